Background: an optimization exercise with open tools, aiming at small area. Do not read the settings as production practice. In this exercise RTL edits were held to simulation tests only and were not proved equivalent to the original. Order is by start time. A run may have started before the one above it ended, and the first run may already hold edits. Not every run is shown, and edits may drop behaviour that the tests do not exercise.

==> flow/run.sh <==
#!/bin/bash
# synth_recipe.tcl (not shown) runs the flow's synth.tcl, then flattens the netlist and writes it again
# the make line also repeats each setting of config.mk as NAME=value (left out here)
make -C /OpenROAD-flow-scripts/flow DESIGN_CONFIG=/design/flow/config.mk WORK_HOME=/design/flow/orfs CLKGATE_MAP_FILE= SYNTH_SCRIPT=/design/flow/synth_recipe.tcl finish
==> flow/config.mk <==
export PLATFORM = sky130hd
export DESIGN_NAME = runningdog
export DESIGN_NICKNAME = runningdog
export VERILOG_FILES = /design/flow/design.v
export SDC_FILE = /design/flow/constraint.sdc
export NUM_CORES = 4
export LEC_CHECK = 0
export CAP_MARGIN = 20
export CORE_MARGIN = 2
export CORE_UTILIZATION = 40
export SLEW_MARGIN = 20
==> flow/constraint.sdc <==
create_clock -name core_clock -period 10.0 [get_ports {CLOCK_50}]
set_input_delay 2.0000 -clock core_clock [delete_from_list [all_inputs] [get_ports {CLOCK_50}]]
set_output_delay 2.0000 -clock core_clock [all_outputs]
set_load 0.01 [all_outputs]
==> flow/design.v <==
module counter(count, hex0, hex1, hex2, hex3, hex4, hex5, clk, resetn, enable);
	input clk;
	input resetn, enable;
	output [6:0] hex0, hex1, hex2, hex3, hex4, hex5;
	output [23:0] count;
	wire signal;
	wire [23:0] display;
	RateDivider rate(.pulse(signal),
					.enable(enable),
					.reset(resetn),
					.clock(clk),
					.counting(28'd49_999));
	DisplayCounter dis(.num(display), .en_able(signal), .reset_n(resetn), .clk(clk));
	hex_decoder h0(.hex_digit(display[3:0]), .segments(hex0));
	hex_decoder h1(.hex_digit(display[7:4]), .segments(hex1));
	hex_decoder h2(.hex_digit(display[11:8]), .segments(hex2));
	hex_decoder h3(.hex_digit(display[15:12]), .segments(hex3));
	hex_decoder h4(.hex_digit(display[19:16]), .segments(hex4));
	hex_decoder h5(.hex_digit(display[23:20]), .segments(hex5));
	assign count = display;
endmodule
module RateDivider(pulse, enable, reset, clock, counting);
	input enable, clock, reset;
	input [27:0] counting;
	output pulse;
	reg [27:0] out;
	always @(posedge clock)
	begin
		if (reset == 1'b0)
			out[27:0] <= counting[27:0];
		else if (enable == 1'b1)
			begin
				if (out == 28'd0)
					out <= counting[27:0];
				else
					out <= out - 1'd1;
			end
	end
	assign pulse = (out == 28'd0) ? 1 : 0;
endmodule
module DisplayCounter(num, en_able, reset_n, clk);
	input en_able, reset_n, clk;
	output reg [23:0] num;
	always @(posedge clk)
	begin
		if (reset_n == 1'b0)
			num <= 23'b0;
		else if (en_able == 1'b1)
			begin
				if (num == 24'b1111_1111_1111_1111_1111_1111) num <= num;
				else
					begin
						num <= num + 1'b1;
					end
			end
	end
endmodule
module hex_decoder(hex_digit, segments);
    input [3:0] hex_digit;
    output reg [6:0] segments;
    always @(*)
        case (hex_digit)
            4'h0: segments = 7'b100_0000;
            4'h1: segments = 7'b111_1001;
            4'h2: segments = 7'b010_0100;
            4'h3: segments = 7'b011_0000;
            4'h4: segments = 7'b001_1001;
            4'h5: segments = 7'b001_0010;
            4'h6: segments = 7'b000_0010;
            4'h7: segments = 7'b111_1000;
            4'h8: segments = 7'b000_0000;
            4'h9: segments = 7'b001_1000;
            4'hA: segments = 7'b000_1000;
            4'hB: segments = 7'b000_0011;
            4'hC: segments = 7'b100_0110;
            4'hD: segments = 7'b010_0001;
            4'hE: segments = 7'b000_0110;
            4'hF: segments = 7'b000_1110;   
            default: segments = 7'h7f;
        endcase
endmodule
module runningdog
	(
		CLOCK_50,
		resetn,
		KEY,
		plot,
		x,
		y,
		colour,
		HEX0,
		HEX1,
		HEX2,
		HEX3,
		HEX4,
		HEX5
	);
	input			CLOCK_50;
	input			resetn;
	input   [3:1]   KEY;
	output			plot;
	output	[7:0]	x;
	output	[6:0]	y;
	output	[2:0]	colour;
	output   [6:0] HEX0, HEX1, HEX2, HEX3, HEX4, HEX5;
	wire writeEn;
	wire ld_x, ld_y, draw, draw_ground;
	wire en_xy, en_delay, finish_draw, finish_erase, finish_death, right, down, up, is_jump, is_kneel, finish_tree_draw, en_erase, en_xy_tree, draw_tree, finish_delay, is_over, set_over;
	wire finish_bird, draw_bird, en_bird, draw_death, is_count;
	wire finish_ground;
	wire [23:0] count;
	assign plot = writeEn;
	counter c0(count, HEX0, HEX1, HEX2, HEX3, HEX4, HEX5, CLOCK_50, KEY[1] & resetn, is_count);
	datapath3 d3(
				 .count(count),
	             .colour(3'b000),
		         .resetn(resetn),
		         .clock(CLOCK_50),
				 .draw(draw),
                 .draw_ground(draw_ground),				 
		         .en_xy(en_xy),
		         .en_delay(en_delay),
				 .right(right),
				 .down(down),
		       .up(up),
		         .x(x),
		         .y(y),
		         .colour_out(colour),
				 .finish_ground(finish_ground),
		         .finish_draw(finish_draw),
		         .finish_erase(finish_erase),
				 .is_jump(is_jump),
				 .is_kneel(is_kneel),
				 .finish_tree_draw(finish_tree_draw),
				 .en_xy_tree(en_xy_tree),
				 .draw_tree(draw_tree),
				 .finish_delay(finish_delay),
				 .en_erase(en_erase),
				 .is_over(is_over),
				 .set_over(set_over),
				 .finish_bird(finish_bird),
				 .draw_bird(draw_bird),
				 .en_bird(en_bird),
				 .draw_death(draw_death),
				 .finish_death(finish_death),
				 .is_count(is_count)
	             );
	 FSM3 fsm3(
		       .clock(CLOCK_50),
		       .resetn(resetn),
		       .go(~KEY[1]),
			   .jump(KEY[2]),
				.kneel(KEY[3]),
			   .finish_ground(finish_ground),
		       .finish_draw(finish_draw),
		       .finish_erase(finish_erase),
			   .x(x),
			   .y(y),		
		       .en_xy(en_xy),
		       .en_delay(en_delay),
			   .right(right),
			   .down(down),
				.up(up),
			   .draw_ground(draw_ground),
		       .draw(draw),
		       .plot(writeEn),
			   .is_jump(is_jump),
				.is_kneel(is_kneel),
			   .finish_tree_draw(finish_tree_draw),
			   .en_xy_tree(en_xy_tree),
			   .draw_tree(draw_tree),
			   .finish_delay(finish_delay),
			   .en_erase(en_erase),
			   .is_over(is_over),
			   .set_over(set_over),
			   .finish_bird(finish_bird),
			   .draw_bird(draw_bird),
			   .en_bird(en_bird),
			   .draw_death(draw_death),
			   .finish_death(finish_death)
		       );
endmodule
module datapath3(count,
				colour, 
				resetn, 
				clock, 
				draw, 
				draw_ground, 
				draw_tree,
				draw_bird,
				draw_death,
				en_xy, 
				en_xy_tree,
				en_erase,
				en_delay,
				en_bird,
				set_over,
				right, 
				down,
				up,	
				x, 
				y, 
				colour_out, 
				finish_ground, 
				finish_draw, 
				finish_erase, 
				finish_tree_draw,
				finish_bird,
				finish_death,
				is_jump,
				is_kneel,
				q,
				finish_delay,
				is_over,
				is_count);
    input resetn, clock;
	input en_xy, en_delay, en_erase, draw, right, down, up, is_jump, is_kneel, draw_ground, en_xy_tree, draw_tree, set_over, draw_bird, en_bird, draw_death;
	input [2:0] colour;
	input [23:0] count;
	output reg is_count;
	output reg finish_erase;
	output reg finish_ground;
	output reg finish_draw;
	output reg finish_tree_draw;
	output reg finish_bird;
	output reg finish_death;
	output finish_delay;
	output reg is_over;
	reg [7:0] ground_x;
	reg [6:0] ground_y;
	output reg [7:0] x;
	output reg [6:0] y;
	output reg [2:0] colour_out;
	reg [7:0] tree_x;
	reg [6:0] tree_y;
	reg [7:0] x_original;
	reg [6:0] y_original;
	reg [7:0] erase_counter_x;
	reg [6:0] erase_counter_y;
	reg [7:0] bird_x;
	reg [6:0] bird_y;
	reg [4:0] bird_q; 
	reg [5:0] death_q;
	reg direction;
	output reg [5:0] q;
	reg [1:0] tree_x_counter;
	reg [6:0] tree_y_counter;
	reg [3:0]  frame;
	reg [19:0] delay;
	reg [19:0] tree_delay;
	reg [3:0] tree_frame;
	wire en_frame;
	wire en_tree_frame;
	wire [7:0] LFSR_out;
	LFSR l0(.clk(clock), .resetn(resetn), .out(LFSR_out));
	reg is_over_q;
	reg is_count_q;
	always @(posedge clock)
	begin
		is_over_q <= is_over;
		if(!resetn)
			is_count_q <= 1'b0;
		else
			is_count_q <= is_count;
	end
	always @(*)
	begin
		is_over = is_over_q;
		if(!resetn)
			is_over = 1'b0;
		if(set_over)
			is_over = 1'b0;
		else
			begin
				if(x_original + 3'd6 > tree_x && x_original + 3'd6 < tree_x + 3'd3)
					begin
						if(y_original + 3'd7 > tree_y)
							is_over = 1'd1;
					end	
				if(x_original > tree_x && x_original < tree_x + 3'd3)
				    begin
					    if(y_original + 3'd7 > tree_y)
						    is_over = 1'd1;
					end
				if(x_original < bird_x && x_original + 3'd3 > bird_x)
					begin
						if(y_original >= bird_y - 3'd7 && y_original <= bird_y + 3'd3)
							is_over = 1'd1;
					end
				if(x_original > bird_x && x_original < bird_x + 3'd1)
					begin
						if(y_original >= bird_y - 3'd7 && y_original <= bird_y + 3'd3)
							is_over = 1'd1;
					end
				if(x_original > bird_x && x_original + 3'd6 > bird_x + 3'd7)
					begin
						if(y_original >= bird_y - 3'd7 && y_original <= bird_y + 3'd3)
							is_over = 1'd1;
					end
			end
		is_count = is_count_q;
		if(draw_ground)
			is_count = 1;
		if(is_over)
			is_count = 0;
	end
	always @(posedge clock)
	begin: ground
	    if(!resetn || set_over)
		    begin
		        ground_x <= 8'd0;
				ground_y <= 7'd115;
				finish_ground <= 1'd0;
		    end
		if(finish_delay)
			begin
				ground_y <= 7'd115;
				ground_x <= 8'd0;
			end
		if(ground_y == 7'd120)
			begin
				ground_y <= 7'd115;
				finish_ground <= 1'd1;
			end	
		else
		    begin
			    if(draw_ground)
				    begin
				        if (ground_x >= 8'd159)
				            begin
					            ground_x <= 0;
						        ground_y <= ground_y + 1;
					        end
						else
							begin
								ground_x <= ground_x + 1;
								finish_ground <= 1'd0;
							end
			        end
			end
	end
	always @(posedge clock)
	begin
		if(!resetn || set_over)
			begin
				erase_counter_x <= 8'd0;
				erase_counter_y <= 7'd0;
				finish_erase <= 1'd0;
			end
		if(finish_delay)
			begin
				erase_counter_y <= 7'd0;
				erase_counter_x <= 8'd0;
			end
		if(erase_counter_y == 7'd120)
			begin
				erase_counter_y <= 7'd0;
				finish_erase <= 1'd1;
			end
		else
			begin
				if(en_erase)
					begin
						if(erase_counter_x >= 8'd159)
							begin
								erase_counter_x <= 0;
								erase_counter_y <= erase_counter_y + 1'd1;
							end
						else
							begin
								erase_counter_x <= erase_counter_x + 1;
								finish_erase <= 1'd0;
							end
					end
			end
	end
	always @(posedge clock)
	begin
		if (!resetn || set_over) begin
			colour_out <= 3'b000;
			end
		else 
			begin
			    if(draw_ground)
				    colour_out <= 3'b111;
			    if (draw && count[23:0] < 24'd5)
				    colour_out <= 3'b100;
				else if(draw &&  count[23:0] >= 24'd5 && count[23:0] < 24'd10)
					colour_out <= 3'b000;
				else if(draw && count[23:0] >= 24'd10)
					colour_out <= 3'b110;
				if (draw_tree)
					colour_out <= 3'b010;
				if(draw_bird)
					colour_out <= 3'b001;
			    if (draw_death)
				    colour_out <= 3'b101;
				if (en_erase && count[23:0] < 24'd10)
					colour_out <= 3'b011;
				else if (en_erase && count[23:0] >= 24'd10)
					colour_out <= 3'b000;
			end
	end
	always @(posedge clock)
	begin: delay_counter
		if (!resetn || set_over)
			delay <= 20'd4920;
		if (delay == 0 && count[23:0] < 24'd5)
			delay <= 20'd4920;
		else if(delay == 0 && count[23:0] >= 24'd5 && count[23:0] < 24'd10)
			delay <= 20'd4900;
		else if(delay == 0 && count[23:0] >= 24'd10)
			delay <= 20'd4890;
	    else if (en_delay)
		begin
			    delay <= delay - 1'b1;
		end
	end
	assign en_frame = (delay == 20'd0)? 1: 0;
	always @(posedge clock)
	begin: frame_counter
	    if (!resetn || set_over)
		    frame <= 4'b0000;
		if (frame == 4'd1)
			frame <= 4'd0;
		else if (en_frame == 1'b1)
		begin
			    frame <= frame + 1'b1;
		end
	end
	assign finish_delay = (frame == 4'd1) ? 1: 0;
	always @(posedge clock)
	begin: x_counter
		if (!resetn || set_over)
			x_original <= 8'd10;
	end
	always @(posedge clock)
	begin: y_counter
	    if (!resetn || set_over)
		    y_original <= 7'd110;
		else if (en_xy)
		begin
			if (is_jump)
				begin
					if (down == 1'b1)
						y_original <= y_original + 1'b1;
					else
						y_original <= y_original - 1'b1;
				end
			else if (is_kneel)
				begin
					if (up == 1'b1)
						y_original <= y_original - 1'b1;
					else
						y_original <= y_original + 1'b1;
				end
		end
	end
	always @(posedge clock)
	begin
		if(!resetn || set_over)
			bird_x <= 8'd60;
		else if(en_bird)
			bird_x <= bird_x - 1'd1;
	end
	always @(posedge clock)
	begin
		if(!resetn || set_over) begin
			bird_y <= 7'd90;
			end
		else if(en_bird)
			begin
					bird_y <= bird_y;
			end
		else if(bird_x == 8'd200)
			begin
				if (LFSR_out[1:0] == 2'b00)
					bird_y <= 7'd80;
				else if (LFSR_out[1:0] == 2'b01)
					bird_y <= 7'd107;
				else if (LFSR_out[1:0] == 2'b10)
					bird_y <= 7'd70;
				else if (LFSR_out[1:0] == 2'b11)
					bird_y <= 7'd90;
			end
	end
	always @(posedge clock)
	begin
		if(!resetn)
			begin
				bird_q <= 5'd0;
				finish_bird <= 1'd0;
			end
		if(finish_delay)
			bird_q <= 5'd0;
		if(bird_q == 5'd17)
			begin
				bird_q <= 5'd0;
				finish_bird <= 1'd1;
			end	
		else if(draw_bird)
			begin
				bird_q <= bird_q + 1'd1;
				finish_bird <= 1'd0;
			end	
	end
	always @(posedge clock)
	begin
		if(!resetn)
			begin
				death_q <= 6'd0;
				finish_death <= 1'd0;
			end
		if(finish_delay)
			death_q <= 6'd0;
		if(death_q == 6'd42)
			begin
				death_q <= 6'd0;
				finish_death <= 1'd1;
			end	
		else if(draw_death)	
			begin
				death_q <= death_q + 1'd1;
				finish_death <= 1'd0;
			end
	end
	always @(posedge clock)
	begin
		if(!resetn || set_over)
			tree_x <= 8'd130;
		else if(en_xy_tree)
		begin
			tree_x <= tree_x - 1'd1;
		end
	end
	always @(posedge clock)
	begin
		if(!resetn || set_over)
			tree_y <= 7'd100;
		else if(tree_x + 2'd3 == 8'd200)
		begin
			if (LFSR_out[1:0] == 2'b00)
			    tree_y <= 7'd112;
			else if (LFSR_out[1:0] == 2'b01)
			    tree_y <= 7'd105;
			else if (LFSR_out[1:0] == 2'b10)
			    tree_y <= 7'd95;
			else if (LFSR_out[1:0] == 2'b11)
			    tree_y <= 7'd90;
		end
	end
	always @(posedge clock)
	begin
		if(!resetn || set_over)
			begin
				tree_x_counter <= 2'd0;
				tree_y_counter <= 7'd0;
				finish_tree_draw <= 1'd0;
			end
		if(finish_delay) begin
			tree_y_counter <= 7'd0;
			tree_x_counter <= 2'd0;
		end
		else if(draw_tree)
				begin
					if(tree_x_counter == 2'd3)
						begin
							tree_x_counter <= 0;
							if(tree_y_counter + tree_y == 7'd114)
								begin
									tree_y_counter <= 7'd0;
									finish_tree_draw <= 1'd1;
								end
							else
								tree_y_counter <= tree_y_counter + 1'd1;
						end
					else
						begin
							tree_x_counter <= tree_x_counter + 1;
							finish_tree_draw <= 1'd0;
						end	
				end
	end
	always @(posedge clock)
	begin: counter
		if (!resetn || set_over) begin
			q <= 4'b0000;
			finish_draw <= 1'd0;
			end
		if(finish_delay) begin
			q <= 4'b0000;
			end
		if (q == 6'd25) begin
			q <= 0;
			finish_draw <= 1'b1;
			end
		else if (draw)
			begin
				q <= q + 1;
				finish_draw <= 1'b0;
			end
	end
	reg [7:0] x_q;
	reg [6:0] y_q;
	always @(posedge clock)
	begin
		x_q <= x;
		y_q <= y;
	end
	always @(*)
	begin
		x = x_q;
		y = y_q;
		if (!resetn || set_over) begin
			x = ground_x;
			y = ground_y;
		end
		else if (draw_ground)
		    begin
			    x = ground_x;
				y = ground_y;
			end
		else if(draw_tree)
			begin
				x = tree_x + tree_x_counter;
				y = tree_y + tree_y_counter;
			end
		else if(draw)
			begin
				if(q == 6'd0) begin
					x = x_original + 2'd3;
					y = y_original;
				end	
				else if (q == 6'd1) begin
					x = x_original + 3'd4;
					y = y_original;
				end
				else if(q == 6'd2) begin
					x = x_original + 3'd5;
					y = y_original;
				end
				else if(q == 6'd3) begin
					x = x_original + 2'd3;
					y = y_original + 1'b1;
				end	
				else if(q == 6'd4) begin
					x = x_original + 3'd5;
					y = y_original + 1'd1;
				end
				else if(q == 6'd5) begin
					x = x_original + 2'd3;
					y = y_original + 2'd2;
				end	
				else if(q == 6'd6) begin
					x = x_original + 3'd4;
					y = y_original + 2'd2;
				end	
				else if(q == 6'd7) begin
					x = x_original + 3'd5;
					y = y_original + 2'd2;
				end
				else if(q == 6'd8) begin
					x = x_original;
					y = y_original + 3'd3;
				end
				else if(q == 6'd9) begin
					x = x_original + 1'd1;
					y = y_original + 3'd3;
				end
				else if(q == 6'd10) begin
					x = x_original + 2'd2;
					y = y_original + 3'd3;
				end
				else if(q == 6'd11) begin
					x = x_original + 2'd3;
					y = y_original + 3'd3;
				end
				else if(q == 6'd12) begin
					x = x_original;
					y = y_original + 3'd4;
				end
				else if(q == 6'd13) begin
					x = x_original + 1'd1;
					y = y_original + 3'd4;
				end
				else if(q == 6'd14) begin
					x = x_original + 2'd2;
					y = y_original + 3'd4;
				end
				else if(q == 6'd15) begin
					x = x_original + 2'd3;
					y = y_original + 3'd4;
				end	
				else if(q == 6'd16) begin
					x = x_original;
					y = y_original + 3'd5;
				end
				else if(q == 6'd17) begin
					x = x_original + 1'd1;
					y = y_original + 3'd5;
				end
				else if(q == 6'd18) begin
					x = x_original + 2'd2;
					y = y_original + 3'd5;
				end
				else if(q == 6'd19) begin
					x = x_original + 3'd3;
					y = y_original + 3'd5;
				end
				else if(q == 6'd20) begin
					x = x_original;
					y = y_original + 3'd6;
				end	
				else if(q == 6'd21) begin
					x = x_original + 3'd3;
					y = y_original + 3'd6;
				end
				else if(q == 6'd22) begin
					x = x_original - 1'd1;
					y = y_original + 2'd3;
				end
				else if(q == 6'd23) begin
					x = x_original - 2'd2;
					y = y_original + 2'd3;
				end
				else if(q == 6'd24) begin
					x = x_original + 2'd3;
					y = y_original - 1'd1;
				end
				else if(q == 6'd25) begin
					x = x_original + 3'd5;
					y = y_original - 1'd1;
				end
			end
		else if(draw_bird) begin
			if(bird_q == 5'd0) begin
				x = bird_x;
				y = bird_y + 2'd2;
				end
			else if(bird_q == 5'd1) begin
				x = bird_x + 1'd1;
				y = bird_y;
				end
			else if(bird_q == 5'd2) begin
				x = bird_x + 1'd1;
				y = bird_y + 2'd1;
				end
			else if(bird_q == 5'd3) begin
				x = bird_x + 1'd1;
				y = bird_y + 2'd2;
				end
			else if(bird_q == 5'd4) begin
				x = bird_x + 2'd2;
				y = bird_y;
				end
			else if(bird_q == 5'd5) begin
				x = bird_x + 2'd2;
				y = bird_y + 2'd2;
				end	
			else if(bird_q == 5'd6) begin
				x = bird_x + 2'd3;
				y = bird_y;
				end	
			else if(bird_q == 5'd7) begin
				x = bird_x + 2'd3;
				y = bird_y + 1'd1;
				end	
			else if(bird_q == 5'd8) begin
				x = bird_x + 2'd3;
				y = bird_y + 2'd2;
				end	
			else if(bird_q == 5'd9) begin
				x = bird_x + 3'd4;
				y = bird_y - 1'd1;
				end
			else if(bird_q == 5'd10) begin
				x = bird_x + 3'd4;
				y = bird_y;
				end
			else if(bird_q == 5'd11) begin
				x = bird_x + 3'd4;
				y = bird_y + 1'd1;
				end	
			else if(bird_q == 5'd12) begin
				x = bird_x + 3'd4;
				y = bird_y + 2'd2;
				end	
			else if(bird_q == 5'd13) begin
				x = bird_x + 3'd5;
				y = bird_y;
				end
			else if(bird_q == 5'd14) begin
				x = bird_x + 3'd5;
				y = bird_y + 1'd1;
				end
			else if(bird_q == 5'd15) begin
				x = bird_x + 3'd5;
				y = bird_y + 2'd2;
				end
			else if(bird_q == 5'd16) begin
				x = bird_x + 3'd6;
				y = bird_y;
				end
			else if(bird_q == 5'd17) begin
				x = bird_x + 3'd6;
				y = bird_y + 2'd2;
				end	
			end
		else if(draw_death) begin
			if(death_q == 6'd0) begin
				x = x_original;
				y = y_original + 2'd2;
			end
			else if(death_q == 6'd1) begin
				x = x_original + 1'd1;
				y = y_original + 2'd2;
			end
			else if(death_q == 6'd2) begin
				x = x_original + 2'd2;
				y = y_original + 2'd2;
			end
			else if(death_q == 6'd3) begin
				x = x_original + 2'd2;
				y = y_original + 1'd1;
			end
			else if(death_q == 6'd4) begin
				x = x_original + 2'd2;
				y = y_original;
			end
			else if(death_q == 6'd5) begin
				x = x_original + 2'd2;
				y = y_original + 2'd3;
			end
			else if(death_q == 6'd6) begin
				x = x_original + 2'd2;
				y = y_original + 3'd4;
			end
			else if(death_q == 6'd7) begin
				x = x_original + 2'd2;
				y = y_original + 3'd5;
			end
			else if(death_q == 6'd8) begin
				x = x_original + 2'd2;
				y = y_original + 3'd6;
			end
			else if(death_q == 6'd9) begin
				x = x_original + 2'd3;
				y = y_original + 2'd2;
			end
			else if(death_q == 6'd10) begin
				x = x_original + 3'd4;
				y = y_original + 2'd2;
			end
			else if(death_q == 6'd11) begin
				x = 70;
				y = 10;
			end
			else if(death_q == 6'd12) begin
				x = 71;
				y = 10;
			end
			else if(death_q == 6'd13) begin
				x = 74;
				y = 10;
			end
			else if(death_q == 6'd14) begin
				x = 76;
				y = 10;
			end
			else if(death_q == 6'd15) begin
				x = 77;
				y = 10;
			end
			else if(death_q == 6'd16) begin
				x = 79;
				y = 10;
			end
			else if(death_q == 6'd17) begin
				x = 80;
				y = 10;
			end
			else if(death_q == 6'd18) begin
				x = 70;
				y = 11;
			end
			else if(death_q == 6'd19) begin
				x = 72;
				y = 11;
			end
			else if(death_q == 6'd20) begin
				x = 76;
				y = 11;
			end
			else if(death_q == 6'd21) begin
				x = 79;
				y = 11;
			end
			else if(death_q == 6'd22) begin
				x = 81;
				y = 11;
			end
			else if(death_q == 6'd23) begin
				x = 70;
				y = 12;
			end
			else if(death_q == 6'd24) begin
				x = 72;
				y = 12;
			end
			else if(death_q == 6'd25) begin
				x = 74;
				y = 12;
			end
			else if(death_q == 6'd26) begin
				x = 76;
				y = 12;
			end
			else if(death_q == 6'd27) begin
				x = 77;
				y = 12;
			end
			else if(death_q == 6'd28) begin
				x = 79;
				y = 12;
			end
			else if(death_q == 6'd29) begin
				x = 81;
				y = 12;
			end
			else if(death_q == 6'd30) begin
				x = 70;
				y = 13;
			end
			else if(death_q == 6'd31) begin
				x = 72;
				y = 13;
			end
			else if(death_q == 6'd32) begin
				x = 74;
				y = 13;
			end
			else if(death_q == 6'd33) begin
				x = 76;
				y = 13;
			end
			else if(death_q == 6'd34) begin
				x = 79;
				y = 13;
			end
			else if(death_q == 6'd35) begin
				x = 81;
				y = 13;
			end
			else if(death_q == 6'd36) begin
				x = 70;
				y = 14;
			end
			else if(death_q == 6'd37) begin
				x = 71;
				y = 14;
			end
			else if(death_q == 6'd38) begin
				x = 74;
				y = 14;
			end
			else if(death_q == 6'd39) begin
				x = 76;
				y = 14;
			end
			else if(death_q == 6'd40) begin
				x = 77;
				y = 14;
			end
			else if(death_q == 6'd41) begin
				x = 79;
				y = 14;
			end
			else if(death_q == 6'd42) begin
				x = 80;
				y = 14;
			end
			end
		else if(en_erase)
			begin
				x = erase_counter_x;
				y = erase_counter_y;
			end	
	end
endmodule
module FSM3(clock, 
			resetn, 
			go, 
			jump,
			kneel,
			finish_ground, 
			finish_draw, 
			finish_erase, 
			finish_tree_draw,
			finish_bird,
			finish_death,
			x, 
			y, 
			en_xy,
			en_xy_tree,
			en_delay, 
			en_bird,
			right,
			down,
			up,
			draw_ground, 
			draw_tree,
			draw_bird,
			draw, 
			draw_death,
			plot, 
			is_jump,
			is_kneel,	
			current_state,
			finish_delay,
			en_erase,
			is_over,
			set_over);
	input resetn, clock, go, finish_ground, finish_draw, finish_erase, finish_tree_draw, finish_death, jump, kneel, finish_bird, finish_delay, is_over;
	input [7:0] x;
	input [6:0] y;
	output reg en_xy, en_xy_tree, en_erase, en_delay, draw_ground, draw, draw_death, plot, down, up, right, is_jump, is_kneel, draw_tree, set_over, draw_bird, en_bird;
	output reg [3:0] current_state;
	reg [3:0] next_state;
	localparam  BEGIN = 4'd0,
	            GROUND = 4'd1,
				DRAW = 4'd2,
				DRAW_TREE = 4'd3,
				DRAW_BIRD = 4'd4,
				DRAW_DEATH = 4'd5,
				DELAY = 4'd6,
				ERASE= 4'd7,
				NEW_XY = 4'd8,
				NEW_XY_TREE = 4'd9,
				NEW_XY_BIRD = 4'd10;
	always @(posedge clock)
	begin
		if(!resetn || current_state == BEGIN)
			is_jump <= 0;
		if(!jump)
			is_jump <= 1;
		else if(down == 1 && y == 7'd115 && current_state == DRAW)
			is_jump <= 0;
	end
	always @(posedge clock)
	begin
		if(!resetn || current_state == BEGIN)
			is_kneel <= 0;
		if(!kneel)
			is_kneel <= 1;
		else if(up == 1 && y == 7'd115 && current_state == DRAW)
			is_kneel <= 0;
	end
	always @(*)
	begin: state_table
		next_state = current_state;
		case (current_state)
			BEGIN: next_state = go ? GROUND : BEGIN;
			GROUND : begin
						if(finish_ground)  
							begin
								if(is_over)
									next_state = DRAW_DEATH;
								else
									next_state = DRAW;
							end
					end
			DRAW: next_state = finish_draw ? DRAW_BIRD : DRAW;
			DRAW_BIRD : next_state = finish_bird ? DRAW_TREE: DRAW_BIRD;
			DRAW_TREE : next_state = finish_tree_draw ? DELAY : DRAW_TREE;
			DRAW_DEATH : next_state = finish_death ? DRAW_BIRD : DRAW_DEATH;
			DELAY : begin 
						if(finish_delay)
							begin
								if(is_over)
									next_state = BEGIN;
								else
									next_state = ERASE;
							end	
					end
			ERASE: begin
						if(finish_erase)
							begin
								if(is_jump || is_kneel)
									next_state = NEW_XY;
								else
									next_state = NEW_XY_TREE;
							end
					end
			NEW_XY: next_state = NEW_XY_TREE;
			NEW_XY_TREE : next_state = NEW_XY_BIRD;
			NEW_XY_BIRD : next_state = GROUND;
			default: next_state = BEGIN;
		endcase
	end
	always @(*)
	begin: signals
		en_xy = 1'b0; 
		en_delay = 1'b0;
		draw = 1'b0;
		plot = 1'b0;
		draw_ground = 1'b0;
		draw_tree = 1'b0;
		draw_bird = 1'b0;
		en_xy_tree = 1'b0;
		en_erase = 1'b0;
		set_over = 1'b0;
		en_bird = 1'b0;
		draw_death = 1'b0;
		case (current_state)
		BEGIN: begin
			set_over = 1'b1;
		end
		GROUND: begin
		    draw_ground = 1'b1;
			plot = 1'b1;
			end
		DRAW: begin
			draw = 1'b1;
			plot = 1'b1;
			end
		DRAW_BIRD: begin
		    draw_bird = 1'b1;
			plot = 1'b1;
		    end
		DRAW_TREE: begin
			draw_tree = 1'b1;
			plot = 1'b1;
			end
		DELAY: begin
			en_delay = 1'b1;
			end	
		DRAW_DEATH: begin
			draw_death = 1'b1;
			plot = 1'b1;
			end
		ERASE: begin
			en_erase = 1'b1;
			plot = 1'b1;
			end
		NEW_XY :
			begin
				en_xy = 1'b1;
			end
		NEW_XY_TREE:
			begin
				en_xy_tree = 1'b1;
			end
		NEW_XY_BIRD:
			begin
				en_bird = 1'b1;
			end
		endcase
	end
	always @(posedge clock)
	begin
		if(!resetn)begin
			right <= 1'b1;
			down <= 1'b0;
			up <= 1'b0;
		end	
		else
			begin
				if (y == 7'd115 && current_state == DRAW)
					begin
						down <= 0;
						up <= 0;
					end
				if (y == 7'd60 && current_state == DRAW)
					begin
						down <= 1;
					end
				if (y == 7'd118 && current_state == DRAW)
					begin
						up <= 1;
					end
			end	
	end
always@(posedge clock)
    begin: state_FFs
        if(!resetn)
            current_state <= BEGIN;
        else
            current_state <= next_state;
    end  
endmodule
module LFSR(clk, resetn, out);
	input clk;
	input resetn;
	output [4:0] out;
	wire xor_out;
	reg [12:0] random_reg;
	reg [3:0] current_reg;
	assign xor_out = random_reg[12] ^ random_reg[3] ^ random_reg[2] ^ random_reg[0];
	always @(posedge clk)
	begin
		if(!resetn)
			begin
				random_reg <= 8'd7;
				current_reg <= 3'd0;
			end
		else
			begin
				random_reg <= {random_reg[11:0], xor_out};
			end
	end
	assign out = random_reg[4:0];
endmodule
==> results.yml, run 1 <==
placed_design:
  routabilityCongestion: 1.03
  hpwlAfterDp_microns: 65800
  port_buffers: 65
worst_hold_path:
  whs_endpoint: "d3.l0.random_reg[12]"
  min_path_cells: 1
  worstHoldPathType: "flop to flop"
  hp-start: "d3.l0.random_reg[11]"
sta:
  period_needed_ns: 7.43
  fin_setup_tns_ns: 0
  grt_setup_unrepaired: "no"
  setup_viol: 0
  worst_pin_slew_ns: 1.34
  fin_crit_sh: 0.743
  fmax_mhz: 135
  skew_ns: 0.0243
  slew_headroom: 0.103
  hold_viol: 0
  slew_viol_final: 0
floorplanning:
  core_area_sq_mm: 0.0539
  initial_core_util: 0.405
  fp-row-count: 85
  ios: 66
  die_h_microns: 238
  chipWidth_microns: 238
  die-area_sq_mm: 0.0564
worst_setup_path:
  worstPathRequired_ns: 8.00
  critPathSlowestCell: "clkdlybuf4s50_1"
  timing.rr.end: "c0.rate.out[5]"
  rrSetupSlack_ns: 4.59
  cp_max_fo: 34
  max_stage_delay_ns: 0.60
  start_kind: "primary input"
  r2r_start: "d3.y_original[0]"
  arrival_ns: 5.43
  reg2reg_depth: 16
  crit_path_end_kind: "primary output"
  path_class: "primary input to primary output"
  crit_top_cell: "clkdlybuf4s50_1"
  crit_chain: "clkdlybuf4s50_1 -> buf_4 -> nor2b_2 -> nand2b_1 -> a221o_1 -> a211oi_1 -> a31oi_1 -> a21oi_1 -> clkdlybuf4s50_1"
final_layout:
  layout-drive-gt1-share: 0.0614
  fin_nets: 3087
  largest_reg_flops: 28
  fill_cells: 5437
  top_regs: "c0.rate.out x28, c0.dis.num x24, d3.delay x20"
  n_antenna_cell: 0
  syn2layout_area_growth_pct: 10.8
  top_register: "c0.rate.out"
cts:
  clock_latency_ns: 0.56
  cts_buffers: 35
  htreeDepth: 2
  tritoncts: "done"
  clk_pin_slew_ns: 0.06
  numClockSinks: 267
  root_buffer: "clkbuf_16"
  post_cts_buffers: 0
  ctsResizeCount: 0
  cts_hold_buf: 0
  clk_path_buf_depth: 3
logic_synthesis:
  synth_cell_type_count: 98
  yosysMostFrequentCell: "nor2_1"
  synth_common_cells: "nor2_1, nand2_1, dfxtp_1"
  synth_nets: 3137
  synth_area_per_cell_sq_um: 7.26
  ys.flop_type: "dfxtp_1"
  synthCells: 3004
  synthTopCellsByArea: "dfxtp_1, ha_1, nor2_1"
  yosysSeqAreaShare: 0.245
  netlist_area_sq_mm: 0.0218
  synth_edf_count: 0
  synth_area_leader_cell: "dfxtp_1"
  synthArstFlopShare: 0
  synth_warnings: 7
  ys_seq_elements: 267
  synth.top_cell.area_share: 0.245
detailed_routing:
  antenna_left: 0
  drc: 0
  drt-total-wl_microns: 88700
  drt_iter0_drc: 2709
  vias: 23700
  wl_per_cell_microns: 24.1
  routed_via_density: 6.44
  drt_pass1_iterations: 8
global_route:
  grt_start_max_net_pins: 46
  grt.overflow.total: 0
  grt_usage: 0.305
  grt_pass1_wl_microns: 134000
  grt_pass1_vias: 21800
  antenna_found_initial: 2
flow_run:
  max_cap_viol_count: 0
outcome:
  status: "complete, no violations"
-- cell type report --
type                    instances  area, sq um  share of cell area
clock inverters                11          138             0.00569
repair buffers                125         1100              0.0455
clock buffers                  51         1020              0.0420
flip-flops and latches        267         5350               0.221
inverters                     115          432              0.0179
multi-input cells            2410        15300               0.632
well taps                     696          871              0.0360
-- logic make-up after synthesis --
kind of cell / synth area share
mux: 0.0269
flops: 0.245
fa+ha+maj: 0.0741
buf+inv: 0.0573
compound gates: 0.268
simple gates: 0.277
xor+xnor: 0.0514
-- layer usage --
layer | part of all wire | vias up | global-route usage | wire (microns)
met2 | 0.44 | 1202 | 0.482 | 39100
li1 | - | 10900 | - | -
met1 | 0.42 | 11300 | 0.401 | 37000
met3 | 0.092 | 247 | 0.0648 | 8140
met4 | 0.051 | 4 | 0.131 | 4500
met5 | 0.00038 | - | 0 | 34
-- worst max-delay path by stage --
stage,from,to,slack [ns]
4_1_cts,resetn,y[4],2.65
2_1_floorplan,resetn,x[2],4.49
5_1_grt,resetn,y[4],2.41
6_report,resetn,y[4],2.57
3_5_place_dp,resetn,y[4],2.67
3_3_place_gp,resetn,y[4],2.68
-- cells in the final DEF (no fill, tap or decap), types with 37 or more instances in the layout --
cell | Yosys | final
a211oi_1 | 39 | 39
a21oi_1 | 214 | 214
a31oi_1 | 59 | 59
and2_1 | 37 | 37
buf_4 | 2 | 59
clkdlybuf4s50_1 | 0 | 65
dfxtp_1 | 267 | 267
ha_1 | 126 | 126
inv_1 | 113 | 113
mux2i_1 | 44 | 44
nand2_1 | 289 | 289
nand2b_1 | 45 | 45
nand3_1 | 117 | 117
nand4_1 | 40 | 40
nor2_1 | 303 | 303
nor2b_1 | 39 | 38
nor3_1 | 89 | 88
o211ai_1 | 44 | 44
o21ai_0 | 226 | 226
o22ai_1 | 51 | 51
xnor2_1 | 77 | 77
xor2_1 | 51 | 51
-- metrics by stage --
step	instance area (sq um)	util	instances	hold slack [ns]	worst slack, ns
2_1_floorplan	21800	-	3004	0.412	4.49
3_3_place_gp	23000	0.426	3612	0.417	2.68
3_5_place_dp	23000	0.427	3612	0.419	2.67
4_1_cts	24200	0.448	3674	0.434	2.65
5_1_grt	24200	0.448	3675	0.450	2.41
6_report	24200	0.448	3675	0.430	2.57
-- worst max-delay path: cells and delay by family --
family	cells	cell delay (ns)
buffers and inverters	3	1.48
AOI/OAI and AO/OA	4	1.14
and+or+nand+nor	2	0.77
Power of run 1 is not shown: the default activity estimate is doubtful for this run.
==> run 2: changes to the inputs <==
==> flow/design.v (replaced) <==
module counter(count, hex0, hex1, hex2, hex3, hex4, hex5, clk, resetn, enable);
	input clk;
	input resetn, enable;
	output [6:0] hex0, hex1, hex2, hex3, hex4, hex5;
	output [23:0] count;
	reg [15:0] rd;
	reg [23:0] num;
	wire pulse = (rd == 16'h487D);
	wire fb = rd[15] ^ rd[13] ^ rd[12] ^ rd[10];
	always @(posedge clk)
	begin
		if (!resetn || (enable && pulse))
			rd <= 16'hFFFF;
		else if (enable)
			rd <= {rd[14:0], fb};
	end
	wire [24:0] inc = {1'b0, num} + 25'd1;
	always @(posedge clk)
	begin
		if (!resetn)
			num <= 24'd0;
		else if (pulse && !inc[24])
			num <= inc[23:0];
	end
	hex_decoder h0(.hex_digit(num[3:0]), .segments(hex0));
	hex_decoder h1(.hex_digit(num[7:4]), .segments(hex1));
	hex_decoder h2(.hex_digit(num[11:8]), .segments(hex2));
	hex_decoder h3(.hex_digit(num[15:12]), .segments(hex3));
	hex_decoder h4(.hex_digit(num[19:16]), .segments(hex4));
	hex_decoder h5(.hex_digit(num[23:20]), .segments(hex5));
	assign count = num;
endmodule
module hex_decoder(hex_digit, segments);
	input [3:0] hex_digit;
	output [6:0] segments;
	localparam [111:0] SEG = {7'b000_1110, 7'b000_0110, 7'b010_0001, 7'b100_0110,
	                          7'b000_0011, 7'b000_1000, 7'b001_1000, 7'b000_0000,
	                          7'b111_1000, 7'b000_0010, 7'b001_0010, 7'b001_1001,
	                          7'b011_0000, 7'b010_0100, 7'b111_1001, 7'b100_0000};
	assign segments = SEG[hex_digit*7 +: 7];
endmodule
module runningdog
	(
		CLOCK_50,
		resetn,
		KEY,
		plot,
		x,
		y,
		colour,
		HEX0,
		HEX1,
		HEX2,
		HEX3,
		HEX4,
		HEX5
	);
	input			CLOCK_50;
	input			resetn;
	input   [3:1]   KEY;
	output			plot;
	output	reg [7:0]	x;
	output	reg [6:0]	y;
	output	reg [2:0]	colour;
	output   [6:0] HEX0, HEX1, HEX2, HEX3, HEX4, HEX5;
	localparam  BEGIN = 4'd0,
	            GROUND = 4'd1,
	            DRAW = 4'd2,
	            DRAW_TREE = 4'd3,
	            DRAW_BIRD = 4'd4,
	            DRAW_DEATH = 4'd5,
	            DELAY = 4'd6,
	            ERASE = 4'd7,
	            NEW_XY = 4'd8,
	            NEW_XY_TREE = 4'd9,
	            NEW_XY_BIRD = 4'd10;
	reg [3:0] state, next_state;
	wire s_begin  = (state == BEGIN);
	wire s_ground = (state == GROUND);
	wire s_draw   = (state == DRAW);
	wire s_tree   = (state == DRAW_TREE);
	wire s_bird   = (state == DRAW_BIRD);
	wire s_death  = (state == DRAW_DEATH);
	wire s_delay  = (state == DELAY);
	wire s_erase  = (state == ERASE);
	wire s_nxy    = (state == NEW_XY);
	wire s_nxtree = (state == NEW_XY_TREE);
	wire s_nxbird = (state == NEW_XY_BIRD);
	assign plot = s_ground | s_draw | s_tree | s_bird | s_death | s_erase;
	wire [23:0] count;
	wire is_count;
	counter c0(count, HEX0, HEX1, HEX2, HEX3, HEX4, HEX5, CLOCK_50, KEY[1] & resetn, is_count);
	wire c_lt5  = (count < 24'd5);
	wire c_lt10 = (count < 24'd10);
	reg [12:0] lfsr;
	always @(posedge CLOCK_50)
	begin
		if (!resetn)
			lfsr <= 13'd7;
		else
			lfsr <= {lfsr[11:0], lfsr[12] ^ lfsr[3] ^ lfsr[2] ^ lfsr[0]};
	end
	reg [6:0] y_o;         
	reg [7:0] tree_x;
	reg [2:0] tcode;       
	reg [1:0] bcode;       
	reg is_jump, is_kneel, down, up;
	wire [6:0] tree_y = tcode[2] ? 7'd100 :
	                    tcode[1] ? (tcode[0] ? 7'd90 : 7'd95) : (tcode[0] ? 7'd105 : 7'd112);
	always @(posedge CLOCK_50)
	begin
		if (!resetn || s_begin)
			y_o <= 7'd110;
		else if (s_nxy)
		begin
			if (is_jump)
				y_o <= down ? y_o + 7'd1 : y_o - 7'd1;
			else if (is_kneel)
				y_o <= up ? y_o - 7'd1 : y_o + 7'd1;
		end
	end
	always @(posedge CLOCK_50)
	begin
		if (!resetn || s_begin)
			tree_x <= 8'd130;
		else if (s_nxtree)
			tree_x <= tree_x - 8'd1;
	end
	always @(posedge CLOCK_50)
	begin
		if (!resetn || s_begin)
			tcode <= 3'b100;
		else if (tree_x == 8'd197)
			tcode <= {1'b0, lfsr[1:0]};
	end
	always @(posedge CLOCK_50)
	begin
		if (!resetn || s_begin)
			bcode <= 2'b11;
		else if (!s_nxbird && tree_x == 8'd14)
			bcode <= lfsr[1:0];
	end
	wire [6:0] bird_base = bcode[1] ? (bcode[0] ? 7'd90 : 7'd70) : (bcode[0] ? 7'd107 : 7'd80);
	wire [6:0] tree_lo = tree_y - 7'd6;
	wire [6:0] bird_lo = bird_base - 7'd7;
	wire tree_xhit = (tree_x == 8'd8) | (tree_x == 8'd9) | (tree_x == 8'd14) | (tree_x == 8'd15);
	wire bird_xhit = s_nxbird ?
		((tree_x >= 8'd69 && tree_x <= 8'd77) || tree_x == 8'd80 || tree_x == 8'd81) :
		((tree_x >= 8'd70 && tree_x <= 8'd78) || tree_x == 8'd81 || tree_x == 8'd82);
	wire coll = (tree_xhit && y_o >= tree_lo && y_o <= 7'd120) ||
	            (bird_xhit && y_o >= bird_lo && y_o <= bird_lo + 7'd10);
	reg is_over_q;
	wire is_over = !s_begin && (coll || (resetn && is_over_q));
	always @(posedge CLOCK_50)
		is_over_q <= is_over;
	assign is_count = !s_begin && !is_over;
	reg [7:0] X;
	reg [6:0] Y;
	reg F;
	reg [1:0] dc;         
	wire [5:0] q = X[5:0];
	wire [7:0] x0 = dc[1] ? (dc[0] ? 8'd71 : 8'd61) : (dc[0] ? 8'd41 : 8'd40);
	wire raster = s_ground | s_erase | s_delay;
	wire sp_term = (s_draw && q == 6'd25) || (s_death && q == 6'd42) || (s_bird && q == 6'd17);
	always @(posedge CLOCK_50)
	begin
		if (!resetn || s_begin)
		begin
			X <= 8'd0;
			Y <= 7'd115;
			F <= 1'b0;
		end
		else if (F)
		begin
			F <= 1'b0;
			X <= s_tree ? x0 : 8'd0;
			Y <= s_tree ? 7'd89 : (s_erase ? 7'd115 : 7'd0);
		end
		else if (raster)
		begin
			if (Y == 7'd120)
			begin
				F <= 1'b1;
				Y <= s_ground ? 7'd115 : 7'd0;
			end
			else if (X == 8'd159)
			begin
				X <= 8'd0;
				Y <= Y + 7'd1;
			end
			else
				X <= X + 8'd1;
		end
		else if (s_draw | s_death | s_bird)
		begin
			if (sp_term)
			begin
				X <= 8'd0;
				F <= 1'b1;
			end
			else
				X <= X + 8'd1;
		end
		else if (s_tree)
		begin
			if (X[1:0] == 2'd3)
			begin
				X <= 8'd0;
				if (y == 7'd114)
				begin
					Y <= 7'd0;
					F <= 1'b1;
				end
				else
					Y <= Y + 7'd1;
			end
			else
				X <= X + 8'd1;
		end
	end
	always @(posedge CLOCK_50)
	begin
		if (!resetn || s_begin)
			dc <= 2'd0;
		else if (s_delay && !F && Y == 7'd120)
			dc <= c_lt5 ? 2'd1 : (c_lt10 ? 2'd2 : 2'd3);
	end
	always @(posedge CLOCK_50)
	begin
		if (!resetn || s_begin)
			colour <= 3'b000;
		else if (s_ground)
			colour <= 3'b111;
		else if (s_draw)
			colour <= c_lt5 ? 3'b100 : (c_lt10 ? 3'b000 : 3'b110);
		else if (s_tree)
			colour <= 3'b010;
		else if (s_bird)
			colour <= 3'b001;
		else if (s_death)
			colour <= 3'b101;
		else if (s_erase)
			colour <= c_lt10 ? 3'b011 : 3'b000;
	end
	localparam [255:0] DOG_X = {8'd15, 8'd15, 8'd15, 8'd15, 8'd15, 8'd15, 8'd15, 8'd13, 8'd8, 8'd9, 8'd13, 8'd10, 8'd13, 8'd12, 8'd11, 8'd10, 8'd13, 8'd12, 8'd11, 8'd10, 8'd13, 8'd12, 8'd11, 8'd10, 8'd15, 8'd14, 8'd13, 8'd15, 8'd13, 8'd15, 8'd14, 8'd13};
	localparam [223:0] DOG_DY = {7'd127, 7'd127, 7'd127, 7'd127, 7'd127, 7'd127, 7'd127, 7'd127, 7'd3, 7'd3, 7'd6, 7'd6, 7'd5, 7'd5, 7'd5, 7'd5, 7'd4, 7'd4, 7'd4, 7'd4, 7'd3, 7'd3, 7'd3, 7'd3, 7'd2, 7'd2, 7'd2, 7'd1, 7'd1, 7'd0, 7'd0, 7'd0};
	localparam [511:0] DEATH_X = {8'd80, 8'd80, 8'd80, 8'd80, 8'd80, 8'd80, 8'd80, 8'd80, 8'd80, 8'd80, 8'd80, 8'd80, 8'd80, 8'd80, 8'd80, 8'd80, 8'd80, 8'd80, 8'd80, 8'd80, 8'd80, 8'd80, 8'd79, 8'd77, 8'd76, 8'd74, 8'd71, 8'd70, 8'd81, 8'd79, 8'd76, 8'd74, 8'd72, 8'd70, 8'd81, 8'd79, 8'd77, 8'd76, 8'd74, 8'd72, 8'd70, 8'd81, 8'd79, 8'd76, 8'd72, 8'd70, 8'd80, 8'd79, 8'd77, 8'd76, 8'd74, 8'd71, 8'd70, 8'd14, 8'd13, 8'd12, 8'd12, 8'd12, 8'd12, 8'd12, 8'd12, 8'd12, 8'd11, 8'd10};
	localparam [447:0] DEATH_Y = {7'd14, 7'd14, 7'd14, 7'd14, 7'd14, 7'd14, 7'd14, 7'd14, 7'd14, 7'd14, 7'd14, 7'd14, 7'd14, 7'd14, 7'd14, 7'd14, 7'd14, 7'd14, 7'd14, 7'd14, 7'd14, 7'd14, 7'd14, 7'd14, 7'd14, 7'd14, 7'd14, 7'd14, 7'd13, 7'd13, 7'd13, 7'd13, 7'd13, 7'd13, 7'd12, 7'd12, 7'd12, 7'd12, 7'd12, 7'd12, 7'd12, 7'd11, 7'd11, 7'd11, 7'd11, 7'd11, 7'd10, 7'd10, 7'd10, 7'd10, 7'd10, 7'd10, 7'd10, 7'd2, 7'd2, 7'd6, 7'd5, 7'd4, 7'd3, 7'd0, 7'd1, 7'd2, 7'd2, 7'd2};
	localparam [95:0] BIRD_DX = {3'd6, 3'd6, 3'd6, 3'd6, 3'd6, 3'd6, 3'd6, 3'd6, 3'd6, 3'd6, 3'd6, 3'd6, 3'd6, 3'd6, 3'd6, 3'd6, 3'd5, 3'd5, 3'd5, 3'd4, 3'd4, 3'd4, 3'd4, 3'd3, 3'd3, 3'd3, 3'd2, 3'd2, 3'd1, 3'd1, 3'd1, 3'd0};
	localparam [223:0] BIRD_DY = {7'd2, 7'd2, 7'd2, 7'd2, 7'd2, 7'd2, 7'd2, 7'd2, 7'd2, 7'd2, 7'd2, 7'd2, 7'd2, 7'd2, 7'd2, 7'd0, 7'd2, 7'd1, 7'd0, 7'd2, 7'd1, 7'd0, 7'd127, 7'd2, 7'd1, 7'd0, 7'd2, 7'd0, 7'd2, 7'd1, 7'd0, 7'd2};
	wire [7:0] dog_x = DOG_X[q[4:0]*8 +: 8];
	wire [6:0] dog_dy = DOG_DY[q[4:0]*7 +: 7];
	wire [7:0] death_x = DEATH_X[q*8 +: 8];
	wire [6:0] death_y = DEATH_Y[q*7 +: 7];
	wire death_abs = (q > 6'd10);
	wire [6:0] dy = s_death ? death_y : dog_dy;
	wire [2:0] bdx = BIRD_DX[q[4:0]*3 +: 3];
	wire [6:0] bird_y = bird_base + BIRD_DY[q[4:0]*7 +: 7];
	wire [7:0] xsum = tree_x + (s_tree ? {6'd0, X[1:0]} : 8'd186 + {5'd0, bdx});
	wire [6:0] ysum = (s_tree ? tree_y : y_o) + (s_tree ? Y : dy);
	always @(*)
	begin
		x = X;
		y = Y;
		if (s_draw)
		begin
			x = dog_x;
			y = ysum;
		end
		else if (s_death)
		begin
			x = death_x;
			y = death_abs ? death_y : ysum;
		end
		else if (s_bird)
		begin
			x = xsum;
			y = bird_y;
		end
		else if (s_tree)
		begin
			x = xsum;
			y = ysum;
		end
	end
	always @(posedge CLOCK_50)
	begin
		if (!resetn || s_begin)
			is_jump <= 1'b0;
		if (!KEY[2])
			is_jump <= 1'b1;
		else if (down && y == 7'd115 && s_draw)
			is_jump <= 1'b0;
	end
	always @(posedge CLOCK_50)
	begin
		if (!resetn || s_begin)
			is_kneel <= 1'b0;
		if (!KEY[3])
			is_kneel <= 1'b1;
		else if (up && y == 7'd115 && s_draw)
			is_kneel <= 1'b0;
	end
	always @(posedge CLOCK_50)
	begin
		if (!resetn)
		begin
			down <= 1'b0;
			up <= 1'b0;
		end
		else if (s_draw)
		begin
			if (y == 7'd115)
			begin
				down <= 1'b0;
				up <= 1'b0;
			end
			if (y == 7'd60)
				down <= 1'b1;
			if (y == 7'd118)
				up <= 1'b1;
		end
	end
	always @(*)
	begin
		next_state = BEGIN;
		case (state)
			BEGIN: next_state = !KEY[1] ? GROUND : BEGIN;
			GROUND: next_state = F ? (is_over ? DRAW_DEATH : DRAW) : GROUND;
			DRAW: next_state = F ? DRAW_BIRD : DRAW;
			DRAW_BIRD: next_state = F ? DRAW_TREE : DRAW_BIRD;
			DRAW_TREE: next_state = F ? DELAY : DRAW_TREE;
			DRAW_DEATH: next_state = F ? DRAW_BIRD : DRAW_DEATH;
			DELAY: next_state = F ? (is_over ? BEGIN : ERASE) : DELAY;
			ERASE: next_state = F ? ((is_jump || is_kneel) ? NEW_XY : NEW_XY_TREE) : ERASE;
			NEW_XY: next_state = NEW_XY_TREE;
			NEW_XY_TREE: next_state = NEW_XY_BIRD;
			NEW_XY_BIRD: next_state = GROUND;
			default: next_state = BEGIN;
		endcase
	end
	always @(posedge CLOCK_50)
	begin
		if (!resetn)
			state <= BEGIN;
		else
			state <= next_state;
	end
endmodule
==> run 2 against run 1 <==
  * Still clean
  * Sequential cell count down 164
  * Clock skew shrank 0.0068 ns
  * Maximum frequency rose by 5.7%
  * Area after synthesis is 55% lower
  * Count of clock-buffer cells in the layout shrank 42
  * Critical path depth increased by 2
  * Highest routed layer is now met4
==> results.yml, run 2 <==
cts:
  clk_path_buf_depth: 2
  clock_latency_ns: 0.37
  root_buffer: "clkbuf_16"
  clk_pin_slew_ns: 0.08
  cts_buffers: 9
  htreeDepth: 3
  post_cts_buffers: 0
  cts_hold_buf: 0
  ctsResizeCount: 0
  tritoncts: "done"
  numClockSinks: 103
final_layout:
  top_regs: "c0.num x24, c0.rd x16, lfsr x13"
  final_common_cell: "nor2_1"
  most-common-layout-cells: "nor2_1, nand2_1, dfxtp_1, o21ai_0, ha_1"
  fill_cells: 2526
  layout-drive-gt1-share: 0.0427
  n_antenna_cell: 0
  top_register: "c0.num"
  fin_nets: 1439
  largest_reg_flops: 24
  utilization: 0.451
  syn2layout_area_growth_pct: 11.3
global_route:
  grt_usage: 0.217
  grt_pass1_vias: 8797
  grt_start_max_net_pins: 54
  antenna_found_initial: 0
  grt.overflow.total: 0
  grt_pass1_wl_microns: 46100
worst_setup_path:
  path_class: "flop to primary output"
  start_kind: "flop"
  r2r_start: "X[1]"
  crit_chain: "nand4bb_1 -> o22ai_1 -> a21oi_1 -> ha_1 -> fa_1 -> a211oi_1 -> o21ai_0 -> and3_1 -> mux2i_1 -> and2_1 -> clkdlybuf4s50_1"
  worstPathRequired_ns: 8.00
  crit_path_end_kind: "primary output"
  rrSetupSlack_ns: 4.65
  timing.rr.end: "Y[6]"
  max_stage_delay_ns: 0.94
  arrival_ns: 5.02
  reg2reg_depth: 16
  worst_path_dominant_cell_family: "simple AND/OR/NAND/NOR gates"
  critPathSlowestCell: "nand4bb_1"
  cp_max_fo: 24
  crit_buf_inv: 1
detailed_routing:
  antenna_left: 0
  routed_via_density: 5.82
  vias: 9669
  drc: 0
  drt-total-wl_microns: 28200
  drt_iter0_drc: 838
  drt_pass1_iterations: 5
  wl_per_cell_microns: 17.0
sta:
  worst_pin_slew_ns: 1.02
  skew_ns: 0.0175
  setup_viol: 0
  fin_crit_sh: 0.702
  hold_viol: 0
  fin_setup_tns_ns: 0
  slew_headroom: 0.322
  fmax_mhz: 142
  grt_setup_unrepaired: "no"
  period_needed_ns: 7.02
  slew_viol_final: 0
logic_synthesis:
  yosys.area_share.xor_xnor: 0.0455
  synthArstFlopShare: 0
  netlist_area_sq_mm: 0.00983
  yosysSeqAreaShare: 0.210
  synthTopCellsByArea: "dfxtp_1, ha_1, nor2_1"
  synthSimpleGateAreaFrac: 0.273
  synthAdderAreaFrac: 0.133
  ys.flop_type: "dfxtp_1"
  synth.top_cell.area_share: 0.210
  synth_nets: 1430
  synth_top_family_by_area: "simple AND/OR/NAND/NOR gates"
  yosysMostFrequentCell: "nor2_1"
  synth_area_per_cell_sq_um: 7.43
  synth_edf_count: 0
  synth_common_cells: "nor2_1, nand2_1, dfxtp_1"
  synth-compound-area-share: 0.228
  synth_area_leader_cell: "dfxtp_1"
  ys_seq_elements: 103
  synth_warnings: 2
  synth_cell_type_count: 92
  synthCells: 1322
  synth_mux_area_frac: 0.0492
worst_hold_path:
  whs_endpoint: "lfsr[6]"
  min_path_cells: 1
  worstHoldPathType: "flop to flop"
  hp-start: "lfsr[5]"
floorplanning:
  core_area_sq_mm: 0.0242
  initial_core_util: 0.405
  die_h_microns: 161
  fp-row-count: 57
  chipWidth_microns: 161
  die-area_sq_mm: 0.0258
  ios: 66
placed_design:
  hpwlAfterDp_microns: 20900
  routabilityCongestion: 0.885
  port_buffers: 65
outcome:
  status: "complete, no violations"
flow_run:
  max_cap_viol_count: 0
==> run 2: cells by family after synthesis <==
group	Yosys count
XOR/XNOR	51
AO/OA/AOI/OAI	351
adder cells (fa/ha/maj)	103
multiplexers	47
AND/OR/NAND/NOR	526
flip-flops	103
buffers and inverters	141
==> run 2: metal layers <==
metal / up-vias / track usage / part of all wire
li1: 4761 / - / -
met1: 4563 / 0.316 / 0.47
met3: 26 / 0.0349 / 0.071
met4: 0 / 0.0479 / 0.014
met5: - / 0 / 0
met2: 319 / 0.337 / 0.44
==> run 2: how the worst max path moves through the flow <==
stage	slack (ns)	from	end	cells after the start
2_1_floorplan	4.71	X[2]	y[6]	15
3_3_place_gp	3.60	X[1]	y[6]	14
3_5_place_dp	3.53	state[0]	y[6]	11
4_1_cts	3.11	X[1]	y[4]	14
5_1_grt	2.72	state[0]	y[6]	11
6_report	2.98	state[0]	y[6]	11
==> run 2: final cells by class <==
class | count | area, sq um | share of cell area
tap | 324 | 405 | 0.0371
clock inverter | 7 | 90.1 | 0.00824
sequential | 103 | 2060 | 0.189
inverter | 63 | 236 | 0.0216
timing repair buffer | 76 | 733 | 0.0670
clock buffer | 9 | 225 | 0.0206
multi-input combinational | 1078 | 7180 | 0.657
==> run 2: per-stage QoR <==
stage | setup slack [ns] | hold WS, ns | std cells | instance area [sq um]
finish | 2.98 | 0.434 | 1660 | 10900
global route | 2.72 | 0.447 | 1660 | 10900
CTS | 3.11 | 0.439 | 1660 | 10900
detailed placement | 3.53 | 0.421 | 1644 | 10600
global placement | 3.60 | 0.415 | 1644 | 10600
floorplan | 4.71 | 0.412 | 1322 | 9830
Power of run 2 is not shown: the default activity estimate is doubtful for this run.
==> run 3: changes to the inputs <==
--- a/flow/design.v
+++ b/flow/design.v
@@ -15,11 +15,11 @@
 			rd <= {rd[14:0], fb};
 	end
-	wire [24:0] inc = {1'b0, num} + 25'd1;
+	wire step = pulse && !(&num);
 	always @(posedge clk)
 	begin
 		if (!resetn)
 			num <= 24'd0;
-		else if (pulse && !inc[24])
-			num <= inc[23:0];
+		else
+			num <= num + {23'd0, step};
 	end
 	hex_decoder h0(.hex_digit(num[3:0]), .segments(hex0));
@@ -108,26 +108,24 @@
 	wire [6:0] tree_y = tcode[2] ? 7'd100 :
 	                    tcode[1] ? (tcode[0] ? 7'd90 : 7'd95) : (tcode[0] ? 7'd105 : 7'd112);
+	wire y_dec = is_jump ? !down : up;
+	wire [6:0] y_z = y_o ^ {7{y_dec}};
+	wire [6:0] y_t = {&y_z[5:0], &y_z[4:0], &y_z[3:0], &y_z[2:0], &y_z[1:0], y_z[0], 1'b1};
 	always @(posedge CLOCK_50)
 	begin
-		if (!resetn || s_begin)
+		if (s_begin)
 			y_o <= 7'd110;
-		else if (s_nxy)
-		begin
-			if (is_jump)
-				y_o <= down ? y_o + 7'd1 : y_o - 7'd1;
-			else if (is_kneel)
-				y_o <= up ? y_o - 7'd1 : y_o + 7'd1;
-		end
+		else if (s_nxy && (is_jump || is_kneel))
+			y_o <= y_o ^ y_t;
 	end
 	always @(posedge CLOCK_50)
 	begin
-		if (!resetn || s_begin)
+		if (s_begin)
 			tree_x <= 8'd130;
-		else if (s_nxtree)
-			tree_x <= tree_x - 8'd1;
+		else
+			tree_x <= tree_x - {7'd0, s_nxtree};
 	end
 	always @(posedge CLOCK_50)
 	begin
-		if (!resetn || s_begin)
+		if (s_begin)
 			tcode <= 3'b100;
 		else if (tree_x == 8'd197)
@@ -136,18 +134,21 @@
 	always @(posedge CLOCK_50)
 	begin
-		if (!resetn || s_begin)
+		if (s_begin)
 			bcode <= 2'b11;
 		else if (!s_nxbird && tree_x == 8'd14)
 			bcode <= lfsr[1:0];
 	end
-	wire [6:0] bird_base = bcode[1] ? (bcode[0] ? 7'd90 : 7'd70) : (bcode[0] ? 7'd107 : 7'd80);
-	wire [6:0] tree_lo = tree_y - 7'd6;
-	wire [6:0] bird_lo = bird_base - 7'd7;
 	wire tree_xhit = (tree_x == 8'd8) | (tree_x == 8'd9) | (tree_x == 8'd14) | (tree_x == 8'd15);
 	wire bird_xhit = s_nxbird ?
 		((tree_x >= 8'd69 && tree_x <= 8'd77) || tree_x == 8'd80 || tree_x == 8'd81) :
 		((tree_x >= 8'd70 && tree_x <= 8'd78) || tree_x == 8'd81 || tree_x == 8'd82);
-	wire coll = (tree_xhit && y_o >= tree_lo && y_o <= 7'd120) ||
-	            (bird_xhit && y_o >= bird_lo && y_o <= bird_lo + 7'd10);
+	wire tree_yhit = (y_o <= 7'd120) &&
+		(tcode[2] ? (y_o >= 7'd94) :
+		 tcode[1] ? (tcode[0] ? (y_o >= 7'd84) : (y_o >= 7'd89)) :
+		            (tcode[0] ? (y_o >= 7'd99) : (y_o >= 7'd106)));
+	wire bird_yhit =
+		bcode[1] ? (bcode[0] ? (y_o >= 7'd83 && y_o <= 7'd93) : (y_o >= 7'd63 && y_o <= 7'd73)) :
+		           (bcode[0] ? (y_o >= 7'd100 && y_o <= 7'd110) : (y_o >= 7'd73 && y_o <= 7'd83));
+	wire coll = (tree_xhit && tree_yhit) || (bird_xhit && bird_yhit);
 	reg is_over_q;
 	wire is_over = !s_begin && (coll || (resetn && is_over_q));
@@ -162,71 +163,48 @@
 	wire [7:0] x0 = dc[1] ? (dc[0] ? 8'd71 : 8'd61) : (dc[0] ? 8'd41 : 8'd40);
 	wire raster = s_ground | s_erase | s_delay;
-	wire sp_term = (s_draw && q == 6'd25) || (s_death && q == 6'd42) || (s_bird && q == 6'd17);
+	wire sprite = s_draw | s_death | s_bird;
+	wire x159 = X[7] & X[4] & X[3] & X[2] & X[1] & X[0];
+	wire y120 = Y[6] & Y[5] & Y[4] & Y[3];
+	wire sp_term = (s_draw & q[4] & q[3] & q[0]) |       
+	               (s_death & q[5] & q[3] & q[1]) |      
+	               (s_bird & q[4] & q[0]);               
+	wire t3 = X[1] & X[0];
+	wire y114 = (y == 7'd114);
+	wire x_inc = !F && (raster ? !y120 : (sprite | s_tree));
+	wire x_clr = s_begin || (!F && ((raster && x159) || sp_term || (s_tree && t3)));
+	wire x_ld = F && s_tree;
+	wire y_inc = !F && ((raster && x159) || (s_tree && t3 && !y114));
+	wire y_115 = s_begin || (F && s_erase) || (!F && s_ground && y120);
+	wire y_89 = F && s_tree;
+	wire y_0 = (F && !s_tree && !s_erase) || (!F && raster && y120 && !s_ground) ||
+	           (!F && s_tree && t3 && y114);
 	always @(posedge CLOCK_50)
 	begin
-		if (!resetn || s_begin)
-		begin
+		if (x_clr)
 			X <= 8'd0;
+		else if (x_ld)
+			X <= x0;
+		else
+			X <= X + {7'd0, x_inc};
+		if (y_115)
 			Y <= 7'd115;
-			F <= 1'b0;
-		end
-		else if (F)
-		begin
-			F <= 1'b0;
-			X <= s_tree ? x0 : 8'd0;
-			Y <= s_tree ? 7'd89 : (s_erase ? 7'd115 : 7'd0);
-		end
-		else if (raster)
-		begin
-			if (Y == 7'd120)
-			begin
-				F <= 1'b1;
-				Y <= s_ground ? 7'd115 : 7'd0;
-			end
-			else if (X == 8'd159)
-			begin
-				X <= 8'd0;
-				Y <= Y + 7'd1;
-			end
-			else
-				X <= X + 8'd1;
-		end
-		else if (s_draw | s_death | s_bird)
-		begin
-			if (sp_term)
-			begin
-				X <= 8'd0;
-				F <= 1'b1;
-			end
-			else
-				X <= X + 8'd1;
-		end
-		else if (s_tree)
-		begin
-			if (X[1:0] == 2'd3)
-			begin
-				X <= 8'd0;
-				if (y == 7'd114)
-				begin
-					Y <= 7'd0;
-					F <= 1'b1;
-				end
-				else
-					Y <= Y + 7'd1;
-			end
-			else
-				X <= X + 8'd1;
-		end
+		else if (y_89)
+			Y <= 7'd89;
+		else if (y_0)
+			Y <= 7'd0;
+		else
+			Y <= Y + {6'd0, y_inc};
+		F <= !F && ((raster && y120) || sp_term || (s_tree && t3 && y114));
 	end
 	always @(posedge CLOCK_50)
 	begin
-		if (!resetn || s_begin)
+		if (s_begin)
 			dc <= 2'd0;
-		else if (s_delay && !F && Y == 7'd120)
+		else if (s_delay && !F && y120)
 			dc <= c_lt5 ? 2'd1 : (c_lt10 ? 2'd2 : 2'd3);
 	end
 	always @(posedge CLOCK_50)
 	begin
-		if (!resetn || s_begin)
+		if (s_begin)
 			colour <= 3'b000;
 		else if (s_ground)
@@ -247,6 +225,6 @@
 	localparam [511:0] DEATH_X = {8'd80, 8'd80, 8'd80, 8'd80, 8'd80, 8'd80, 8'd80, 8'd80, 8'd80, 8'd80, 8'd80, 8'd80, 8'd80, 8'd80, 8'd80, 8'd80, 8'd80, 8'd80, 8'd80, 8'd80, 8'd80, 8'd80, 8'd79, 8'd77, 8'd76, 8'd74, 8'd71, 8'd70, 8'd81, 8'd79, 8'd76, 8'd74, 8'd72, 8'd70, 8'd81, 8'd79, 8'd77, 8'd76, 8'd74, 8'd72, 8'd70, 8'd81, 8'd79, 8'd76, 8'd72, 8'd70, 8'd80, 8'd79, 8'd77, 8'd76, 8'd74, 8'd71, 8'd70, 8'd14, 8'd13, 8'd12, 8'd12, 8'd12, 8'd12, 8'd12, 8'd12, 8'd12, 8'd11, 8'd10};
 	localparam [447:0] DEATH_Y = {7'd14, 7'd14, 7'd14, 7'd14, 7'd14, 7'd14, 7'd14, 7'd14, 7'd14, 7'd14, 7'd14, 7'd14, 7'd14, 7'd14, 7'd14, 7'd14, 7'd14, 7'd14, 7'd14, 7'd14, 7'd14, 7'd14, 7'd14, 7'd14, 7'd14, 7'd14, 7'd14, 7'd14, 7'd13, 7'd13, 7'd13, 7'd13, 7'd13, 7'd13, 7'd12, 7'd12, 7'd12, 7'd12, 7'd12, 7'd12, 7'd12, 7'd11, 7'd11, 7'd11, 7'd11, 7'd11, 7'd10, 7'd10, 7'd10, 7'd10, 7'd10, 7'd10, 7'd10, 7'd2, 7'd2, 7'd6, 7'd5, 7'd4, 7'd3, 7'd0, 7'd1, 7'd2, 7'd2, 7'd2};
-	localparam [95:0] BIRD_DX = {3'd6, 3'd6, 3'd6, 3'd6, 3'd6, 3'd6, 3'd6, 3'd6, 3'd6, 3'd6, 3'd6, 3'd6, 3'd6, 3'd6, 3'd6, 3'd6, 3'd5, 3'd5, 3'd5, 3'd4, 3'd4, 3'd4, 3'd4, 3'd3, 3'd3, 3'd3, 3'd2, 3'd2, 3'd1, 3'd1, 3'd1, 3'd0};
-	localparam [223:0] BIRD_DY = {7'd2, 7'd2, 7'd2, 7'd2, 7'd2, 7'd2, 7'd2, 7'd2, 7'd2, 7'd2, 7'd2, 7'd2, 7'd2, 7'd2, 7'd2, 7'd0, 7'd2, 7'd1, 7'd0, 7'd2, 7'd1, 7'd0, 7'd127, 7'd2, 7'd1, 7'd0, 7'd2, 7'd0, 7'd2, 7'd1, 7'd0, 7'd2};
+	localparam [255:0] BIRD_XOFF = {8'd192, 8'd192, 8'd192, 8'd192, 8'd192, 8'd192, 8'd192, 8'd192, 8'd192, 8'd192, 8'd192, 8'd192, 8'd192, 8'd192, 8'd192, 8'd192, 8'd191, 8'd191, 8'd191, 8'd190, 8'd190, 8'd190, 8'd190, 8'd189, 8'd189, 8'd189, 8'd188, 8'd188, 8'd187, 8'd187, 8'd187, 8'd186};
+	localparam [895:0] BIRD_Y = {7'd92, 7'd92, 7'd92, 7'd92, 7'd92, 7'd92, 7'd92, 7'd92, 7'd92, 7'd92, 7'd92, 7'd92, 7'd92, 7'd92, 7'd92, 7'd90, 7'd92, 7'd91, 7'd90, 7'd92, 7'd91, 7'd90, 7'd89, 7'd92, 7'd91, 7'd90, 7'd92, 7'd90, 7'd92, 7'd91, 7'd90, 7'd92, 7'd72, 7'd72, 7'd72, 7'd72, 7'd72, 7'd72, 7'd72, 7'd72, 7'd72, 7'd72, 7'd72, 7'd72, 7'd72, 7'd72, 7'd72, 7'd70, 7'd72, 7'd71, 7'd70, 7'd72, 7'd71, 7'd70, 7'd69, 7'd72, 7'd71, 7'd70, 7'd72, 7'd70, 7'd72, 7'd71, 7'd70, 7'd72, 7'd109, 7'd109, 7'd109, 7'd109, 7'd109, 7'd109, 7'd109, 7'd109, 7'd109, 7'd109, 7'd109, 7'd109, 7'd109, 7'd109, 7'd109, 7'd107, 7'd109, 7'd108, 7'd107, 7'd109, 7'd108, 7'd107, 7'd106, 7'd109, 7'd108, 7'd107, 7'd109, 7'd107, 7'd109, 7'd108, 7'd107, 7'd109, 7'd82, 7'd82, 7'd82, 7'd82, 7'd82, 7'd82, 7'd82, 7'd82, 7'd82, 7'd82, 7'd82, 7'd82, 7'd82, 7'd82, 7'd82, 7'd80, 7'd82, 7'd81, 7'd80, 7'd82, 7'd81, 7'd80, 7'd79, 7'd82, 7'd81, 7'd80, 7'd82, 7'd80, 7'd82, 7'd81, 7'd80, 7'd82};
 	wire [7:0] dog_x = DOG_X[q[4:0]*8 +: 8];
 	wire [6:0] dog_dy = DOG_DY[q[4:0]*7 +: 7];
@@ -255,7 +233,7 @@
 	wire death_abs = (q > 6'd10);
 	wire [6:0] dy = s_death ? death_y : dog_dy;
-	wire [2:0] bdx = BIRD_DX[q[4:0]*3 +: 3];
-	wire [6:0] bird_y = bird_base + BIRD_DY[q[4:0]*7 +: 7];
-	wire [7:0] xsum = tree_x + (s_tree ? {6'd0, X[1:0]} : 8'd186 + {5'd0, bdx});
+	wire [7:0] bird_xoff = BIRD_XOFF[q[4:0]*8 +: 8];
+	wire [6:0] bird_y = BIRD_Y[{bcode, q[4:0]}*7 +: 7];
+	wire [7:0] xsum = tree_x + (s_tree ? {6'd0, X[1:0]} : bird_xoff);
 	wire [6:0] ysum = (s_tree ? tree_y : y_o) + (s_tree ? Y : dy);
 	always @(*)
@@ -284,20 +262,17 @@
 		end
 	end
+	wire y115 = (y == 7'd115);
 	always @(posedge CLOCK_50)
 	begin
-		if (!resetn || s_begin)
-			is_jump <= 1'b0;
 		if (!KEY[2])
 			is_jump <= 1'b1;
-		else if (down && y == 7'd115 && s_draw)
+		else if (!resetn || s_begin || (down && y115 && s_draw))
 			is_jump <= 1'b0;
 	end
 	always @(posedge CLOCK_50)
 	begin
-		if (!resetn || s_begin)
-			is_kneel <= 1'b0;
 		if (!KEY[3])
 			is_kneel <= 1'b1;
-		else if (up && y == 7'd115 && s_draw)
+		else if (!resetn || s_begin || (up && y115 && s_draw))
 			is_kneel <= 1'b0;
 	end
@@ -311,5 +286,5 @@
 		else if (s_draw)
 		begin
-			if (y == 7'd115)
+			if (y115)
 			begin
 				down <= 1'b0;
==> run 3 against run 2 <==
  * Maximum frequency increased by 5.3%
  * Highest routed layer unchanged
  * Final cell count decreased by 10%
  * Non-clock buffer count increased by 1
  * Die area decreased by 11%
  * First-iteration DRC count decreased by 22%
  * Synthesized cell count decreased by 9.5%
  * Utilization increased by 0.30 points
  * Critical endpoint is now x[6]
  * Global-route usage about the same
  * Critical path type unchanged
  * Via count decreased by 11%
  * Still clean
==> results.yml, run 3 <==
floorplanning:
  initial_core_util: 0.404
  die_h_microns: 152
  ios: 66
  die-area_sq_mm: 0.0231
  fp-row-count: 54
  chipWidth_microns: 152
  core_area_sq_mm: 0.0217
worst_setup_path:
  arrival_ns: 4.67
  max_stage_delay_ns: 0.64
  critPathSlowestCell: "dfxtp_1"
  start_kind: "flop"
  crit_start: "X[1]"
  crit_chain: "inv_1 -> ha_1 -> nand2b_1 -> o211ai_1 -> o2111ai_1 -> o21ai_0 -> ha_1 -> fa_1 -> a21oi_1 -> o21bai_1 -> a21o_1 -> a21oi_1 -> xnor2_1 -> mux2i_1 -> a211oi_1 -> clkdlybuf4s50_1"
  crit_buf_inv: 2
  worstPathRequired_ns: 8.00
  path_class: "flop to primary output"
  r2r_start: "X[1]"
  crit_path_end_kind: "primary output"
  reg2reg_depth: 22
  critical_path.endpoint: "x[6]"
  cp_max_fo: 15
  worst_path_dominant_cell_family: "compound AO/OA/AOI/OAI gates"
  timing.rr.end: "Y[6]"
  crit_cells: 16
  rrSetupSlack_ns: 4.70
cts:
  root_buffer: "clkbuf_16"
  clock_latency_ns: 0.35
  clk_pin_slew_ns: 0.07
  numClockSinks: 103
  ctsResizeCount: 0
  cts_hold_buf: 0
  tritoncts: "done"
  post_cts_buffers: 0
  cts_buffers: 9
  clk_path_buf_depth: 2
  htreeDepth: 3
logic_synthesis:
  synth_warnings: 2
  synth_common_cells: "nand2_1, nor2_1, dfxtp_1"
  yosysMostFrequentCell: "nand2_1"
  synth_area_per_cell_sq_um: 7.32
  synthArstFlopShare: 0
  synth.top_cell.area_share: 0.235
  ys_seq_elements: 103
  ys.flop_type: "dfxtp_1"
  yosysSeqAreaShare: 0.235
  synthTopCellsByArea: "dfxtp_1, ha_1, nand2_1"
  netlist_area_sq_mm: 0.00876
  synthCells: 1197
  synth_cell_type_count: 89
  synth_nets: 1268
  synth_edf_count: 0
  synth_area_leader_cell: "dfxtp_1"
sta:
  slew_viol_final: 0
  worst_pin_slew_ns: 0.883
  grt_setup_unrepaired: "no"
  skew_ns: 0.00838
  fin_crit_sh: 0.667
  hold_viol: 0
  fmax_mhz: 150
  fin_ws_ns: 3.33
  slew_headroom: 0.408
  setup_viol: 0
  period_needed_ns: 6.67
  fin_setup_tns_ns: 0
detailed_routing:
  routed_via_density: 5.77
  drt_pass1_iterations: 5
  drt_iter0_drc: 654
  drc: 0
  drt-total-wl_microns: 25900
  vias: 8600
  antenna_left: 0
  wl_per_cell_microns: 17.4
final_layout:
  most-common-layout-cells: "nand2_1, nor2_1, dfxtp_1, a21oi_1, o21ai_0"
  n_antenna_cell: 0
  largest_reg_flops: 24
  utilization: 0.454
  syn2layout_area_growth_pct: 12.4
  top_regs: "c0.num x24, c0.rd x16, lfsr x13"
  final_area_sq_mm: 0.00985
  top_register: "c0.num"
  layout-drive-gt1-share: 0.0438
  fin_nets: 1277
  final_common_cell: "nand2_1"
placed_design:
  dpl_worst_slack_ns: 3.83
  placed_cell_area_sq_mm: 0.00955
  hpwlAfterDp_microns: 19000
  routabilityCongestion: 0.953
  port_buffers: 65
worst_hold_path:
  worstHoldPathType: "flop to flop"
flow_run:
  max_cap_viol_count: 0
global_route:
  grt_pass1_vias: 7794
  grt.overflow.total: 0
  grt_start_max_net_pins: 60
  antenna_found_initial: 0
  grt_pass1_wl_microns: 41500
  grt_usage: 0.217
outcome:
  status: "complete, no violations"
run 3: changes by cell type in the layout (fill, tap and decap cells not counted), moves of 12 or more:
cell and delta:
ha_1 -36, o21ai_0 -21, nand2_1 +33, nor2_1 -33
nand3_1 -14, a211oi_1 -12
run 3: final cells by class:
cell class	instances	area, sq um
Sequential cell	103	2060
Multi-Input combinational cell	962	6200
Tap cell	280	350
Timing Repair Buffer	77	741
Clock buffer	12	256
Clock inverter	4	36.3
Fill cell	2196	11800
Inverter	53	199
run 3: worst min-delay path by stage:
stage	startpoint	to	slack [ns]	cells after the start
finish	lfsr[6]	lfsr[7]	0.43	1
global route	lfsr[6]	lfsr[7]	0.44	1
CTS	lfsr[6]	lfsr[7]	0.44	1
detailed placement	lfsr[6]	lfsr[7]	0.42	1
global placement	lfsr[9]	lfsr[10]	0.41	1
floorplan	lfsr[9]	lfsr[10]	0.41	1
run 3: per-layer routing:
layer  vias up  share of wire  track usage
met3        56          0.065       0.0371
met5         -              0            0
met4         0          0.028       0.0788
met1      3938           0.48        0.313
met2       340           0.43        0.323
li1       4266              -            -
run 3: cells by family after synthesis:
group                    Yosys count  synth area share
multiplexers                      43            0.0497
buffers and inverters            132            0.0581
adder cells (fa/ha/maj)           66            0.0960
XOR/XNOR                          61            0.0610
AO/OA/AOI/OAI                    323             0.236
flip-flops                       103             0.235
AND/OR/NAND/NOR                  469             0.264
run 3: worst reg2reg max path, delay by kind of cell, from the launching register on:
family	cells	cell delay, ns
XOR/XNOR	2	0.23
adder cells (fa/ha/maj)	5	1.45
AND/OR/NAND/NOR	6	1.01
buffers and inverters	1	0.07
AO/OA/AOI/OAI	8	1.85
flip-flops	1	0.64
run 3: per-stage QoR:
| step | std cells | hold WS (ns) |
|---|---|---|
| 5_1_grt | 1491 | 0.445 |
| 3_3_place_gp | 1475 | 0.413 |
| 4_1_cts | 1491 | 0.435 |
| 3_5_place_dp | 1475 | 0.419 |
| 6_report | 1491 | 0.433 |
| 2_1_floorplan | 1197 | 0.412 |
Power of run 3 is not shown: the default activity estimate is doubtful for this run.
==> run 4: changes to the inputs <==
--- a/flow/config.mk
+++ b/flow/config.mk
@@ -6,4 +6,5 @@
 export NUM_CORES = 4
 export LEC_CHECK = 0
+export ABC_AREA = 1
 export CAP_MARGIN = 20
 export CORE_MARGIN = 2
==> run 4 against run 3 <==
  * Hold slack worse by 0.020 ns
  * Sequential cell count stayed put
  * Global-route usage is 1.9 points higher
  * Critical path type unchanged
  * Critical endpoint is now y[6]
  * Largest cell class unchanged
==> results.yml, run 4 <==
cts:
  htreeDepth: 3
  tritoncts: "done"
  ctsResizeCount: 0
  post_cts_buffers: 0
  clk_pin_slew_ns: 0.07
  cts_buffers: 9
  clk_path_buf_depth: 2
  clock_latency_ns: 0.36
  cts_hold_buf: 0
  root_buffer: "clkbuf_16"
  numClockSinks: 103
final_layout:
  final_area_sq_mm: 0.00975
  most-common-layout-cells: "nand2_1, inv_1, nor2_1, o21ai_0, nand3_1"
  layout-drive-gt1-share: 0.0363
  fill_cells: 2229
  n_antenna_cell: 0
  final_common_cell: "nand2_1"
  fin_nets: 1499
  top_register: "c0.num"
  largest_reg_flops: 24
  syn2layout_area_growth_pct: 12.4
  top_regs: "c0.num x24, c0.rd x16, lfsr x13"
logic_synthesis:
  synthTopCellsByArea: "dfxtp_1, nand2_1, ha_1"
  ys.flop_type: "dfxtp_1"
  synth_area_per_cell_sq_um: 6.21
  synth_common_cells: "nand2_1, inv_1, nor2_1"
  yosysMostFrequentCell: "nand2_1"
  synthCells: 1397
  synth_cell_type_count: 60
  synth_nets: 1468
  yosysSeqAreaShare: 0.238
  synth_area_leader_cell: "dfxtp_1"
  synth.top_cell.area_share: 0.238
  synthArstFlopShare: 0
  synth_warnings: 2
  netlist_area_sq_mm: 0.00867
  synth_edf_count: 0
  ys_seq_elements: 103
worst_setup_path:
  arrival_ns: 5.11
  path_class: "flop to primary output"
  r2r_start: "X[2]"
  critPathSlowestCell: "dfxtp_1"
  worst_path_dominant_cell_family: "buffers and inverters"
  start_kind: "flop"
  crit_chain: "clkinv_1 -> nand2_1 -> nand3_1 -> nand3_1 -> nand2_1 -> nand2_1 -> nand2_1 -> a221oi_1 -> ha_1 -> inv_1 -> fa_1 -> inv_1 -> nand2_1 -> nand3_1 -> inv_1 -> nand2_1 -> nand3_1 -> nand2_1 -> nand3_2 -> nand2_2 -> clkdlybuf4s50_1"
  worstPathRequired_ns: 8.00
  max_stage_delay_ns: 0.86
  crit_start: "X[2]"
  crit_path_end_kind: "primary output"
  crit_buf_inv: 5
  crit_top_cell: "nand2_1"
  cp_max_fo: 25
floorplanning:
  initial_core_util: 0.410
  die_h_microns: 151
  die-area_sq_mm: 0.0229
  chipWidth_microns: 151
  ios: 66
  fp-row-count: 53
  core_area_sq_mm: 0.0212
sta:
  fin_setup_tns_ns: 0
  period_needed_ns: 7.11
  slew_viol_final: 0
  hold_viol: 0
  fin_crit_sh: 0.711
  slew_headroom: 0.395
  skew_ns: 0.0119
  setup_viol: 0
  worst_pin_slew_ns: 0.906
  fmax_mhz: 141
  grt_setup_unrepaired: "no"
placed_design:
  hpwlAfterDp_microns: 20100
  routabilityCongestion: 0.906
  port_buffers: 65
  placed_cell_area_sq_mm: 0.00945
global_route:
  grt_pass1_vias: 8375
  grt_use_met1: 0.332
  grt_pass1_wl_microns: 43200
  grt.busiest_layer: "met2"
  grt_use_met2: 0.377
  antenna_found_initial: 0
  grt.overflow.total: 0
  grt_usage: 0.235
  grt_start_max_net_pins: 28
  grt_use_met3: 0.0383
worst_hold_path:
  worstHoldPathType: "flop to flop"
  hp-start: "lfsr[8]"
detailed_routing:
  routed_via_density: 5.34
  antenna_left: 0
  drt-total-wl_microns: 26400
  drt_iter0_drc: 650
  wl_per_cell_microns: 15.5
  drt_pass1_iterations: 5
  vias: 9114
  drc: 0
flow_run:
  max_cap_viol_count: 0
outcome:
  status: "complete, no violations"
## run 4: layout make-up
cell class / instances / area (sq um) / share of cell area
inverter: 212 / 797 / 0.0818
sequential: 103 / 2060 / 0.212
clock inverter: 6 / 62.6 / 0.00642
tap: 275 / 344 / 0.0353
timing repair buffer: 67 / 666 / 0.0683
clock buffer: 10 / 239 / 0.0245
multi-input combinational: 1035 / 5580 / 0.572
## run 4: cell families after synthesis
family,Yosys count,synth area share
muxes,1,0.00115
buffers and inverters,259,0.119
DFF,103,0.238
xor gates and xnor gates,23,0.0232
and+or+nand+nor,639,0.314
AOI/OAI and AO/OA,306,0.208
adders and majority gates,66,0.0970
## run 4: tightest hold or removal path, cell delays in order, from the launching register on
cell and delay (ns):
dfxtp_1 0.31, nand2_1 0.04, inv_1 0.04
## run 4: path summary, 6_finish.rpt
| kind | end | slack, ns | depth (start not counted) |
|---|---|---|---|
| max | y[6] | 2.89 | 21 |
| min | lfsr[9] | 0.41 | 2 |
| max reg2reg | Y[6] | 4.29 | 31 |
| min reg2reg | lfsr[9] | 0.41 | 2 |
## run 4: routing by layer
| layer | part of all wire | routed length, microns |
|---|---|---|
| met1 | 0.48 | 12800 |
| met2 | 0.44 | 11600 |
| met3 | 0.063 | 1670 |
| met4 | 0.016 | 425 |
| met5 | 0 | 0 |
## run 4: metrics by stage
stage	setup WS, ns	instances	util	hold WS [ns]
6_report	2.89	1708	0.461	0.413
5_1_grt	2.51	1708	0.461	0.427
4_1_cts	2.94	1708	0.461	0.417
3_5_place_dp	3.32	1692	0.447	0.399
3_3_place_gp	3.42	1692	0.447	0.392
2_1_floorplan	5.21	1397	-	0.390
Power of run 4 is not shown: the default activity estimate is doubtful for this run.
==> run 5: changes to the inputs <==
==> flow/flow/run.sh (new file) <==
#!/bin/bash
# Layout flow: the standard synthesis with a stronger ABC script for the
# combinational logic (flow/my_synth.tcl, flow/abc_deep.script), then the standard flow's
# standard layout (standard.sh) of that netlist. Each tool's output goes to a
# log in this folder: synth.log, layout.log.
set -euo pipefail
W=$(pwd)
export MY_ABC_SCRIPT=$W/flow/abc_deep.script
make -C $FLOW_HOME DESIGN_CONFIG=$W/config.mk WORK_HOME=$W/syn CLKGATE_MAP_FILE= \
  SYNTH_SCRIPT=$W/flow/my_synth.tcl synth > $W/synth.log 2>&1
cp $W/syn/results/$FLOW_PLATFORM/runningdog/base/1_2_yosys.v $W/my_netlist.v
grep -A3 "Chip area" $W/syn/reports/$FLOW_PLATFORM/runningdog/base/synth_stat.txt >> $W/synth.log || true
echo "export SYNTH_NETLIST_FILES = $W/my_netlist.v" >> $W/config.mk
bash standard.sh > $W/layout.log 2>&1
==> flow/flow/abc_deep.script (new file) <==
strash
ifraig
&get -n
&st
&deepsyn -T 120
&put
dch -f
amap
topo
==> flow/flow/my_synth.tcl (new file) <==
# synth_recipe.tcl with two changes to ORFS's synth.tcl: no adder extraction
# (extract_fa), and ABC_SCRIPT (deep synthesis and area mapping) in place of
# ORFS's ABC script. Registers are mapped exactly as in the standard synthesis.
proc synth {args} { yosys synth -nofsm -noshare {*}$args }
set f [open $::env(SCRIPTS_DIR)/synth.tcl]
set txt [read $f]
close $f
set n0 [string length $txt]
set txt [string map [list \
  "extract_fa {*}\[dont_use_extract_fa_args\]" "" \
  "log_cmd abc {*}\$abc_args" "log_cmd abc {*}\[lreplace \$abc_args 1 1 $::env(MY_ABC_SCRIPT)\]"] $txt]
if { [string length $txt] == $n0 } { error "synth.tcl patch did not apply" }
eval $txt
# left out here: clear keep_hierarchy, flatten, clean up, hide names made inside functions, write 1_2_yosys.v
==> flow/standard.sh (new file) <==
#!/bin/bash
# synth_recipe.tcl (not shown) runs the flow's synth.tcl, then flattens the netlist and writes it again
# the make line also repeats each setting of config.mk as NAME=value (left out here)
make -C /OpenROAD-flow-scripts/flow DESIGN_CONFIG=/design/flow/config.mk WORK_HOME=/design/flow/orfs CLKGATE_MAP_FILE= SYNTH_SCRIPT=/design/flow/synth_recipe.tcl "${@:-finish}"
--- a/flow/config.mk
+++ b/flow/config.mk
@@ -6,7 +6,7 @@
 export NUM_CORES = 4
 export LEC_CHECK = 0
-export ABC_AREA = 1
 export CAP_MARGIN = 20
 export CORE_MARGIN = 2
 export CORE_UTILIZATION = 40
 export SLEW_MARGIN = 20
+export SYNTH_NETLIST_FILES = /design/flow/my_netlist.v
removed: flow/run.sh
==> run 5 against run 4 <==
  * Still clean
  * Hold slack gained 0.024 ns
  * Sequential share of layout area grew 6.0 points
  * Synthesized cell count down 32%
  * First-iteration DRC count shrank 0.46%
  * Routed wire length fell by 22%
  * Area after synthesis down 27%
  * Critical endpoint is now y[4]
==> results.yml, run 5 <==
floorplanning:
  initial_core_util: 0.405
  core_area_sq_mm: 0.0157
  die_h_microns: 130
  fp-row-count: 46
  ios: 66
  chipWidth_microns: 130
  die-area_sq_mm: 0.0169
detailed_routing:
  routed_via_density: 5.70
  antenna_left: 0
  wl_per_cell_microns: 16.5
  drt_pass1_iterations: 7
  drt-total-wl_microns: 20600
  drt_iter0_drc: 647
  drc: 0
  vias: 7135
cts:
  cts_hold_buf: 0
  htreeDepth: 3
  root_buffer: "clkbuf_16"
  ctsResizeCount: 0
  cts_buffers: 9
  clk_path_buf_depth: 2
  clock_latency_ns: 0.36
  tritoncts: "done"
  clk_pin_slew_ns: 0.08
  numClockSinks: 103
  post_cts_buffers: 0
sta:
  slew_viol_final: 0
  grt_setup_unrepaired: "no"
  setup_viol: 0
  hold_viol: 0
  fin_setup_tns_ns: 0
  holdWs_ns: 0.437
  slew_headroom: 0.521
  fmax_mhz: 130
  fin_crit_sh: 0.770
  period_needed_ns: 7.70
  skew_ns: 0.0147
  worst_pin_slew_ns: 0.713
global_route:
  antenna_found_initial: 0
  grt_pass1_vias: 6289
  grt_pass1_wl_microns: 32800
  grt_start_max_net_pins: 21
  grt_usage: 0.247
  grt.overflow.total: 0
final_layout:
  finalNonFillerCells: 1252
  largest_reg_flops: 24
  syn2layout_area_growth_pct: 19.5
  n_antenna_cell: 0
  final_common_cell: "nor2_1"
  top_regs: "c0.num x24, c0.rd x16, lfsr x13"
  top_register: "c0.num"
  fill_cells: 1620
  layout-drive-gt1-share: 0.0174
  most-common-layout-cells: "nor2_1, clkinv_1, nand2_1, dfxtp_1, o21ai_0"
  fin_nets: 1036
  utilization: 0.484
placed_design:
  port_buffers: 65
  placed_cells: 1236
  routabilityCongestion: 0.945
  hpwlAfterDp_microns: 16200
logic_synthesis:
  synth_area_per_cell_sq_um: 6.67
  synth_nets: 958
  netlist_area_sq_mm: 0.00636
  synth_warnings: 0
  synthCells: 953
worst_hold_path:
  worstHoldPathType: "flop to flop"
worst_setup_path:
  crit_path_end_kind: "primary output"
  cp_max_fo: 8
  worstPathRequired_ns: 8.00
  arrival_ns: 5.70
  rrSetupSlack_ns: 3.68
  start_kind: "flop"
  path_class: "flop to primary output"
outcome:
  status: "complete, no violations"
flow_run:
  max_cap_viol_count: 0
-- run 5: path summary, 6_finish.rpt --
path | cells after the start | start | endpoint
max | 20 | state[0] | y[4]
min | 2 | lfsr[3] | lfsr[4]
max reg2reg | 25 | state[0] | Y[4]
min reg2reg | 2 | lfsr[3] | lfsr[4]
-- run 5: per-stage QoR --
stage	setup WS (ns)	instance area, sq um
final	2.30	7600
after global routing	1.59	7600
after CTS	2.42	7600
after detailed placement	2.85	7290
after global placement	2.87	7290
after floorplan	3.90	6360
-- run 5: final cells by class --
| cell class | instances | area [sq um] | share of cell area |
|---|---|---|---|
| Timing Repair Buffer | 67 | 666 | 0.0876 |
| Clock inverter | 7 | 77.6 | 0.0102 |
| Tap cell | 216 | 270 | 0.0356 |
| Inverter | 125 | 469 | 0.0618 |
| Multi-Input combinational cell | 725 | 3830 | 0.504 |
| Sequential cell | 103 | 2060 | 0.271 |
| Clock buffer | 9 | 225 | 0.0296 |
-- run 5: metal layers --
layer  GRT usage  routed length [microns]
met4      0.0886                      622
met5           0                        0
met3      0.0545                     1470
met2       0.384                     9020
met1       0.338                     9490
-- run 5: worst max-delay path, cell delays in order (launching register included) --
cell and delay (ns):
dfxtp_1 0.52, clkinv_1 0.31, nor2_1 0.29, clkinv_1 0.14
nor2_1 0.19, nand2_1 0.27, clkinv_1 0.22, o21ai_0 0.17
a21oi_1 0.24, o22a_1 0.20, nor2_1 0.07, o21ai_0 0.32
o22ai_1 0.19, nor2_1 0.12, a21oi_1 0.04, a2111oi_0 0.47
o21ai_0 0.25, or2_0 0.32, o21a_1 0.13, o221ai_1 0.27
clkdlybuf4s50_1 0.60
Power of run 5 is not shown: the default activity estimate is doubtful for this run.
==> run 6: changes to the inputs <==
--- a/flow/flow/run.sh
+++ b/flow/flow/run.sh
@@ -12,3 +12,6 @@
 grep -A3 "Chip area" $W/syn/reports/$FLOW_PLATFORM/runningdog/base/synth_stat.txt >> $W/synth.log || true
 echo "export SYNTH_NETLIST_FILES = $W/my_netlist.v" >> $W/config.mk
+# smallest buffer on each port; small clock buffers, no dummy clock loads
+echo "export BUFFER_PORTS_ARGS = -buffer_cell sky130_fd_sc_hd__buf_1" >> $W/config.mk
+echo "export CTS_ARGS = -sink_clustering_enable -repair_clock_nets -dont_use_dummy_load -buf_list sky130_fd_sc_hd__clkbuf_8" >> $W/config.mk
 bash standard.sh > $W/layout.log 2>&1
--- a/flow/config.mk
+++ b/flow/config.mk
@@ -11,2 +11,4 @@
 export SLEW_MARGIN = 20
 export SYNTH_NETLIST_FILES = /design/flow/my_netlist.v
+export BUFFER_PORTS_ARGS = -buffer_cell sky130_fd_sc_hd__buf_1
+export CTS_ARGS = -sink_clustering_enable -repair_clock_nets -dont_use_dummy_load -buf_list sky130_fd_sc_hd__clkbuf_8
==> run 6 against run 5 <==
  * First-iteration DRC count grew 31%
  * Utilization shrank 3.5 points
  * Design area decreased by 7.0%
  * Critical endpoint is now x[7]
==> results.yml, run 6 <==
outcome:
  status: "complete, no violations"
global_route:
  grt_usage: 0.243
  antenna_found_initial: 0
  grt_pass1_wl_microns: 32900
  grt_start_max_net_pins: 19
  grt_pass1_vias: 6430
  grt.overflow.total: 0
cts:
  numClockSinks: 103
  cts_hold_buf: 0
  htreeDepth: 3
  clk_path_buf_depth: 2
  clk_pin_slew_ns: 0.11
  cts_buffers: 9
  post_cts_buffers: 0
  root_buffer: "clkbuf_8"
  ctsResizeCount: 0
  tritoncts: "done"
  clock_latency_ns: 0.39
logic_synthesis:
  synth_nets: 961
  synth_area_per_cell_sq_um: 6.70
  netlist_area_sq_mm: 0.00640
  synth_warnings: 0
  synthCells: 956
detailed_routing:
  drt_iter0_drc: 850
  drc: 0
  wl_per_cell_microns: 16.5
  antenna_left: 0
  vias: 7300
  drt_pass1_iterations: 6
  routed_via_density: 5.84
  drt-total-wl_microns: 20600
worst_setup_path:
  cp_max_fo: 17
  path_class: "flop to primary output"
  r2r_start: "state[0]"
  arrival_ns: 5.86
  start_kind: "flop"
  crit_path_end_kind: "primary output"
  worstPathRequired_ns: 8.00
  timing.rr.end: "Y[0]"
  reg2reg_depth: 29
  rrSetupSlack_ns: 3.70
final_layout:
  top_register: "c0.num"
  final_common_cell: "nor2_1"
  top_regs: "c0.num x24, c0.rd x16, lfsr x13"
  largest_reg_flops: 24
  fin_nets: 1040
  most-common-layout-cells: "nor2_1, clkinv_1, dfxtp_1, o21ai_0, nand2_1"
  n_antenna_cell: 0
  layout-drive-gt1-share: 0.0116
  syn2layout_area_growth_pct: 10.3
sta:
  fmax_mhz: 127
  hold_viol: 0
  skew_ns: 0.0308
  fin_crit_sh: 0.786
  setup_viol: 0
  slew_viol_final: 0
  period_needed_ns: 7.86
  grt_setup_unrepaired: "no"
  worst_pin_slew_ns: 0.787
  slew_headroom: 0.462
  fin_setup_tns_ns: 0
floorplanning:
  die_h_microns: 131
  ios: 66
  chipWidth_microns: 131
  fp-row-count: 46
  initial_core_util: 0.406
  die-area_sq_mm: 0.0170
  core_area_sq_mm: 0.0158
placed_design:
  hpwlAfterDp_microns: 15900
  routabilityCongestion: 0.944
  port_buffers: 65
worst_hold_path:
  hp-start: "lfsr[11]"
  min_path_cells: 1
  worstHoldPathType: "flop to flop"
  whs_endpoint: "lfsr[12]"
flow_run:
  max_cap_viol_count: 0
[run 6: changes by cell type in the layout (fill, tap and decap cells not counted), sizes merged, moves of 6 or more]
cell | before | now
o22ai | 29 | 22
o21a | 16 | 8
buf | 2 | 68
nand3 | 18 | 29
a21oi | 58 | 47
nor2 | 179 | 193
nand2 | 117 | 87
nor3 | 44 | 51
a22oi | 5 | 11
clkdlybuf4s50 | 65 | 0
a31o | 8 | 0
[run 6: worst max-delay path by stage]
stage          endpoint  startpoint  depth (start not counted)  slack [ns]
3_5_place_dp       x[7]    state[0]                         24        2.75
4_1_cts            x[7]    state[0]                         24        2.32
3_3_place_gp       x[7]    state[0]                         25        3.00
2_1_floorplan      x[6]    state[0]                         23        3.93
5_1_grt            x[7]    state[0]                         25        1.71
6_report           x[7]    state[0]                         24        2.14
[run 6: final cells by class]
class,count,area (sq um)
clock buffer,9,124
fill,1710,8700
inverter,129,484
multi-input combinational,724,3860
sequential,103,2060
tap,216,270
timing repair buffer,68,267
[run 6: through the flow]
stage	instances	cell area, sq um	util	hold slack (ns)	setup slack, ns
final	1249	7070	0.448	0.439	2.14
after global routing	1249	7070	0.448	0.460	1.71
after CTS	1249	7070	0.448	0.447	2.32
after detailed placement	1240	6940	0.440	0.425	2.75
after global placement	1240	6940	0.440	0.416	3.00
after floorplan	956	6400	-	0.409	3.93
[run 6: per-layer routing]
metal  global-route usage  vias to the layer above  part of all wire
met4               0.0832                        0             0.027
met1                0.334                     3313              0.45
met5                    0                        -                 0
li1                     -                     3623                 -
met3               0.0391                       55             0.073
met2                0.388                      309              0.45
[run 6: worst max-delay path, cell delays in order (launching register included)]
cell	delay (ns)
dfxtp_1	0.51
clkinv_1	0.24
nor2_1	0.34
nand3_1	0.57
clkinv_1	0.53
nor2_1	0.10
clkinv_1	0.07
nor2_1	0.04
nor3_1	0.27
nor2_1	0.12
clkinv_1	0.07
o22ai_1	0.07
or3_1	0.34
o21ai_0	0.12
nand2_1	0.10
o21ai_0	0.10
nor2_1	0.08
o32ai_1	0.62
nor2_1	0.15
o22ai_1	0.19
nor2_1	0.10
a21oi_1	0.22
a22oi_1	0.11
o21ai_0	0.20
buf_1	0.20
Power of run 6 is not shown: the default activity estimate is doubtful for this run.
==> run 7: changes to the inputs <==
--- a/flow/design.v
+++ b/flow/design.v
@@ -65,14 +65,14 @@
 	output   [6:0] HEX0, HEX1, HEX2, HEX3, HEX4, HEX5;
 	localparam  BEGIN = 4'd0,
-	            GROUND = 4'd1,
-	            DRAW = 4'd2,
-	            DRAW_TREE = 4'd3,
-	            DRAW_BIRD = 4'd4,
-	            DRAW_DEATH = 4'd5,
-	            DELAY = 4'd6,
-	            ERASE = 4'd7,
-	            NEW_XY = 4'd8,
-	            NEW_XY_TREE = 4'd9,
-	            NEW_XY_BIRD = 4'd10;
+	            GROUND = 4'd8,
+	            DRAW = 4'd4,
+	            DRAW_TREE = 4'd7,
+	            DRAW_BIRD = 4'd5,
+	            DRAW_DEATH = 4'd6,
+	            DELAY = 4'd9,
+	            ERASE = 4'd10,
+	            NEW_XY = 4'd1,
+	            NEW_XY_TREE = 4'd2,
+	            NEW_XY_BIRD = 4'd3;
 	reg [3:0] state, next_state;
 	wire s_begin  = (state == BEGIN);
@@ -167,16 +167,20 @@
 	wire y120 = Y[6] & Y[5] & Y[4] & Y[3];
 	wire sp_term = (s_draw & q[4] & q[3] & q[0]) |       
-	               (s_death & q[5] & q[3] & q[1]) |      
-	               (s_bird & q[4] & q[0]);               
-	wire t3 = X[1] & X[0];
+	               (s_death & q[5] & q[3] & q[1]);       
+	wire b_term = s_bird & Y[4] & Y[0];                  
+	wire t3 = (X[1:0] + 2'd1 == tree_x[1:0]);
 	wire y114 = (y == 7'd114);
-	wire x_inc = !F && (raster ? !y120 : (sprite | s_tree));
-	wire x_clr = s_begin || (!F && ((raster && x159) || sp_term || (s_tree && t3)));
+	wire [7:0] bird_x = tree_x + 8'd186;
+	wire b_step;           
+	wire x_inc = !F && (raster ? !y120 : (s_draw | s_death | s_tree | (s_bird && b_step)));
+	wire x_clr = s_begin || (!F && ((raster && x159) || sp_term));
+	wire x_tree = (F && s_bird) || (!F && s_tree && t3);
+	wire x_bird = (F && (s_draw || s_death)) || (!F && b_term);
 	wire x_ld = F && s_tree;
-	wire y_inc = !F && ((raster && x159) || (s_tree && t3 && !y114));
+	wire y_inc = !F && ((raster && x159) || (s_tree && t3 && !y114) || (s_bird && !b_term));
 	wire y_115 = s_begin || (F && s_erase) || (!F && s_ground && y120);
 	wire y_89 = F && s_tree;
 	wire y_0 = (F && !s_tree && !s_erase) || (!F && raster && y120 && !s_ground) ||
-	           (!F && s_tree && t3 && y114);
+	           (!F && s_tree && t3 && y114) || b_term;
 	always @(posedge CLOCK_50)
 	begin
@@ -185,4 +189,8 @@
 		else if (x_ld)
 			X <= x0;
+		else if (x_tree)
+			X <= tree_x;
+		else if (x_bird)
+			X <= bird_x;
 		else
 			X <= X + {7'd0, x_inc};
@@ -195,5 +203,5 @@
 		else
 			Y <= Y + {6'd0, y_inc};
-		F <= !F && ((raster && y120) || sp_term || (s_tree && t3 && y114));
+		F <= !F && ((raster && y120) || sp_term || b_term || (s_tree && t3 && y114));
 	end
 	always @(posedge CLOCK_50)
@@ -225,5 +233,5 @@
 	localparam [511:0] DEATH_X = {8'd80, 8'd80, 8'd80, 8'd80, 8'd80, 8'd80, 8'd80, 8'd80, 8'd80, 8'd80, 8'd80, 8'd80, 8'd80, 8'd80, 8'd80, 8'd80, 8'd80, 8'd80, 8'd80, 8'd80, 8'd80, 8'd80, 8'd79, 8'd77, 8'd76, 8'd74, 8'd71, 8'd70, 8'd81, 8'd79, 8'd76, 8'd74, 8'd72, 8'd70, 8'd81, 8'd79, 8'd77, 8'd76, 8'd74, 8'd72, 8'd70, 8'd81, 8'd79, 8'd76, 8'd72, 8'd70, 8'd80, 8'd79, 8'd77, 8'd76, 8'd74, 8'd71, 8'd70, 8'd14, 8'd13, 8'd12, 8'd12, 8'd12, 8'd12, 8'd12, 8'd12, 8'd12, 8'd11, 8'd10};
 	localparam [447:0] DEATH_Y = {7'd14, 7'd14, 7'd14, 7'd14, 7'd14, 7'd14, 7'd14, 7'd14, 7'd14, 7'd14, 7'd14, 7'd14, 7'd14, 7'd14, 7'd14, 7'd14, 7'd14, 7'd14, 7'd14, 7'd14, 7'd14, 7'd14, 7'd14, 7'd14, 7'd14, 7'd14, 7'd14, 7'd14, 7'd13, 7'd13, 7'd13, 7'd13, 7'd13, 7'd13, 7'd12, 7'd12, 7'd12, 7'd12, 7'd12, 7'd12, 7'd12, 7'd11, 7'd11, 7'd11, 7'd11, 7'd11, 7'd10, 7'd10, 7'd10, 7'd10, 7'd10, 7'd10, 7'd10, 7'd2, 7'd2, 7'd6, 7'd5, 7'd4, 7'd3, 7'd0, 7'd1, 7'd2, 7'd2, 7'd2};
-	localparam [255:0] BIRD_XOFF = {8'd192, 8'd192, 8'd192, 8'd192, 8'd192, 8'd192, 8'd192, 8'd192, 8'd192, 8'd192, 8'd192, 8'd192, 8'd192, 8'd192, 8'd192, 8'd192, 8'd191, 8'd191, 8'd191, 8'd190, 8'd190, 8'd190, 8'd190, 8'd189, 8'd189, 8'd189, 8'd188, 8'd188, 8'd187, 8'd187, 8'd187, 8'd186};
+	localparam [31:0] BIRD_STEP = {1'd0, 1'd0, 1'd0, 1'd0, 1'd0, 1'd0, 1'd0, 1'd0, 1'd0, 1'd0, 1'd0, 1'd0, 1'd0, 1'd0, 1'd0, 1'd0, 1'd1, 1'd0, 1'd0, 1'd1, 1'd0, 1'd0, 1'd0, 1'd1, 1'd0, 1'd0, 1'd1, 1'd0, 1'd1, 1'd0, 1'd0, 1'd1};
 	localparam [895:0] BIRD_Y = {7'd92, 7'd92, 7'd92, 7'd92, 7'd92, 7'd92, 7'd92, 7'd92, 7'd92, 7'd92, 7'd92, 7'd92, 7'd92, 7'd92, 7'd92, 7'd90, 7'd92, 7'd91, 7'd90, 7'd92, 7'd91, 7'd90, 7'd89, 7'd92, 7'd91, 7'd90, 7'd92, 7'd90, 7'd92, 7'd91, 7'd90, 7'd92, 7'd72, 7'd72, 7'd72, 7'd72, 7'd72, 7'd72, 7'd72, 7'd72, 7'd72, 7'd72, 7'd72, 7'd72, 7'd72, 7'd72, 7'd72, 7'd70, 7'd72, 7'd71, 7'd70, 7'd72, 7'd71, 7'd70, 7'd69, 7'd72, 7'd71, 7'd70, 7'd72, 7'd70, 7'd72, 7'd71, 7'd70, 7'd72, 7'd109, 7'd109, 7'd109, 7'd109, 7'd109, 7'd109, 7'd109, 7'd109, 7'd109, 7'd109, 7'd109, 7'd109, 7'd109, 7'd109, 7'd109, 7'd107, 7'd109, 7'd108, 7'd107, 7'd109, 7'd108, 7'd107, 7'd106, 7'd109, 7'd108, 7'd107, 7'd109, 7'd107, 7'd109, 7'd108, 7'd107, 7'd109, 7'd82, 7'd82, 7'd82, 7'd82, 7'd82, 7'd82, 7'd82, 7'd82, 7'd82, 7'd82, 7'd82, 7'd82, 7'd82, 7'd82, 7'd82, 7'd80, 7'd82, 7'd81, 7'd80, 7'd82, 7'd81, 7'd80, 7'd79, 7'd82, 7'd81, 7'd80, 7'd82, 7'd80, 7'd82, 7'd81, 7'd80, 7'd82};
 	wire [7:0] dog_x = DOG_X[q[4:0]*8 +: 8];
@@ -233,7 +241,6 @@
 	wire death_abs = (q > 6'd10);
 	wire [6:0] dy = s_death ? death_y : dog_dy;
-	wire [7:0] bird_xoff = BIRD_XOFF[q[4:0]*8 +: 8];
-	wire [6:0] bird_y = BIRD_Y[{bcode, q[4:0]}*7 +: 7];
-	wire [7:0] xsum = tree_x + (s_tree ? {6'd0, X[1:0]} : bird_xoff);
+	assign b_step = BIRD_STEP[Y[4:0]];
+	wire [6:0] bird_y = BIRD_Y[{bcode, Y[4:0]}*7 +: 7];
 	wire [6:0] ysum = (s_tree ? tree_y : y_o) + (s_tree ? Y : dy);
 	always @(*)
@@ -252,13 +259,7 @@
 		end
 		else if (s_bird)
-		begin
-			x = xsum;
 			y = bird_y;
-		end
 		else if (s_tree)
-		begin
-			x = xsum;
 			y = ysum;
-		end
 	end
 	wire y115 = (y == 7'd115);
==> run 7 against run 6 <==
  * Synthesized cell count is 0.52% higher
  * Utilization fell by 0.14 points
  * Global-route usage down 1.2 points
  * Critical path depth down 1
  * Via count down 2.1%
  * Sequential cell count is the same
  * Highest routed layer unchanged
  * Worst setup slack better by 0.55 ns
  * Design area shrank 0.32%
  * Maximum frequency rose by 7.6%
  * Still clean on timing, DRC and antenna
  * Clock skew rose by 0.0015 ns
  * Register-to-register slack gained 0.45 ns
  * Routed wire length down 6.3%
==> results.yml, run 7 <==
global_route:
  grt_pass1_vias: 6355
  grt_pass1_wl_microns: 31200
  antenna_found_initial: 0
  grt_usage: 0.231
  grt_start_max_net_pins: 20
  grt.overflow.total: 0
final_layout:
  syn2layout_area_growth_pct: 10.2
  fin_nets: 1044
  seq_area_sq_mm: 0.00206
  top_regs: "c0.num x24, c0.rd x16, lfsr x13"
  final_common_cell: "nor2_1"
  multiInputGateArea_sq_mm: 0.00382
  layout-drive-gt1-share: 0.0106
  top_register: "c0.num"
  fill_cells: 1685
  most-common-layout-cells: "nor2_1, clkinv_1, dfxtp_1, nand2_1, o21ai_0"
  n_antenna_cell: 0
  largest_reg_flops: 24
floorplanning:
  core_area_sq_mm: 0.0158
  ios: 66
  chipWidth_microns: 130
  die_h_microns: 130
  fp-row-count: 46
  initial_core_util: 0.405
  die-area_sq_mm: 0.0170
worst_setup_path:
  start_kind: "flop"
  cp_max_fo: 9
  arrival_ns: 5.30
  crit_path_end_kind: "primary output"
  path_class: "flop to primary output"
  rrSetupSlack_ns: 4.15
  worstPathRequired_ns: 8.00
cts:
  cts_buffers: 9
  clock_latency_ns: 0.39
  tritoncts: "done"
  root_buffer: "clkbuf_8"
  cts_hold_buf: 0
  numClockSinks: 103
  post_cts_buffers: 0
  clk_pin_slew_ns: 0.10
  clk_path_buf_depth: 2
  ctsResizeCount: 0
  htreeDepth: 3
outcome:
  status: "complete, no violations"
logic_synthesis:
  netlist_area_sq_mm: 0.00639
  synth_area_per_cell_sq_um: 6.65
  synth_nets: 966
  synthCells: 961
  synth_warnings: 0
detailed_routing:
  antenna_left: 0
  drc: 0
  vias: 7144
  drt_iter0_drc: 676
  drt-total-wl_microns: 19300
  drt_pass1_iterations: 7
  routed_via_density: 5.70
  wl_per_cell_microns: 15.4
sta:
  skew_ns: 0.0323
  slew_headroom: 0.436
  worst_pin_slew_ns: 0.837
  hold_viol: 0
  slew_viol_final: 0
  fin_setup_tns_ns: 0
  setup_viol: 0
  fin_crit_sh: 0.730
  fmax_mhz: 137
  grt_setup_unrepaired: "no"
  period_needed_ns: 7.30
worst_hold_path:
  worstHoldPathType: "flop to flop"
flow_run:
  max_cap_viol_count: 0
placed_design:
  routabilityCongestion: 0.973
  port_buffers: 65
  hpwlAfterDp_microns: 15100
==> run 7: area by class of cell <==
| class | instances | area share |
|---|---|---|
| Multi-Input combinational cell | 724 | 0.543 |
| Sequential cell | 103 | 0.293 |
| Inverter | 134 | 0.0714 |
| Tap cell | 216 | 0.0384 |
| Timing Repair Buffer | 67 | 0.0368 |
| Clock buffer | 9 | 0.0176 |
==> run 7: worst max-delay path, stage by stage (launching register included) <==
cell	delay, ns
dfxtp_1	0.36
clkinv_1	0.12
nand2_1	0.22
nor2_1	0.43
clkinv_1	0.38
nor2_1	0.36
clkinv_1	0.30
a21oi_1	0.21
o21ai_0	0.17
o221ai_1	0.21
o21ai_0	0.14
and2_0	0.20
o22ai_1	0.21
o22ai_1	0.12
o21ai_0	0.23
nand3b_1	0.11
o21ai_0	0.12
nor2_1	0.10
nor2b_1	0.16
nor2_1	0.09
o21ai_0	0.15
o31ai_1	0.09
o221ai_1	0.26
buf_1	0.19
==> run 7: final timing paths <==
check,from,end,depth (start not counted)
worst max-delay path,state[3],y[6],23
worst max register to register,state[3],Y[6],27
worst min-delay path,lfsr[3],lfsr[4],2
worst min register to register,lfsr[3],lfsr[4],2
==> run 7: per-layer routing <==
metal | part of all wire | global-route usage | vias up
met2 | 0.45 | 0.373 | 277
met3 | 0.069 | 0.0493 | 40
met1 | 0.45 | 0.306 | 3226
li1 | - | - | 3601
met4 | 0.028 | 0.0845 | 0
met5 | 0 | 0 | -
==> run 7: stage by stage <==
| step | setup slack (ns) | util | hold WS, ns | cells | cell area [sq um] |
|---|---|---|---|---|---|
| finish | 2.70 | 0.447 | 0.425 | 1253 | 7040 |
| global route | 2.17 | 0.447 | 0.443 | 1253 | 7040 |
| CTS | 2.85 | 0.447 | 0.425 | 1253 | 7040 |
| detailed placement | 3.28 | 0.439 | 0.422 | 1244 | 6920 |
| global placement | 3.47 | 0.439 | 0.416 | 1244 | 6920 |
| floorplan | 4.31 | - | 0.412 | 961 | 6390 |
Power of run 7 is not shown: the default activity estimate is doubtful for this run.
==> run 8: changes to the inputs <==
==> flow/flow/run.sh (replaced) <==
#!/bin/bash
# Layout flow: the standard synthesis with stronger ABC scripts for the
# combinational logic (flow/my_synth.tcl; flow/abc_*.script, deep synthesis
# and area mapping), run four ways in parallel, keeping the smallest netlist;
# then the standard layout (standard.sh) of that netlist, with the
# smallest buffer on each port and small clock buffers. Each tool's output
# goes to a log in this folder: synth_*.log, layout.log.
set -euo pipefail
W=$(pwd)
best=""; best_area=""
for s in deep dc2 synch amap; do
  (
    export MY_ABC_SCRIPT=$W/flow/abc_$s.script
    make -C $FLOW_HOME DESIGN_CONFIG=$W/config.mk WORK_HOME=$W/syn_$s CLKGATE_MAP_FILE= \
      SYNTH_SCRIPT=$W/flow/my_synth.tcl synth > $W/synth_$s.log 2>&1
  ) &
done
wait
for s in deep dc2 synch amap; do
  r=$W/syn_$s/reports/$FLOW_PLATFORM/runningdog/base/synth_stat.txt
  [ -f $W/syn_$s/results/$FLOW_PLATFORM/runningdog/base/1_2_yosys.v ] && [ -f $r ] || continue
  a=$(grep "Chip area" $r | awk '{print $NF}')
  echo "$s $a" >> $W/synth_choice.log
  if [ -z "$best" ] || awk "BEGIN{exit !($a < $best_area)}"; then best=$s; best_area=$a; fi
done
echo "chosen: $best $best_area" >> $W/synth_choice.log
cp $W/syn_$best/results/$FLOW_PLATFORM/runningdog/base/1_2_yosys.v $W/my_netlist.v
echo "export SYNTH_NETLIST_FILES = $W/my_netlist.v" >> $W/config.mk
echo "export BUFFER_PORTS_ARGS = -buffer_cell sky130_fd_sc_hd__buf_1" >> $W/config.mk
echo "export CTS_ARGS = -sink_clustering_enable -repair_clock_nets -dont_use_dummy_load -buf_list sky130_fd_sc_hd__clkbuf_8" >> $W/config.mk
bash standard.sh > $W/layout.log 2>&1
==> flow/flow/abc_amap.script (new file) <==
strash
ifraig
&get -n
&st
&deepsyn -T 120
&put
amap
topo
==> flow/flow/abc_dc2.script (new file) <==
strash
ifraig
dc2
&get -n
&st
&deepsyn -T 120
&put
dch -f
amap
topo
==> flow/flow/abc_synch.script (new file) <==
strash
&get -n
&st
&synch2
&deepsyn -T 120
&put
dch -f
amap
topo
==> run 8 against run 7 <==
  * Still clean
  * Sequential cell count unchanged
  * Final cell count shrank 1.9%
  * Non-clock buffer count increased by 1
  * First-iteration DRC count shrank 22%
  * Hold slack improved by 0.014 ns
  * Design area fell by 0.91%
  * Clock skew shrank 0.014 ns
  * Largest cell class unchanged
==> results.yml, run 8 <==
sta:
  period_needed_ns: 7.78
  fmax_mhz: 129
  setup_viol: 0
  fin_crit_sh: 0.778
  hold_viol: 0
  skew_ns: 0.0179
  fin_setup_tns_ns: 0
  worst_pin_slew_ns: 0.922
  grt_setup_unrepaired: "no"
  slew_viol_final: 0
  slew_headroom: 0.380
detailed_routing:
  antenna_left: 0
  wl_per_cell_microns: 15.6
  drc: 0
  drt_pass1_iterations: 6
  routed_via_density: 5.70
  drt-total-wl_microns: 19200
  drt_iter0_drc: 527
  vias: 7005
cts:
  numClockSinks: 103
  clk_path_buf_depth: 2
  post_cts_buffers: 0
  clock_latency_ns: 0.38
  tritoncts: "done"
  cts_hold_buf: 0
  root_buffer: "clkbuf_8"
  htreeDepth: 3
  ctsResizeCount: 0
  clk_pin_slew_ns: 0.09
  cts_buffers: 9
worst_setup_path:
  crit_chain: "clkinv_1 -> nor2_1 -> clkinv_1 -> nor2_1 -> clkinv_1 -> nor2_1 -> clkinv_1 -> o21ai_0 -> nor2_1 -> a21oi_1 -> a21oi_1 -> nor2_1 -> nor2_1 -> nor2_1 -> nor2_1 -> and2_0 -> or2_0 -> nor2_1 -> nor2_1 -> nand2_1 -> o21ai_0 -> a221oi_1 -> buf_1"
  crit_path_end_kind: "primary output"
  reg2reg_depth: 27
  path_class: "flop to primary output"
  worstPathRequired_ns: 8.00
  start_kind: "flop"
  crit_start: "state[1]"
  arrival_ns: 5.78
  crit_top_cell: "nor2_1"
  rrSetupSlack_ns: 3.24
  max_stage_delay_ns: 0.62
  r2r_start: "state[1]"
  critPathSlowestCell: "nor2_1"
  cp_max_fo: 13
  timing.rr.end: "is_kneel"
placed_design:
  hpwlAfterDp_microns: 14900
  placed_cells: 1220
  port_buffers: 65
  routabilityCongestion: 0.947
floorplanning:
  die-area_sq_mm: 0.0168
  initial_core_util: 0.413
  fp-row-count: 45
  die_h_microns: 130
  chipWidth_microns: 130
  core_area_sq_mm: 0.0153
  ios: 66
final_layout:
  top_regs: "c0.num x24, c0.rd x16, lfsr x13"
  fin_nets: 1025
  most-common-layout-cells: "nor2_1, clkinv_1, dfxtp_1, nand2_1, buf_1"
  multiInputGateArea_sq_mm: 0.00375
  fill_cells: 1675
  syn2layout_area_growth_pct: 10.3
  final_common_cell: "nor2_1"
  finalNonFillerCells: 1229
  layout-drive-gt1-share: 0.0118
  n_antenna_cell: 0
  top_register: "c0.num"
  largest_reg_flops: 24
  seq_area_sq_mm: 0.00206
outcome:
  status: "complete, no violations"
logic_synthesis:
  synthCells: 941
  synth_nets: 946
  synth_area_per_cell_sq_um: 6.72
  netlist_area_sq_mm: 0.00632
  synth_warnings: 0
worst_hold_path:
  worstHoldPathType: "flop to flop"
  min_path_cells: 2
  hp-start: "lfsr[3]"
  whs_endpoint: "lfsr[4]"
global_route:
  grt.overflow.total: 0
  grt_start_max_net_pins: 20
  grt_usage: 0.228
  grt_pass1_vias: 6115
  antenna_found_initial: 0
  grt_pass1_wl_microns: 30800
flow_run:
  max_cap_viol_count: 0
==> run 8: worst max-delay path, delay by kind of cell, from the launching register on <==
family,cells,cell delay (ns)
simple gates,13,2.45
buf+inv,5,1.40
compound gates,5,0.98
flops,1,0.60
==> run 8: layout make-up <==
type,count,share of cell area
clock buffer,9,0.0177
inverter,136,0.0731
multi-input combinational,702,0.538
sequential,103,0.295
tap,211,0.0378
timing repair buffer,68,0.0382
==> run 8: layer usage <==
metal,vias up,wire [microns],track usage
met3,30,1460,0.0435
met5,-,0,0
met1,3146,9330,0.337
met4,0,366,0.0797
met2,277,8040,0.331
li1,3552,-,-
==> run 8: stage by stage <==
step                      hold WS (ns)  setup WS [ns]  utilization  cell area, sq um
after floorplan                  0.412           3.80            -              6320
after global placement           0.428           2.94        0.448              6860
after detailed placement         0.427           2.71        0.448              6860
after CTS                        0.444           2.29        0.456              6980
after global routing             0.456           1.55        0.456              6980
final                            0.439           2.22        0.456              6980
==> run 8: worst max path at each step <==
stage / end / slack, ns
global placement: y[6] / 2.94
floorplan: y[6] / 3.80
global route: y[6] / 1.55
CTS: y[6] / 2.29
detailed placement: y[6] / 2.71
finish: y[6] / 2.22
Power of run 8 is not shown: the default activity estimate is doubtful for this run.
==> run 9: changes to the inputs <==
--- a/flow/design.v
+++ b/flow/design.v
@@ -234,5 +234,5 @@
 	localparam [447:0] DEATH_Y = {7'd14, 7'd14, 7'd14, 7'd14, 7'd14, 7'd14, 7'd14, 7'd14, 7'd14, 7'd14, 7'd14, 7'd14, 7'd14, 7'd14, 7'd14, 7'd14, 7'd14, 7'd14, 7'd14, 7'd14, 7'd14, 7'd14, 7'd14, 7'd14, 7'd14, 7'd14, 7'd14, 7'd14, 7'd13, 7'd13, 7'd13, 7'd13, 7'd13, 7'd13, 7'd12, 7'd12, 7'd12, 7'd12, 7'd12, 7'd12, 7'd12, 7'd11, 7'd11, 7'd11, 7'd11, 7'd11, 7'd10, 7'd10, 7'd10, 7'd10, 7'd10, 7'd10, 7'd10, 7'd2, 7'd2, 7'd6, 7'd5, 7'd4, 7'd3, 7'd0, 7'd1, 7'd2, 7'd2, 7'd2};
 	localparam [31:0] BIRD_STEP = {1'd0, 1'd0, 1'd0, 1'd0, 1'd0, 1'd0, 1'd0, 1'd0, 1'd0, 1'd0, 1'd0, 1'd0, 1'd0, 1'd0, 1'd0, 1'd0, 1'd1, 1'd0, 1'd0, 1'd1, 1'd0, 1'd0, 1'd0, 1'd1, 1'd0, 1'd0, 1'd1, 1'd0, 1'd1, 1'd0, 1'd0, 1'd1};
-	localparam [895:0] BIRD_Y = {7'd92, 7'd92, 7'd92, 7'd92, 7'd92, 7'd92, 7'd92, 7'd92, 7'd92, 7'd92, 7'd92, 7'd92, 7'd92, 7'd92, 7'd92, 7'd90, 7'd92, 7'd91, 7'd90, 7'd92, 7'd91, 7'd90, 7'd89, 7'd92, 7'd91, 7'd90, 7'd92, 7'd90, 7'd92, 7'd91, 7'd90, 7'd92, 7'd72, 7'd72, 7'd72, 7'd72, 7'd72, 7'd72, 7'd72, 7'd72, 7'd72, 7'd72, 7'd72, 7'd72, 7'd72, 7'd72, 7'd72, 7'd70, 7'd72, 7'd71, 7'd70, 7'd72, 7'd71, 7'd70, 7'd69, 7'd72, 7'd71, 7'd70, 7'd72, 7'd70, 7'd72, 7'd71, 7'd70, 7'd72, 7'd109, 7'd109, 7'd109, 7'd109, 7'd109, 7'd109, 7'd109, 7'd109, 7'd109, 7'd109, 7'd109, 7'd109, 7'd109, 7'd109, 7'd109, 7'd107, 7'd109, 7'd108, 7'd107, 7'd109, 7'd108, 7'd107, 7'd106, 7'd109, 7'd108, 7'd107, 7'd109, 7'd107, 7'd109, 7'd108, 7'd107, 7'd109, 7'd82, 7'd82, 7'd82, 7'd82, 7'd82, 7'd82, 7'd82, 7'd82, 7'd82, 7'd82, 7'd82, 7'd82, 7'd82, 7'd82, 7'd82, 7'd80, 7'd82, 7'd81, 7'd80, 7'd82, 7'd81, 7'd80, 7'd79, 7'd82, 7'd81, 7'd80, 7'd82, 7'd80, 7'd82, 7'd81, 7'd80, 7'd82};
+	localparam [223:0] BIRD_DY = {7'd2, 7'd2, 7'd2, 7'd2, 7'd2, 7'd2, 7'd2, 7'd2, 7'd2, 7'd2, 7'd2, 7'd2, 7'd2, 7'd2, 7'd2, 7'd0, 7'd2, 7'd1, 7'd0, 7'd2, 7'd1, 7'd0, 7'd127, 7'd2, 7'd1, 7'd0, 7'd2, 7'd0, 7'd2, 7'd1, 7'd0, 7'd2};
 	wire [7:0] dog_x = DOG_X[q[4:0]*8 +: 8];
 	wire [6:0] dog_dy = DOG_DY[q[4:0]*7 +: 7];
@@ -242,24 +242,20 @@
 	wire [6:0] dy = s_death ? death_y : dog_dy;
 	assign b_step = BIRD_STEP[Y[4:0]];
-	wire [6:0] bird_y = BIRD_Y[{bcode, Y[4:0]}*7 +: 7];
-	wire [6:0] ysum = (s_tree ? tree_y : y_o) + (s_tree ? Y : dy);
+	wire [6:0] bird_dy = BIRD_DY[Y[4:0]*7 +: 7];
+	wire [6:0] bird_base = bcode[1] ? (bcode[0] ? 7'd90 : 7'd70) : (bcode[0] ? 7'd107 : 7'd80);
+	wire [6:0] y_base = s_tree ? tree_y : s_bird ? bird_base :
+	                    ((s_death && death_abs) || raster) ? 7'd0 : y_o;
+	wire [6:0] y_off = (s_tree || raster) ? Y : s_bird ? bird_dy : dy;
+	wire [6:0] ysum = y_base + y_off;
 	always @(*)
 	begin
 		x = X;
-		y = Y;
+		y = ysum;
 		if (s_draw)
 		begin
 			x = dog_x;
-			y = ysum;
 		end
 		else if (s_death)
-		begin
 			x = death_x;
-			y = death_abs ? death_y : ysum;
-		end
-		else if (s_bird)
-			y = bird_y;
-		else if (s_tree)
-			y = ysum;
 	end
 	wire y115 = (y == 7'd115);
==> run 9 against run 8 <==
  * Register-to-register slack improved by 0.90 ns
  * Maximum frequency is 7.7% higher
  * Still clean
  * Utilization is 0.58 points lower
  * Highest routed layer unchanged
  * Routed wire length down 6.7%
  * Final cell count fell by 2.1%
  * Design area is 2.0% lower
==> results.yml, run 9 <==
worst_setup_path:
  critPathSlowestCell: "dfxtp_1"
  crit_path_end_kind: "primary output"
  start_kind: "flop"
  worstPathRequired_ns: 8.00
  max_stage_delay_ns: 0.45
  crit_top_cell: "nor2_1"
  cp_max_fo: 7
  arrival_ns: 5.23
  path_class: "flop to primary output"
sta:
  skew_ns: 0.0314
  slew_viol_final: 0
  grt_setup_unrepaired: "no"
  fmax_mhz: 138
  period_needed_ns: 7.23
  fin_setup_tns_ns: 0
  setup_viol: 0
  worst_pin_slew_ns: 0.642
  hold_viol: 0
  slew_headroom: 0.561
  fin_crit_sh: 0.723
final_layout:
  most-common-layout-cells: "nor2_1, clkinv_1, dfxtp_1, nand2_1, o21ai_0"
  multiInputGateArea_sq_mm: 0.00360
  layout-drive-gt1-share: 0.0108
  fill_cells: 1625
  seq_area_sq_mm: 0.00206
  largest_reg_flops: 24
  n_antenna_cell: 0
  final_area_sq_mm: 0.00684
  top_register: "c0.num"
  fin_nets: 1022
  utilization: 0.450
  top_regs: "c0.num x24, c0.rd x16, lfsr x13"
  syn2layout_area_growth_pct: 9.94
  final_common_cell: "nor2_1"
cts:
  clk_path_buf_depth: 2
  tritoncts: "done"
  numClockSinks: 103
  clock_latency_ns: 0.39
  cts_hold_buf: 0
  post_cts_buffers: 0
  htreeDepth: 3
  ctsResizeCount: 0
  cts_buffers: 9
  clk_pin_slew_ns: 0.10
  root_buffer: "clkbuf_8"
placed_design:
  placed_cell_area_sq_mm: 0.00672
  hpwlAfterDp_microns: 13800
  port_buffers: 65
  routabilityCongestion: 1.01
global_route:
  grt_pass1_wl_microns: 28900
  grt.overflow.total: 0
  grt_start_max_net_pins: 24
  antenna_found_initial: 0
  grt_pass1_vias: 6067
  grt_usage: 0.216
detailed_routing:
  drt_pass1_iterations: 6
  vias: 6861
  drt-total-wl_microns: 17900
  antenna_left: 0
  drc: 0
  routed_via_density: 5.70
  wl_per_cell_microns: 14.9
  drt_iter0_drc: 573
logic_synthesis:
  netlist_area_sq_mm: 0.00622
  synth_warnings: 0
  synthCells: 939
  synth_nets: 944
  synth_area_per_cell_sq_um: 6.63
flow_run:
  max_cap_viol_count: 0
outcome:
  status: "complete, no violations"
floorplanning:
  core_area_sq_mm: 0.0152
  ios: 66
  fp-row-count: 45
  die-area_sq_mm: 0.0166
  die_h_microns: 129
  initial_core_util: 0.409
  chipWidth_microns: 129
worst_hold_path:
  worstHoldPathType: "flop to flop"
run 9: cell types whose count changed in the layout (fill, tap and decap cells not counted), moves of 7 or more:
cell / before / now
o21ai_0: 63 / 75
a211oi_1: 15 / 23
o32ai_1: 15 / 8
nor3_1: 49 / 29
clkinv_1: 136 / 149
nand2_1: 84 / 91
nor4_1: 15 / 6
run 9: cell type report:
cell class                 count  area share
tap                          188      0.0344
multi-input combinational    687       0.526
sequential                   103       0.302
inverter                     149      0.0818
clock buffer                   9      0.0181
timing repair buffer          67      0.0379
run 9: path summary, 6_finish.rpt:
kind                            endpoint  cells past startpoint  startpoint  slack, ns
worst min register to register  lfsr[10]                      1     lfsr[9]       0.45
worst max register to register      Y[3]                     35    state[2]       4.14
worst max-delay path                y[6]                     29    state[2]       2.77
worst min-delay path            lfsr[10]                      1     lfsr[9]       0.45
run 9: worst max-delay path: cells and delay by family (launching register included):
kind	cells	cell delay [ns]
AND/OR/NAND/NOR	16	2.22
buffers and inverters	6	1.04
AO/OA/AOI/OAI	7	1.14
flip-flops	1	0.45
run 9: layer usage:
metal / track usage / routed length, microns
met5: 0 / 0
met2: 0.353 / 7920
met4: 0.0723 / 487
met3: 0.0474 / 1080
met1: 0.284 / 8420
run 9: through the flow:
stage	std cells	hold slack, ns	setup WS, ns
floorplan	939	0.412	3.91
global placement	1194	0.417	3.49
detailed placement	1194	0.427	3.33
CTS	1203	0.452	2.87
global route	1203	0.463	1.98
finish	1203	0.447	2.77
Power of run 9 is not shown: the default activity estimate is doubtful for this run.
==> run 10: changes to the inputs <==
--- a/flow/design.v
+++ b/flow/design.v
@@ -72,7 +72,7 @@
 	            DELAY = 4'd9,
 	            ERASE = 4'd10,
-	            NEW_XY = 4'd1,
-	            NEW_XY_TREE = 4'd2,
-	            NEW_XY_BIRD = 4'd3;
+	            NEW_XY = 4'd12,
+	            NEW_XY_TREE = 4'd13,
+	            NEW_XY_BIRD = 4'd14;
 	reg [3:0] state, next_state;
 	wire s_begin  = (state == BEGIN);
==> run 10 against run 9 <==
  * Still clean on timing, DRC and antenna
  * Sequential share of layout area is 0.46 points higher
  * Via count shrank 0.96%
  * Maximum frequency fell by 3.3%
  * Critical path depth is 7 lower
  * Count of clock-buffer cells in the layout is the same
  * Highest routed layer unchanged
==> results.yml, run 10 <==
detailed_routing:
  wl_per_cell_microns: 15.3
  drt_pass1_iterations: 5
  drt-total-wl_microns: 18000
  drt_iter0_drc: 584
  top_layer: "met4"
  antenna_left: 0
  wl_met2_microns: 8060
  drc: 0
  routed_via_density: 5.79
  vias: 6795
  met1_length_microns: 8340
  route.met3.wl_microns: 1080
floorplanning:
  die-area_sq_mm: 0.0163
  initial_core_util: 0.405
  chipWidth_microns: 128
  die_h_microns: 128
  fp-row-count: 45
  core_area_sq_mm: 0.0151
  ios: 66
sta:
  setup_viol: 0
  skew_ns: 0.0366
  fin_setup_tns_ns: 0
  fin_crit_sh: 0.747
  period_needed_ns: 7.47
  worst_pin_slew_ns: 0.991
  fmax_mhz: 134
  grt_setup_unrepaired: "no"
  hold_viol: 0
  slew_headroom: 0.331
  slew_viol_final: 0
cts:
  ctsResizeCount: 0
  root_buffer: "clkbuf_8"
  clk_path_buf_depth: 2
  cts_buffers: 9
  post_cts_buffers: 0
  clock_latency_ns: 0.38
  clk_pin_slew_ns: 0.10
  numClockSinks: 103
  cts_hold_buf: 0
  htreeDepth: 3
  tritoncts: "done"
final_layout:
  most-common-layout-cells: "nor2_1, clkinv_1, dfxtp_1, nand2_1, o21ai_0"
  fin_nets: 993
  syn2layout_area_growth_pct: 10.1
  n_antenna_cell: 0
  layout-drive-gt1-share: 0.0112
  largest_reg_flops: 24
  final_common_cell: "nor2_1"
  top_register: "c0.num"
  top_regs: "c0.num x24, c0.rd x16, lfsr x13"
worst_hold_path:
  worstHoldPathType: "flop to flop"
  min_path_cells: 1
  whs_endpoint: "lfsr[11]"
  hp-start: "lfsr[10]"
worst_setup_path:
  reg2reg_depth: 25
  cp_max_fo: 8
  crit_top_cell: "nor2_1"
  rrSetupSlack_ns: 3.58
  timing.rr.end: "Y[5]"
  max_stage_delay_ns: 0.52
  crit_buf_inv: 5
  worst_path_dominant_cell_family: "simple AND/OR/NAND/NOR gates"
  crit_path_end_kind: "primary output"
  crit_chain: "clkinv_1 -> nor2_1 -> clkinv_1 -> nor2_1 -> clkinv_1 -> nor2_1 -> clkinv_1 -> o2111ai_1 -> o311ai_0 -> o221ai_1 -> o21ai_0 -> o22ai_1 -> o22ai_1 -> and2_0 -> nor2_1 -> nor2_1 -> nor2_1 -> nor2_1 -> o22ai_1 -> nor2_1 -> a21oi_1 -> buf_1"
  start_kind: "flop"
  critPathSlowestCell: "nor2_1"
  r2r_start: "state[2]"
  arrival_ns: 5.47
  path_class: "flop to primary output"
  worstPathRequired_ns: 8.00
global_route:
  grt_pass1_vias: 6074
  grt_usage: 0.221
  grt_start_max_net_pins: 20
  grt_pass1_wl_microns: 29500
  antenna_found_initial: 0
  grt.overflow.total: 0
logic_synthesis:
  synthCells: 910
  synth_nets: 915
  netlist_area_sq_mm: 0.00612
  synth_area_per_cell_sq_um: 6.72
  synth_warnings: 0
placed_design:
  hpwlAfterDp_microns: 14000
  port_buffers: 65
  routabilityCongestion: 0.956
flow_run:
  max_cap_viol_count: 0
outcome:
  status: "complete, no violations"
-- run 10: changes by cell type in the layout (fill, tap and decap cells not counted), sizes merged, moves of 6 or more --
cell     change
nor3        +17
o21ai       +12
a21oi        -6
nand3        -9
or2          +6
clkinv      -27
a2111oi      +7
o221ai       -6
nor2        -12
-- run 10: worst max-delay path by stage --
stage / end / startpoint / cells past startpoint / slack [ns]
after global placement: y[6] / state[2] / 22 / 3.14
after global routing: y[6] / state[2] / 22 / 1.89
after CTS: y[6] / state[2] / 22 / 2.67
final: y[6] / state[2] / 22 / 2.53
after detailed placement: y[6] / state[2] / 22 / 3.09
after floorplan: y[6] / state[2] / 21 / 4.12
-- run 10: metrics by stage --
step / utilization / hold WS, ns / setup WS, ns / cell area [sq um] / instances
final: 0.446 / 0.441 / 2.53 / 6740 / 1174
after global placement: 0.438 / 0.417 / 3.14 / 6610 / 1165
after detailed placement: 0.438 / 0.424 / 3.09 / 6610 / 1165
after CTS: 0.446 / 0.435 / 2.67 / 6740 / 1174
after global routing: 0.446 / 0.447 / 1.89 / 6740 / 1174
after floorplan: - / 0.412 / 4.12 / 6120 / 910
-- run 10: area by class of cell --
type,count,area [sq um]
well taps,188,235
multi-input cells,685,3600
repair buffers,67,259
inverters,122,458
clock buffers,9,124
fillers,1631,8350
flip-flops and latches,103,2060
-- run 10: per-layer routing --
metal	track usage	up-vias
li1	-	3448
met1	0.293	3075
met2	0.362	231
met3	0.0455	41
met4	0.0737	0
met5	0	-
Power of run 10 is not shown: the default activity estimate is doubtful for this run.
==> run 11: changes to the inputs <==
--- a/flow/flow/run.sh
+++ b/flow/flow/run.sh
@@ -28,4 +28,4 @@
 echo "export SYNTH_NETLIST_FILES = $W/my_netlist.v" >> $W/config.mk
 echo "export BUFFER_PORTS_ARGS = -buffer_cell sky130_fd_sc_hd__buf_1" >> $W/config.mk
-echo "export CTS_ARGS = -sink_clustering_enable -repair_clock_nets -dont_use_dummy_load -buf_list sky130_fd_sc_hd__clkbuf_8" >> $W/config.mk
+echo "export CTS_ARGS = -sink_clustering_enable -repair_clock_nets -dont_use_dummy_load -sink_clustering_size 14 -buf_list sky130_fd_sc_hd__clkbuf_8" >> $W/config.mk
 bash standard.sh > $W/layout.log 2>&1
--- a/flow/config.mk
+++ b/flow/config.mk
@@ -12,3 +12,3 @@
 export SYNTH_NETLIST_FILES = /design/flow/my_netlist.v
 export BUFFER_PORTS_ARGS = -buffer_cell sky130_fd_sc_hd__buf_1
-export CTS_ARGS = -sink_clustering_enable -repair_clock_nets -dont_use_dummy_load -buf_list sky130_fd_sc_hd__clkbuf_8
+export CTS_ARGS = -sink_clustering_enable -repair_clock_nets -dont_use_dummy_load -sink_clustering_size 14 -buf_list sky130_fd_sc_hd__clkbuf_8
==> run 11 against run 10 <==
  * Critical path depth did not move
  * Area after synthesis stayed put
  * Worst setup slack did not move
  * First-iteration DRC count unchanged
  * Clock skew unchanged
  * Still clean on timing, DRC and antenna
  * Via count unchanged
  * Final cell count unchanged
  * Sequential cell count unchanged
  * Routed wire length did not move
  * Sequential share of layout area unchanged
  * Global-route usage unchanged
  * Non-clock buffer count unchanged
  * Critical endpoint unchanged
==> results.yml, run 11 <==
outcome:
  status: "complete, no violations"
detailed_routing:
  antenna_left: 0
  wl_per_cell_microns: 15.3
  vias: 6795
  drc: 0
  routed_via_density: 5.79
  drt_iter0_drc: 584
  drt-total-wl_microns: 18000
  drt_pass1_iterations: 5
worst_hold_path:
  min_path_cells: 1
  whs_endpoint: "lfsr[11]"
  hp-start: "lfsr[10]"
  worstHoldPathType: "flop to flop"
floorplanning:
  core_area_sq_mm: 0.0151
  die_h_microns: 128
  chipWidth_microns: 128
  fp-row-count: 45
  ios: 66
  initial_core_util: 0.405
  die-area_sq_mm: 0.0163
global_route:
  antenna_found_initial: 0
  grt_pass1_wl_microns: 29500
  grt_start_max_net_pins: 20
  grt.overflow.total: 0
  grt_usage: 0.221
  grt_pass1_vias: 6074
worst_setup_path:
  rrSetupSlack_ns: 3.58
  path_class: "flop to primary output"
  crit_top_cell: "nor2_1"
  cp_max_fo: 8
  start_kind: "flop"
  crit_chain: "clkinv_1 -> nor2_1 -> clkinv_1 -> nor2_1 -> clkinv_1 -> nor2_1 -> clkinv_1 -> o2111ai_1 -> o311ai_0 -> o221ai_1 -> o21ai_0 -> o22ai_1 -> o22ai_1 -> and2_0 -> nor2_1 -> nor2_1 -> nor2_1 -> nor2_1 -> o22ai_1 -> nor2_1 -> a21oi_1 -> buf_1"
  critPathSlowestCell: "nor2_1"
  worst_path_dominant_cell_family: "simple AND/OR/NAND/NOR gates"
  reg2reg_depth: 25
  r2r_start: "state[2]"
  crit_buf_inv: 5
  crit_path_end_kind: "primary output"
  arrival_ns: 5.47
  timing.rr.end: "Y[5]"
  max_stage_delay_ns: 0.52
  worstPathRequired_ns: 8.00
logic_synthesis:
  synth_area_per_cell_sq_um: 6.72
  synth_nets: 915
  synthCells: 910
  synth_warnings: 0
  netlist_area_sq_mm: 0.00612
final_layout:
  layout-drive-gt1-share: 0.0112
  fin_nets: 993
  top_regs: "c0.num x24, c0.rd x16, lfsr x13"
  largest_reg_flops: 24
  finalNonFillerCells: 1174
  syn2layout_area_growth_pct: 10.1
  final_common_cell: "nor2_1"
  n_antenna_cell: 0
  most-common-layout-cells: "nor2_1, clkinv_1, dfxtp_1, nand2_1, o21ai_0"
  top_register: "c0.num"
placed_design:
  routabilityCongestion: 0.956
  placed_cells: 1165
  port_buffers: 65
  hpwlAfterDp_microns: 14000
sta:
  fin_setup_tns_ns: 0
  slew_viol_final: 0
  fmax_mhz: 134
  fin_crit_sh: 0.747
  period_needed_ns: 7.47
  grt_setup_unrepaired: "no"
  skew_ns: 0.0366
  hold_viol: 0
  setup_viol: 0
  worst_pin_slew_ns: 0.991
  slew_headroom: 0.331
cts:
  htreeDepth: 3
  clk_pin_slew_ns: 0.10
  cts_buffers: 9
  clock_latency_ns: 0.38
  root_buffer: "clkbuf_8"
  post_cts_buffers: 0
  tritoncts: "done"
  ctsResizeCount: 0
  clk_path_buf_depth: 2
  cts_hold_buf: 0
  numClockSinks: 103
flow_run:
  max_cap_viol_count: 0
run 11: layer usage:
metal	GRT usage	vias up	wire length [microns]
met5	0	-	0
met3	0.0455	41	1080
li1	-	3448	-
met1	0.293	3075	8340
met4	0.0737	0	500
met2	0.362	231	8060
run 11: worst max path at each step:
stage	from	endpoint	cells past startpoint
finish	state[2]	y[6]	22
global route	state[2]	y[6]	22
CTS	state[2]	y[6]	22
detailed placement	state[2]	y[6]	22
global placement	state[2]	y[6]	22
floorplan	state[2]	y[6]	21
run 11: final cells by class:
cell class | instances | area [sq um]
multi-input combinational | 685 | 3600
clock buffer | 9 | 124
tap | 188 | 235
fill | 1631 | 8350
timing repair buffer | 67 | 259
inverter | 122 | 458
sequential | 103 | 2060
run 11: metrics by stage:
stage	instance area [sq um]	util	hold WS, ns	setup slack [ns]
after floorplan	6120	-	0.412	4.12
after global placement	6610	0.438	0.417	3.14
after detailed placement	6610	0.438	0.424	3.09
after CTS	6740	0.446	0.435	2.67
after global routing	6740	0.446	0.447	1.89
final	6740	0.446	0.441	2.53
Power of run 11 is not shown: the default activity estimate is doubtful for this run.
==> run 12: changes to the inputs <==
--- a/flow/flow/run.sh
+++ b/flow/flow/run.sh
@@ -28,4 +28,4 @@
 echo "export SYNTH_NETLIST_FILES = $W/my_netlist.v" >> $W/config.mk
 echo "export BUFFER_PORTS_ARGS = -buffer_cell sky130_fd_sc_hd__buf_1" >> $W/config.mk
-echo "export CTS_ARGS = -sink_clustering_enable -repair_clock_nets -dont_use_dummy_load -sink_clustering_size 14 -buf_list sky130_fd_sc_hd__clkbuf_8" >> $W/config.mk
+echo "export CTS_ARGS = -sink_clustering_enable -repair_clock_nets -dont_use_dummy_load -sink_clustering_size 30 -buf_list sky130_fd_sc_hd__clkbuf_16" >> $W/config.mk
 bash standard.sh > $W/layout.log 2>&1
--- a/flow/config.mk
+++ b/flow/config.mk
@@ -12,3 +12,3 @@
 export SYNTH_NETLIST_FILES = /design/flow/my_netlist.v
 export BUFFER_PORTS_ARGS = -buffer_cell sky130_fd_sc_hd__buf_1
-export CTS_ARGS = -sink_clustering_enable -repair_clock_nets -dont_use_dummy_load -sink_clustering_size 14 -buf_list sky130_fd_sc_hd__clkbuf_8
+export CTS_ARGS = -sink_clustering_enable -repair_clock_nets -dont_use_dummy_load -sink_clustering_size 30 -buf_list sky130_fd_sc_hd__clkbuf_16
==> run 12 against run 11 <==
  * Still clean on timing, DRC and antenna
  * Routed wire length up 0.20%
  * Die area unchanged
  * Final cell count is the same
  * First-iteration DRC count down 2.2%
  * Count of clock-buffer cells in the layout is the same
  * Largest cell class unchanged
==> results.yml, run 12 <==
sta:
  hold_viol: 0
  fmax_mhz: 134
  fin_setup_tns_ns: 0
  setup_viol: 0
  grt_setup_unrepaired: "no"
  slew_headroom: 0.333
  worst_pin_slew_ns: 0.987
  skew_ns: 0.0243
  slew_viol_final: 0
  fin_crit_sh: 0.747
  period_needed_ns: 7.47
final_layout:
  seq_area_sq_mm: 0.00206
  top_register: "c0.num"
  final_common_cell: "nor2_1"
  top_regs: "c0.num x24, c0.rd x16, lfsr x13"
  fill_cells: 1615
  layout-drive-gt1-share: 0.0112
  syn2layout_area_growth_pct: 11.8
  multiInputGateArea_sq_mm: 0.00360
  n_antenna_cell: 0
  fin_nets: 993
  most-common-layout-cells: "nor2_1, clkinv_1, dfxtp_1, nand2_1, o21ai_0"
  largest_reg_flops: 24
detailed_routing:
  drt_pass1_iterations: 5
  wl_per_cell_microns: 15.3
  routed_via_density: 5.79
  drc: 0
  antenna_left: 0
  drt-total-wl_microns: 18000
  vias: 6792
  drt_iter0_drc: 571
global_route:
  grt_pass1_vias: 6084
  grt.overflow.total: 0
  grt_usage: 0.222
  antenna_found_initial: 0
  grt_start_max_net_pins: 20
  grt_pass1_wl_microns: 29500
cts:
  htreeDepth: 3
  post_cts_buffers: 0
  numClockSinks: 103
  root_buffer: "clkbuf_16"
  cts_hold_buf: 0
  clk_path_buf_depth: 2
  ctsResizeCount: 0
  cts_buffers: 9
  tritoncts: "done"
  clock_latency_ns: 0.35
  clk_pin_slew_ns: 0.07
floorplanning:
  core_area_sq_mm: 0.0151
  die_h_microns: 128
  initial_core_util: 0.405
  fp-row-count: 45
  die-area_sq_mm: 0.0163
  chipWidth_microns: 128
  ios: 66
logic_synthesis:
  synth_area_per_cell_sq_um: 6.72
  synth_warnings: 0
  synthCells: 910
  synth_nets: 915
  netlist_area_sq_mm: 0.00612
placed_design:
  port_buffers: 65
  routabilityCongestion: 0.956
  hpwlAfterDp_microns: 14000
worst_setup_path:
  path_class: "flop to primary output"
  crit_path_end_kind: "primary output"
  worstPathRequired_ns: 8.00
  cp_max_fo: 8
  start_kind: "flop"
  arrival_ns: 5.47
outcome:
  status: "complete, no violations"
flow_run:
  max_cap_viol_count: 0
worst_hold_path:
  worstHoldPathType: "flop to flop"
-- run 12: changes by cell type in the layout (fill, tap and decap cells not counted) --
cell,change
clkbuf_8,-9
clkbuf_16,+9
-- run 12: final cells by class --
cell class	count	share of cell area
Inverter	122	0.0670
Multi-Input combinational cell	685	0.526
Sequential cell	103	0.302
Clock buffer	9	0.0329
Tap cell	188	0.0344
Timing Repair Buffer	67	0.0379
-- run 12: layer usage --
metal,share of wire,wire [microns],global-route usage
met5,0,0,0
met4,0.031,556,0.0808
met3,0.054,965,0.0380
met2,0.45,8040,0.365
met1,0.47,8440,0.293
-- run 12: per-stage QoR --
| stage | area [sq um] | setup slack, ns | std cells | utilization | hold WS [ns] |
|---|---|---|---|---|---|
| after floorplan | 6120 | 4.12 | 910 | - | 0.412 |
| after global placement | 6610 | 3.14 | 1165 | 0.438 | 0.417 |
| after detailed placement | 6610 | 3.09 | 1165 | 0.438 | 0.424 |
| after CTS | 6840 | 2.71 | 1174 | 0.453 | 0.442 |
| after global routing | 6840 | 1.94 | 1174 | 0.453 | 0.453 |
| final | 6840 | 2.53 | 1174 | 0.453 | 0.439 |
-- run 12: critical path, cell delays in order, from the launching register on --
cell and delay [ns]:
dfxtp_1 0.46, clkinv_1 0.21, nor2_1 0.16, clkinv_1 0.13
nor2_1 0.53, clkinv_1 0.35, nor2_1 0.48, clkinv_1 0.32
o2111ai_1 0.27, o311ai_0 0.16, o221ai_1 0.26, o21ai_0 0.21
o22ai_1 0.24, o22ai_1 0.14, and2_0 0.20, nor2_1 0.11
nor2_1 0.06, nor2_1 0.12, nor2_1 0.08, o22ai_1 0.15
nor2_1 0.07, a21oi_1 0.24, buf_1 0.18
-- run 12: worst paths after layout --
kind            start  slack [ns]  depth (start not counted)       to
max          state[2]        2.53                         22     y[6]
max reg2reg  state[2]        3.56                         25     Y[5]
min reg2reg   lfsr[8]        0.44                          1  lfsr[9]
min           lfsr[8]        0.44                          1  lfsr[9]
Power of run 12 is not shown: the default activity estimate is doubtful for this run.

==> separate check: timing with driven ports <==
No port has a modelled driver above. Below, the same layouts with a new extraction and two added sets of constraints.
Step 1 assumes that a clkbuf_16 drives the clock port and a buf_2 every other input.
Step 2 adds t to the input delays and takes it off the output delays; t is the mean of the earliest and latest rising clock arrival at the registers after step 1. Input paths then give back, and output paths get back, about the clock's delay inside the block.
a / b / c = ideal ports / drivers / drivers and shift; a / b = the first two.
run	t (ns)	slack for setup (ns)	worst setup path after step 2
run 1	0.613	2.574 / 2.547 / 2.547	input to output
run 2	0.413	2.977 / 2.928 / 3.341	register to output
run 3	0.391	3.330 / 3.288 / 3.678	register to output
run 4	0.402	2.886 / 2.840 / 3.242	register to output
run 5	0.399	2.301 / 2.257 / 2.657	register to output
run 6	0.413	2.145 / 2.106 / 2.520	register to output
run 7	0.414	2.698 / 2.660 / 3.074	register to output
run 8	0.405	2.220 / 2.186 / 2.591	register to output
run 9	0.410	2.775 / 2.734 / 3.144	register to output
run 10	0.395	2.525 / 2.489 / 2.884	register to output
run 11	0.395	2.525 / 2.489 / 2.884	register to output
run 12	0.377	2.525 / 2.484 / 2.861	register to output
After both steps every run listed still meets setup and hold. The setup slack of run 1, which loses most, moves by -0.027 ns with the drivers and by -0.027 ns with both steps.
